This design comes from an exercise in tuning for small area on the open sky130 flow, not from production work. RTL that was checked went through simulation tests only; none was proved equivalent to the original. The runs stand in the order in which they began. Some may have run side by side, so a run need not build on the results above it, and the first need not be the original design. The series may have gaps, and a smaller design here may also do less where the tests do not look. Function not checked in runs 5, 6, 18 and 23: the RTL went through the layout flow alone. In runs 7 to 24 the design's own scripts or RTL, not TritonCTS, make the clock network. The clock input has no modelled driver; a real chip could not lean on it and would need a root buffer or a full tree. Power and IR drop assume default switching activity.

### design/flow/config.mk
export PLATFORM = sky130hd
export DESIGN_NAME = gowin_top_entity
export DESIGN_NICKNAME = gowin_top_entity
export VERILOG_FILES = /design/flow/design.v
export SDC_FILE = /design/flow/constraint.sdc
export NUM_CORES = 4
export LEC_CHECK = 0
export CAP_MARGIN = 20
export CORE_MARGIN = 2
export CORE_UTILIZATION = 40
export SLEW_MARGIN = 20
### design/flow/constraint.sdc
create_clock -name core_clock -period 40.0 [get_ports {Sys_clk}]
set_input_delay 8.0000 -clock core_clock [delete_from_list [all_inputs] [get_ports {Sys_clk}]]
set_output_delay 8.0000 -clock core_clock [all_outputs]
set_load 0.01 [all_outputs]
### design/flow/design.v
module CW_DFF ( i_Clk , i_Rst , i_En , i_Din , o_Qout );
    parameter n = 4;
    parameter [ n -1 :0 ] RV = {n{1'b0}};
    input   i_Clk, i_Rst, i_En;
    input   [ n -1 :0 ]  i_Din;
    output  [ n -1 :0 ]  o_Qout;
    reg     [ n -1 :0 ]  o_Qout;
    always @ ( posedge i_Clk )
        if ( i_Rst )
            o_Qout <= RV;
        else if ( i_En )
            o_Qout <= i_Din;
endmodule
module CW_rDFF ( i_Clk , i_pRst, i_En, i_Din , o_Qout );
    parameter n = 4;
    input   i_Clk, i_pRst, i_En;
    input   [ n -1 :0 ]  i_Din;
    output  [ n -1 :0 ]  o_Qout;
    reg     [ n -1 :0 ]  o_Qout;
    always @ ( posedge i_Clk ) begin
        if (i_pRst)
            o_Qout <= {{n-1{1'b0}},1'b1};
        else if (i_En)
            o_Qout <= i_Din;
    end
endmodule
module CW_Div_Even (i_Clk,i_Rst,i_En,o_Clk,o_Rise,i_Div);
input i_Clk, i_Rst, i_En;
parameter WIDE = 32;
input [WIDE-1:0] i_Div;
output o_Clk, o_Rise;
reg outCLK;
reg [WIDE-1:0 ]Cnt ;
wire wrap = !(Cnt < (i_Div[WIDE-1:1]-1));
 always @ (posedge i_Clk)
 begin
 if (i_Rst) begin Cnt <= 0; outCLK <= 1'b0; end
 else if (i_En) begin
 if (!wrap) Cnt <= Cnt +32'b1;   
 else begin Cnt <= 0; outCLK <= ~outCLK; end
 end
 end
 assign o_Clk = outCLK ;
 assign o_Rise = i_En & wrap & ~outCLK ;
 endmodule
module CW_Clk_Div(i_CLK,i_Rst,i_En,o_CLK,o_Rise,i_Div);
  input i_CLK, i_Rst, i_En;
  output o_CLK, o_Rise;
  parameter WIDE = 32;
input [WIDE-1:0] i_Div ;
wire CLK_Even;
assign o_CLK = CLK_Even ;
CW_Div_Even DUT_Even (.i_Clk(i_CLK),.i_Rst(i_Rst),.i_En(i_En),.o_Clk(CLK_Even),.o_Rise(o_Rise), .i_Div(i_Div));
endmodule
module  CW_Reset_Delay ( i_Clk, i_Key, o_Reset);
parameter DELAY = 28'd16;
input       i_Clk;
input       i_Key;
output      o_Reset;
reg o_Reset;
reg [27:0]  Count;
always @ ( posedge i_Clk )
    begin
        if ( i_Key )
            begin
                Count   <=  28'h0;
                o_Reset <=  1'b0;
            end
        else
            begin
                if(Count!=DELAY)
                    begin
                        Count   <=  Count+28'h1;
                        o_Reset  <=  1'b0;
                    end
                else
                    o_Reset <=  1'b1;
            end
    end
endmodule
module CW_UDL_Count(Clk, kRst, En, pRst, Inc, Dec, Load, i_Data, o_Qout) ;
  parameter n = 8 , num = 100,initial_value = 17'd3661;
  input Clk, kRst, En, pRst, Inc, Dec, Load ;
  input  [n-1:0] i_Data ;
  output [n-1:0] o_Qout ;
  reg    [n-1:0]   next ;  
  wire carry_add,carry_sub;
  CW_DFF #(n, initial_value) Dut_UDL_Count( .i_Clk(Clk) , .i_Rst(kRst) , .i_En(En) , .i_Din(next) , .o_Qout(o_Qout) );
  assign  carry_add = pRst ? 1'b0 : ( Dec == 1'b0  &&   (o_Qout > (num - 1 ) ) ? 1'b1  :  1'b0 );
  assign  carry_sub = pRst ? 1'b0 : ( Dec == 1'b1  &&    o_Qout == {         n{1'b0}          }    ? 1'b1  :  1'b0 );
  always@(*) begin
	 casex( {pRst,carry_add, carry_sub,  Inc, Dec, Load} )
		  6'b1xxxxx: next = initial_value ;  
		  6'b0xxxx1: next = i_Data ;     
		  6'b010x0x: next = {n{1'b0}} ;  
        6'b001010: next = n - {{(n-1){1'b0}}, 1'b1} ; 
        6'b000100: next = o_Qout + {{(n-1){1'b0}}, 1'b1};  
        6'b000010: next = o_Qout - {{(n-1){1'b0}}, 1'b1};  
        default: next = o_Qout ;
    endcase
  end
endmodule
module CW_Shift_Register1(clk, rst, en, out) ;
  parameter n = 4 ;
  input clk, rst, en;
  output [n-1:0] out ;
wire [n-1:0] next =  {out[n-2:0],out[n-1]} ;
  CW_rDFF #(n) Dut_Shift_Register1(clk,rst, en, next, out) ;
endmodule
module CW_Mux21 (Data_Path_A, Data_Path_B, Sel, Data_Out);
     parameter n = 8 ;
   input[n-1:0] Data_Path_A; 
   input[n-1:0] Data_Path_B; 
   input Sel; 
   output[n-1:0] Data_Out; 
   wire  [n-1:0] Data_Out;
   assign Data_Out = (Sel == 1'b0) ? Data_Path_A : Data_Path_B ;
endmodule
module CW_Mux31 (Data_Path_A, Data_Path_B, Data_Path_C,Sel, Data_Out); 
   parameter n = 8 ;
   input[n-1:0] Data_Path_A; 
   input[n-1:0] Data_Path_B; 
   input[n-1:0] Data_Path_C; 
   input[2:0] Sel; 
   output[n-1:0] Data_Out; 
   wire  [n-1:0] Data_Out;
   assign Data_Out = (Sel ==  3'b100) ? Data_Path_A :
                     (Sel ==  3'b010) ? Data_Path_B :
                     (Sel ==  3'b001) ? Data_Path_C :  {n{1'bx}};
endmodule
module CW_Mux21_OneHot (Data_Path_A, Data_Path_B, Sel, Data_Out);
     parameter n = 8 ;
   input[n-1:0] Data_Path_A; 
   input[n-1:0] Data_Path_B; 
   input [1:0] Sel; 
   output[n-1:0] Data_Out; 
   wire  [n-1:0] Data_Out;
   assign Data_Out = (Sel == 2'b01) ? Data_Path_A : 
                     (Sel == 2'b10) ? Data_Path_B : {n{1'b0}};
endmodule
module CW_GT_Comp(a, b, eq) ;
  parameter k=8 ;
  input  [k-1:0]   a ;
  input  [k-1:0]   b ;
  output eq ;
  assign   eq = (a > b) ;
endmodule
module CW_LT_Comp(a, b, eq) ;
  parameter k=8 ;
  input  [k-1:0]   a ;
  input  [k-1:0]   b ;
  output eq ;
  assign   eq = (a < b) ;
endmodule
module CW_EqComp(a, b, eq) ;
  parameter k=8 ;
  input  [k-1:0]   a ;
  input  [k-1:0]   b ;
  output eq ;
  assign   eq = (a == b) ;
endmodule
module Dec24(a,b) ;
   parameter n=2 ;
   parameter m=4 ;
   input  [n-1:0] a ;
   output [m-1:0] b ;
   assign b = 4'b1<<a ;
endmodule
module Timer1(clk, en, krst, rst, tload, tsel, done) ;
  parameter n=3 ;
  input clk, en, krst, rst, tload, tsel ;
  output done ;
  wire [n-1:0] count ; 
  reg  [n-1:0] next_count ;
  CW_DFF  #(n) state(clk, krst, en, next_count, count) ;
  assign done = ~(|count) ; 
  always@(*) begin
    casex({rst, tload, tsel, done})
      4'b1xxx: next_count = 3'b0 ;
      4'b011x: next_count = 3'd2 ;
      4'b010x: next_count = 3'd1 ;
      4'b00x0: next_count = count - 3'b1 ;
      4'b00x1: next_count = count ;
      default: next_count = count ;
    endcase
  end
endmodule
module Flash(clk, en, krst, rst, in, out) ;
  input clk, en, krst, rst, in ;  
  output out ;	        
  reg  out ;                        
  wire [4-1:0] state, next ;  
  reg  [4-1:0] next1  ;       
  reg  tload, tsel ;                
  wire done ;                       
  CW_DFF #(4) state_reg(clk, krst, en, next, state) ;
  Timer1 timer(clk, en, krst, rst, tload, tsel, done) ;
  always @(*) begin
    case(state) 
      4'b0000: {out, tload, tsel, next1} = 
              {1'b0, 1'b1, 1'b1, in ? 4'b0001 : 4'b0000 } ;
      4'b0001:   {out, tload, tsel, next1} = 
              {1'b1, done, 1'b0, done ? 4'b0010 : 4'b0001 } ;
      4'b0010:   {out, tload, tsel, next1} = 
              {1'b0, done, 1'b1, done ? 4'b0011 : 4'b0010 } ;
      4'b0011:   {out, tload, tsel, next1} = 
              {1'b1, done, 1'b0, done ? 4'b0100 : 4'b0011 } ;
      4'b0100:   {out, tload, tsel, next1} = 
              {1'b0, done, 1'b1, done ? 4'b0101 : 4'b0100 } ;
      4'b0101:   {out, tload, tsel, next1} = 
              {1'b1, done, 1'b1, done ? 4'b1001 : 4'b0101 } ;
      4'b1001 :{out, tload, tsel, next1} = 
              {1'b0, 1'b1, 1'b1, 4'b1010 } ;
      4'b1010 :{out, tload, tsel, next1} = 
              {1'b0, 1'b1, 1'b1, 4'b1011 } ;
      4'b1011 :{out, tload, tsel, next1} = 
              {1'b0, 1'b1, 1'b1, 4'b1100 } ;
      4'b1100 :{out, tload, tsel, next1} = 
              {1'b0, 1'b1, 1'b1, 4'b1101 } ;
      4'b1101 :{out, tload, tsel, next1} = 
              {1'b0, 1'b1, 1'b1, 4'b1110 } ;
        4'b1110 :{out, tload, tsel, next1} = 
              {1'b0, 1'b1, 1'b1, 4'b1111 } ;
        4'b1111 :{out, tload, tsel, next1} = 
              {1'b0, 1'b1, 1'b1, 4'b1000 } ;
        4'b1000 :{out, tload, tsel, next1} = 
              {1'b0, 1'b1, 1'b1, 4'b0111 } ;
        4'b0111 :{out, tload, tsel, next1} = 
              {1'b0, 1'b1, 1'b1, 4'b0000 } ;
      default:{out, tload, tsel, next1} = 
              {1'b1, done, 1'b1, done ? 4'b0000 : 4'b0101 } ;
    endcase
  end
  assign next = rst ? 4'b0000 : next1 ;
endmodule 
module Timer2(clk, en, krst, rst, tload, tsel, done, codd) ;
  parameter n=4 ;
  input clk, en, krst, rst, tload, tsel, codd ;
  output done ;
  wire [n-1:0] count ; 
  reg  [n-1:0] next_count ;
  CW_DFF #(n) state(clk, krst, en, next_count, count) ;
  assign done = ~(|count) ;
  always@(*) begin
    casex({rst, tload, tsel, done})
      4'b1xxx: next_count = 4'b0 ;
      4'b011x: next_count = codd? 4'd4 :4'd4;
      4'b010x: next_count = 4'd4 ;
      4'b00x0: next_count = count - 1'b1 ;
      4'b00x1: next_count = count ;
      default: next_count = count ;
    endcase
  end
endmodule
module Counter2(clk, en, krst, rst, cload, cdec, cdone) ;
  parameter n=5 ;
  input clk, en, krst, rst, cload, cdec ;
  output cdone;
  wire [n-1:0] count ; 
  reg  [n-1:0] next_count ;
  wire cdone , codd ;
  CW_DFF #(n) state(clk, krst, en, next_count, count) ;
  assign cdone = ~(|count) ;
  always@(*) begin
    casex({rst, cload, cdec, cdone})
      4'b1xxx: next_count = 5'b0 ;
      4'b01xx: next_count = 20 - 1 ;
      4'b0010: next_count = count - 1'b1 ;
      4'b00x1: next_count = count ;
      default: next_count = count ;
    endcase
  end
endmodule
module Flash2(clk, en, krst, rst, in, out) ;
  input clk, en, krst, rst, in ;  
  output out ;	        
  reg  out ;                        
  wire [2-1:0] state, next ;  
  reg  [2-1:0] next1  ;       
  reg  tload, tsel, cload, cdec ;   
  wire tdone, cdone,codd ; 
  CW_DFF #(2) state_reg(clk, krst, en, next, state) ;
  Timer2   timer(clk, en, krst, rst, tload, tsel, tdone, 1'b1) ;
  Counter2 counter(clk, en, krst, rst, cload, cdec, cdone) ;
  always @(*) begin
    case(state) 
      2'b00:  {out, tload, tsel, cload, cdec,  next1} = 
               {1'b0, 1'b1, 1'b1, 1'b1, 1'b0, 
                in ? 2'b01 : 2'b00 } ;
      2'b01:{out, tload, tsel, cload, cdec, next1} = 
               {1'b1, tdone, 1'b0, 1'b0, 1'b0, 
                tdone ? (cdone ? 2'b00 : 2'b10) : 2'b01 } ;
      2'b10:{out, tload, tsel, cload, cdec, next1} = 
               {1'b0, tdone, 1'b1, 1'b0, tdone, 
                tdone ? 2'b01 : 2'b10 } ;
      default:{out, tload, tsel, cload, cdec, next1} = 
               {1'b0, tdone, 1'b1, 1'b0, tdone, 
                tdone ? 2'b01 : 2'b10 } ;
    endcase
  end
  assign next  = rst ?  2'b00:  next1;
endmodule  
module CW_Alarm(Clk,kRst,Clk_10hz,p_Global_Rst,Clock_Sec_Cnt,Sw,Key,BeepCtrl,Alarm_Hour_min);
input Clk,kRst,Clk_10hz,p_Global_Rst,Sw;
input [1:0] Key;
input [16:0] Clock_Sec_Cnt;
output BeepCtrl;
output [16:0]  Alarm_Hour_min;
wire [16:0] Alarm_Sec_Cnt;
wire EQ_Flag;
wire Beepctrl;
CW_EqComp #(17) Dut_Eqcomp_zero (.a(Alarm_Hour_min), .b(Clock_Sec_Cnt), .eq(EQ_Flag) );
Flash2 Dut_Flash2 (.clk(Clk), .en(Clk_10hz), .krst(kRst), .rst(p_Global_Rst), .in(EQ_Flag), .out(BeepCtrl)) ; 
CW_UDL_Count #(17,17'd86399,17'd3660) Dut_CW_UDL_Count_Alarm(
.Clk(Clk), .kRst(kRst), .En(Clk_10hz), .pRst(p_Global_Rst), .Inc(1'b0), .Dec(1'b0), .Load(Sw), 
.i_Data(Alarm_Sec_Cnt), .o_Qout(Alarm_Hour_min)) ;
 wire [3:0] Alarm_Mod_Cnt_oneHot ;
 wire [11:0] Alarm_Adjust_Increase;
 Dec24 Dut_Key2Onehot(.a(Key[1:0]),.b( Alarm_Mod_Cnt_oneHot)) ;
CW_Mux21_OneHot #(12) Dut_CW_Mux21_Alarm_Sec_Cnt(
	.Data_Path_A(12'd3600), 
	.Data_Path_B(12'd60), 
	.Sel(Alarm_Mod_Cnt_oneHot[2:1]),
	.Data_Out(Alarm_Adjust_Increase) );
wire [16:0] Alarm_Sec_Cnt_tmp;
assign Alarm_Sec_Cnt =  Alarm_Sec_Cnt_tmp > 17'd86399 ? 17'd0 : Alarm_Sec_Cnt_tmp ;	
assign Alarm_Sec_Cnt_tmp = Sw  ?   Alarm_Hour_min + Alarm_Adjust_Increase : Alarm_Hour_min ;
endmodule
module  CW_Seven_Segment_Numeric_LED_4Bit_Disp
(
	CLK, KRst, En, RSTn, idata_valid,oData_fetched,iLed_FourCode, Seven_Segment_Code_Out, Bit_Sel_Out
);
	input  CLK, KRst, En, RSTn, idata_valid;
	input  [23:0] iLed_FourCode;
	output [7:0]  Seven_Segment_Code_Out; 
	output [4:1]  Bit_Sel_Out;
	output oData_fetched;
	parameter	
	         bit_3 		= 6'b1101,
				bit_2 		= 6'b1011,
				bit_1 		= 6'b0111,
				bit_4 		= 6'b1110,
				bit_dark   	= 6'b1111,
				bit_all 	= 6'b0000;
	reg   [5:0]  Single_Seven_Segment_Code;
	wire  [23:0] Led_FourCode;
	wire  [23:0] Led_FourCode_TMP;
	wire [4:1] BIT_CS_Current;
   	wire  clk_400hz = CLK;
	CW_DFF #(24, {6'd40,6'd41,6'd63,6'd63}) Led_FourCode_DFF(.i_Clk(clk_400hz),.i_Rst(KRst),.i_En(En),.i_Din(Led_FourCode_TMP),.o_Qout(Led_FourCode));
	assign oData_fetched = idata_valid == 1'b1 &&  BIT_CS_Current == bit_2;
CW_Mux31 #(24) Dut_CW_Mux31(
	.Data_Path_A({6'd40,6'd41,6'd63,6'd63}), 
	.Data_Path_B(iLed_FourCode), 
	.Data_Path_C(Led_FourCode),
	.Sel(
	{ RSTn == 1'b0,
	~(RSTn == 1'b0) && idata_valid==1'b1 && BIT_CS_Current==4'b0111,
	~(RSTn == 1'b0|(idata_valid==1'b1 && BIT_CS_Current==4'b0111))}),
	.Data_Out(Led_FourCode_TMP) ); 
	parameter		_0    = 8'b1100_0000, 	  
					_1    = 8'b1111_1001, 	 
					_2    = 8'b10100100,	 
					_3    = 8'b10110000,	 
					_4    = 8'b10011001,	 
					_5    = 8'b10010010,	 
					_6    = 8'b10000010,	 
					_7    = 8'b11111000,	 
					_8    = 8'b10000000,	 
					_9    = 8'b10010000,	 
					_A    = 8'b11001110,	 
					_b    = 8'b11000111,	 
					_C    = 8'b11000011,	 
					_D    = 8'b11100001, 	 
					_E    = 8'b11010001,	 
					_F    = 8'b11010000,	 
					_0dot = 8'b0100_0000,
					_1dot = 8'b0111_1001, 
					_2dot = 8'b00100100,
					_3dot = 8'b00110000,
					_4dot = 8'b00011001,
					_5dot = 8'b00010010,
					_6dot = 8'b00000010,
					_7dot = 8'b01111000,
					_8dot = 8'b00000000,
					_9dot = 8'b00010000,
					_Adot = 8'b01001110,
					_bdot = 8'b01000111,
					_Cdot = 8'b01000011,
					_Ddot = 8'b01100001, 
					_Edot = 8'b01010001,
					_Fdot = 8'b01010000,
 					_neg  = 8'b10111111,            
					_h    = 8'b0000_1011,
					_i    = 8'b1101_1111, 
					_M    = 8'b0000_0000,  
					_Dark  = 8'b1111_1111;  
	always @ (*)
	 begin
		case (BIT_CS_Current)
			bit_1:     Single_Seven_Segment_Code = Led_FourCode[5:0];
			bit_2:     Single_Seven_Segment_Code = Led_FourCode[11:6];
			bit_3:     Single_Seven_Segment_Code = Led_FourCode[17:12];
			bit_4:     Single_Seven_Segment_Code = Led_FourCode[23:18];			
			default :  Single_Seven_Segment_Code = Led_FourCode[5:0];
		endcase
	end
	reg [7:0] seven_segment_code;
	always @ (*)	
	  begin
		case(Single_Seven_Segment_Code)
			6'd0:   seven_segment_code = _0;
			6'd1:   seven_segment_code = _1;
			6'd2:   seven_segment_code = _2;
			6'd3:   seven_segment_code = _3;
			6'd4:   seven_segment_code = _4;
			6'd5:   seven_segment_code = _5;
			6'd6:   seven_segment_code = _6;
			6'd7:   seven_segment_code = _7;
			6'd8:   seven_segment_code = _8;
			6'd9:   seven_segment_code = _9;
			6'd10:  seven_segment_code = _A;
			6'd11:  seven_segment_code = _b;
			6'd12:  seven_segment_code = _C;
			6'd13:  seven_segment_code = _D;
			6'd14:  seven_segment_code = _E;
			6'd15:  seven_segment_code = _F;
			6'd16:  seven_segment_code = _0dot;
			6'd17:  seven_segment_code = _1dot;
			6'd18:  seven_segment_code = _2dot;
			6'd19:  seven_segment_code = _3dot;
			6'd20:  seven_segment_code = _4dot;
			6'd21:  seven_segment_code = _5dot;
			6'd22:  seven_segment_code = _6dot;
			6'd23:  seven_segment_code = _7dot;
			6'd24:  seven_segment_code = _8dot;
			6'd25:  seven_segment_code = _9dot;
			6'd26:  seven_segment_code = _Adot;
			6'd27:  seven_segment_code = _bdot;
			6'd28:  seven_segment_code = _Cdot;
			6'd29:  seven_segment_code = _Ddot;
			6'd30:  seven_segment_code = _Edot;
			6'd31:  seven_segment_code = _Fdot;
			6'd40:  seven_segment_code = _h;
			6'd41:  seven_segment_code = _i;
			6'd62:  seven_segment_code = _M;
			6'd63:  seven_segment_code = _Dark;
		 default:  seven_segment_code = _Dark;
		endcase
	end
	assign Seven_Segment_Code_Out = ~seven_segment_code; 
	assign Bit_Sel_Out = BIT_CS_Current;
	reg [3:0] BIT_CS_next;
	CW_DFF #(4, 4'b0111) BIT_CS_DFF(.i_Clk(clk_400hz),.i_Rst(KRst),.i_En(En),.i_Din(BIT_CS_next),.o_Qout(BIT_CS_Current));
	always @ (*)
	 begin
	  case (BIT_CS_Current)
			bit_1: BIT_CS_next = bit_2;
			bit_2: BIT_CS_next = bit_3;
			bit_3: BIT_CS_next = bit_4;
			bit_4: BIT_CS_next = bit_1;
		  default:BIT_CS_next = bit_1;
	  endcase
	end
endmodule
module gowin_top_entity(
Sys_clk  ,
Beep ,
Key , 
Sw ,
Uart_rxd ,
Uart_txd ,
Blue_Led ,
Tri_color_LED_1,
Tri_color_LED_2,
Tri_color_LED_3,
Tri_color_LED_4,
Dig_Seg_Sel  ,
Seg_Blue_Led
);
    input            Sys_clk  ;        
    output       Beep ; 
    input   [8:1]  Key ;          
    input   [4:1]  Sw ;           
    input           Uart_rxd ;             
    output          Uart_txd ;            
    output  [8:1]  Blue_Led ;            
    output  [2:0] Tri_color_LED_1;         
    output  [2:0] Tri_color_LED_2;        
    output  [2:0] Tri_color_LED_3;        
    output  [2:0] Tri_color_LED_4;        
    output    [3:0]  Dig_Seg_Sel  ;        
    output    [7:0]  Seg_Blue_Led  ;        
assign Tri_color_LED_2 = 3'b000;
assign Tri_color_LED_3 = 3'b000;
assign Uart_txd = 1'b1;
wire [2:0] virtul_Tri_color_LED_1;
wire [2:0] virtul_Tri_color_LED_2;
wire [2:0] virtul_Tri_color_LED_3;
wire [2:0] virtul_Tri_color_LED_4;
wire [19:0] virtul_key;
wire  virtul_Sys_Clk_50Mhz;
wire [4:1] virtul_Sw;
wire [8:1]  virtul_Blue_Led ;  
wire    [3:0]  virtul_Dig_Seg_Sel  ;        
wire    [7:0]  virtul_Seg_Blue_Led  ;        
wire virtul_Beep ; 
wire [8:1]  Blue_Led ;  
wire [8:1]  Key;
wire [4:1]  Sw; 
wire Beep ; 
wire Sys_clk  ;        
wire    [3:0]  Dig_Seg_Sel  ;        
wire    [7:0]  Seg_Blue_Led  ;        
assign  Dig_Seg_Sel = {virtul_Dig_Seg_Sel[0],virtul_Dig_Seg_Sel[1],virtul_Dig_Seg_Sel[2],virtul_Dig_Seg_Sel[3]}  ;
assign  Seg_Blue_Led = ~virtul_Seg_Blue_Led;
assign  Beep  = virtul_Beep; 
assign  virtul_key[0] = ~Key[1] ;
assign  virtul_key[7:6] = ~Key[8:7] ;
assign virtul_Sys_Clk_50Mhz = Sys_clk;
assign virtul_Sw[1] = Sw[1];
assign virtul_Sw[2] = Sw[2];
assign virtul_Sw[3] = Sw[3];
assign virtul_Sw[4] = Sw[4];
assign Tri_color_LED_1 = virtul_Tri_color_LED_1 ;
assign Tri_color_LED_4 = virtul_Tri_color_LED_4 ;
assign virtul_Tri_color_LED_1[0] = virtul_key[0] ;
assign virtul_Tri_color_LED_1[2] = 1'b0 ;
wire Reset_Delay;
assign virtul_Tri_color_LED_1[1] = Reset_Delay;
assign Blue_Led = virtul_Blue_Led;
CW_Reset_Delay	#(28'd16)	DUT_Reset_Delay	(	
							 .i_Clk(virtul_Sys_Clk_50Mhz),   
							 .i_Key(virtul_key[0]), 
							 .o_Reset(Reset_Delay));
wire p_Global_Rst;
assign p_Global_Rst = ~ Reset_Delay ;							 
wire Clk_1khz,Clk_1hz, rst_clock;
wire [16:0] Sec_Cnt;
wire [3:0] hour_tens;
wire [3:0] hour_ones;
wire [3:0] minute_tens;
wire [3:0] minute_ones;
wire [3:0] sec_tens;
wire [3:0] sec_ones;
wire Clock_Load;
assign Clock_Load = virtul_Sw[1];
wire Adjust_Clock_Load ;
assign Adjust_Clock_Load = ~Clock_Load;
wire [16:0] Adjust_Sec_Cnt;
wire [16:0] next_Adjust_Sec_Cnt;
wire [16:0] next1_Adjust_Sec_Cnt;
wire [11:0] Adjust_Increase;
wire Tick_1khz, Tick_1hz, Tick_10hz, Tick_400hz;
wire k_Rst = virtul_key[0];
CW_Clk_Div Dut_CW_Clk_Div_1khz  (.i_CLK(virtul_Sys_Clk_50Mhz),.i_Rst(k_Rst),.i_En(1'b1),.o_CLK(Clk_1khz),.o_Rise(Tick_1khz),.i_Div(32'd4));
CW_Clk_Div  Dut_CW_Clk_Div_1hz   (.i_CLK(virtul_Sys_Clk_50Mhz),.i_Rst(k_Rst),.i_En(Tick_1khz),.o_CLK(Clk_1hz),.o_Rise(Tick_1hz),.i_Div(32'd20));
CW_UDL_Count #(17,17'd86399,17'd0) Dut_CW_UDL_Count_Run(.Clk(virtul_Sys_Clk_50Mhz), .kRst(k_Rst), .En(Tick_1hz), .pRst(p_Global_Rst), .Inc(1'b1), .Dec(1'b0), .Load(Clock_Load), .i_Data(Adjust_Sec_Cnt), .o_Qout(Sec_Cnt)) ;
 wire [1:0] Mod_Cnt_bin ;
 wire [2:0] Mod_Cnt_oneHot ;
reg previous_Sw,Sw_Pulse;
always @(posedge virtul_Sys_Clk_50Mhz)
begin
if (k_Rst) previous_Sw<=1'b0;
else if (Tick_10hz) previous_Sw<=virtul_Sw[1];
end 
always @(posedge virtul_Sys_Clk_50Mhz)
begin
if (k_Rst)
   Sw_Pulse <= 1'b0;
else if (Tick_10hz) begin
if ({previous_Sw,virtul_Sw[1]}==2'b01)
   Sw_Pulse <= 1'b1;
else if ({previous_Sw,virtul_Sw[1]}==2'b10)
   Sw_Pulse <= 1'b0;
end
end
wire Sw_Pulse_Rise = Tick_10hz & ~Sw_Pulse & ({previous_Sw,virtul_Sw[1]}==2'b01);
CW_Shift_Register1 #(3) Dut_CW_Shift_Register1(virtul_Sys_Clk_50Mhz, p_Global_Rst | k_Rst, Sw_Pulse_Rise, Mod_Cnt_oneHot) ;
assign virtul_Blue_Led [8:1] = {Mod_Cnt_oneHot,1'b0,virtul_key[7:6],1'b0,Sec_Cnt[0]};
 assign virtul_Tri_color_LED_4= Mod_Cnt_oneHot;
 CW_Mux31 #(12) Dut_CW_Mux31_Adjust_Sec_Cnt(
	.Data_Path_A(12'd3600), 
	.Data_Path_B(12'd60), 
	.Data_Path_C(12'b1),
	.Sel(Mod_Cnt_oneHot),
	.Data_Out(Adjust_Increase) );
wire [16:0] Adjust_Sec_Cnt_tmp;
assign Adjust_Sec_Cnt =  Adjust_Sec_Cnt_tmp > 17'd86399 ? 17'd0 : Adjust_Sec_Cnt_tmp ;
assign Adjust_Sec_Cnt_tmp = virtul_Sw[2]  ?   Sec_Cnt + Adjust_Increase : Sec_Cnt ;    
wire [11:0] min_sec;
assign min_sec = Sec_Cnt%12'd3600;
wire Clk_10hz;
wire GT_zero,LT_twenty;
wire Beep_ctrl;
CW_GT_Comp #(12) Dut_GTcomp_zero (.a(min_sec), .b(12'b0), .eq(GT_zero) );
CW_LT_Comp #(12) Dut_LTcomp_20seconds (.a(min_sec), .b(12'd20), .eq(LT_twenty) );
CW_Clk_Div  Dut_CW_Clk_Div_10hz   (.i_CLK(virtul_Sys_Clk_50Mhz),.i_Rst(k_Rst),.i_En(Tick_1khz),.o_CLK(Clk_10hz),.o_Rise(Tick_10hz),.i_Div(32'd2));
Flash Dut_Flash (.clk(virtul_Sys_Clk_50Mhz), .en(Tick_10hz), .krst(k_Rst), .rst(p_Global_Rst), .in(GT_zero&LT_twenty), .out(Beep_ctrl)) ; 
wire Alarm_BeepCtrl;
assign virtul_Beep = (Clk_1khz & Beep_ctrl) | (Clk_1khz & Alarm_BeepCtrl);
wire [16:0] Alarm_Sec_Cnt;
CW_Alarm Dut_alarm(
.Clk(virtul_Sys_Clk_50Mhz),
.kRst(k_Rst),
.Clk_10hz(Tick_10hz),
.p_Global_Rst(p_Global_Rst),
.Clock_Sec_Cnt(Sec_Cnt),
.Sw(virtul_Sw[3]),
.Key({~virtul_key[7],~virtul_key[6]}),
.BeepCtrl( Alarm_BeepCtrl ),
.Alarm_Hour_min(Alarm_Sec_Cnt));
wire [3:0] Alarm_hour_tens;
wire [3:0] Alarm_hour_ones;
wire [3:0] Alarm_minute_tens;
wire [3:0] Alarm_minute_ones;
wire [3:0] Alarm_sec_tens;
wire [3:0] Alarm_sec_ones;
wire [12:0] Alarm_tmp_line;
wire [11:0] Alarm_tmp_line_jia;
wire [7:0] Alarm_tmp_line_yi;
wire [5:0] Alarm_tmp_line_bing;
wire [1:0] Alarm_tmp_line_ding;
assign  { Alarm_tmp_line,Alarm_hour_tens} = Alarm_Sec_Cnt/16'd36_000;
assign  { Alarm_tmp_line_jia, Alarm_hour_ones} = (Alarm_Sec_Cnt%16'd36_000)/12'd3600 ;
assign   { Alarm_tmp_line_yi, Alarm_minute_tens} = (Alarm_Sec_Cnt%12'd3600)/10'd600;
assign   { Alarm_tmp_line_bing, Alarm_minute_ones } = (Alarm_Sec_Cnt%10'd600)/6'd60 ;
assign   { Alarm_tmp_line_ding, Alarm_sec_tens } = (Alarm_Sec_Cnt%6'd60)/4'd10 ;
assign   Alarm_sec_ones  =Alarm_Sec_Cnt%4'd10;
wire [3:0] Alarm_bit4_seg7 ;
wire [3:0] Alarm_bit3_seg7 ;
wire [3:0] Alarm_bit2_seg7 ;
wire [3:0] Alarm_bit1_seg7 ;
wire Alarm_data_fetched;
wire [23:0] Alarm_Hex_FourNum;
CW_Mux21 Alarm_Dut_mux_mod1 (.Data_Path_A({Alarm_hour_tens,Alarm_hour_ones}), .Data_Path_B({Alarm_minute_tens,Alarm_minute_ones}), .Sel(virtul_Sw[4]), .Data_Out({Alarm_bit4_seg7,Alarm_bit3_seg7}));
CW_Mux21 Alarm_Dut_mux_mod2 (.Data_Path_A({Alarm_minute_tens,Alarm_minute_ones}), .Data_Path_B({Alarm_sec_tens,Alarm_sec_ones}), .Sel(virtul_Sw[4]), .Data_Out({Alarm_bit2_seg7,Alarm_bit1_seg7}));
assign Alarm_Hex_FourNum = {{2'b01,Alarm_bit1_seg7,2'b01,Alarm_bit2_seg7,2'b01,Alarm_bit3_seg7,2'b01,Alarm_bit4_seg7}};
wire [12:0] tmp_line;
wire [11:0] tmp_line_jia;
wire [7:0] tmp_line_yi;
wire [5:0] tmp_line_bing;
wire [1:0] tmp_line_ding;
assign  { tmp_line,hour_tens} = Sec_Cnt/16'd36_000;
assign  { tmp_line_jia, hour_ones} = (Sec_Cnt%16'd36_000)/12'd3600 ;
assign   { tmp_line_yi, minute_tens} = (Sec_Cnt%12'd3600)/10'd600;
assign   { tmp_line_bing, minute_ones } = (Sec_Cnt%10'd600)/6'd60 ;
assign   { tmp_line_ding, sec_tens } = (Sec_Cnt%6'd60)/4'd10 ;
assign   sec_ones  =Sec_Cnt%4'd10;
wire [3:0] bit4_seg7 ;
wire [3:0] bit3_seg7 ;
wire [3:0] bit2_seg7 ;
wire [3:0] bit1_seg7 ;
wire data_fetched;
wire [23:0] Hex_FourNum;
CW_Mux21 Dut_mux_mod1 (.Data_Path_A({hour_tens,hour_ones}), .Data_Path_B({minute_tens,minute_ones}), .Sel(virtul_Sw[4]), .Data_Out({bit4_seg7,bit3_seg7}));
CW_Mux21 Dut_mux_mod2 (.Data_Path_A({minute_tens,minute_ones}), .Data_Path_B({sec_tens,sec_ones}), .Sel(virtul_Sw[4]), .Data_Out({bit2_seg7,bit1_seg7}));
assign Hex_FourNum = {{2'b00,bit1_seg7,2'b00,bit2_seg7,1'b0,Sec_Cnt[0],bit3_seg7,2'b00,bit4_seg7}};
wire [23:0] Hex_FourNum_path;
assign Hex_FourNum_path = virtul_Sw[3] ? Alarm_Hex_FourNum : Hex_FourNum ;
wire Clk_400hz;
CW_Clk_Div Dut_CW_Clk_400hz(.i_CLK(virtul_Sys_Clk_50Mhz),.i_Rst(k_Rst),.i_En(1'b1),.o_CLK(Clk_400hz),.o_Rise(Tick_400hz),.i_Div(32'd10) );
CW_Seven_Segment_Numeric_LED_4Bit_Disp  Dut_CW_Seven_Segment_Numeric_LED_Disp
(
	.CLK(virtul_Sys_Clk_50Mhz), .KRst(k_Rst), .En(Tick_400hz), .RSTn(~p_Global_Rst), .idata_valid(1'b1),.oData_fetched(data_fetched),
    .iLed_FourCode(Hex_FourNum_path), .Seven_Segment_Code_Out(virtul_Seg_Blue_Led), .Bit_Sel_Out(virtul_Dig_Seg_Sel) );	 
endmodule
### design/flow/run.sh
#!/bin/bash
# synth_recipe.tcl (not shown) runs the flow's synth.tcl, then flattens the netlist and writes it again
# the make line also repeats each setting of config.mk as NAME=value (left out here)
make -C /OpenROAD-flow-scripts/flow DESIGN_CONFIG=/design/flow/config.mk WORK_HOME=/design/flow/orfs CLKGATE_MAP_FILE= SYNTH_SCRIPT=/design/flow/synth_recipe.tcl finish
==> run notes, run 1 <==
- During synthesis, Yosys emitted a total of 20 warnings.
- Layout overhead on the synthesized area: 6.37%
- Hold Worst Slack: between 400 and 500 ps
- Counting flops with a built-in enable in the synthesized netlist gives 0.
- Worst path depth: 4
- Register-to-register setup slack: 26570 ps
- Int Pwr: between 0.0004 and 0.0005 W
- Average instance area after synthesis: 6.87 µm²
- The worst setup path is of the in2out kind.
- Mean number of vias per cell: approximately 6
* Post-detailed-route count of antenna-violating nets: 0
* Max transition margin: between 20% and 30%
- DPL Wire Length: between 50 and 60 mm
- From bottom edge to top edge, the die measures around 270 µm.
- The count of final hold-check violations is 0.
* Antenna diode count: 0
- Along the worst path, the maximum fanout reaches 30.
* Path type of the worst min-delay path: reg2reg
* Clock transition at the registers of the reported paths: 60 ps
* Number of buffers created by CTS: 23
- Clock tree synthesis found a total of ~210 sinks.
* Post-layout minimum cycle time: roughly 18000 ps
- The synthesized netlist contains 138 unique library cells.
- Deepest clock path buffer count: 3
- Number of post-CTS setup repair buffers: 0
- Arrival time at the worst endpoint: ~9700 ps
- The startpoint identified for the worst hold timing path is Dut_CW_Clk_400hz.DUT_Even.Cnt[0].
- Critical Path Start Type: input pin
- The worst path uses around 44% of the clock period.
- Post-synthesis cell count: roughly 4k
- In this design, the critical path's most frequently occurring cell is sky130_fd_sc_hd__clkdlybuf4s50_1.
- Max Freq: approximately 0.057 GHz
- At the end of routability-driven placement, the weighted congestion stood at 0.920.
- Grouping stages by cell kind, the critical path spends the most delay in buffers and inverters.
* Largest clock skew in the final design: ~12 ps
* Gate power share: 35.9%
* Initial core utilization: about two fifths
- Remaining Overflow, GRT: 0
* Global-route wire length before repair: about 140 mm
- Summed over all cells, the static leakage comes to around 11 nW.
- Tot Pwr: between 0.0006 and 0.0007 W
- Aggregate global-route resource usage: 22.3%
* Run status: timing/DRC/antenna clean
* First-pass detailed-route iteration total: 7
- After detailed routing, the number of remaining DRC violations is 0.
- Setup repair after global routing left no endpoint under its margin.
* Total Routed Length: 82.7 mm
* DR vias: approximately 30k
- CTS built an H-tree with a depth of 1.
- In this run switching power makes up roughly 35% of total power.
- Flop pwr share: 32.1%
- Share of the yosys chip area belonging to registers: 15.2%
- Area of the mapped netlist: 27400 µm²
* Number of cells traversed by the worst register-to-register path: 36
- Sum of buffers and inverters on the critical path: 4
- Share of total power in the clock network: ~32%
- In this run the power density over the cells is around 23 nW/µm².
- Worst hold path depth: 1
- Highest ir drop seen on vdd: around 0.04 mV
- Initial antenna violation count: 2
* IO Count: 48
- In this run the core area contains 96 standard-cell rows.
* Worst Hold Endpoint: Dut_CW_Clk_400hz.DUT_Even.Cnt[0]
* Post-cts sizing count: 0
- Synth Register Bits: between 200 and 250
- Final Max Tran Viols: 0
- The net count of the finished layout is between 3k and 4k.
- The number of hold buffers added after CTS was 0.
- Horizontal extent of the die: roughly 270 µm
- Max-Cap Viols: 0
* Worst path max stage delay: around 550 ps
- Clock latency on the worst-skew pair, taken at its later pin, is 530 ps.
- In the final routed layout, each cell accounts on average for roughly 17 µm.
- Nature of the critical path endpoint: output pin
- Setup TNS: 0 ps
- The core region is 68200 µm².
- The die covers roughly 71000 µm².
* Via count of the first global-routing pass: approximately 26k
- For this block, the initial DRC count from the detailed router was between 2k and 2.5k.
- The critical path goes through clkdlybuf4s50_1, buf_4, inv_2, clkdlybuf4s50_1.
- TritonCTS built the clock tree.
- At the pin with the least slew margin, the transition time is approximately 1100 ps.
- Finish-stage setup viols: 0
- Async SR Flop Fraction: 0%
- Largest net degree at the start of global routing: 70
* IO Port Bufs: 31
- For the worst setup path, the data required time is ~32000 ps.
* Fraction of final layout cells sized beyond drive strength 1: approximately 7%
- The slowest stage of the critical path is the sky130_fd_sc_hd__clkdlybuf4s50_1 cell.
- For this design the total switching power over the nets is between 0.0002 and 0.00025 W.
- Most frequently used flop master after synthesis: sky130_fd_sc_hd__dfxtp_1
- The tree is rooted in a sky130_fd_sc_hd__clkbuf_16.
[cells in the mapped netlist (19+ instances only)]
| cell type | instances | area [µm²] |
|---|---|---|
| sky130_fd_sc_hd__a31oi_1 | 75 | 469 |
| sky130_fd_sc_hd__nand2_1 | 374 | 1400 |
| sky130_fd_sc_hd__ha_1 | 47 | 588 |
| sky130_fd_sc_hd__and3_1 | 58 | 363 |
| sky130_fd_sc_hd__nor3_1 | 129 | 646 |
| sky130_fd_sc_hd__a21boi_0 | 19 | 143 |
| sky130_fd_sc_hd__o211ai_1 | 60 | 450 |
| sky130_fd_sc_hd__a221oi_1 | 19 | 166 |
| sky130_fd_sc_hd__inv_1 | 110 | 413 |
| sky130_fd_sc_hd__a22oi_1 | 41 | 308 |
| sky130_fd_sc_hd__buf_2 | 24 | 120 |
| sky130_fd_sc_hd__a21o_1 | 33 | 248 |
| sky130_fd_sc_hd__and2_1 | 57 | 357 |
| sky130_fd_sc_hd__a21oi_1 | 287 | 1440 |
| sky130_fd_sc_hd__o32ai_1 | 21 | 184 |
| sky130_fd_sc_hd__o21ai_0 | 299 | 1500 |
| sky130_fd_sc_hd__xor2_1 | 70 | 613 |
| sky130_fd_sc_hd__o21a_1 | 40 | 300 |
| sky130_fd_sc_hd__dfxtp_1 | 208 | 4160 |
| sky130_fd_sc_hd__o221ai_1 | 19 | 166 |
| sky130_fd_sc_hd__nor2b_1 | 50 | 313 |
| sky130_fd_sc_hd__buf_4 | 22 | 165 |
| sky130_fd_sc_hd__xnor2_1 | 164 | 1440 |
| sky130_fd_sc_hd__nand2b_1 | 37 | 231 |
| sky130_fd_sc_hd__or2_2 | 42 | 263 |
| sky130_fd_sc_hd__o21ai_1 | 20 | 100 |
| sky130_fd_sc_hd__nand3_1 | 162 | 811 |
| sky130_fd_sc_hd__nor2_1 | 411 | 1540 |
| sky130_fd_sc_hd__nor4_1 | 57 | 357 |
| sky130_fd_sc_hd__mux2i_1 | 67 | 671 |
| sky130_fd_sc_hd__a211oi_1 | 48 | 360 |
| sky130_fd_sc_hd__nand4_1 | 43 | 269 |
| sky130_fd_sc_hd__or3_1 | 48 | 300 |
| sky130_fd_sc_hd__clkbuf_1 | 193 | 724 |
| sky130_fd_sc_hd__o22ai_1 | 46 | 288 |
| sky130_fd_sc_hd__buf_1 | 29 | 109 |
| sky130_fd_sc_hd__o31ai_1 | 46 | 345 |
[layout by cell type, fill, tap and decap left out, types with 58 or more instances in the layout]
master | synthesis | layout
sky130_fd_sc_hd__xor2_1 | 70 | 70
sky130_fd_sc_hd__inv_1 | 110 | 110
sky130_fd_sc_hd__a31oi_1 | 75 | 75
sky130_fd_sc_hd__buf_4 | 22 | 60
sky130_fd_sc_hd__o211ai_1 | 60 | 60
sky130_fd_sc_hd__nand2_1 | 374 | 374
sky130_fd_sc_hd__nor2_1 | 411 | 411
sky130_fd_sc_hd__nor3_1 | 129 | 128
sky130_fd_sc_hd__nand3_1 | 162 | 162
sky130_fd_sc_hd__mux2i_1 | 67 | 67
sky130_fd_sc_hd__o21ai_0 | 299 | 298
sky130_fd_sc_hd__xnor2_1 | 164 | 164
sky130_fd_sc_hd__conb_1 | 2 | 68
sky130_fd_sc_hd__dfxtp_1 | 208 | 203
sky130_fd_sc_hd__a21oi_1 | 287 | 287
sky130_fd_sc_hd__and3_1 | 58 | 58
[layer usage]
metal	wire length (µm)	track usage, %
met1	38800	30.8
met4	2100	6.00
met2	37500	37.1
met3	4310	2.06
met5	27	0
[worst reg2reg max path, delay by kind of cell, from the launching register on]
kind	cells	cell delay, ps
mux	1	450
xor+xnor	1	230
compound gates	21	7020
flops	1	610
buf+inv	1	450
simple gates	12	4590
[final cells by class]
type | count | area, µm²
multi-input combinational | 3461 | 21900
inverter | 123 | 462
clock buffer | 32 | 639
fill | 7086 | 39000
tap | 882 | 1100
clock inverter | 6 | 123
timing repair buffer | 91 | 761
sequential | 208 | 4170
[kinds of logic (layout without fill, tap and decap cells)]
family	Yosys count	count (layout)	share of synthesized area [%]
AOI/OAI and AO/OA	1387	1387	34.7
xor gates and xnor gates	242	242	7.99
adders and majority gates	66	66	2.87
buffers and inverters	394	252	5.88
DFF	208	208	15.2
muxes	99	99	4.12
other	2	68	0.0274
and+or+nand+nor	1599	1599	29.2
[through the flow]
stage                     util, %  worst slack, ps  cell area [µm²]  cells
final                        42.8            22340            29200   4803
after global routing         42.8            22230            29200   4803
after global placement       41.7            22310            28400   4764
after CTS                    42.8            22330            29200   4802
after floorplan                 -            23200            27700   4063
after detailed placement     41.7            22330            28400   4764
[how the worst max path moves through the flow]
stage,end,start
after CTS,Tri_color_LED_1[0],Key[1]
after global placement,Tri_color_LED_1[0],Key[1]
after detailed placement,Tri_color_LED_1[0],Key[1]
final,Tri_color_LED_1[0],Key[1]
after global routing,Tri_color_LED_1[0],Key[1]
after floorplan,Tri_color_LED_1[0],Key[1]
[registers in the layout, indices dropped and copies added (netlist names), 4 cells and up, named ones only]
register                                                 flops
Dut_CW_Clk_400hz.DUT_Even.Cnt                               32
Dut_CW_Clk_Div_1hz.DUT_Even.Cnt                             32
Dut_CW_Clk_Div_1khz.DUT_Even.Cnt                            32
DUT_Reset_Delay.Count                                       28
Dut_CW_UDL_Count_Run.Dut_UDL_Count.o_Qout                   17
Dut_alarm.Dut_CW_UDL_Count_Alarm.Dut_UDL_Count.o_Qout       15
Dut_alarm.Dut_Flash2.counter.state.o_Qout                    5
Dut_CW_Seven_Segment_Numeric_LED_Disp.BIT_CS_DFF.o_Qout      4
Dut_Flash.state_reg.o_Qout                                   4
Dut_alarm.Dut_Flash2.timer.state.o_Qout                      4
[power by group through the flow]
stage               clock network [W]  registers (W)  logic [W]
finish                       0.000216       0.000217   0.000243
CTS                          0.000221       0.000217   0.000241
global placement                    0       0.000222   0.000237
detailed placement                  0       0.000222   0.000239
global route                 0.000230       0.000218   0.000269
floorplan                           0       0.000220   0.000189
==> inputs of run 2 (changes only) <==
==> design/flow/design.v (replaced) <==
module gowin_top_entity(
    Sys_clk, Beep, Key, Sw, Uart_rxd, Uart_txd, Blue_Led,
    Tri_color_LED_1, Tri_color_LED_2, Tri_color_LED_3, Tri_color_LED_4,
    Dig_Seg_Sel, Seg_Blue_Led
);
    input        Sys_clk;
    output       Beep;
    input  [8:1] Key;
    input  [4:1] Sw;
    input        Uart_rxd;
    output       Uart_txd;
    output [8:1] Blue_Led;
    output [2:0] Tri_color_LED_1;
    output [2:0] Tri_color_LED_2;
    output [2:0] Tri_color_LED_3;
    output [2:0] Tri_color_LED_4;
    output [3:0] Dig_Seg_Sel;
    output [7:0] Seg_Blue_Led;
    wire rst = ~Key[1];
    reg [3:0] u;       
    reg [2:0] q;       
    reg       rd;      
    wire u9 = (u == 4'd9);
    always @(posedge Sys_clk)
        if (rst) begin
            u  <= 4'd5;
            q  <= 3'd0;
            rd <= 1'b0;
        end else begin
            u <= u9 ? 4'd0 : u + 4'd1;
            if (u9) q <= q + 3'd1;
            if (q == 3'd2 && u == 4'd1) rd <= 1'b1;    
        end
    wire [2:0] w8      = {q[1:0], 1'b0} + u[2:0];               
    wire       tick10  = (w8 == 3'd6);                           
    wire       clk1k   = (w8[1:0] == 2'd3) | (w8[1:0] == 2'd0);  
    wire       tick1hz = (q == 3'd4) && (u == 4'd2);             
    wire       latch   = u9 && (q[1:0] == 2'd0) && rd;           
    reg       prev_sw;
    reg [2:0] md;      
    always @(posedge Sys_clk) begin
        if (rst) prev_sw <= 1'b0;
        else if (tick10) prev_sw <= Sw[1];
        if (rst) md <= 3'b001;
        else if (tick10 && rd && !prev_sw && Sw[1]) md <= {md[1:0], md[2]};
    end
    reg [4:0] hr;
    reg [5:0] mn;
    reg [5:0] sc;
    wire inc_s = ~Sw[1] | (Sw[2] & md[0]);
    wire inc_m = Sw[1] & Sw[2] & md[1];
    wire inc_h = Sw[1] & Sw[2] & md[2];
    wire hr23 = (hr == 5'd23);
    wire mn59 = (mn == 6'd59);
    wire sc59 = (sc == 6'd59);
    wire s_c  = inc_s & sc59;
    wire m_in = inc_m | s_c;
    wire m_c  = m_in & mn59;
    wire h_in = inc_h | m_c;
    always @(posedge Sys_clk)
        if (rst || (tick1hz && h_in && hr23)) begin
            hr <= 5'd0; mn <= 6'd0; sc <= 6'd0;
        end else if (tick1hz) begin
            if (inc_s) sc <= sc59 ? 6'd0 : sc + 6'd1;
            if (m_in)  mn <= mn59 ? 6'd0 : mn + 6'd1;
            if (h_in)  hr <= hr + 5'd1;
        end
    reg [4:0] ah;
    reg [5:0] am;
    wire a_en  = tick10 & rd & Sw[3];
    wire a_m   = ~Key[7] &  Key[8];    
    wire a_h   =  Key[7] & ~Key[8];    
    wire am59  = (am == 6'd59);
    wire ah23  = (ah == 5'd23);
    wire ah_in = a_h | (a_m & am59);
    always @(posedge Sys_clk)
        if (rst) begin
            ah <= 5'd1; am <= 6'd1;
        end else if (a_en && ah_in && ah23) begin
            ah <= 5'd0; am <= 6'd0;
        end else if (a_en) begin
            if (a_m)   am <= am59 ? 6'd0 : am + 6'd1;
            if (ah_in) ah <= ah + 5'd1;
        end
    reg [4:0] cp;      
    wire chime_in = (mn == 6'd0) && (sc != 6'd0) && (sc < 6'd20);
    always @(posedge Sys_clk)
        if (rst) cp <= 5'd0;
        else if (tick10) begin
            if (cp == 5'd0) cp <= chime_in ? 5'd1 : 5'd0;
            else if (cp == 5'd22) cp <= 5'd0;
            else cp <= cp + 5'd1;
        end
    wire chime_out = (cp == 5'd1) | (cp == 5'd2) | (cp == 5'd3) |
                     (cp == 5'd6) | (cp == 5'd7) | (cp == 5'd8) |
                     (cp == 5'd11) | (cp == 5'd12) | (cp == 5'd13);
    reg [5:0] fs;      
    reg [2:0] ft;      
    wire eq = (ah == hr) && (am == mn) && (sc == 6'd0);
    always @(posedge Sys_clk)
        if (rst) begin
            fs <= 6'd0; ft <= 3'd0;
        end else if (tick10) begin
            if (fs == 6'd0) begin
                if (eq) fs <= 6'd1;
                ft <= 3'd0;
            end else if (ft == 3'd4) begin
                ft <= 3'd0;
                fs <= (fs == 6'd39) ? 6'd0 : fs + 6'd1;
            end else
                ft <= ft + 3'd1;
        end
    assign Beep = clk1k & (chime_out | fs[0]);
    reg [5:0] p1, p2;    
    reg       da, dob;   
    always @(posedge Sys_clk)
        if (rst) begin
            p1 <= 6'd63; p2 <= 6'd63; da <= 1'b0; dob <= 1'b0;
        end else if (latch) begin
            p1  <= Sw[4] ? (Sw[3] ? am : mn) : (Sw[3] ? {1'b0, ah} : {1'b0, hr});
            p2  <= Sw[4] ? (Sw[3] ? 6'd0 : sc) : (Sw[3] ? am : mn);
            da  <= Sw[3] | sc[0];
            dob <= Sw[3];
        end
    wire [1:0] s = q[1:0];
    wire [5:0] pv = s[1] ? p2 : p1;
    reg  [7:0] seg;
    reg  [3:0] dg;
    always @(*) begin
        dg = s[0] ? (pv % 6'd10) : (pv / 6'd10);
        if (pv == 6'd63)
            seg = !s[1] ? 8'hFF : (s[0] ? 8'h0B : 8'hDF);
        else begin
            case (dg)
                4'd0: seg[6:0] = 7'h40;
                4'd1: seg[6:0] = 7'h79;
                4'd2: seg[6:0] = 7'h24;
                4'd3: seg[6:0] = 7'h30;
                4'd4: seg[6:0] = 7'h19;
                4'd5: seg[6:0] = 7'h12;
                4'd6: seg[6:0] = 7'h02;
                4'd7: seg[6:0] = 7'h78;
                4'd8: seg[6:0] = 7'h00;
                default: seg[6:0] = 7'h10;
            endcase
            seg[7] = ~((s == 2'd1) ? da : dob);
        end
    end
    assign Seg_Blue_Led = seg;
    assign Dig_Seg_Sel  = ~(4'b0001 << s);
    assign Blue_Led        = {md, 1'b0, ~Key[8], ~Key[7], 1'b0, sc[0]};
    assign Tri_color_LED_1 = {1'b0, rd, ~Key[1]};
    assign Tri_color_LED_2 = 3'b000;
    assign Tri_color_LED_3 = 3'b000;
    assign Tri_color_LED_4 = md;
    assign Uart_txd        = 1'b1;
endmodule
==> run notes, run 2 <==
- Largest net degree at the start of global routing: 30
* Synth Register Bits: 68
* DPL Wire Length: 7.77 mm
* Highest ir drop seen on vdd: around 0.023 mV
- Int Pwr: 0.000123 W
- Setup violations remaining at the end of the flow were counted as 0.
- Setup TNS: 0 ps
* Arrival time at the worst endpoint: between 10000 and 15000 ps
* Required time reported for the critical path endpoint: roughly 32000 ps
- After detailed routing, the met2 layer carries between 4 and 5 mm of wire.
- Pin placement for this block handled 48 I/O pins.
- Horizontal extent of the die: approximately 110 µm
- Final Max Tran Viols: 0
- The first detailed-routing pass ran for 6 iterations.
- Top area cells in the synthesized netlist: sky130_fd_sc_hd__dfxtp_1 30%, sky130_fd_sc_hd__ha_1 8.4%, sky130_fd_sc_hd__nor2_1 5.5%
- Global-route wire length before repair: about 18 mm
* Most frequently used flop master after synthesis: sky130_fd_sc_hd__dfxtp_1
- Cell-by-cell trace of the critical path: clkdlybuf4s50_1, buf_4, inv_1, clkdlybuf4s50_1
- After clock tree synthesis, the clock-pin slew on the worst setup and hold paths is 60 ps.
* Wire length on met3: 341 µm
- Dividing the detail-routed via count by the number of cells gives ~5.5.
- Share of total power in the clock network: just over 50%
- Quantity of hold-fixing buffers added after cts: 0
- Fin util: between 40% and 50%
* Worst path max stage delay: ~760 ps
- Clock tree from TritonCTS: yes
- Switching share of power: between 20% and 30%
* Post-cts sizing count: 0
- In this run the remaining antenna-violating nets after routing total 0.
- Counting flops with an async set or reset pin after synthesis yields a share of 0%.
- Synthesis produced approximately 550 cells.
- The detailed router put a total of around 5 mm of wire on met1.
- Sequential cells burn between 40% and 50% of the power.
* Clock latency on the worst-skew pair: roughly 330 ps
* Post-layout minimum cycle time: between 15000 and 20000 ps
* IO Port Bufs: 31
- Core Rows: 39
- Yosys mapped the design onto 72 distinct sky130hd cell types.
- Max-Cap Viols: 0
* Crit-path max FO: 29
- Fill count: approximately 1.1k
* Die height: between 100 and 150 µm
* Cell type with the highest aggregate area in the netlist: sky130_fd_sc_hd__dfxtp_1
- Via count of the first global-routing pass: roughly 3.8k
- Measured against its own limit, the worst slew margin works out to about 33%.
* Proportion of netlist area held by the largest area contributor: about 30%
- In this run, synthesis inferred 0 flip-flops with an integrated enable.
- The commonest cells after synthesis are 68 x sky130_fd_sc_hd__dfxtp_1, 68 x sky130_fd_sc_hd__nor2_1, 51 x sky130_fd_sc_hd__nand2_1.
* Die area: 12400 µm²
* Largest clock skew in the final design: around 7.1 ps
* Portion of the clock cycle consumed by the worst path in the final layout: between 40% and 50%
* Antenna diode count: 0
- Final-report hold violation count: 0
- Clock net sink count: 68
- Clock Tree Root: sky130_fd_sc_hd__clkbuf_16
- Fraction of final layout cells sized beyond drive strength 1: under 10%
* Number of post-CTS setup repair buffers: 0
- The run finished with no timing, DRC or antenna violations.
- Dividing the synthesized area by the synthesized cell count gives 8.34 µm².
- Setup repair after global routing missed its margin: false
- In this design, the largest share of critical-path delay is due to buffers and inverters.
- After the last flow step, the layout net total stands at 610.
- For this design the static power due to leakage is around 2 nW.
* Pwr Density: 30.3 nW/µm²
* Most frequent cells in the layout: 68 x sky130_fd_sc_hd__nor2_1, 68 x sky130_fd_sc_hd__dfxtp_1, 51 x sky130_fd_sc_hd__nand2_1
- For this run, the number of Yosys warnings is 1.
- CP max stage cell: sky130_fd_sc_hd__inv_1
* Core box area: between 10000 and 15000 µm²
- The highest metal layer carrying signal wires in the routed design is met4.
- The detailed router placed slightly below 4k vias in this run.
* Transition time of the tightest slew-check pin: between 1000 and 1500 ps
- Area of the mapped netlist: ~4600 µm²
- STA classifies the critical path endpoint as an output pin.
* Power dissipated by switching net loads: ~0.000035 W
- Global routing finished with a remaining overflow of 0.
- Initial core utilization: 40.7%
- Total Routed Length: 10.5 mm
- Most repeated library cell on the critical path: sky130_fd_sc_hd__clkdlybuf4s50_1
* Crit Path Category: in2out
- Routability-driven placement finished with a final weighted congestion of approximately 0.84.
- H-Tree Level Count: 3
- Together, buffers and inverters on the worst path number 4.
- From synthesis to final layout, the design area changed by 13.4%.
- Share of the yosys chip area belonging to registers: 29.5%
- Starting DRT DRC Count: roughly 190
- Gate power share: 5.5%
- Aggregate global-route resource usage: between 10% and 20%
- Detail-routed net length per standard cell: between 10 and 15 µm
- DR DRC count: 0
- Critical Path Start Type: input pin
- Based on the critical path, the design can be clocked at up to between 0.05 and 0.06 GHz.
* Initial antenna violation count: 0
* Number of buffers created by CTS: 9
* Deepest clock path buffer count: 2
- The tightest min-delay check is of the reg2reg type.
-- run 2: layout make-up --
cell class,instances,area [µm²],area share (%)
sequential,68,1360,26.0
clock buffer,12,256,4.91
tap,143,179,3.42
multi-input combinational,424,2950,56.5
inverter,30,113,2.15
timing repair buffer,32,318,6.08
clock inverter,4,47.5,0.910
-- run 2: kinds of logic after synthesis --
| family | share of synthesized area, % |
|---|---|
| flip-flops | 29.5 |
| other | 0.163 |
| buffers and inverters | 7.11 |
| AND/OR/NAND/NOR | 21.9 |
| multiplexers | 9.44 |
| AO/OA/AOI/OAI | 16.6 |
| XOR/XNOR | 6.84 |
| adder cells (fa/ha/maj) | 8.41 |
-- run 2: through the flow --
stage	instances	setup WS [ps]	cell area (µm²)	hold WS (ps)	total power, W
5_1_grt	713	21820	5230	483	0.000165
3_5_place_dp	697	21920	4920	449	0.0000794
4_1_cts	713	21920	5230	457	0.000161
2_1_floorplan	561	23230	4640	431	0.0000772
6_report	713	21940	5230	461	0.000158
3_3_place_gp	697	21960	4920	437	0.0000792
-- run 2: power groups by stage --
stage | clock [W] | combinational (W) | sequential (W)
2_1_floorplan | 0 | 0.00000680 | 0.0000704
3_3_place_gp | 0 | 0.00000851 | 0.0000707
3_5_place_dp | 0 | 0.00000875 | 0.0000707
4_1_cts | 0.0000826 | 0.00000877 | 0.0000692
5_1_grt | 0.0000854 | 0.00000988 | 0.0000694
6_report | 0.0000804 | 0.00000875 | 0.0000692
-- run 2: final timing paths --
check                                          end  cells past startpoint    from  slack (ps)
worst max-delay path            Tri_color_LED_1[0]                      4  Key[1]       21940
worst min-delay path                           dob                      2     dob         460
worst max register to register               am[3]                      9    q[0]       36890
worst min register to register                 dob                      2     dob         460
-- run 2: per-layer routing --
metal,up-vias,track usage [%]
li1,1953,-
met1,1844,22.8
met2,70,29.3
met3,22,4.08
met4,0,6.58
met5,-,0
-- run 2: tightest hold or removal path: stages, from the launching register on --
cell	delay (ps)
sky130_fd_sc_hd__dfxtp_1	310
sky130_fd_sc_hd__nand2_1	50
sky130_fd_sc_hd__a21oi_1	50
==> inputs of run 3 (changes only) <==
==> design/flow/flow/run.sh (new file) <==
#!/bin/bash
# Layout flow: ORFS as in standard.sh, with these changes:
#  - synthesis: the standard flow's synthesis script, but adders are left to ABC
#    (no ha/fa pre-mapping) and ABC maps for area with a deeper script
#    (flow/abc_area_deep.script); registers are inferred and named as in the
#    standard synthesis;
#  - port buffers use the smallest buffer (buf_1);
#  - CTS inserts no dummy loads.
# Each tool's output goes to a log file in this folder.
set -uo pipefail
HERE=$(pwd)
FLOWDIR=$HERE/flow
CFG=${FLOW_CONFIG:-$HERE/config.mk}
export MY_ABC_SCRIPT=$FLOWDIR/abc_area_deep.script
CTS="-sink_clustering_enable -repair_clock_nets -dont_use_dummy_load"
[ -f $FLOWDIR/cts_args.txt ] && CTS="$(cat $FLOWDIR/cts_args.txt)"
make -C $FLOW_HOME DESIGN_CONFIG=$CFG WORK_HOME=$HERE/orfs CLKGATE_MAP_FILE= \
  SYNTH_SCRIPT=$FLOWDIR/my_synth.tcl ADDER_MAP_FILE= \
  BUFFER_PORTS_ARGS="-buffer_cell sky130_fd_sc_hd__buf_1" \
  CTS_ARGS="$CTS" \
  finish > $HERE/make_finish.log 2>&1
status=$?
R=$HERE/orfs/results/${FLOW_PLATFORM:-sky130hd}/gowin_top_entity/base
if [[ -f $R/6_final.odb ]]; then
  : # left out here: write the final layout as DEF
fi
exit $status
==> design/flow/flow/abc_area_deep.script (new file) <==
strash
&get -n
&deepsyn -T 30
&put
dch
map -a
==> design/flow/flow/my_synth.tcl (new file) <==
# The standard flow's synthesis script with one change: the technology mapping ABC pass
# (the one given a -script) uses the script named in MY_ABC_SCRIPT.
proc synth {args} { yosys synth -nofsm -noshare {*}$args }
proc abc {args} {
  set i [lsearch -exact $args -script]
  if { $i >= 0 && [info exists ::env(MY_ABC_SCRIPT)] } {
    set args [lreplace $args [expr {$i + 1}] [expr {$i + 1}] $::env(MY_ABC_SCRIPT)]
  }
  yosys abc {*}$args
}
source $::env(SCRIPTS_DIR)/synth.tcl
# left out here: clear keep_hierarchy, flatten, clean up, hide names made inside functions, write 1_2_yosys.v
==> design/flow/standard.sh (new file) <==
#!/bin/bash
# synth_recipe.tcl (not shown) runs the flow's synth.tcl, then flattens the netlist and writes it again
# the make line also repeats each setting of config.mk as NAME=value (left out here)
make -C /OpenROAD-flow-scripts/flow DESIGN_CONFIG=/design/flow/config.mk WORK_HOME=/design/flow/orfs CLKGATE_MAP_FILE= SYNTH_SCRIPT=/design/flow/synth_recipe.tcl "${@:-finish}"
removed: design/flow/run.sh
==> run notes, run 3 <==
- For this run, the top clock speed supported by timing is around 0.06 GHz.
* Total Routed Length: between 8 and 9 mm
* Run status: timing/DRC/antenna clean
* Transition time of the tightest slew-check pin: 623 ps
* Clock net sink count: slightly below 70
- Fin util: approximately 44%
- Setup TNS: 0 ps
- Number of post-CTS setup repair buffers: 0
- Across the VDD grid, the largest voltage drop is about 0.018 mV.
* Post-detailed-route count of antenna-violating nets: 0
* Mean number of vias per cell: around 5.2
* DR DRC count: 0
* Critical Path Start Type: input pin
- In the post-route analysis, the smallest setup slack over all paths is between 20000 and 25000 ps.
- After clock tree synthesis, the clock-pin slew on the worst setup and hold paths is ~70 ps.
* Clock latency on the worst-skew pair: 340 ps
- The worst path uses around 43% of the clock period.
- Counting distinct cell types in the post-synthesis netlist gives 32.
- Cell area reported after detailed placement: roughly 3700 µm²
- Layout overhead on the synthesized area: 8.30%
* Crit Path Category: in2out
- The HPWL after detailed placement is roughly 6.5 mm.
* Average instance area after synthesis: 6.79 µm²
- The tightest min-delay check is of the reg2reg type.
- Finish-stage setup viols: 0
* Global-route wire length before repair: about 14 mm
- The net count of the finished layout is around 570.
- For this configuration, the core starts out at a cell density of around 41%.
- sky130_fd_sc_hd__nor2_1 is the most common cell in the netlist.
- In this run the static leakage power is 1.30 nW.
- After layout, the design draws a total of 0.000117 W.
- Top area cells in the synthesized netlist: sky130_fd_sc_hd__dfxtp_1 39%, sky130_fd_sc_hd__nor2_1 10%, sky130_fd_sc_hd__clkinv_1 9.1%
- Post-cts sizing count: 0
* Aggregate global-route resource usage: around 18%
- Via count of the first global-routing pass: between 3k and 4k
- The clock tree synthesis step divided the H-tree into 3 levels.
* Async SR Flop Fraction: 0%
- The share of the Yosys chip area taken by registers is 38.6%.
- The synthesized netlist occupies a cell area of about 3500 µm².
- Register-to-register setup slack: between 30000 and 40000 ps
* Max transition margin: 58.0%
- Along the worst path, the maximum fanout reaches 20.
* Most frequently used flop master after synthesis: sky130_fd_sc_hd__dfxtp_1
- For this run, the number of Yosys warnings is 1.
- 0 antenna diodes ended up in the layout.
* Largest clock skew in the final design: roughly 26 ps
* First-pass detailed-route iteration total: 4
* Required time reported for the critical path endpoint: 32000 ps
- The die is between 90 and 100 µm tall.
* Max-Cap Viols: 0
- The count of buffers added on input and output ports is 31.
- The top cell types in the final layout, fill and taps aside, are 94 x sky130_fd_sc_hd__nor2_1, 86 x sky130_fd_sc_hd__clkinv_1, 68 x sky130_fd_sc_hd__dfxtp_1.
- The longest clock path from root to sink contains 2 buffers.
* Final-report hold violation count: 0
- Leading cell type in the layout, fill and taps excluded: sky130_fd_sc_hd__nor2_1
- Remaining Overflow, GRT: 0
* Number of synthesized flops with an enable pin: 0
- Counting the buffers created by CTS gives 9.
* Post-synthesis cell count: between 500 and 600
- STA puts the critical path data arrival time at between 9000 and 10000 ps.
- The worst register-to-register path has a depth of 24.
* Final Max Tran Viols: 0
* Fraction of final layout cells sized beyond drive strength 1: approximately 3.1%
- Cell type with the highest aggregate area in the netlist: sky130_fd_sc_hd__dfxtp_1
* Setup repair after global routing missed its margin: false
- In this run the core area contains 34 standard-cell rows.
- After detailed routing, the average wire length per cell comes to ~13 µm.
- After clock tree synthesis, the flow added hold-fix buffers numbering 0.
- Most frequent cells after synthesis: 94 x sky130_fd_sc_hd__nor2_1, 86 x sky130_fd_sc_hd__clkinv_1, 68 x sky130_fd_sc_hd__dfxtp_1
* IO Count: 48
* Nature of the critical path endpoint: output pin
- Initial antenna violation count: 0
- For this design the ratio of total power to cell area is between 30 and 40 nW/µm².
- After routing the design area is between 3000 and 4000 µm².
- Largest net degree at the start of global routing: 21
- Clock tree from TritonCTS: yes
- Place WS: around 23000 ps
- RD Place Congestion: 0.950
- Counting flops and latches in the post-synthesis netlist gives just under 70.
- DR vias: roughly 3.4k
* Critical register-to-register path endpoint: sc[2]
* Worst Min Path Start: u[0]
- Die area: roughly 9600 µm²
- Horizontal extent of the die: approximately 100 µm
- Counting instances, the worst hold path has a depth of 1.
* Core box area: 8640 µm²
* Worst Hold Endpoint: u[0]
- Worst R2R Start: q[1]
- For the finished layout, the period the worst path requires is about 17000 ps.
- The root buffer cell chosen for the clock tree is sky130_fd_sc_hd__clkbuf_8.
- Summed over its instances, the top area cell type makes up between 30 and 40% of the synthesized netlist area.
* Starting DRT DRC Count: 189
==> run 3: cell count changes in the layout (fill, tap and decap cells not counted), moves of 10 or more <==
cell	previous run	this run
sky130_fd_sc_hd__nor3_1	8	37
sky130_fd_sc_hd__a21oi_1	24	34
sky130_fd_sc_hd__nor2_1	68	94
sky130_fd_sc_hd__clkinv_1	0	86
sky130_fd_sc_hd__ha_1	31	0
sky130_fd_sc_hd__nand3_1	26	10
sky130_fd_sc_hd__mux2i_1	15	1
sky130_fd_sc_hd__nand2_1	51	65
sky130_fd_sc_hd__o21ai_0	25	42
sky130_fd_sc_hd__xnor2_1	19	0
sky130_fd_sc_hd__inv_1	29	0
sky130_fd_sc_hd__buf_1	0	31
sky130_fd_sc_hd__clkdlybuf4s50_1	31	0
==> run 3: cell type report <==
cell class	instances	area, µm²
fill	930	4810
inverter	86	323
tap	108	135
sequential	68	1360
clock buffer	9	124
multi-input combinational	358	1760
timing repair buffer	32	124
==> run 3: cells by family after synthesis <==
group	count (synthesis)	share of synthesized area, %
other	2	0.213
AO/OA/AOI/OAI	116	19.6
XOR/XNOR	10	2.48
flip-flops	68	38.6
multiplexers	1	0.284
buffers and inverters	102	12.5
AND/OR/NAND/NOR	221	26.3
==> run 3: per-stage QoR <==
step | cells | hold WS (ps)
floorplan | 528 | 387
global placement | 652 | 409
detailed placement | 652 | 413
CTS | 661 | 429
global route | 661 | 458
finish | 661 | 433
==> run 3: how the worst max path moves through the flow <==
stage | startpoint | endpoint | slack (ps)
after detailed placement | Key[1] | Tri_color_LED_1[0] | 22920
after global routing | Key[1] | Tri_color_LED_1[0] | 22770
after global placement | Key[1] | Tri_color_LED_1[0] | 22920
after CTS | Key[1] | Tri_color_LED_1[0] | 22920
final | Key[1] | Tri_color_LED_1[0] | 22910
after floorplan | Key[1] | Tri_color_LED_1[0] | 23540
==> run 3: critical path: stages <==
cell                       delay, ps
sky130_fd_sc_hd__buf_1            60
sky130_fd_sc_hd__buf_4           230
sky130_fd_sc_hd__clkinv_1        510
sky130_fd_sc_hd__buf_1           280
==> run 3: routing by layer <==
metal	global-route usage, %	vias up	wire length [µm]
li1	-	1797	-
met1	23.7	1522	4100
met2	29.0	78	3710
met3	2.72	13	342
met4	8.44	0	199
met5	0	-	0
==> run 3: report_power, final <==
part / internal, W / switching (W)
Clock: 0.0000200 / 0.0000222
Combinational: 0.00000167 / 0.00000457
Sequential: 0.0000682 / 0.000000580
Total: 0.0000899 / 0.0000274
==> inputs of run 4 (changes only) <==
--- a/design/flow/config.mk
+++ b/design/flow/config.mk
@@ -7,5 +7,5 @@
 export LEC_CHECK = 0
 export CAP_MARGIN = 20
 export CORE_MARGIN = 2
-export CORE_UTILIZATION = 40
+export CORE_UTILIZATION = 70
 export SLEW_MARGIN = 20
==> run notes, run 4 <==
- Path type of the worst min-delay path: reg2reg
- Mean number of vias per cell: approximately 5.7
* Via count of the first global-routing pass: 2977
- Finish-stage setup viols: 0
- Wire length on met3: approximately 630 µm
- Entering global routing, the biggest net connects 21 pins.
- After synthesis, the cell types taking the most area are sky130_fd_sc_hd__dfxtp_1 39%, sky130_fd_sc_hd__nor2_1 10%, sky130_fd_sc_hd__clkinv_1 9.1%.
* Most common cell in the synthesized netlist: sky130_fd_sc_hd__nor2_1
- Deepest clock path buffer count: 2
- In the final layout, the share of cells above drive strength 1 is just over 3%.
- The H-tree was split into 3 levels.
- Clock tree synthesis selected as its root buffer the cell sky130_fd_sc_hd__clkbuf_8.
- For this block, the routed nets add up to 8.36 mm of wire.
- The count of final hold-check violations is 0.
- Async SR Flop Fraction: 0%
- In this run the worst path has a maximum fanout of 20.
* Int Pwr: 0.0000899 W
- Post-CTS timing repair inserted 0 buffers for setup.
- Power dissipated by switching net loads: ~0.000027 W
* Initial core utilization: 73.8%
- Detail-routed net length per standard cell: 13.5 µm
- Of the total power, the share spent switching nets is a little under a quarter.
- TritonCTS built the clock tree.
- Proportion of netlist area held by the largest area contributor: roughly two fifths
* Transition time of the tightest slew-check pin: between 600 and 700 ps
- Horizontal extent of the die: about 75 µm
- Core Rows: 25
- STA classifies the critical path startpoint as an input pin.
* Synth Register Bits: between 60 and 70
- Of the synthesized area, sequential elements account for between 30% and 40%.
- Relative to the synthesized area, the layout overhead comes to 6.84%.
- IO Port Bufs: 31
- Leading cell type in the layout, fill and taps excluded: sky130_fd_sc_hd__nor2_1
* Fill count: 380
- In the final timing run, aggregate negative setup slack is 0 ps.
- Hold Worst Slack: around 430 ps
- Setup repair after global routing left no endpoint under its margin.
- In this run, the combinational gates consume under 10% of the power.
* Max transition margin: ~56%
- Clock transition at the registers of the reported paths: 70 ps
- The first global-routing pass estimated 13.2 mm of wire.
- Initial antenna violation count: 0
* Post-detailed-route count of antenna-violating nets: 0
- Starting DRT DRC Count: about 260
* Most frequent cells in the layout: 94 x sky130_fd_sc_hd__nor2_1, 86 x sky130_fd_sc_hd__clkinv_1, 68 x sky130_fd_sc_hd__dfxtp_1
* Aggregate global-route resource usage: approximately 31%
- Crit Path Category: in2out
- Final Max Tran Viols: 0
- Die area: approximately 5600 µm²
- Number of synthesized flops with an enable pin: 0
* Fin nets: ~570
* Share of total power in the clock network: 35.8%
- Sorting the synthesized cells by how often they occur yields 94 x sky130_fd_sc_hd__nor2_1, 86 x sky130_fd_sc_hd__clkinv_1, 68 x sky130_fd_sc_hd__dfxtp_1.
* Max Freq: slightly below 0.06 GHz
- Average instance area after synthesis: between 6 and 7 µm²
- The number of antenna diodes in the final layout is 0.
- After floorplanning, the core was sized to cover approximately 4800 µm².
- Arrival time at the worst endpoint: 9070 ps
* Clock latency on the worst-skew pair: approximately 340 ps
- Wire segments on met2 add up to a little under 4 mm in the final route.
* Run status: timing/DRC/antenna clean
- Uppermost signal routing layer after detailed routing: met4
* Unique cell type count in the Yosys netlist: 32
- IR analysis of the VDD net gives a maximum drop of 0.0228 mV.
- The number of hold buffers added after CTS was 0.
- The cell area that synthesis handed to floorplanning was between 3000 and 4000 µm².
* DPL Wire Length: 6.33 mm
- After technology mapping, the gate count stands at 520.
- Number of buffers created by CTS: 9
- Post-cts sizing count: 0
- DR DRC count: 0
- Leakage power of the design: around 1.3 nW
- Clock net sink count: around 70
- Largest clock skew in the final design: about 14 ps
* Required time reported for the critical path endpoint: between 30000 and 40000 ps
- RD Place Congestion: 0.964
- Most frequently used flop master after synthesis: sky130_fd_sc_hd__dfxtp_1
- During I/O placement, the number of pins put on the boundary was between 40 and 50.
- sky130_fd_sc_hd__dfxtp_1 takes more of the synthesized area than any other cell.
- Nature of the critical path endpoint: output pin
- Warning count from the yosys run: 1
- Flop pwr share: 58.7%
- Across the run, the number of max-cap violations was 0.
* Pwr Density: just over 30 nW/µm²
- Subtracting the final worst setup slack from the clock period gives 17070 ps.
- Dividing the final minimum period by the clock period gives 42.7%.
* DR vias: approximately 3.6k
- The die is ~75 µm tall.
* Remaining Overflow, GRT: 0
* First-pass detailed-route iteration total: 5
- Routed metal-1 wirelength: 3.65 mm
run 4: routing by layer:
layer	up-vias	global-route usage [%]
met5	-	0
met3	17	6.02
met2	140	51.1
met4	0	12.5
met1	1611	40.6
li1	1793	-
run 4: path summary, 6_finish.rpt:
kind         startpoint                 end  slack, ps  cells after the start
max              Key[1]  Tri_color_LED_1[0]      22930                      4
min                u[0]                u[0]        430                      1
max reg2reg        q[1]               sc[3]      34970                     24
min reg2reg        u[0]                u[0]        430                      1
run 4: area by class of cell:
type                       count  area, µm²  area share, %
multi-input combinational    358       1760           46.5
clock buffer                   9        124           3.28
tap                           67       83.8           2.22
sequential                    68       1360           36.1
inverter                      86        323           8.56
timing repair buffer          32        124           3.28
run 4: power groups by stage:
stage          sequential [W]  combinational, W  clock [W]
3_5_place_dp        0.0000702        0.00000614          0
6_report            0.0000688        0.00000638  0.0000419
2_1_floorplan       0.0000701        0.00000492          0
4_1_cts             0.0000687        0.00000620  0.0000423
5_1_grt             0.0000688        0.00000712  0.0000450
3_3_place_gp        0.0000702        0.00000596          0
run 4: through the flow:
step	total power [W]	std cells	cell area [µm²]	worst slack, ps	util [%]
floorplan	0.0000750	528	3560	23540	-
global placement	0.0000762	611	3650	23000	76.2
detailed placement	0.0000764	611	3650	22960	76.2
CTS	0.000117	620	3770	22960	78.8
global route	0.000121	620	3770	22900	78.8
finish	0.000117	620	3770	22930	78.8
run 4: worst max-delay path, stage by stage:
cell                       delay [ps]
sky130_fd_sc_hd__buf_1             70
sky130_fd_sc_hd__buf_4            220
sky130_fd_sc_hd__clkinv_1         500
sky130_fd_sc_hd__buf_1            270
run 4: cells by family (layout without fill, tap and decap cells):
logic type	count (synthesis)	count (layout)	share of synthesized area, %
AOI/OAI and AO/OA	116	116	19.6
xor gates and xnor gates	10	10	2.48
buffers and inverters	102	127	12.5
DFF	68	68	38.6
muxes	1	1	0.284
other	2	10	0.213
and+or+nand+nor	221	221	26.3
==> inputs of run 5 (changes only) <==
--- a/design/flow/design.v
+++ b/design/flow/design.v
@@ -19,18 +19,20 @@
     wire rst = ~Key[1];
     reg [3:0] u;       
     reg [2:0] q;       
-    reg       rd;      
+    reg       fl;      
     wire u9 = (u == 4'd9);
     always @(posedge Sys_clk)
         if (rst) begin
             u  <= 4'd5;
             q  <= 3'd0;
-            rd <= 1'b0;
+            fl <= 1'b1;
         end else begin
             u <= u9 ? 4'd0 : u + 4'd1;
             if (u9) q <= q + 3'd1;
-            if (q == 3'd2 && u == 4'd1) rd <= 1'b1;    
+            if (u9 && q == 3'd7) fl <= 1'b0;
         end
+    wire rd = ~fl | (q > 3'd2) | ((q == 3'd2) & (u > 4'd1));
+    wire hi = fl & ((q < 3'd4) | (q == 3'd4));
     wire [2:0] w8      = {q[1:0], 1'b0} + u[2:0];               
     wire       tick10  = (w8 == 3'd6);                           
     wire       clk1k   = (w8[1:0] == 2'd3) | (w8[1:0] == 2'd0);  
@@ -39,8 +41,7 @@
     reg       prev_sw;
     reg [2:0] md;      
     always @(posedge Sys_clk) begin
-        if (rst) prev_sw <= 1'b0;
-        else if (tick10) prev_sw <= Sw[1];
+        if (tick10) prev_sw <= Sw[1];    
         if (rst) md <= 3'b001;
         else if (tick10 && rd && !prev_sw && Sw[1]) md <= {md[1:0], md[2]};
     end
@@ -97,26 +98,21 @@
     reg [5:0] fs;      
     reg [2:0] ft;      
     wire eq = (ah == hr) && (am == mn) && (sc == 6'd0);
-    always @(posedge Sys_clk)
-        if (rst) begin
-            fs <= 6'd0; ft <= 3'd0;
-        end else if (tick10) begin
+    always @(posedge Sys_clk) begin
+        if (rst) fs <= 6'd0;
+        else if (tick10) begin
             if (fs == 6'd0) begin
                 if (eq) fs <= 6'd1;
-                ft <= 3'd0;
-            end else if (ft == 3'd4) begin
-                ft <= 3'd0;
+            end else if (ft == 3'd4)
                 fs <= (fs == 6'd39) ? 6'd0 : fs + 6'd1;
-            end else
-                ft <= ft + 3'd1;
         end
+        if (tick10) ft <= (fs == 6'd0 || ft == 3'd4) ? 3'd0 : ft + 3'd1;
+    end
     assign Beep = clk1k & (chime_out | fs[0]);
     reg [5:0] p1, p2;    
     reg       da, dob;   
     always @(posedge Sys_clk)
-        if (rst) begin
-            p1 <= 6'd63; p2 <= 6'd63; da <= 1'b0; dob <= 1'b0;
-        end else if (latch) begin
+        if (latch) begin
             p1  <= Sw[4] ? (Sw[3] ? am : mn) : (Sw[3] ? {1'b0, ah} : {1'b0, hr});
             p2  <= Sw[4] ? (Sw[3] ? 6'd0 : sc) : (Sw[3] ? am : mn);
             da  <= Sw[3] | sc[0];
@@ -128,7 +124,7 @@
     reg  [3:0] dg;
     always @(*) begin
         dg = s[0] ? (pv % 6'd10) : (pv / 6'd10);
-        if (pv == 6'd63)
+        if (hi)
             seg = !s[1] ? 8'hFF : (s[0] ? 8'h0B : 8'hDF);
         else begin
             case (dg)
==> design/flow/flow/cts_args.txt (new file) <==
-sink_clustering_enable -sink_clustering_size 100 -sink_clustering_max_diameter 500 -buf_list sky130_fd_sc_hd__clkbuf_16 -root_buf sky130_fd_sc_hd__clkbuf_16 -dont_use_dummy_load -repair_clock_nets
--- a/design/flow/config.mk
+++ b/design/flow/config.mk
@@ -7,5 +7,5 @@
 export LEC_CHECK = 0
 export CAP_MARGIN = 20
 export CORE_MARGIN = 2
-export CORE_UTILIZATION = 70
+export CORE_UTILIZATION = 60
 export SLEW_MARGIN = 20
==> run notes, run 5 <==
- After synthesis, the cell types taking the most area are sky130_fd_sc_hd__dfxtp_1 28%, sky130_fd_sc_hd__edfxtp_1 15%, sky130_fd_sc_hd__nor2_1 10%.
- Starting DRT DRC Count: around 190
* Clock transition at the registers of the reported paths: about 50 ps
- Across the VDD grid, the largest voltage drop is approximately 0.027 mV.
- The die is 81.1 µm tall.
* Most frequently used flop master after synthesis: sky130_fd_sc_hd__dfxtp_1
- DPL Wire Length: 6.14 mm
- Area of the mapped netlist: roughly 3600 µm²
* Fraction of final layout cells sized beyond drive strength 1: 2.41%
- Summing all multi-input logic gate instances after layout gives ~1600 µm².
* Global-route wire length before repair: around 13 mm
* Unique cell type count in the Yosys netlist: 27
- For the worst setup path, the data arrival time is ~8900 ps.
- Share of the yosys chip area belonging to registers: 43.2%
- Counting the fill cells in the layout gives between 500 and 600.
- Quantity of hold-fixing buffers added after cts: 0
- Core Rows: 28
- The number of setup buffers added after CTS is 0.
- Final-report hold violation count: 0
- Initial antenna violation count: 0
- Cell type with the highest aggregate area in the netlist: sky130_fd_sc_hd__dfxtp_1
- TritonCTS built the clock tree.
- The synthesized design devotes to its leading area cell type between 20% and 30% of total area.
* DR DRC count: 0
- In this run the static leakage power is roughly 1.3 nW.
- Counting flops with a built-in enable in the synthesized netlist gives 18.
* Hold Worst Slack: between 400 and 500 ps
* Warning count from the yosys run: 1
* Post-route standard cell area excluding fillers: just under 4000 µm²
- Horizontal extent of the die: 81.1 µm
- RD Place Congestion: between 0.8 and 0.9
- Prior to clock tree synthesis, the placed netlist has a worst setup slack of 23130 ps.
- Across the run, the number of max-cap violations was 0.
* Number of cells traversed by the worst register-to-register path: 34
- Detailed routing placed a total of 3.60 mm of wire on met2.
- Async SR Flop Fraction: 0%
- TritonCTS created 9 clock buffers.
- First-pass detailed-route iteration total: 5
- Path type of the worst min-delay path: reg2reg
- Routed metal-1 wirelength: 3.71 mm
- Counting every sink on the clock net gives 68.
* H-Tree Level Count: 3
- Max transition margin: ~33%
- The clock arrives with 17.6 ps of skew.
- Nature of the critical path endpoint: output pin
- Global routing used a little over a quarter of the available tracks.
* Mean number of vias per cell: roughly 5.5
- Most frequent cells in the layout: 98 x sky130_fd_sc_hd__nor2_1, 96 x sky130_fd_sc_hd__clkinv_1, 67 x sky130_fd_sc_hd__nand2_1
* Uppermost signal routing layer after detailed routing: met4
- Deepest clock path buffer count: 2
- The max-slew violation count is 0.
* Post-synthesis cell count: between 500 and 600
- The via count of the first global-routing pass came to between 2k and 3k.
- Pwr Density: 36.0 nW/µm²
* DR vias: 3373
* Fin nets: roughly 560
- In the final layout, flip-flops and latches occupy approximately 1500 µm².
- Counting I/O delays and the setup requirement, the final critical path takes approximately 17000 ps.
* Remaining Overflow, GRT: 0
- For this configuration, the core starts out at a cell density of between 60% and 70%.
- In this run the remaining antenna-violating nets after routing total 0.
* IO Count: 48
- Buffers placed on the I/O ports in this run total 31.
- Transition time of the tightest slew-check pin: ~1000 ps
- Portion of the clock cycle consumed by the worst path in the final layout: roughly 42%
- In this run the worst setup path begins at Key[1].
- Most common cell in the synthesized netlist: sky130_fd_sc_hd__nor2_1
- Largest net degree at the start of global routing: 21
- STA classifies the critical path startpoint as an input pin.
* Average instance area after synthesis: a little over 7 µm²
* Clock latency on the worst-skew pair: about 330 ps
- Setup violations remaining at the end of the flow were counted as 0.
- Core box area: ~5800 µm²
* Detail-routed net length per standard cell: 13.0 µm
- Leaving out fill and tap cells, the most frequent cell in the layout is sky130_fd_sc_hd__nor2_1.
- The critical path in this run is classified as in2out.
- Worst R2R Start: u[0]
- Crit path capture: Tri_color_LED_1[0]
* Final setup margin: roughly 23000 ps
* Max Freq: about 0.059 GHz
- Setup repair after global routing left no endpoint under its margin.
- In this run the cell area measured after placement is between 3000 and 4000 µm².
- Run status: timing/DRC/antenna clean
- Required time reported for the critical path endpoint: ~32000 ps
- Crit-path max FO: 20
- Counting instances in the post-synthesis netlist gives the leading cell types as 98 x sky130_fd_sc_hd__nor2_1, 96 x sky130_fd_sc_hd__clkinv_1, 67 x sky130_fd_sc_hd__nand2_1.
* Wire length on met3: 490 µm
* Register-to-register setup slack: between 30000 and 40000 ps
* Total Routed Length: 8.02 mm
- The cell sitting at the root of the clock tree is a sky130_fd_sc_hd__clkbuf_16.
- Adding up every negative setup slack in the final design gives 0 ps.
- In this run the critical register-to-register path is captured at am[4].
- Die area: about 6600 µm²
- The number of gates resized after CTS was 0.
* Layout overhead on the synthesized area: 10.2%
* Synth Register Bits: 68
- Antenna diode count: 0
run 5: worst min path at each step:
stage | from | end | slack (ps) | cells past startpoint
2_1_floorplan | u[0] | u[0] | 390 | 1
3_3_place_gp | u[0] | u[0] | 410 | 1
3_5_place_dp | u[0] | u[0] | 410 | 1
4_1_cts | u[0] | u[0] | 420 | 1
5_1_grt | u[0] | u[0] | 460 | 1
6_report | u[0] | u[0] | 420 | 1
run 5: layout make-up:
| class | instances | area share, % |
|---|---|---|
| multi-input cells | 334 | 40.2 |
| clock buffers | 9 | 5.73 |
| inverters | 96 | 9.17 |
| flip-flops and latches | 68 | 39.2 |
| repair buffers | 33 | 3.34 |
| well taps | 75 | 2.39 |
run 5: report_power, final:
group          leakage [nW]  internal, W  switching, W
logic                 0.648   0.00000161    0.00000462
clock network         0.111    0.0000392     0.0000244
registers             0.569    0.0000712   0.000000568
run 5: through the flow:
step                      instances  total power, W  utilization [%]
after global routing            615        0.000146             67.6
after floorplan                 514       0.0000779                -
final                           615        0.000142             67.6
after CTS                       615        0.000142             67.6
after detailed placement        606       0.0000792             63.7
after global placement          606       0.0000791             63.7
run 5: kinds of logic (layout without fill, tap and decap cells):
| family | count (synthesis) | in the layout | synth area share (%) |
|---|---|---|---|
| mux | 1 | 1 | 0.281 |
| flops | 68 | 68 | 43.2 |
| xor+xnor | 5 | 5 | 1.23 |
| buf+inv | 112 | 138 | 13.5 |
| other cells | 2 | 10 | 0.211 |
| simple gates | 217 | 217 | 25.1 |
| compound gates | 101 | 101 | 16.5 |
run 5: layer usage:
| metal | track usage, % | up-vias |
|---|---|---|
| li1 | - | 1734 |
| met1 | 34.5 | 1508 |
| met2 | 42.1 | 111 |
| met3 | 4.33 | 20 |
| met4 | 13.7 | 0 |
| met5 | 0 | - |
run 5: worst max-delay path, stage by stage:
cell and delay, ps:
sky130_fd_sc_hd__buf_1 70, sky130_fd_sc_hd__buf_4 230, sky130_fd_sc_hd__clkinv_1 360, sky130_fd_sc_hd__buf_1 230
==> inputs of run 6 (changes only) <==
==> design/flow/flow/cts_args.txt (replaced) <==
-sink_clustering_enable -sink_clustering_size 100 -sink_clustering_max_diameter 500 -dont_use_dummy_load -repair_clock_nets
==> run notes, run 6 <==
- The number of gates resized after CTS was 0.
- The count of final hold-check violations was 0.
- DR vias: between 3k and 4k
* Nature of the critical path endpoint: output pin
* Max transition margin: 32.8%
- Clock transition at the registers of the reported paths: roughly 70 ps
- Largest clock skew in the final design: roughly 26 ps
* Pwr Density: ~31 nW/µm²
* Post-detailed-route count of antenna-violating nets: 0
- Remaining Overflow, GRT: 0
- IO Count: 48
* Proportion of netlist area held by the largest area contributor: roughly 28%
- The startpoint identified for the worst hold timing path is u[0].
- Clock latency on the worst-skew pair: around 340 ps
- Number of cells traversed by the worst register-to-register path: 34
* Share of the yosys chip area belonging to registers: approximately 43%
* Unique cell type count in the Yosys netlist: 27
- Quantity of hold-fixing buffers added after cts: 0
- IO Port Bufs: 31
- Worst Hold Endpoint: u[0]
- Setup repair after global routing missed its margin: false
* Die area: about 6600 µm²
- Clock net sink count: between 60 and 70
- Across all register-to-register paths, the minimum setup slack is 34920 ps.
* Transition time of the tightest slew-check pin: 1000 ps
* Final Max Tran Viols: 0
- Leaving out fill and tap cells, the most frequent cell in the layout is sky130_fd_sc_hd__nor2_1.
- Initial antenna violation count: 0
- Layout overhead on the synthesized area: 7.40%
- For the worst setup path, the data required time is ~32000 ps.
- The via count of the first global-routing pass is roughly 3k.
- In this run, the number of DRC markers left after iteration 0 of detailed routing was around 140.
- Detail-routed net length per standard cell: about 13 µm
* Async SR Flop Fraction: 0%
- TritonCTS built the clock tree.
* Portion of the clock cycle consumed by the worst path in the final layout: 42.2%
- Mean number of vias per cell: 5.42
- The first global-routing pass estimated about 13 mm of wire.
- Clock Tree Root: sky130_fd_sc_hd__clkbuf_8
- In this run the critical register-to-register path is launched from u[0].
- Across the VDD grid, the largest voltage drop is roughly 0.024 mV.
- The routed design could run at a clock period as short as 16900 ps.
- At the end of the flow, the number of nets in the layout was 556.
- The worst register-to-register path ends at am[2].
* Number of post-CTS setup repair buffers: 0
- Leakage power of the design: 1.28 nW
* First-pass detailed-route iteration total: 5
- In this run the worst path has a maximum fanout of 20.
- Setup violations remaining at the end of the flow were counted as 0.
* Die height: 81.1 µm
* Most frequently used flop master after synthesis: sky130_fd_sc_hd__dfxtp_1
* Path type of the worst min-delay path: reg2reg
- Of all cell types, the one taking the most synthesized area is sky130_fd_sc_hd__dfxtp_1.
- Crit Path Category: in2out
- In the routed design, unresolved DRC markers number 0.
- Antenna diode count: 0
- For this run, the top clock speed supported by timing is approximately 0.059 GHz.
- Counting the fill cells in the layout gives about 550.
- Total Routed Length: 7.90 mm
* Number of buffers created by CTS: 9
* H-Tree Level Count: 3
- Most repeated library cell on the critical path: sky130_fd_sc_hd__buf_1
* Deepest clock path buffer count: 2
- The sequential cells in the finished layout cover a total of between 1500 and 2000 µm².
- Global routing used a little over a quarter of the available tracks.
- For the final routed database, the setup TNS stands at 0 ps.
- Summing all multi-input logic gate instances after layout gives 1580 µm².
- Cell area reported after detailed placement: roughly 3700 µm²
* Most common cell in the synthesized netlist: sky130_fd_sc_hd__nor2_1
- Largest net degree at the start of global routing: 21
- Routability-driven placement finished with a final weighted congestion of between 0.8 and 0.9.
- A synthesized cell averages roughly 7.0 µm².
* Fraction of final layout cells sized beyond drive strength 1: ~2.4%
- Yosys attributes the largest share of cell area to sky130_fd_sc_hd__dfxtp_1 28%, sky130_fd_sc_hd__edfxtp_1 15%, sky130_fd_sc_hd__nor2_1 10%.
* Run status: timing/DRC/antenna clean
- CP max stage cell: sky130_fd_sc_hd__clkinv_1
- DPL Wire Length: 6.14 mm
* Area of the mapped netlist: about 3600 µm²
* Core Rows: 28
- Counting instances in the post-synthesis netlist gives the leading cell types as 98 x sky130_fd_sc_hd__nor2_1, 96 x sky130_fd_sc_hd__clkinv_1, 67 x sky130_fd_sc_hd__nand2_1.
* Critical Path Start Type: input pin
* Worst hold path depth: 1
- For this run, the number of Yosys warnings is 1.
* Arrival time at the worst endpoint: approximately 9000 ps
- Most frequent cells in the layout: 98 x sky130_fd_sc_hd__nor2_1, 96 x sky130_fd_sc_hd__clkinv_1, 67 x sky130_fd_sc_hd__nand2_1
- For this run, the share of the core covered by cells in the final layout is 65.9%.
* Core box area: approximately 5800 µm²
* Cell-by-cell trace of the critical path: buf_1, buf_4, clkinv_1, buf_1
- Initial core utilization: 61.3%
- In this design, the stage delay of the slowest critical-path cell is approximately 360 ps.
* Post-route standard cell area excluding fillers: roughly 3800 µm²
- Synthesis handed over a netlist of around 500 instances.
* Horizontal extent of the die: a little over 80 µm
- Number of synthesized flops with an enable pin: 18
- Synth Register Bits: 68
* Max-Cap Viols: 0
run 6: routing by layer:
| metal | GRT usage, % | up-vias | wire length, µm |
|---|---|---|---|
| met2 | 40.9 | 110 | 3510 |
| met5 | 0 | - | 0 |
| li1 | - | 1733 | - |
| met1 | 34.6 | 1470 | 3670 |
| met3 | 4.33 | 23 | 461 |
| met4 | 13.7 | 0 | 258 |
run 6: kinds of logic (layout without fill, tap and decap cells):
family                 Yosys count  count (layout)  share of synthesized area, %
XOR/XNOR                         5               5                          1.23
buffers and inverters          112             138                          13.5
flip-flops                      68              68                          43.2
other                            2              10                         0.211
AO/OA/AOI/OAI                  101             101                          16.5
AND/OR/NAND/NOR                217             217                          25.1
multiplexers                     1               1                         0.281
run 6: area by class of cell:
type | count | share of cell area, %
inverter | 96 | 9.41
tap | 75 | 2.45
clock buffer | 9 | 3.23
timing repair buffer | 33 | 3.43
sequential | 68 | 40.2
multi-input combinational | 334 | 41.2
run 6: worst max-delay path by stage:
stage,startpoint,end,slack [ps]
after floorplan,Key[1],Tri_color_LED_1[0],23660
after global placement,Key[1],Tri_color_LED_1[0],23160
after detailed placement,Key[1],Tri_color_LED_1[0],23130
after CTS,Key[1],Tri_color_LED_1[0],23130
after global routing,Key[1],Tri_color_LED_1[0],23010
final,Key[1],Tri_color_LED_1[0],23100
run 6: where the power goes:
part / internal (W) / total (W) / switching, W / leakage (nW)
registers: 0.0000711 / 0.0000716 / 0.000000567 / 0.569
logic: 0.00000161 / 0.00000620 / 0.00000459 / 0.648
clock network: 0.0000200 / 0.0000419 / 0.0000219 / 0.0647
total: 0.0000927 / 0.000120 / 0.0000270 / 1.28
run 6: per-stage QoR:
| step | power (W) | hold slack (ps) | worst slack, ps | cells |
|---|---|---|---|---|
| 2_1_floorplan | 0.0000779 | 388 | 23660 | 514 |
| 3_3_place_gp | 0.0000791 | 410 | 23160 | 606 |
| 3_5_place_dp | 0.0000792 | 410 | 23130 | 606 |
| 4_1_cts | 0.000120 | 428 | 23130 | 615 |
| 5_1_grt | 0.000124 | 461 | 23010 | 615 |
| 6_report | 0.000120 | 424 | 23100 | 615 |
run 6: critical path, delay by kind of cell:
family,cells,cell delay [ps]
buffers and inverters,4,900
==> inputs of run 7 (changes only) <==
--- a/design/flow/design.v
+++ b/design/flow/design.v
@@ -86,10 +86,9 @@
     reg [4:0] cp;      
     wire chime_in = (mn == 6'd0) && (sc != 6'd0) && (sc < 6'd20);
     always @(posedge Sys_clk)
-        if (rst) cp <= 5'd0;
+        if (rst) cp <= 5'd23;
         else if (tick10) begin
-            if (cp == 5'd0) cp <= chime_in ? 5'd1 : 5'd0;
-            else if (cp == 5'd22) cp <= 5'd0;
+            if (cp == 5'd23) cp <= chime_in ? 5'd1 : 5'd23;
             else cp <= cp + 5'd1;
         end
     wire chime_out = (cp == 5'd1) | (cp == 5'd2) | (cp == 5'd3) |
@@ -98,24 +97,24 @@
     reg [5:0] fs;      
     reg [2:0] ft;      
     wire eq = (ah == hr) && (am == mn) && (sc == 6'd0);
+    wire f_idle = (fs == 6'd0);
     always @(posedge Sys_clk) begin
         if (rst) fs <= 6'd0;
         else if (tick10) begin
-            if (fs == 6'd0) begin
-                if (eq) fs <= 6'd1;
-            end else if (ft == 3'd4)
-                fs <= (fs == 6'd39) ? 6'd0 : fs + 6'd1;
+            if (f_idle) begin
+                if (eq) fs <= 6'd39;
+            end else if (ft == 3'b100)
+                fs <= fs - 6'd1;
         end
-        if (tick10) ft <= (fs == 6'd0 || ft == 3'd4) ? 3'd0 : ft + 3'd1;
+        if (tick10) ft <= f_idle ? 3'b000 : {ft[1:0], ~ft[1] & ~ft[2]};
     end
     assign Beep = clk1k & (chime_out | fs[0]);
     reg [5:0] p1, p2;    
-    reg       da, dob;   
+    reg       dob;       
     always @(posedge Sys_clk)
         if (latch) begin
             p1  <= Sw[4] ? (Sw[3] ? am : mn) : (Sw[3] ? {1'b0, ah} : {1'b0, hr});
             p2  <= Sw[4] ? (Sw[3] ? 6'd0 : sc) : (Sw[3] ? am : mn);
-            da  <= Sw[3] | sc[0];
             dob <= Sw[3];
         end
     wire [1:0] s = q[1:0];
@@ -139,7 +138,7 @@
                 4'd8: seg[6:0] = 7'h00;
                 default: seg[6:0] = 7'h10;
             endcase
-            seg[7] = ~((s == 2'd1) ? da : dob);
+            seg[7] = ~(dob | ((s == 2'd1) & sc[0]));
         end
     end
     assign Seg_Blue_Led = seg;
==> design/flow/flow/run.sh (replaced) <==
#!/bin/bash
# Layout flow: ORFS as in standard.sh, with these changes:
#  - synthesis: the standard flow's synthesis script, but adders are left to ABC
#    (no ha/fa pre-mapping) and ABC maps for area with a deeper script
#    (flow/abc_area_deep.script); registers are inferred and named as in the
#    standard synthesis;
#  - port buffers use the smallest buffer (buf_1);
#  - one tie cell per constant value, without splitting its fanout;
set -uo pipefail
HERE=$(pwd)
FLOWDIR=$HERE/flow
CFG=${FLOW_CONFIG:-$HERE/config.mk}
export MY_ABC_SCRIPT=$FLOWDIR/abc_area_deep.script
[ -f $FLOWDIR/clk_buf.txt ] && export MY_CLK_BUF="$(cat $FLOWDIR/clk_buf.txt)"
[ -f $FLOWDIR/clk_n.txt ] && export MY_CLK_N="$(cat $FLOWDIR/clk_n.txt)"
make -C $FLOW_HOME DESIGN_CONFIG=$CFG WORK_HOME=$HERE/orfs CLKGATE_MAP_FILE= \
  SYNTH_SCRIPT=$FLOWDIR/my_synth.tcl ADDER_MAP_FILE= \
  BUFFER_PORTS_ARGS="-buffer_cell sky130_fd_sc_hd__buf_1" \
  PRE_CTS_TCL=$FLOWDIR/pre_cts.tcl SKIP_REPAIR_TIE_FANOUT=1 \
  finish > $HERE/make_finish.log 2>&1
status=$?
R=$HERE/orfs/results/${FLOW_PLATFORM:-sky130hd}/gowin_top_entity/base
if [[ -f $R/6_final.odb ]]; then
  : # left out here: write the final layout as DEF
fi
exit $status
==> design/flow/flow/clk_buf.txt (new file) <==
sky130_fd_sc_hd__clkbuf_8
==> design/flow/flow/clk_n.txt (new file) <==
4
==> design/flow/flow/pre_cts.tcl (new file) <==
set cts_buf_cell sky130_fd_sc_hd__clkbuf_8
if { [info exists ::env(MY_CLK_BUF)] } { set cts_buf_cell $::env(MY_CLK_BUF) }
set k 4
if { [info exists ::env(MY_CLK_N)] } { set k $::env(MY_CLK_N) }
set block [ord::get_db_block]
set clknet [$block findNet Sys_clk]
set master [[ord::get_db] findMaster $cts_buf_cell]

set sinks {}
foreach it [$clknet getITerms] {
  set bb [[$it getInst] getBBox]
  lappend sinks [list $it [expr {([$bb xMin] + [$bb xMax]) / 2.0}] [expr {([$bb yMin] + [$bb yMax]) / 2.0}]]
}
# initial centres: spread along the diagonal of the sinks' bounding box
set xs [lsort -real [lmap s $sinks {lindex $s 1}]]
set ys [lsort -real [lmap s $sinks {lindex $s 2}]]
set n [llength $sinks]
set centres {}
for {set c 0} {$c < $k} {incr c} {
  set i [expr {int(($c + 0.5) * $n / $k)}]
  lappend centres [list [lindex $xs $i] [lindex $ys [expr {($c % 2) ? $n - 1 - $i : $i}]]]
}
for {set iter 0} {$iter < 20} {incr iter} {
  set assign {}
  foreach s $sinks {
    set best 0; set bd 1e30
    for {set c 0} {$c < $k} {incr c} {
      lassign [lindex $centres $c] cx cy
      set d [expr {abs([lindex $s 1] - $cx) + abs([lindex $s 2] - $cy)}]
      if { $d < $bd } { set bd $d; set best $c }
    }
    lappend assign $best
  }
  set newc {}
  for {set c 0} {$c < $k} {incr c} {
    set sx 0.0; set sy 0.0; set m 0
    foreach s $sinks a $assign {
      if { $a == $c } { set sx [expr {$sx + [lindex $s 1]}]; set sy [expr {$sy + [lindex $s 2]}]; incr m }
    }
    if { $m > 0 } { lappend newc [list [expr {$sx / $m}] [expr {$sy / $m}]] } else { lappend newc [lindex $centres $c] }
  }
  set centres $newc
}
for {set c 0} {$c < $k} {incr c} {
  set members {}
  foreach s $sinks a $assign { if { $a == $c } { lappend members [lindex $s 0] } }
  if { [llength $members] == 0 } { continue }
  set inst [odb::dbInst_create $block $master clkbuf_leaf_$c]
  set net [odb::dbNet_create $block clknet_leaf_$c]
  $net setSigType CLOCK
  foreach it $members { $it disconnect; $it connect $net }
  [$inst findITerm A] connect $clknet
  [$inst findITerm X] connect $net
  lassign [lindex $centres $c] cx cy
  $inst setLocation [expr {int($cx)}] [expr {int($cy)}]
  $inst setPlacementStatus PLACED
  puts "pre_cts: $cts_buf_cell clkbuf_leaf_$c drives [llength $members] registers"
}
proc clock_tree_synthesis {args} { puts "pre_cts: clock_tree_synthesis skipped" }
removed: design/flow/flow/cts_args.txt
==> run notes, run 7 <==
- In this run the static leakage power is approximately 1.2 nW.
- Hold Worst Slack: around 460 ps
- sky130_fd_sc_hd__clkinv_1 is the most common cell in the netlist.
- Final Max Tran Viols: 0
* Area of the mapped netlist: 3470 µm²
- Power dissipated by switching net loads: between 0.00002 and 0.000025 W
* Core box area: ~5500 µm²
- Share of the yosys chip area belonging to registers: approximately 44%
- Worst hold path depth: 1
- Global routing used 25.6% of the available tracks.
* Setup TNS: 0 ps
- Largest clock skew in the final design: 40.2 ps
- Number of post-CTS setup repair buffers: 0
* Initial core utilization: approximately 63%
- Of the total power, the clock network draws between 20 and 25%.
* Worst path depth: 4
- The critical path contains buffers and inverters numbering 4 combined.
* Average instance area after synthesis: about 7.2 µm²
- Along the worst path, the maximum fanout reaches 18.
* Int Pwr: between 0.00008 and 0.00009 W
- Mean number of vias per cell: around 5.5
* Most frequently used flop master after synthesis: sky130_fd_sc_hd__dfxtp_1
- Gate power share: between 6 and 7%
* Leading cell type in the layout, fill and taps excluded: sky130_fd_sc_hd__clkinv_1
- After technology mapping, the gate count stands at 482.
* Cell-by-cell trace of the critical path: buf_1, buf_4, clkinv_1, buf_1
- IO Port Bufs: 31
- Post-cts sizing count: 0
- The detail route stage leaves a number of antenna-violating nets equal to 0.
- Post-layout minimum cycle time: 17110 ps
* Detail-routed net length per standard cell: 13.8 µm
- The worst setup path is launched from an input pin.
* Number of cells traversed by the worst register-to-register path: 23
* IO Count: 48
- For this design, the slowest cell found on the critical path is sky130_fd_sc_hd__clkinv_1.
* Final-report hold violation count: 0
* Antenna diode count: 0
* Number of synthesized flops with an enable pin: 17
- In this run the power density over the cells is about 28 nW/µm².
- At the worst endpoint, the arrival time is between 9000 and 10000 ps.
- Measured against its own limit, the worst slew margin works out to 42.7%.
- Met2 global-route usage: between 40% and 50%
- The worst hold path begins at u[0].
* Most used routing layer: met2
- The layout has ~540 filler cells.
- In the global route stage, met3 resource usage came out at 2.04%.
- IR analysis of the VDD net gives a maximum drop of 0.0250 mV.
- The via count of the first global-routing pass is ~2.9k.
* Layout overhead on the synthesized area: 4.51%
- In the finished design, the share of the clock period the worst path needs comes to 42.8%.
- Most repeated library cell on the critical path: sky130_fd_sc_hd__buf_1
- Fin nets: ~520
* Flop pwr share: 68.8%
- The number of antenna violations at the first check in global routing is 0.
- Quantity of hold-fixing buffers added after cts: 0
- In the routed design, unresolved DRC markers number 0.
- DR vias: about 3.2k
- The tool flagged a number of max-cap violations equal to 0.
* First-pass detailed-route iteration total: 4
- The die is approximately 80 µm wide.
* RD Place Congestion: 0.896
- Clock latency on the worst-skew pair, taken at its later pin, is 180 ps.
- Die area: around 6400 µm²
- Die height: roughly 80 µm
- Most frequent cells in the layout: 91 x sky130_fd_sc_hd__clkinv_1, 82 x sky130_fd_sc_hd__nor2_1, 76 x sky130_fd_sc_hd__nand2_1
* Fraction of met1 tracks used by global routing: 36.1%
* Switching share of power: about a fifth
- Global-route wire length before repair: around 13 mm
- Crit Path Category: in2out
- The worst hold path terminates at u[0].
- For the pin with the worst max-slew slack, the measured transition is about 850 ps.
- Total Routed Length: 7.96 mm
- In this run, synthesis produced a sequential element count of 67.
- Warning count from the yosys run: 1
* Remaining Overflow, GRT: 0
* Top area cells in the synthesized netlist: sky130_fd_sc_hd__dfxtp_1 29%, sky130_fd_sc_hd__edfxtp_1 15%, sky130_fd_sc_hd__clkinv_1 9.9%
- Finish-stage setup viols: 0
- The detailed router finished its first iteration with ~120 violations.
- Path type of the worst min-delay path: reg2reg
* Unique cell type count in the Yosys netlist: 26
* Register-to-register setup slack: 35020 ps
- In the synthesized netlist, the cells that appear most often are 91 x sky130_fd_sc_hd__clkinv_1, 82 x sky130_fd_sc_hd__nor2_1, 76 x sky130_fd_sc_hd__nand2_1.
- The initialized floorplan defines 27 standard-cell rows.
* Nature of the critical path endpoint: output pin
* Async SR Flop Fraction: 0%
* Clock transition at the registers of the reported paths: between 100 and 150 ps
* Critical register-to-register path endpoint: mn[4]
- Top delay family on crit path: buffers and inverters
- Proportion of netlist area held by the largest area contributor: 28.9%
- Run status: timing/DRC/antenna clean
- Cell type with the highest aggregate area in the netlist: sky130_fd_sc_hd__dfxtp_1
- Summed over all nets, the half-perimeter wirelength after detailed placement is between 6 and 7 mm.
* Largest net degree at the start of global routing: 22
* Worst R2R Start: q[0]
* Max Freq: a little under 0.06 GHz
* Worst path max stage delay: between 500 and 600 ps
- Setup repair after global routing left no endpoint under its margin.
- Of the cells placed in the final design, the portion with a size suffix greater than 1 is 1.59%.
- At the worst endpoint, the required time is roughly 32000 ps.
-- run 7: cell types whose count changed after synthesis, sizes merged, moves of 4 or more --
cell / before / now
a221oi: 1 / 6
nand2: 67 / 76
o221ai: 2 / 10
nor2: 98 / 82
nand3: 11 / 6
o21ai: 35 / 22
a22oi: 10 / 4
o211ai: 0 / 4
a21oi: 28 / 24
clkinv: 96 / 91
-- run 7: cell families (layout without fill, tap and decap cells) --
kind of cell,Yosys count,count (layout),share of synthesized area [%]
buffers and inverters,107,128,13.3
other,2,2,0.217
xor gates and xnor gates,3,3,0.758
AOI/OAI and AO/OA,94,94,17.1
DFF,67,67,43.6
and+or+nand+nor,209,209,24.9
-- run 7: worst max path at each step --
stage | from | endpoint | slack, ps
after floorplan | Key[1] | Tri_color_LED_1[0] | 23490
after global placement | Key[1] | Tri_color_LED_1[0] | 22920
after detailed placement | Key[1] | Tri_color_LED_1[0] | 22910
after CTS | Key[1] | Tri_color_LED_1[0] | 22900
after global routing | Key[1] | Tri_color_LED_1[0] | 22800
final | Key[1] | Tri_color_LED_1[0] | 22890
-- run 7: area by class of cell --
cell class	count	area [µm²]	area share, %
Sequential cell	67	1510	41.7
Multi-Input combinational cell	308	1490	41.2
Inverter	91	342	9.43
Timing Repair Buffer	33	131	3.63
Tap cell	72	90.1	2.49
Buffer	4	55.1	1.52
-- run 7: metrics by stage --
| step | cell area [µm²] | instances | power (W) | utilization [%] | worst slack, ps |
|---|---|---|---|---|---|
| after detailed placement | 3570 | 571 | 0.0000786 | 64.4 | 22910 |
| final | 3620 | 575 | 0.000102 | 65.4 | 22890 |
| after floorplan | 3470 | 482 | 0.0000773 | - | 23490 |
| after global routing | 3620 | 575 | 0.000106 | 65.4 | 22800 |
| after global placement | 3570 | 571 | 0.0000783 | 64.4 | 22920 |
| after CTS | 3620 | 575 | 0.0000979 | 65.4 | 22900 |
-- run 7: power groups by stage --
stage	clock network, W	registers [W]	logic (W)
floorplan	0	0.0000719	0.00000540
global placement	0	0.0000720	0.00000636
detailed placement	0	0.0000720	0.00000654
CTS	0.0000192	0.0000720	0.00000660
global route	0.0000278	0.0000706	0.00000779
finish	0.0000252	0.0000705	0.00000670
-- run 7: routing by layer --
| metal | part of all wire, % | vias up |
|---|---|---|
| met5 | 0 | - |
| met1 | 46 | 1437 |
| met3 | 5.7 | 6 |
| met4 | 0.78 | 0 |
| met2 | 47 | 83 |
| li1 | - | 1651 |
==> inputs of run 8 (changes only) <==
==> design/flow/flow/pre_cts.tcl (replaced) <==
# Clock distribution for this small design: instead of a clock tree, the
# registers are split by location into MY_CLK_N groups (1, 2 or 4) of equal
# size, and one clock buffer at the centre of each group drives it. The clock port
# then feeds those buffers only. clock_tree_synthesis is made a no-op for the
# rest of this step.
set cts_buf_cell sky130_fd_sc_hd__clkbuf_8
if { [info exists ::env(MY_CLK_BUF)] } { set cts_buf_cell $::env(MY_CLK_BUF) }
set k 4
if { [info exists ::env(MY_CLK_N)] } { set k $::env(MY_CLK_N) }
set block [ord::get_db_block]
set clknet [$block findNet Sys_clk]
set master [[ord::get_db] findMaster $cts_buf_cell]

set sinks {}
foreach it [$clknet getITerms] {
  set bb [[$it getInst] getBBox]
  lappend sinks [list $it [expr {([$bb xMin] + [$bb xMax]) / 2.0}] [expr {([$bb yMin] + [$bb yMax]) / 2.0}]]
}
# groups of equal size: split at the median x, then each half at its
# median y (k = 4), or at the median x only (k = 2)
proc bisect { pts axis } {
  set srt [lsort -real -index $axis $pts]
  set h [expr {[llength $srt] / 2}]
  return [list [lrange $srt 0 [expr {$h - 1}]] [lrange $srt $h end]]
}
if { $k == 1 } {
  set groups [list $sinks]
} elseif { $k == 2 } {
  set groups [bisect $sinks 1]
} else {
  set k 4
  set groups {}
  foreach half [bisect $sinks 1] { lappend groups {*}[bisect $half 2] }
}
set centres {}
foreach g $groups {
  set sx 0.0; set sy 0.0
  foreach s $g { set sx [expr {$sx + [lindex $s 1]}]; set sy [expr {$sy + [lindex $s 2]}] }
  lappend centres [list [expr {$sx / [llength $g]}] [expr {$sy / [llength $g]}]]
}
for {set c 0} {$c < $k} {incr c} {
  set members [lmap s [lindex $groups $c] {lindex $s 0}]
  if { [llength $members] == 0 } { continue }
  set inst [odb::dbInst_create $block $master clkbuf_leaf_$c]
  set net [odb::dbNet_create $block clknet_leaf_$c]
  $net setSigType CLOCK
  foreach it $members { $it disconnect; $it connect $net }
  [$inst findITerm A] connect $clknet
  [$inst findITerm X] connect $net
  lassign [lindex $centres $c] cx cy
  $inst setLocation [expr {int($cx)}] [expr {int($cy)}]
  $inst setPlacementStatus PLACED
  puts "pre_cts: $cts_buf_cell clkbuf_leaf_$c drives [llength $members] registers"
}
proc clock_tree_synthesis {args} { puts "pre_cts: clock_tree_synthesis skipped" }
==> run notes, run 8 <==
- Fraction of final layout cells sized beyond drive strength 1: ~1.6%
* Total Routed Length: approximately 8.0 mm
* Setup repair after global routing missed its margin: false
* Transition time of the tightest slew-check pin: 840 ps
* Run status: timing/DRC/antenna clean
- Portion of netlist area occupied by mux cells: 0%
- Required time reported for the critical path endpoint: approximately 32000 ps
- Clock latency on the worst-skew pair, taken at its later pin, is between 150 and 200 ps.
- Derived from the worst setup path, the maximum achievable clock frequency is between 0.05 and 0.06 GHz.
- The via count of the first global-routing pass was approximately 2.9k.
* Complex-gate fraction of the synthesized area: between 10% and 20%
- Cell type with the highest aggregate area in the netlist: sky130_fd_sc_hd__dfxtp_1
- Clock transition at the registers of the reported paths: ~110 ps
* Worst R2R Start: q[0]
- Top area cells in the synthesized netlist: sky130_fd_sc_hd__dfxtp_1 29%, sky130_fd_sc_hd__edfxtp_1 15%, sky130_fd_sc_hd__clkinv_1 9.9%
- Crit path capture: Tri_color_LED_1[0]
* Arrival time at the worst endpoint: roughly 9100 ps
* Die area: 6400 µm²
- Remaining Overflow, GRT: 0
- Die height: 80 µm
* Worst Min Path Start: u[0]
- Most frequent cells in the layout: 91 x sky130_fd_sc_hd__clkinv_1, 82 x sky130_fd_sc_hd__nor2_1, 76 x sky130_fd_sc_hd__nand2_1
* Share of the synthesized netlist area taken by xor and xnor gates: less than 1%
- Tot Pwr: 0.000102 W
* Register-to-register setup slack: ~35000 ps
- RD Place Congestion: around 0.90
* Number of cells traversed by the worst register-to-register path: 23
* First-pass detailed-route iteration total: 4
- Post-Synth Adder-Cell Area: 0%
- Max-Cap Viols: 0
- Setup TNS: 0 ps
- Leading cell type in the layout, fill and taps excluded: sky130_fd_sc_hd__clkinv_1
- Antenna diode count: 0
- Synth Register Bits: 67
- Initial core utilization: 62.6%
- Of the available clock period, the critical path in the final layout requires 42.8%.
- Detailed placement ended at an HPWL of 6.28 mm.
* Most frequently used flop master after synthesis: sky130_fd_sc_hd__dfxtp_1
* Async SR Flop Fraction: 0%
* Crit Path Category: in2out
- Quantity of hold-fixing buffers added after cts: 0
- After synthesis, flip-flops and latches occupy between 40% and 50% of the total area.
* Largest clock skew in the final design: roughly 17 ps
- The mapped netlist covers 3470 µm².
* Highest ir drop seen on vdd: about 0.025 mV
- Initial antenna violation count: 0
* IO Port Bufs: 31
- The most critical setup path has its startpoint at Key[1].
- Warning count from the yosys run: 1
- Core Rows: 27
- In the post-synthesis netlist, the cell with the most instances is sky130_fd_sc_hd__clkinv_1.
* Proportion of netlist area held by the largest area contributor: roughly 29%
- Critical register-to-register path endpoint: mn[4]
* Fill count: around 530
- After synthesis, the mean cell area works out to between 7 and 8 µm².
* DR vias: roughly 3.2k
* Largest net degree at the start of global routing: 19
- Fraction of the mapped netlist area in simple logic gates: about a quarter
- Post-detailed-route count of antenna-violating nets: 0
- Core box area: between 5000 and 6000 µm²
* Largest family of logic cells by synthesized area: simple AND/OR/NAND/NOR gates
- Post-synthesis cell count: 482
- In this run the tightest slew margin relative to its limit is between 40 and 50%.
- Setup violations remaining at the end of the flow were counted as 0.
- Layout overhead on the synthesized area: 4.51%
- Path type of the worst min-delay path: reg2reg
* Final Max Tran Viols: 0
- Post-layout minimum cycle time: about 17000 ps
* Nature of the critical path endpoint: output pin
- Dividing total power by cell area gives a power density of roughly 28 nW/µm².
- In the final design database the tool counted ~520 nets.
- Pin placement for this block handled 48 I/O pins.
- Yosys mapped a number of flops with a built-in enable equal to 17.
- In this run, the number of DRC markers left after iteration 0 of detailed routing was around 110.
- Detail-routed net length per standard cell: roughly 14 µm
- The count of final hold-check violations came to 0.
* Horizontal extent of the die: ~80 µm
- Crit-path max FO: 18
- Counting instances, the worst hold path has a depth of 1.
* Critical Path Start Type: input pin
* Number of post-CTS setup repair buffers: 0
- Mean number of vias per cell: 5.53
- The commonest cells after synthesis are 91 x sky130_fd_sc_hd__clkinv_1, 82 x sky130_fd_sc_hd__nor2_1, 76 x sky130_fd_sc_hd__nand2_1.
- DR DRC count: 0
* Aggregate global-route resource usage: 25.6%
* Leakage power of the design: ~1.2 nW
- The first global-routing pass estimated 13.3 mm of wire.
* Unique cell type count in the Yosys netlist: 26
* Post-cts sizing count: 0
## run 8: cell counts after synthesis
Identical to the previous run, type by type.
## run 8: cell type report
cell class,count,area [µm²],share of cell area (%)
plain buffers,4,55.1,1.52
well taps,72,90.1,2.49
multi-input cells,308,1490,41.2
repair buffers,33,131,3.63
flip-flops and latches,67,1510,41.7
inverters,91,342,9.43
## run 8: logic make-up after synthesis
| logic type | Yosys count |
|---|---|
| buf+inv | 107 |
| simple gates | 209 |
| other cells | 2 |
| xor+xnor | 3 |
| flops | 67 |
| compound gates | 94 |
## run 8: how the worst min path moves through the flow
stage | to | slack (ps)
after floorplan | u[0] | 390
after global placement | u[0] | 400
after detailed placement | u[0] | 420
after CTS | u[0] | 420
after global routing | u[0] | 470
final | u[0] | 460
## run 8: layer usage
| metal | up-vias | wire length (µm) | part of all wire [%] | track usage [%] |
|---|---|---|---|---|
| li1 | 1645 | - | - | - |
| met1 | 1438 | 3640 | 46 | 36.0 |
| met2 | 82 | 3710 | 47 | 43.9 |
| met3 | 14 | 509 | 6.4 | 2.60 |
| met4 | 0 | 110 | 1.4 | 3.05 |
| met5 | - | 0 | 0 | 0 |
## run 8: per-stage QoR
step	worst slack, ps	cell area, µm²	cells	utilization (%)	hold WS, ps
2_1_floorplan	23490	3470	482	-	388
3_3_place_gp	22920	3570	571	64.4	404
3_5_place_dp	22910	3570	571	64.4	419
4_1_cts	22900	3620	575	65.4	419
5_1_grt	22800	3620	575	65.4	467
6_report	22890	3620	575	65.4	459
## run 8: where the power goes
part / total (W) / switching, W / leakage (nW) / internal (W)
Clock: 0.0000252 / 0.0000159 / 0.0288 / 0.00000928
Sequential: 0.0000705 / 0.000000534 / 0.560 / 0.0000699
Combinational: 0.00000671 / 0.00000500 / 0.605 / 0.00000171
Total: 0.000102 / 0.0000215 / 1.19 / 0.0000809
## run 8: critical path, stage by stage
cell and delay (ps):
sky130_fd_sc_hd__buf_1 70, sky130_fd_sc_hd__buf_4 220, sky130_fd_sc_hd__clkinv_1 530, sky130_fd_sc_hd__buf_1 280
==> inputs of run 9 (changes only) <==
==> design/flow/flow/abc_area_deep.script (replaced) <==
strash
&get -n
&deepsyn -T 30
&put
dch
amap -m
==> run notes, run 9 <==
* Initial antenna violation count: 0
- DR DRC count: 0
* Fraction of final layout cells sized beyond drive strength 1: between 1 and 1.5%
* Most frequent cells after synthesis: 85 x sky130_fd_sc_hd__nor2_1, 69 x sky130_fd_sc_hd__clkinv_1, 50 x sky130_fd_sc_hd__dfxtp_1
* Top area cells in the synthesized netlist: sky130_fd_sc_hd__dfxtp_1 29%, sky130_fd_sc_hd__edfxtp_1 15%, sky130_fd_sc_hd__nor2_1 9.4%
- The number of hold buffers added after CTS was 0.
- Critical Path Start Type: input pin
* Most frequent cells in the layout: 85 x sky130_fd_sc_hd__nor2_1, 69 x sky130_fd_sc_hd__clkinv_1, 50 x sky130_fd_sc_hd__dfxtp_1
- Leakage power of the design: between 1 and 1.5 nW
- For the worst setup path, the data arrival time is ~9200 ps.
- Area of the mapped netlist: between 3000 and 4000 µm²
* Setup TNS: 0 ps
- Clock transition at the registers of the reported paths: 100 ps
* Leading cell type in the layout, fill and taps excluded: sky130_fd_sc_hd__nor2_1
- Switching share of power: 21.0%
- Share of total power in the clock network: roughly 25%
- After synthesis the netlist holds a flip-flop and latch count of 67.
- The clock reaches the later pin of the worst-skew pair after ~160 ps.
* Int Pwr: about 0.000081 W
* Core Rows: 27
- IO Port Bufs: 31
* Fill count: just over 500
- After routing the design area is approximately 3500 µm².
* Proportion of netlist area held by the largest area contributor: 29.5%
- Required time reported for the critical path endpoint: 32000 ps
- Fin nets: 470
- The first global-routing pass estimated 12.8 mm of wire.
- The tool flagged a number of max-cap violations equal to 0.
* Worst R2R Start: q[1]
- Post-cts sizing count: 0
- Pwr Density: about 29 nW/µm²
- Register-to-register setup slack: roughly 35000 ps
* Detail-routed net length per standard cell: ~15 µm
- Max Freq: just under 0.06 GHz
- Most common cell in the synthesized netlist: sky130_fd_sc_hd__nor2_1
- Counting flops with a built-in enable in the synthesized netlist gives 17.
* Highest ir drop seen on vdd: 0.0219 mV
- Share of the yosys chip area belonging to registers: approximately 45%
* Number of post-CTS setup repair buffers: 0
- Most frequently used flop master after synthesis: sky130_fd_sc_hd__dfxtp_1
- Die area: 6270 µm²
* Crit Path Category: in2out
- Remaining Overflow, GRT: 0
* Transition time of the tightest slew-check pin: roughly 900 ps
- Layout overhead on the synthesized area: 4.61%
- Antenna diode count: 0
* Cell type with the highest aggregate area in the netlist: sky130_fd_sc_hd__dfxtp_1
- Once the floorplan was initialized, standard cells occupied 62.0% of the core.
- Horizontal extent of the die: 79.2 µm
* Power dissipated by switching net loads: about 0.000022 W
- Post-detailed-route count of antenna-violating nets: 0
- After the first detailed-routing iteration, the DRC count stood at 226.
- Max transition margin: approximately 40%
- After detailed routing, the number of vias per cell comes to a little under 6.
* Via count of the first global-routing pass: 2745
* First-pass detailed-route iteration total: 7
- Aggregate global-route resource usage: 24.9%
- Total Routed Length: roughly 7.7 mm
* IO Count: 48
* Warning count from the yosys run: 1
* Core box area: 5470 µm²
- In this run the most critical hold path is launched from u[0].
- The HPWL after detailed placement is between 6 and 7 mm.
- Flop pwr share: ~69%
* Final Max Tran Viols: 0
- Once placement finished, the instance area stood at ~3500 µm².
* Post-layout minimum cycle time: between 15000 and 20000 ps
- The run finished with no timing, DRC or antenna violations.
- Largest net degree at the start of global routing: 20
- Finish-stage setup viols: 0
- Synthesis handed over a netlist of about 430 instances.
- The multi-input combinational cells in the finished layout cover a total of 1500 µm².
* Portion of the clock cycle consumed by the worst path in the final layout: 42.9%
* Setup repair after global routing missed its margin: false
* Footprint of the flip-flops and latches: approximately 1500 µm²
* RD Place Congestion: about 0.94
* Final-report hold violation count: 0
* Start point of the critical path: Key[1]
- The die is approximately 79 µm tall.
- A synthesized cell averages between 7 and 8 µm².
- For the final database, setup skew stands at 5.04 ps.
- Nature of the critical path endpoint: output pin
* Async SR Flop Fraction: 0%
- Of all nets on the critical path, the largest fanout is 19.
* DR vias: 3051
* Hold Worst Slack: roughly 460 ps
- Path type of the worst min-delay path: reg2reg
- Gate power share: 6.1%
* Unique cell type count in the Yosys netlist: 43
## run 9: cell types whose count changed after synthesis, sizes merged, moves of 4 or more
cell / change
a211oi: +14
nor3: -19
or2: +4
o21ai: -4
nand4: -4
a21oi: -6
o21a: +5
nand2: -38
clkinv: -22
## run 9: cells by family after synthesis
family	synth area share, %
buf+inv	11.2
simple gates	20.7
flops	44.5
compound gates	23.3
other cells	0.221
## run 9: worst max-delay path, stage by stage
cell and delay (ps):
sky130_fd_sc_hd__buf_1 70, sky130_fd_sc_hd__buf_4 210, sky130_fd_sc_hd__clkinv_1 560, sky130_fd_sc_hd__buf_1 300
## run 9: layer usage
layer / routed length [µm] / GRT usage, % / vias up
li1: - / - / 1563
met1: 3550 / 35.7 / 1391
met2: 3590 / 43.1 / 87
met3: 429 / 1.59 / 10
met4: 104 / 2.41 / 0
met5: 0 / 0 / -
## run 9: final timing paths
kind	endpoint	depth (start not counted)
worst max-delay path	Tri_color_LED_1[0]	4
worst min-delay path	u[0]	1
worst min register to register	u[0]	1
worst max register to register	mn[5]	22
## run 9: through the flow
step | util [%] | cells | setup WS [ps] | power [W]
global placement | 63.9 | 522 | 22880 | 0.0000781
global route | 64.9 | 526 | 22770 | 0.000106
floorplan | - | 433 | 23490 | 0.0000770
finish | 64.9 | 526 | 22840 | 0.000102
detailed placement | 63.9 | 522 | 22870 | 0.0000782
CTS | 64.9 | 526 | 22860 | 0.0000975
## run 9: cell type report
| type | instances | share of cell area [%] |
|---|---|---|
| Buffer | 4 | 1.55 |
| Inverter | 69 | 7.30 |
| Multi-Input combinational cell | 281 | 42.3 |
| Sequential cell | 67 | 42.6 |
| Tap cell | 72 | 2.54 |
| Timing Repair Buffer | 33 | 3.70 |
## run 9: power groups by stage
stage / clock [W] / sequential, W / combinational, W
final: 0.0000257 / 0.0000705 / 0.00000625
after global routing: 0.0000284 / 0.0000706 / 0.00000702
after CTS: 0.0000192 / 0.0000721 / 0.00000620
after detailed placement: 0 / 0.0000721 / 0.00000619
after global placement: 0 / 0.0000720 / 0.00000606
after floorplan: 0 / 0.0000719 / 0.00000508
==> inputs of run 10 (changes only) <==
--- a/design/flow/config.mk
+++ b/design/flow/config.mk
@@ -5,7 +5,7 @@
 export SDC_FILE = /design/flow/constraint.sdc
 export NUM_CORES = 4
 export LEC_CHECK = 0
-export CAP_MARGIN = 20
+export CAP_MARGIN = 0
 export CORE_MARGIN = 2
 export CORE_UTILIZATION = 60
-export SLEW_MARGIN = 20
+export SLEW_MARGIN = 0
==> run notes, run 10 <==
- Run status: timing/DRC/antenna clean
- Portion of netlist area occupied by mux cells: 0%
* Async SR Flop Fraction: 0%
* Required time reported for the critical path endpoint: 32000 ps
- Setup repair after global routing left no endpoint under its margin.
- Nature of the critical path endpoint: output pin
- Post-layout minimum cycle time: 17160 ps
* Number of synthesized flops with an enable pin: 17
* Fraction of the mapped netlist area in simple logic gates: between 20% and 30%
- Using the TritonRoute via totals, the vias-per-cell ratio works out to a little under 6.
- Die height: roughly 80 µm
* Clock latency on the worst-skew pair: approximately 160 ps
- The average instance in the mapped netlist occupies around 7.8 µm².
- The largest total area in the synthesized netlist belongs to sky130_fd_sc_hd__dfxtp_1.
- Gate power share: a little over 6%
- For this run, design rule violations remaining after detail routing come to 0.
- Via count of the first global-routing pass: approximately 2.7k
- Internal power comes to between 0.00008 and 0.00009 W.
- Initial antenna violation count: 0
- Gates resized during post-CTS repair numbered 0.
- Largest net degree at the start of global routing: 20
- After clock tree synthesis, the flow added hold-fix buffers numbering 0.
* Detail-routed net length per standard cell: roughly 15 µm
* Post-Place Cells: 522
- The initialized floorplan defines 27 standard-cell rows.
- Share of the synthesized netlist area taken by xor and xnor gates: 0%
- Counting distinct cell types in the post-synthesis netlist gives 43.
* Final-report hold violation count: 0
- Finish-stage setup viols: 0
- Final setup margin: 22840 ps
* Footprint of the multi-input gates: between 1500 and 2000 µm²
- Share of total power in the clock network: between 20% and 30%
* Non-filler instance count after layout: 526
- STA puts the critical path data arrival time at between 9000 and 10000 ps.
* Initial core utilization: about 62%
* Total Routed Length: roughly 7.7 mm
* Pwr Density: 28.9 nW/µm²
- Most frequently used flop master after synthesis: sky130_fd_sc_hd__dfxtp_1
* DPL Wire Length: approximately 6.0 mm
- In the synthesized netlist, the number of instances is about 430.
* Post-detailed-route count of antenna-violating nets: 0
* Complex-gate fraction of the synthesized area: between 20% and 30%
* Layout overhead on the synthesized area: 4.61%
- Fraction of final layout cells sized beyond drive strength 1: around 1.3%
- Largest clock skew in the final design: 5.04 ps
- The core region is roughly 5500 µm².
* Footprint of the flip-flops and latches: ~1500 µm²
- Horizontal extent of the die: 79.2 µm
* Highest ir drop seen on vdd: ~0.022 mV
- Leaving out fill and tap cells, the most frequent cell in the layout is sky130_fd_sc_hd__nor2_1.
- At the end of the flow, the number of nets in the layout was between 400 and 500.
* Place WS: roughly 23000 ps
- Fill count: just over 500
* Post-Synth Adder-Cell Area: 0%
- Synth Register Bits: 67
- Power dissipated by switching net loads: approximately 0.000022 W
- DR vias: between 3k and 4k
- Path type of the worst min-delay path: reg2reg
- The congestion estimate from routability-driven global placement came to 0.936.
- Remaining Overflow, GRT: 0
- Warning count from the yosys run: 1
* Share of the yosys chip area belonging to registers: approximately 45%
- By area, the combinational part of the netlist is dominated by compound AO/OA/AOI/OAI gates.
* Crit Path Category: in2out
- The die covers between 6000 and 7000 µm².
- Crit-path max FO: 19
- Net switching is between 20% and 30% of the power.
* Antenna diode count: 0
* Transition time of the tightest slew-check pin: approximately 900 ps
- First-pass detailed-route iteration total: 7
* Proportion of netlist area held by the largest area contributor: between 20% and 30%
- Max-Cap Viols: 0
* Starting DRT DRC Count: about 230
- 48 I/O pins were placed.
- The worst path uses 42.9% of the clock period.
- Based on the critical path, the design can be clocked at up to slightly below 0.06 GHz.
- Flop pwr share: between 60% and 70%
- Global-route wire length before repair: between 10 and 15 mm
- Input and output buffers added on the ports amount to 31.
- Counting instances in the post-synthesis netlist gives the leading cell types as 85 x sky130_fd_sc_hd__nor2_1, 69 x sky130_fd_sc_hd__clkinv_1, 50 x sky130_fd_sc_hd__dfxtp_1.
- Leakage power of the design: 1.17 nW
* Max transition margin: about two fifths
- Final Max Tran Viols: 0
* Area of the mapped netlist: about 3400 µm²
* Top area cells in the synthesized netlist: sky130_fd_sc_hd__dfxtp_1 29%, sky130_fd_sc_hd__edfxtp_1 15%, sky130_fd_sc_hd__nor2_1 9.4%
* Most common cell in the synthesized netlist: sky130_fd_sc_hd__nor2_1
- Number of post-CTS setup repair buffers: 0
* Clock transition at the registers of the reported paths: about 100 ps
- Aggregate global-route resource usage: about a quarter
* Critical Path Start Type: input pin
* Setup TNS: 0 ps
- In the layout the commonest cells are 85 x sky130_fd_sc_hd__nor2_1, 69 x sky130_fd_sc_hd__clkinv_1, 50 x sky130_fd_sc_hd__dfxtp_1.
## run 10: final cells by class
| cell class | instances | share of cell area, % |
|---|---|---|
| inverter | 69 | 7.30 |
| tap | 72 | 2.54 |
| sequential | 67 | 42.6 |
| buffer | 4 | 1.55 |
| multi-input combinational | 281 | 42.3 |
| timing repair buffer | 33 | 3.70 |
## run 10: worst paths after layout
check | slack [ps] | endpoint | startpoint | depth (start not counted)
worst max-delay path | 22840 | Tri_color_LED_1[0] | Key[1] | 4
worst max register to register | 35190 | mn[5] | q[1] | 22
worst min-delay path | 460 | u[0] | u[0] | 1
worst min register to register | 460 | u[0] | u[0] | 1
## run 10: metrics by stage
stage	power, W	hold WS (ps)	utilization (%)	instance area [µm²]
after detailed placement	0.0000782	441	63.9	3490
after global placement	0.0000781	435	63.9	3490
after global routing	0.000106	501	64.9	3550
after CTS	0.0000975	442	64.9	3550
after floorplan	0.0000770	405	-	3390
final	0.000102	461	64.9	3550
## run 10: worst max-delay path, stage by stage
cell                       delay, ps
sky130_fd_sc_hd__buf_1            70
sky130_fd_sc_hd__buf_4           210
sky130_fd_sc_hd__clkinv_1        560
sky130_fd_sc_hd__buf_1           300
## run 10: power by group through the flow
stage	combinational [W]	sequential, W	clock [W]
2_1_floorplan	0.00000508	0.0000719	0
3_3_place_gp	0.00000606	0.0000720	0
3_5_place_dp	0.00000619	0.0000721	0
4_1_cts	0.00000620	0.0000721	0.0000192
5_1_grt	0.00000702	0.0000706	0.0000284
6_report	0.00000625	0.0000705	0.0000257
## run 10: cell families (layout without fill, tap and decap cells)
logic type | after synthesis | in the layout
flops | 67 | 67
other cells | 2 | 2
simple gates | 165 | 165
buf+inv | 85 | 106
compound gates | 114 | 114
## run 10: per-layer routing
layer	global-route usage (%)	wire length [µm]	share of wire, %	vias to the layer above
met1	35.7	3550	46	1391
li1	-	-	-	1563
met2	43.1	3590	47	87
met5	0	0	0	-
met3	1.59	429	5.6	10
met4	2.41	104	1.4	0
==> inputs of run 11 (changes only) <==
--- a/design/flow/flow/run.sh
+++ b/design/flow/flow/run.sh
@@ -1,16 +1,16 @@
 #!/bin/bash
 # Layout flow: ORFS as in standard.sh, with these changes:
 #  - synthesis: the standard flow's synthesis script, but adders are left to ABC
-#    (no ha/fa pre-mapping) and ABC maps for area with a deeper script
-#    (flow/abc_area_deep.script); registers are inferred and named as in the
-#    standard synthesis;
+#    (no ha/fa pre-mapping), and ABC maps for area with deeper scripts
+#    (flow/abc*.script; the smallest result is kept, see flow/my_synth.tcl);
+#    registers are inferred and named as in the standard synthesis;
 #  - port buffers use the smallest buffer (buf_1);
 #  - one tie cell per constant value, without splitting its fanout;
 set -uo pipefail
 HERE=$(pwd)
 FLOWDIR=$HERE/flow
 CFG=${FLOW_CONFIG:-$HERE/config.mk}
-export MY_ABC_SCRIPT=$FLOWDIR/abc_area_deep.script
+export MY_ABC_SCRIPTS="$FLOWDIR/abc1.script $FLOWDIR/abc2.script $FLOWDIR/abc3.script $FLOWDIR/abc4.script"
 [ -f $FLOWDIR/clk_buf.txt ] && export MY_CLK_BUF="$(cat $FLOWDIR/clk_buf.txt)"
 [ -f $FLOWDIR/clk_n.txt ] && export MY_CLK_N="$(cat $FLOWDIR/clk_n.txt)"
 make -C $FLOW_HOME DESIGN_CONFIG=$CFG WORK_HOME=$HERE/orfs CLKGATE_MAP_FILE= \
==> design/flow/flow/abc1.script (new file) <==
strash
&get -n
&deepsyn -T 30
&put
dch
amap -m
==> design/flow/flow/abc2.script (new file) <==
strash
&get -n
&deepsyn -T 30
&put
dch -f
amap -m
==> design/flow/flow/abc3.script (new file) <==
strash
&get -n
&deepsyn -T 30
&put
dch
amap -F 3 -A 10
==> design/flow/flow/abc4.script (new file) <==
strash
&get -n
&deepsyn -T 30
&put
dch
map -a
==> design/flow/flow/my_synth.tcl (replaced) <==
# The standard flow's synthesis script with one change: the technology mapping ABC pass
# (the one given a -script) is run once with each script in MY_ABC_SCRIPTS,
# and the result with the least cell area is kept. Registers are not touched
# by ABC, so they stay as the standard synthesis makes them.
proc synth {args} { yosys synth -nofsm -noshare {*}$args }
proc abc_area_of_design {} {
  set lib_args {}
  foreach lib $::env(LIB_FILES) { lappend lib_args -liberty $lib }
  set s [tee -q -s result.string stat {*}$lib_args]
  if { [regexp {Chip area for (?:top )?module[^:]*:\s*([0-9.eE+-]+)} $s -> a] } { return $a }
  return 1e30
}
proc abc {args} {
  set i [lsearch -exact $args -script]
  if { $i < 0 || ![info exists ::env(MY_ABC_SCRIPTS)] } {
    yosys abc {*}$args
    return
  }
  yosys design -save pre_abc
  set best ""
  set best_area 1e30
  foreach s $::env(MY_ABC_SCRIPTS) {
    yosys design -load pre_abc
    yosys abc {*}[lreplace $args [expr {$i + 1}] [expr {$i + 1}] $s]
    set a [abc_area_of_design]
    puts "my_synth: ABC script $s gives area $a"
    if { $a < $best_area } {
      set best_area $a
      set best $s
      yosys design -save best_abc
    }
  }
  puts "my_synth: keeping the result of $best ($best_area)"
  yosys design -load best_abc
}
source $::env(SCRIPTS_DIR)/synth.tcl
# left out here: clear keep_hierarchy, flatten, clean up, hide names made inside functions, write 1_2_yosys.v
--- a/design/flow/config.mk
+++ b/design/flow/config.mk
@@ -5,7 +5,7 @@
 export SDC_FILE = /design/flow/constraint.sdc
 export NUM_CORES = 4
 export LEC_CHECK = 0
-export CAP_MARGIN = 0
+export CAP_MARGIN = 20
 export CORE_MARGIN = 2
 export CORE_UTILIZATION = 60
-export SLEW_MARGIN = 0
+export SLEW_MARGIN = 20
removed: design/flow/flow/abc_area_deep.script
==> run notes, run 11 <==
- For the final database, setup skew stands at 10.7 ps.
- Pwr Density: between 20 and 30 nW/µm²
- Warning count from the yosys run: 1
* Transition time of the tightest slew-check pin: roughly 700 ps
- Post-detailed-route count of antenna-violating nets: 0
- Once the clock tree was built, the setup fixing pass inserted 0 buffers.
- Portion of the clock cycle consumed by the worst path in the final layout: 42.6%
- Setup repair after global routing missed its margin: false
* Unique cell type count in the Yosys netlist: 44
- Setup TNS: 0 ps
- Most common cell in the synthesized netlist: sky130_fd_sc_hd__nor2_1
- Fraction of final layout cells sized beyond drive strength 1: under 10%
- Setup violations remaining at the end of the flow were counted as 0.
- Final Max Tran Viols: 0
* DR vias: around 3k
- Final-report hold violation count: 0
- For this block, the initial DRC count from the detailed router was approximately 130.
* Max Freq: 0.0587 GHz
- Most frequent cells in the layout: 77 x sky130_fd_sc_hd__nor2_1, 65 x sky130_fd_sc_hd__clkinv_1, 50 x sky130_fd_sc_hd__dfxtp_1
* Die area: 6270 µm²
* Mean number of vias per cell: approximately 5.7
* Initial core utilization: 62.0%
* Critical Path Start Type: input pin
- Footprint of the multi-input gates: 1520 µm²
* Register-to-register setup slack: 35650 ps
- sky130_fd_sc_hd__dfxtp_1 takes more of the synthesized area than any other cell.
- Share of the yosys chip area belonging to registers: approximately 45%
- Walking the worst path, the cells encountered are buf_1, buf_4, clkinv_1, buf_1.
* Post-route standard cell area excluding fillers: between 3000 and 4000 µm²
- The synthesized design devotes to its leading area cell type 29.5% of total area.
- In this run the horizontal extent of the chip is 79.2 µm.
- For this run, the slowest stage of the critical path takes slightly below 500 ps.
- Core box area: around 5500 µm²
- Max-Cap Viols: 0
* Cell area reported after detailed placement: between 3000 and 4000 µm²
- Number of synthesized flops with an enable pin: 17
* Arrival time at the worst endpoint: just over 9000 ps
- The number of antenna violations at the first check in global routing was 0.
- In this run, synthesis produced a sequential element count of 67.
* Die height: slightly below 80 µm
* RD Place Congestion: 0.868
- Post-synthesis cell count: 428
- Post-Place Cells: slightly above 500
- Remaining Overflow, GRT: 0
- The net count of the finished layout is 466.
- Non-filler instance count after layout: approximately 520
- In this run the static leakage power is 1.18 nW.
- Final setup margin: 22950 ps
- At the worst endpoint, the required time is between 30000 and 40000 ps.
- Total Routed Length: around 7.6 mm
- In this run, post-CTS repair resized a total of 0 instances.
- Quantity of hold-fixing buffers added after cts: 0
- Most frequent cells after synthesis: 77 x sky130_fd_sc_hd__nor2_1, 65 x sky130_fd_sc_hd__clkinv_1, 50 x sky130_fd_sc_hd__dfxtp_1
- Among all stages on the critical path, the largest delay is contributed by sky130_fd_sc_hd__clkinv_1.
* Top area cells in the synthesized netlist: sky130_fd_sc_hd__dfxtp_1 30%, sky130_fd_sc_hd__edfxtp_1 15%, sky130_fd_sc_hd__nor2_1 8.5%
* Average instance area after synthesis: around 8 µm²
- The worst hold path belongs to the class reg2reg.
* Antenna diode count: 0
- Sum of buffers and inverters on the critical path: 4
* Largest net degree at the start of global routing: 19
- In the final routed layout, each cell accounts on average for roughly 15 µm.
- Clock latency on the worst-skew pair: around 160 ps
- Run status: timing/DRC/antenna clean
- IO Port Bufs: 31
- The pre-antenna-repair detailed-routing pass consisted of 5 iterations.
- Crit-path max FO: 18
* Highest ir drop seen on vdd: just under 0.03 mV
* Area of the mapped netlist: between 3000 and 4000 µm²
- The layout has 500 filler cells.
- The kind of cell with the highest combined delay along the critical path is buffers and inverters.
- Global-route wire length before repair: approximately 13 mm
- Most repeated library cell on the critical path: sky130_fd_sc_hd__buf_1
* Layout overhead on the synthesized area: 4.83%
* Max transition margin: a little over half
- Most frequently used flop master after synthesis: sky130_fd_sc_hd__dfxtp_1
* Post-layout minimum cycle time: approximately 17000 ps
- Via count of the first global-routing pass: ~2.7k
* Leading cell type in the layout, fill and taps excluded: sky130_fd_sc_hd__nor2_1
- Counting flops with an async set or reset pin after synthesis yields a share of 0%.
- Place WS: around 23000 ps
* Clock transition at the registers of the reported paths: between 100 and 150 ps
- IO Count: 48
* DR DRC count: 0
- Core Rows: 27
- Aggregate global-route resource usage: between 20% and 30%
- The worst setup path is captured at an output pin.
* Footprint of the flip-flops and latches: between 1500 and 2000 µm²
* Crit Path Category: in2out
- Summed over all nets, the half-perimeter wirelength after detailed placement is 5.96 mm.
-- run 11: cell count changes after synthesis, sizes merged, moves of 3 or more --
cell     before  now
nor2         85   77
nand3         6    9
clkinv       69   65
nand2        38   41
a2111oi       1    6
o22ai        13   17
-- run 11: worst paths after layout --
path | depth (start not counted) | to | start
max | 4 | Tri_color_LED_1[0] | Key[1]
min | 1 | u[0] | u[0]
max reg2reg | 16 | am[4] | q[1]
min reg2reg | 1 | u[0] | u[0]
-- run 11: cell type report --
| class | count | area share, % |
|---|---|---|
| buffer | 4 | 1.55 |
| inverter | 65 | 6.86 |
| multi-input combinational | 280 | 42.6 |
| sequential | 67 | 42.5 |
| tap | 72 | 2.53 |
| timing repair buffer | 34 | 3.91 |
-- run 11: logic make-up after synthesis --
logic type | synth area share (%)
flops | 44.6
simple gates | 20.5
compound gates | 23.9
buf+inv | 10.7
other cells | 0.221
-- run 11: metrics by stage --
stage,util [%],power [W],hold WS [ps]
finish,65.0,0.000103,467
global route,65.0,0.000106,505
CTS,65.0,0.0000977,435
detailed placement,64.0,0.0000784,437
global placement,64.0,0.0000782,434
floorplan,-,0.0000770,405
-- run 11: power breakdown --
part           internal [W]  switching [W]
Clock            0.00000930      0.0000166
Combinational    0.00000188     0.00000447
Sequential        0.0000699    0.000000555
-- run 11: per-layer routing --
| layer | global-route usage [%] | share of wire [%] |
|---|---|---|
| met1 | 34.1 | 46 |
| met3 | 1.82 | 5.3 |
| met4 | 3.79 | 2.0 |
| met5 | 0 | 0 |
| met2 | 43.4 | 47 |
-- run 11: worst register-to-register path: cells and delay by family (launching register included) --
family	cells	cell delay (ps)
AND/OR/NAND/NOR	11	2280
buffers and inverters	2	510
flip-flops	1	640
AO/OA/AOI/OAI	3	830
==> inputs of run 12 (changes only) <==
==> design/flow/flow/run.sh (replaced) <==
#!/bin/bash
# Layout flow: ORFS as in standard.sh, with these changes:
#  - synthesis: the standard flow's synthesis script, but adders are left to ABC
#    (no ha/fa pre-mapping) and ABC maps for area with a deeper script
#    (flow/abc_area_deep.script); registers are inferred and named as in the
#    standard synthesis;
#  - port buffers use the smallest buffer (buf_1);
#  - one tie cell per constant value, without splitting its fanout;
set -uo pipefail
HERE=$(pwd)
FLOWDIR=$HERE/flow
CFG=${FLOW_CONFIG:-$HERE/config.mk}
export MY_ABC_SCRIPT=$FLOWDIR/abc_area_deep.script
[ -f $FLOWDIR/clk_buf.txt ] && export MY_CLK_BUF="$(cat $FLOWDIR/clk_buf.txt)"
[ -f $FLOWDIR/clk_n.txt ] && export MY_CLK_N="$(cat $FLOWDIR/clk_n.txt)"
make -C $FLOW_HOME DESIGN_CONFIG=$CFG WORK_HOME=$HERE/orfs CLKGATE_MAP_FILE= \
  SYNTH_SCRIPT=$FLOWDIR/my_synth.tcl ADDER_MAP_FILE= \
  BUFFER_PORTS_ARGS="-buffer_cell sky130_fd_sc_hd__buf_1" \
  PRE_CTS_TCL=$FLOWDIR/pre_cts.tcl SKIP_REPAIR_TIE_FANOUT=1 \
  finish > $HERE/make_finish.log 2>&1
status=$?
R=$HERE/orfs/results/${FLOW_PLATFORM:-sky130hd}/gowin_top_entity/base
if [[ -f $R/6_final.odb ]]; then
  : # left out here: write the final layout as DEF
fi
exit $status
==> design/flow/flow/abc_area_deep.script (new file) <==
strash
&get -n
&deepsyn -T 30
&put
dch
amap -m
==> design/flow/flow/clk_buf.txt (replaced) <==
sky130_fd_sc_hd__buf_6
==> design/flow/flow/my_synth.tcl (replaced) <==
# The standard flow's synthesis script with one change: the technology mapping ABC pass
# (the one given a -script) uses the script named in MY_ABC_SCRIPT.
proc synth {args} { yosys synth -nofsm -noshare {*}$args }
proc abc {args} {
  set i [lsearch -exact $args -script]
  if { $i >= 0 && [info exists ::env(MY_ABC_SCRIPT)] } {
    set args [lreplace $args [expr {$i + 1}] [expr {$i + 1}] $::env(MY_ABC_SCRIPT)]
  }
  yosys abc {*}$args
}
source $::env(SCRIPTS_DIR)/synth.tcl
# left out here: clear keep_hierarchy, flatten, clean up, hide names made inside functions, write 1_2_yosys.v
removed: design/flow/flow/abc1.script
removed: design/flow/flow/abc2.script
removed: design/flow/flow/abc3.script
removed: design/flow/flow/abc4.script
==> run notes, run 12 <==
- Critical Path Start Type: input pin
- In the post-route analysis, the smallest setup slack over all paths is around 23000 ps.
- Setup repair after global routing missed its margin: false
* Most frequent cells in the layout: 85 x sky130_fd_sc_hd__nor2_1, 69 x sky130_fd_sc_hd__clkinv_1, 50 x sky130_fd_sc_hd__dfxtp_1
- Leading cell type in the layout, fill and taps excluded: sky130_fd_sc_hd__nor2_1
- Once placement completed, the tool counted placed cells totaling around 520.
- For this run, the number of Yosys warnings is 1.
- At the end of the flow, the number of nets in the layout was between 400 and 500.
- Die area: roughly 6300 µm²
* IO Count: 48
* Remaining Overflow, GRT: 0
- Synth Register Bits: 67
- Path type of the worst min-delay path: reg2reg
- After detailed routing, the number of vias per cell comes to 5.82.
- CP max stage cell: sky130_fd_sc_hd__clkinv_1
- Detail-routed net length per standard cell: roughly 15 µm
- Highest ir drop seen on vdd: around 0.036 mV
- In this run the critical register-to-register path is captured at mn[5].
* Total Routed Length: 7.67 mm
- Setup slack on the worst reg-to-reg path comes out at between 30000 and 40000 ps.
- Post-cts sizing count: 0
* Worst path depth: 4
- Global-route wire length before repair: between 10 and 15 mm
- The netlist uses 43 different library cells.
- Fin util: 64.7%
* Final-report hold violation count: 0
- Buffers inserted to repair hold after CTS numbered 0.
* Most frequently used flop master after synthesis: sky130_fd_sc_hd__dfxtp_1
* Proportion of netlist area held by the largest area contributor: 29.5%
* Share of total power in the clock network: between 20% and 30%
* Most frequent cells after synthesis: 85 x sky130_fd_sc_hd__nor2_1, 69 x sky130_fd_sc_hd__clkinv_1, 50 x sky130_fd_sc_hd__dfxtp_1
* Antenna diode count: 0
- In this design, the stage delay of the slowest critical-path cell is about 560 ps.
- Int Pwr: approximately 0.000080 W
- Pwr Density: about 29 nW/µm²
- Adding up every negative setup slack in the final design gives 0 ps.
- Via count of the first global-routing pass: about 2.8k
* Cell type with the highest aggregate area in the netlist: sky130_fd_sc_hd__dfxtp_1
- Summing the sequential cell areas from Yosys gives ~45% of the chip area.
- Max transition margin: approximately two fifths
* Die height: roughly 79 µm
- Timing would allow up to 0.0583 GHz.
- DPL Wire Length: 6.02 mm
* Post-detailed-route count of antenna-violating nets: 0
- Number of cells traversed by the worst register-to-register path: 22
* Switching share of power: between 20% and 30%
- Post-layout minimum cycle time: between 15000 and 20000 ps
* First-pass detailed-route iteration total: 5
* Run status: timing/DRC/antenna clean
* Clock transition at the registers of the reported paths: about 110 ps
- Portion of the clock cycle consumed by the worst path in the final layout: between 40% and 50%
* Top area cells in the synthesized netlist: sky130_fd_sc_hd__dfxtp_1 29%, sky130_fd_sc_hd__edfxtp_1 15%, sky130_fd_sc_hd__nor2_1 9.4%
- Initial core utilization: roughly 62%
- Clock latency on the worst-skew pair: ~140 ps
* Max-Cap Viols: 0
- Among the stages of the critical path, the cell type that occurs most often is sky130_fd_sc_hd__buf_1.
- Counting flops with an async set or reset pin after synthesis yields a share of 0%.
- Gate power share: 6.2%
- The analysis attributes to net switching a power of ~0.000021 W.
- Nature of the critical path endpoint: output pin
- Flop pwr share: 69.7%
- STA puts the critical path data required time at roughly 32000 ps.
- The cell area that synthesis handed to floorplanning was 3390 µm².
- Post-synthesis cell count: roughly 430
* DR vias: between 3k and 4k
- Starting DRT DRC Count: 218
- Number of synthesized flops with an enable pin: 17
* Largest net degree at the start of global routing: 20
- Horizontal extent of the die: about 79 µm
* IO Port Bufs: 31
* Largest clock skew in the final design: around 6.3 ps
- Arrival time at the worst endpoint: about 9000 ps
* Most common cell in the synthesized netlist: sky130_fd_sc_hd__nor2_1
- After the flow finishes, the layout carries non-filler instances totaling 526.
- In the final layout, the share of cells above drive strength 1 is between 1 and 1.5%.
* Number of post-CTS setup repair buffers: 0
- The initialized floorplan defines 27 standard-cell rows.
- Walking the worst path, the cells encountered are buf_1, buf_4, clkinv_1, buf_1.
- In the routed design, unresolved DRC markers number 0.
* Core box area: approximately 5500 µm²
* Initial antenna violation count: 0
- RD Place Congestion: just over 0.9
- Along the worst path, the maximum fanout reaches 19.
* Worst R2R Start: q[1]
- The critical path in this run is classified as in2out.
* Average instance area after synthesis: around 7.8 µm²
- The area growth from synthesis to layout is 4.31%.
- Top delay family on crit path: buffers and inverters
- Following the worst setup path forward leads to its endpoint at Tri_color_LED_1[0].
* Transition time of the tightest slew-check pin: between 800 and 900 ps
* Aggregate global-route resource usage: between 20% and 30%
* Place WS: between 20000 and 25000 ps
* Finish-stage setup viols: 0
* Sum of buffers and inverters on the critical path: 4
* Leakage power of the design: about 1.2 nW
- Final Max Tran Viols: 0
* Start point of the critical path: Key[1]
[run 12: area by class of cell]
type	count	area, µm²
Fill cell	508	1930
Sequential cell	67	1510
Multi-Input combinational cell	281	1500
Inverter	69	259
Timing Repair Buffer	33	131
Tap cell	72	90.1
Buffer	4	45.0
[run 12: cells by family (layout without fill, tap and decap cells)]
kind of cell | count (synthesis) | after routing | synth area share [%]
AO/OA/AOI/OAI | 114 | 114 | 23.3
AND/OR/NAND/NOR | 165 | 165 | 20.7
flip-flops | 67 | 67 | 44.5
other | 2 | 2 | 0.221
buffers and inverters | 85 | 106 | 11.2
[run 12: worst min-delay path by stage]
stage / start / cells past startpoint / slack, ps / to
6_report: u[0] / 1 / 460 / u[0]
5_1_grt: u[0] / 1 / 500 / u[0]
4_1_cts: u[0] / 1 / 440 / u[0]
3_5_place_dp: u[0] / 1 / 440 / u[0]
3_3_place_gp: u[0] / 1 / 430 / u[0]
2_1_floorplan: u[0] / 1 / 400 / u[0]
[run 12: metal layers]
metal | track usage (%) | part of all wire [%] | vias to the layer above
met1 | 35.4 | 47 | 1405
li1 | - | - | 1566
met4 | 2.41 | 1.1 | 0
met3 | 1.59 | 5.2 | 7
met2 | 43.3 | 47 | 81
met5 | 0 | 0 | -
[run 12: stage by stage]
stage	power [W]	hold WS (ps)	instance area, µm²
2_1_floorplan	0.0000770	405	3390
3_3_place_gp	0.0000781	435	3490
3_5_place_dp	0.0000782	441	3490
4_1_cts	0.0000963	442	3540
5_1_grt	0.000105	503	3540
6_report	0.000101	463	3540
[run 12: power by group through the flow]
stage                     Clock [W]  Sequential, W  Combinational, W
final                     0.0000244      0.0000705        0.00000625
after global routing      0.0000269      0.0000706        0.00000702
after CTS                 0.0000181      0.0000721        0.00000620
after detailed placement          0      0.0000721        0.00000619
after global placement            0      0.0000720        0.00000606
after floorplan                   0      0.0000719        0.00000508
==> inputs of run 13 (changes only) <==
--- a/design/flow/config.mk
+++ b/design/flow/config.mk
@@ -8,4 +8,5 @@
 export CAP_MARGIN = 20
 export CORE_MARGIN = 2
 export CORE_UTILIZATION = 60
+export GPL_TIMING_DRIVEN = 0
 export SLEW_MARGIN = 20
==> run notes, run 13 <==
* Most frequent cells after synthesis: 85 x sky130_fd_sc_hd__nor2_1, 69 x sky130_fd_sc_hd__clkinv_1, 50 x sky130_fd_sc_hd__dfxtp_1
* Required time reported for the critical path endpoint: 32000 ps
* Proportion of netlist area held by the largest area contributor: a little under 30%
- Crit-path max FO: 19
* Initial antenna violation count: 0
- Clock latency on the worst-skew pair: 140 ps
- Initial core utilization: slightly above 60%
- Place WS: around 22000 ps
- Unique cell type count in the Yosys netlist: 43
* Max transition margin: roughly 40%
- Number of synthesized flops with an enable pin: 17
- Core box area: about 5500 µm²
- For the worst setup path, the data arrival time is a little under 10000 ps.
- DR DRC count: 0
* Aggregate global-route resource usage: roughly 25%
* Warning count from the yosys run: 1
- Nature of the critical path endpoint: output pin
* Die area: 6270 µm²
* Global-route wire length before repair: roughly 13 mm
- Most frequently used flop master after synthesis: sky130_fd_sc_hd__dfxtp_1
- In this run the post-CTS setup repair buffer count came out at 0.
- Post-synthesis cell count: ~430
* Leading cell type in the layout, fill and taps excluded: sky130_fd_sc_hd__nor2_1
- Worst R2R Start: q[1]
- The die is 79.2 µm wide.
- Final-report hold violation count: 0
- For this run, the detailed router's first-pass iteration total came to 4.
- Critical Path Start Type: input pin
- Across the run, the number of max-cap violations was 0.
- For this run the aggregate overflow at the end of global routing stands at 0.
* Path type of the worst min-delay path: reg2reg
* Quantity of hold-fixing buffers added after cts: 0
- Starting DRT DRC Count: ~220
- Top area cells in the synthesized netlist: sky130_fd_sc_hd__dfxtp_1 29%, sky130_fd_sc_hd__edfxtp_1 15%, sky130_fd_sc_hd__nor2_1 9.4%
* Transition time of the tightest slew-check pin: around 900 ps
- Antenna diode count: 0
- The worst path in the final design needs a cycle of around 18000 ps, including I/O delays and setup.
- Post-detailed-route count of antenna-violating nets: 0
- Via count of the first global-routing pass: between 2k and 3k
* Number of cells traversed by the worst register-to-register path: 22
- Area of the mapped netlist: 3390 µm²
- In this run the core area contains 27 standard-cell rows.
- Counting instances, the worst hold path has a depth of 1.
- Average instance area after synthesis: approximately 7.8 µm²
- Setup repair after global routing left no endpoint under its margin.
* Die height: a little under 80 µm
- Final Max Tran Viols: 0
- Pwr Density: about 28 nW/µm²
* Final setup margin: 22240 ps
* IO Port Bufs: 31
- Synth Register Bits: 67
* Most frequent cells in the layout: 85 x sky130_fd_sc_hd__nor2_1, 69 x sky130_fd_sc_hd__clkinv_1, 50 x sky130_fd_sc_hd__dfxtp_1
- Most common cell in the synthesized netlist: sky130_fd_sc_hd__nor2_1
- Total Routed Length: 7.79 mm
- Dividing the detail-routed via count by the number of cells gives 5.77.
- Share of the yosys chip area belonging to registers: around 45%
- Setup TNS: 0 ps
* RD Place Congestion: around 0.98
- IO Count: 48
- Detail-routed net length per standard cell: roughly 14 µm
- Post-cts sizing count: 0
- In the final layout, the share of cells above drive strength 1 is around 4.7%.
- Portion of the clock cycle consumed by the worst path in the final layout: approximately 44%
* Highest ir drop seen on vdd: ~0.023 mV
* Largest net degree at the start of global routing: 20
- Largest clock skew in the final design: ~9.8 ps
- Fin util: between 60% and 70%
- The routed layout has ~3.1k vias.
- Worst Min Path Start: u[0]
- Async SR Flop Fraction: 0%
* Max Freq: between 0.05 and 0.06 GHz
- Finish-stage setup viols: 0
- For this design the static power due to leakage is between 1 and 1.5 nW.
- Crit Path Category: in2out
- Start point of the critical path: Key[1]
- Cell type with the highest aggregate area in the netlist: sky130_fd_sc_hd__dfxtp_1
- DPL Wire Length: 6.00 mm
- Layout overhead on the synthesized area: 7.78%
- After clock tree synthesis, the clock-pin slew on the worst setup and hold paths is around 110 ps.
- The run finished with no timing, DRC or antenna violations.
* Fin nets: a little under 500
-- run 13: cell count changes in the layout (fill, tap and decap cells not counted) --
| cell | before | now |
|---|---|---|
| sky130_fd_sc_hd__buf_4 | 2 | 17 |
| sky130_fd_sc_hd__nor3_1 | 13 | 12 |
| sky130_fd_sc_hd__nor3_2 | 0 | 1 |
-- run 13: cell families after synthesis --
logic type,after synthesis,share of synthesized area [%]
buffers and inverters,85,11.2
other,2,0.221
and+or+nand+nor,165,20.7
AOI/OAI and AO/OA,114,23.3
DFF,67,44.5
-- run 13: final cells by class --
| cell class | instances | area [µm²] |
|---|---|---|
| inverter | 69 | 259 |
| fill | 480 | 1820 |
| multi-input combinational | 281 | 1510 |
| tap | 72 | 90.1 |
| buffer | 20 | 165 |
| sequential | 67 | 1510 |
| timing repair buffer | 32 | 124 |
-- run 13: worst max-delay path, stage by stage --
cell and delay [ps]:
sky130_fd_sc_hd__buf_1 520, sky130_fd_sc_hd__clkinv_1 760, sky130_fd_sc_hd__buf_4 360, sky130_fd_sc_hd__buf_1 120
-- run 13: worst paths after layout --
path / to / slack (ps)
setup / recovery: Tri_color_LED_1[0] / 22240
hold / removal: u[0] / 460
setup reg to reg: mn[5] / 35070
hold reg to reg: u[0] / 460
-- run 13: stage by stage --
stage / cell area, µm² / std cells / power [W] / hold slack [ps]
5_1_grt: 3660 / 541 / 0.000106 / 489
2_1_floorplan: 3390 / 433 / 0.0000770 / 405
3_3_place_gp: 3600 / 536 / 0.0000788 / 430
3_5_place_dp: 3610 / 537 / 0.0000790 / 441
4_1_cts: 3660 / 541 / 0.0000971 / 440
6_report: 3660 / 541 / 0.000102 / 464
-- run 13: power breakdown --
part            total [W]  switching (W)  internal (W)
combinational  0.00000703     0.00000468    0.00000235
sequential      0.0000705    0.000000600     0.0000699
clock           0.0000247      0.0000166    0.00000810
-- run 13: metal layers --
layer / vias up / wire length, µm / track usage, %
met2: 104 / 3460 / 41.2
li1: 1598 / - / -
met3: 17 / 371 / 2.27
met5: - / 0 / 0
met1: 1402 / 3730 / 35.1
met4: 0 / 221 / 7.07
==> inputs of run 14 (changes only) <==
--- a/design/flow/flow/run.sh
+++ b/design/flow/flow/run.sh
@@ -13,10 +13,12 @@
 export MY_ABC_SCRIPT=$FLOWDIR/abc_area_deep.script
 [ -f $FLOWDIR/clk_buf.txt ] && export MY_CLK_BUF="$(cat $FLOWDIR/clk_buf.txt)"
 [ -f $FLOWDIR/clk_n.txt ] && export MY_CLK_N="$(cat $FLOWDIR/clk_n.txt)"
+EXTRA_MAKE=""
+[ -f $FLOWDIR/extra_make.txt ] && EXTRA_MAKE="$(cat $FLOWDIR/extra_make.txt)"
 make -C $FLOW_HOME DESIGN_CONFIG=$CFG WORK_HOME=$HERE/orfs CLKGATE_MAP_FILE= \
   SYNTH_SCRIPT=$FLOWDIR/my_synth.tcl ADDER_MAP_FILE= \
   BUFFER_PORTS_ARGS="-buffer_cell sky130_fd_sc_hd__buf_1" \
-  PRE_CTS_TCL=$FLOWDIR/pre_cts.tcl SKIP_REPAIR_TIE_FANOUT=1 \
+  PRE_CTS_TCL=$FLOWDIR/pre_cts.tcl SKIP_REPAIR_TIE_FANOUT=1 $EXTRA_MAKE \
   finish > $HERE/make_finish.log 2>&1
 status=$?
 R=$HERE/orfs/results/${FLOW_PLATFORM:-sky130hd}/gowin_top_entity/base
==> design/flow/flow/extra_make.txt (new file) <==
SYNTH_INSBUF=0
==> run notes, run 14 <==
* Leading cell type in the layout, fill and taps excluded: sky130_fd_sc_hd__nor2_1
- Number of post-CTS setup repair buffers: 0
- Pwr Density: roughly 29 nW/µm²
- Fin nets: approximately 470
- After detailed routing, the average wire length per cell comes to approximately 15 µm.
- Hold Worst Slack: approximately 470 ps
- Max Freq: 0.0568 GHz
* Arrival time at the worst endpoint: 9610 ps
- Portion of the clock cycle consumed by the worst path in the final layout: around 44%
- Of all nets on the critical path, the largest fanout is 19.
- Horizontal extent of the die: ~80 µm
- 0 antenna diodes ended up in the layout.
* Post-detailed-route count of antenna-violating nets: 0
- For this run, the number of Yosys warnings is 1.
- After synthesis, the share of flip-flops with an asynchronous set or reset is 0%.
- Layout overhead on the synthesized area: 7.99%
* Share of the yosys chip area belonging to registers: between 40% and 50%
* Worst Min Path Start: u[0]
* Most repeated library cell on the critical path: sky130_fd_sc_hd__buf_1
- The analysis attributes to cell leakage a power of between 1 and 1.5 nW.
- DR vias: 3105
- The floorplan step defined a die boundary enclosing roughly 6100 µm².
- Proportion of netlist area held by the largest area contributor: between 30% and 40%
* Top area cells in the synthesized netlist: sky130_fd_sc_hd__dfxtp_1 31%, sky130_fd_sc_hd__edfxtp_1 16%, sky130_fd_sc_hd__nor2_1 9.7%
- Most used routing layer: met2
- Global routing consumed, over all layers together, about a quarter of the routing resources.
- Fraction of final layout cells sized beyond drive strength 1: under 10%
* Final Max Tran Viols: 0
- Core box area: between 5000 and 6000 µm²
* Worst path max stage delay: roughly 760 ps
- Between clock sinks in the finished design, the worst skew comes to between 15 and 20 ps.
- Initial antenna violation count: 0
* Crit Path Category: in2out
* Nature of the critical path endpoint: output pin
- For this run, the leading register cell type out of synthesis is sky130_fd_sc_hd__dfxtp_1.
- Tracing the worst setup path back leads to its startpoint at Key[1].
- The synthesized design contains 17 enable-type register cells.
- The synthesized design contains 67 register bits.
- DR DRC count: 0
* Fin util: between 60% and 70%
- The first detailed-routing pass ran for 5 iterations.
* Clock transition at the registers of the reported paths: approximately 120 ps
* Setup repair after global routing missed its margin: false
- Post-cts sizing count: 0
- Most frequent cells after synthesis: 85 x sky130_fd_sc_hd__nor2_1, 69 x sky130_fd_sc_hd__clkinv_1, 50 x sky130_fd_sc_hd__dfxtp_1
- Most common cell in the synthesized netlist: sky130_fd_sc_hd__nor2_1
* Cell type with the highest aggregate area in the netlist: sky130_fd_sc_hd__dfxtp_1
- Max transition margin: a little over a third
- In this design, the largest share of critical-path delay is due to buffers and inverters.
* Finish-stage setup viols: 0
- During I/O placement, the number of pins put on the boundary was between 40 and 50.
- The floorplan has 26 rows.
- Cell-by-cell trace of the critical path: buf_1, clkinv_1, buf_1
- Via count of the first global-routing pass: 2771
- Post-Place Cells: just over 500
* Non-filler instance count after layout: 523
* Max-Cap Viols: 0
- CP max stage cell: sky130_fd_sc_hd__clkinv_1
- After clock tree synthesis, the flow added hold-fix buffers numbering 0.
- Global routing consumed, on the met2 layer, between 40% and 50% of the routing resources.
- Using the TritonRoute via totals, the vias-per-cell ratio works out to 5.94.
* Sum of buffers and inverters on the critical path: 3
- The top cell types in the final layout, fill and taps aside, are 85 x sky130_fd_sc_hd__nor2_1, 69 x sky130_fd_sc_hd__clkinv_1, 50 x sky130_fd_sc_hd__dfxtp_1.
* Unique cell type count in the Yosys netlist: 42
- DPL Wire Length: around 6 mm
* Post-synthesis cell count: around 420
- Run status: timing/DRC/antenna clean
- Path type of the worst min-delay path: reg2reg
* Initial core utilization: 63.3%
- For this run, global-route usage on met3 was measured as 0.930%.
- Total Routed Length: 7.72 mm
* Starting DRT DRC Count: 287
- Power comes to ~0.0001 W.
- Worst R2R Start: q[1]
* Fraction of met1 tracks used by global routing: a little over a third
- Largest net degree at the start of global routing: 20
* Final-report hold violation count: 0
- For the pin with the worst max-slew slack, the measured transition is 942 ps.
- Die height: around 80 µm
- The clock period could shrink to roughly 18000 ps.
- In the final timing run, aggregate negative setup slack is 0 ps.
- IO Port Bufs: 31
* RD Place Congestion: between 0.9 and 1
* Highest ir drop seen on vdd: approximately 0.030 mV
- Area of the mapped netlist: ~3300 µm²
- Average instance area after synthesis: 7.85 µm²
* Register-to-register setup slack: approximately 35000 ps
- At the worst endpoint, the required time is around 32000 ps.
- Global-route wire length before repair: approximately 13 mm
- Remaining Overflow, GRT: 0
- Critical Path Start Type: input pin
* Clock latency on the worst-skew pair: 140 ps
[run 14: cell types whose count changed in the layout (fill, tap and decap cells not counted), sizes merged]
cell / before / now
buf: 52 / 36
[run 14: area by class of cell]
type / instances / area, µm²
fillers: 422 / 1640
flip-flops and latches: 67 / 1510
inverters: 69 / 259
multi-input cells: 281 / 1510
repair buffers: 32 / 124
plain buffers: 4 / 45.0
well taps: 70 / 87.6
[run 14: final timing paths]
path                   endpoint  depth (start not counted)
max          Tri_color_LED_1[0]                          3
min                        u[0]                          1
max reg2reg               mn[2]                         22
min reg2reg                u[0]                          1
[run 14: cells by family (layout without fill, tap and decap cells)]
logic type             after synthesis  count (layout)  synth area share, %
and+or+nand+nor                    165             165                 21.5
AOI/OAI and AO/OA                  114             114                 24.2
DFF                                 67              67                 46.2
buffers and inverters               69             105                 7.91
other                                2               2                0.229
[run 14: metrics by stage]
stage,area [µm²],setup slack [ps]
after CTS,3530,22410
after floorplan,3270,23700
final,3530,22390
after global routing,3530,22290
after detailed placement,3490,22400
after global placement,3480,22410
[run 14: per-layer routing]
| layer | part of all wire (%) | up-vias |
|---|---|---|
| met2 | 47 | 104 |
| met3 | 5.9 | 18 |
| met5 | 0 | - |
| met4 | 2.1 | 0 |
| li1 | - | 1558 |
| met1 | 45 | 1425 |
[run 14: worst register-to-register path, delay by kind of cell, from the launching register on]
| kind | cells | cell delay (ps) |
|---|---|---|
| AO/OA/AOI/OAI | 6 | 1460 |
| flip-flops | 1 | 490 |
| buffers and inverters | 3 | 500 |
| AND/OR/NAND/NOR | 13 | 2410 |
[run 14: report_power, final]
group	switching, W	total [W]	internal [W]
combinational	0.00000457	0.00000623	0.00000166
clock	0.0000167	0.0000248	0.00000811
sequential	0.000000574	0.0000705	0.0000699
total	0.0000219	0.000102	0.0000797
==> inputs of run 15 (changes only) <==
--- a/design/flow/flow/run.sh
+++ b/design/flow/flow/run.sh
@@ -1,16 +1,16 @@
 #!/bin/bash
 # Layout flow: ORFS as in standard.sh, with these changes:
 #  - synthesis: the standard flow's synthesis script, but adders are left to ABC
-#    (no ha/fa pre-mapping) and ABC maps for area with a deeper script
-#    (flow/abc_area_deep.script); registers are inferred and named as in the
-#    standard synthesis;
+#    (no ha/fa pre-mapping), and ABC maps for area with deeper scripts
+#    (flow/abc*.script; the smallest result is kept, see flow/my_synth.tcl);
+#    registers are inferred and named as in the standard synthesis;
 #  - port buffers use the smallest buffer (buf_1);
 #  - one tie cell per constant value, without splitting its fanout;
 set -uo pipefail
 HERE=$(pwd)
 FLOWDIR=$HERE/flow
 CFG=${FLOW_CONFIG:-$HERE/config.mk}
-export MY_ABC_SCRIPT=$FLOWDIR/abc_area_deep.script
+export MY_ABC_SCRIPTS="$(ls $FLOWDIR/abc*.script | tr "\n" " ")"
 [ -f $FLOWDIR/clk_buf.txt ] && export MY_CLK_BUF="$(cat $FLOWDIR/clk_buf.txt)"
 [ -f $FLOWDIR/clk_n.txt ] && export MY_CLK_N="$(cat $FLOWDIR/clk_n.txt)"
 EXTRA_MAKE=""
==> design/flow/flow/abc1.script (new file) <==
strash
&get -n
&deepsyn -J 150 -T 120 -S 0
&put
dch
amap -m
==> design/flow/flow/abc2.script (new file) <==
strash
&get -n
&deepsyn -J 150 -T 120 -S 0
&put
dch -f
amap -m
==> design/flow/flow/abc3.script (new file) <==
strash
&get -n
&deepsyn -J 150 -T 120 -S 0
&put
dch
amap -F 3 -A 10
==> design/flow/flow/abc4.script (new file) <==
strash
&get -n
&deepsyn -J 150 -T 120 -S 1
&put
dch
amap -m
==> design/flow/flow/abc5.script (new file) <==
strash
&get -n
&deepsyn -J 150 -T 120 -S 2
&put
dch
amap -m
==> design/flow/flow/abc6.script (new file) <==
strash
&get -n
&deepsyn -J 150 -T 120 -S 3
&put
dch
amap -m
==> design/flow/flow/my_synth.tcl (replaced) <==
# The standard flow's synthesis script with one change: the technology mapping ABC pass
# (the one given a -script) is run once with each script in MY_ABC_SCRIPTS,
# and the result with the least cell area is kept. Registers are not touched
# by ABC, so they stay as the standard synthesis makes them.
proc synth {args} { yosys synth -nofsm -noshare {*}$args }
proc abc_area_of_design {} {
  set lib_args {}
  foreach lib $::env(LIB_FILES) { lappend lib_args -liberty $lib }
  set s [tee -q -s result.string stat {*}$lib_args]
  if { [regexp {Chip area for (?:top )?module[^:]*:\s*([0-9.eE+-]+)} $s -> a] } { return $a }
  return 1e30
}
proc abc {args} {
  set i [lsearch -exact $args -script]
  if { $i < 0 || ![info exists ::env(MY_ABC_SCRIPTS)] } {
    yosys abc {*}$args
    return
  }
  yosys design -save pre_abc
  set best ""
  set best_area 1e30
  foreach s $::env(MY_ABC_SCRIPTS) {
    yosys design -load pre_abc
    yosys abc {*}[lreplace $args [expr {$i + 1}] [expr {$i + 1}] $s]
    set a [abc_area_of_design]
    puts "my_synth: ABC script $s gives area $a"
    if { $a < $best_area } {
      set best_area $a
      set best $s
      yosys design -save best_abc
    }
  }
  puts "my_synth: keeping the result of $best ($best_area)"
  yosys design -load best_abc
}
source $::env(SCRIPTS_DIR)/synth.tcl
# left out here: clear keep_hierarchy, flatten, clean up, hide names made inside functions, write 1_2_yosys.v
--- a/design/flow/config.mk
+++ b/design/flow/config.mk
@@ -8,5 +8,5 @@
 export CAP_MARGIN = 20
 export CORE_MARGIN = 2
 export CORE_UTILIZATION = 60
-export GPL_TIMING_DRIVEN = 0
+export PLACE_DENSITY = 0.8
 export SLEW_MARGIN = 20
removed: design/flow/flow/abc_area_deep.script
removed: design/flow/flow/extra_make.txt
==> run notes, run 15 <==
* Proportion of netlist area held by the largest area contributor: a little under a third
- Most common cell in the synthesized netlist: sky130_fd_sc_hd__nor2_1
- Run status: timing/DRC/antenna clean
* Start point of the critical path: Key[1]
- After layout, the worst path uses a little over two fifths of the clock period.
* RD Place Congestion: around 0.94
- The tightest hold path in the finished design has a slack of between 400 and 500 ps.
- Leaving out fill and tap cells, the most frequent cell in the layout is sky130_fd_sc_hd__nor2_1.
* Die area: 6100 µm²
- Pwr Density: between 20 and 30 nW/µm²
- Setup repair after global routing missed its margin: false
- The worst setup path is launched from an input pin.
- By area the synthesized netlist is led by sky130_fd_sc_hd__dfxtp_1 30%, sky130_fd_sc_hd__edfxtp_1 15%, sky130_fd_sc_hd__nor2_1 8.5%.
* Share of the yosys chip area belonging to registers: about 46%
* Total Routed Length: 6.92 mm
* Post-detailed-route count of antenna-violating nets: 0
- Largest clock skew in the final design: between 9 and 10 ps
* Via count of the first global-routing pass: between 2k and 3k
- Area of the mapped netlist: approximately 3300 µm²
* Path type of the worst min-delay path: reg2reg
- Number of post-CTS setup repair buffers: 0
- Once the floorplan was initialized, standard cells occupied between 60% and 70% of the core.
- DPL Wire Length: ~5.3 mm
* Quantity of hold-fixing buffers added after cts: 0
- The first TritonRoute pass finished after 4 iterations.
- Antenna diode count: 0
* Worst path max stage delay: 620 ps
- Synth Register Bits: 67
- In this run the worst path has a maximum fanout of 15.
* Unique cell type count in the Yosys netlist: 36
- Arrival time at the worst endpoint: roughly 9400 ps
- For this block, the initial DRC count from the detailed router was about 180.
- The first global-routing pass estimated 11.7 mm of wire.
* Worst R2R Start: u[0]
* Fill count: 470
- Most repeated library cell on the critical path: sky130_fd_sc_hd__buf_1
- The number of antenna violations at the first check in global routing came to 0.
- The top cell types in the final layout, fill and taps aside, are 75 x sky130_fd_sc_hd__nor2_1, 54 x sky130_fd_sc_hd__clkinv_1, 50 x sky130_fd_sc_hd__dfxtp_1.
* Core box area: between 5000 and 6000 µm²
* Detail-routed net length per standard cell: approximately 14 µm
* Transition time of the tightest slew-check pin: 710 ps
* Horizontal extent of the die: between 70 and 80 µm
* Fin nets: about 450
- Most frequently used flop master after synthesis: sky130_fd_sc_hd__dfxtp_1
- The count of buffers added on input and output ports is 31.
- Crit Path Category: in2out
- Clock transition at the registers of the reported paths: between 100 and 150 ps
- Nature of the critical path endpoint: output pin
* Max Freq: roughly 0.057 GHz
- Aggregate global-route resource usage: between 20% and 30%
- The number of buffers and inverters on the critical path is 3.
* Post-synthesis cell count: 415
- The tool flagged a number of max-cap violations equal to 0.
- Post-layout minimum cycle time: about 17000 ps
- Die height: between 70 and 80 µm
- Clock latency on the worst-skew pair, taken at its later pin, is 140 ps.
* Max transition margin: between 50 and 60%
* Highest ir drop seen on vdd: approximately 0.023 mV
- DR DRC count: 0
* Number of synthesized flops with an enable pin: 17
* Core Rows: 26
- The max-slew violation count was 0.
- Entering global routing, the biggest net connects 18 pins.
- Fraction of final layout cells sized beyond drive strength 1: between 1 and 1.5%
* Async SR Flop Fraction: 0%
* Remaining Overflow, GRT: 0
* Finish-stage setup viols: 0
- Final-report hold violation count: 0
- Across all layers, the routed design uses 2895 vias.
- Worst Min Path Start: u[0]
* Setup TNS: 0 ps
- Warning count from the yosys run: 1
- Mean number of vias per cell: about 5.7
- Leakage power of the design: ~1.1 nW
- Average instance area after synthesis: between 7 and 8 µm²
* Post-cts sizing count: 0
- From synthesis to final layout, the design area changed by 4.14%.
* Most frequent cells after synthesis: 75 x sky130_fd_sc_hd__nor2_1, 54 x sky130_fd_sc_hd__clkinv_1, 50 x sky130_fd_sc_hd__dfxtp_1
- Cell type with the highest aggregate area in the netlist: sky130_fd_sc_hd__dfxtp_1
- Required time reported for the critical path endpoint: about 32000 ps
- Top delay family on crit path: buffers and inverters
- CP max stage cell: sky130_fd_sc_hd__clkinv_1
- IO Count: 48
- Traced cell by cell, the critical path runs through buf_1, clkinv_1, buf_1.
-- run 15: cell types whose count changed after synthesis, moves of 3 or more --
cell,delta
sky130_fd_sc_hd__o221ai_1,-7
sky130_fd_sc_hd__a221oi_1,-4
sky130_fd_sc_hd__a21oi_1,-3
sky130_fd_sc_hd__a222oi_1,-3
sky130_fd_sc_hd__nor4_1,-4
sky130_fd_sc_hd__o21ai_0,+6
sky130_fd_sc_hd__nor2_1,-10
sky130_fd_sc_hd__nand4_1,+3
sky130_fd_sc_hd__o22ai_1,+24
sky130_fd_sc_hd__buf_4,+16
sky130_fd_sc_hd__clkinv_1,-15
-- run 15: through the flow --
step	worst slack, ps	instance area (µm²)	util (%)	power, W	cells
global placement	22630	3390	65.1	0.0000779	501
global route	22490	3430	65.9	0.000105	505
finish	22590	3430	65.9	0.000101	505
CTS	22640	3430	65.9	0.0000962	505
floorplan	23590	3300	-	0.0000768	415
detailed placement	22630	3390	65.1	0.0000781	501
-- run 15: final timing paths --
path                                            to  slack, ps  cells past startpoint
worst max register to register               sc[3]      35490                     21
worst max-delay path            Tri_color_LED_1[0]      22590                      3
worst min-delay path                          u[0]        460                      1
worst min register to register                u[0]        460                      1
-- run 15: per-layer routing --
layer | track usage (%) | wire (µm) | up-vias
met4 | 5.79 | 130 | 0
met1 | 30.9 | 3310 | 1297
met3 | 1.61 | 341 | 11
met5 | 0 | 0 | -
met2 | 39.3 | 3140 | 75
li1 | - | - | 1512
-- run 15: area by class of cell --
| class | count | area, µm² | share of cell area (%) |
|---|---|---|---|
| flip-flops and latches | 67 | 1510 | 44.0 |
| multi-input cells | 278 | 1460 | 42.6 |
| inverters | 54 | 203 | 5.91 |
| repair buffers | 32 | 124 | 3.61 |
| well taps | 70 | 87.6 | 2.55 |
| plain buffers | 4 | 45.0 | 1.31 |
-- run 15: logic make-up (layout without fill, tap and decap cells) --
logic type	count (synthesis)	after routing	synth area share, %
compound gates	125	125	24.5
flops	67	67	45.9
buf+inv	70	90	9.80
simple gates	151	151	19.6
other cells	2	2	0.228
-- run 15: where the power goes --
part	switching [W]	total, W	leakage [nW]	internal, W
registers	0.000000618	0.0000706	0.561	0.0000700
clock network	0.0000165	0.0000246	0.0242	0.00000810
logic	0.00000446	0.00000611	0.544	0.00000165
==> inputs of run 16 (changes only) <==
--- a/design/flow/config.mk
+++ b/design/flow/config.mk
@@ -8,5 +8,4 @@
 export CAP_MARGIN = 20
 export CORE_MARGIN = 2
 export CORE_UTILIZATION = 60
-export PLACE_DENSITY = 0.8
 export SLEW_MARGIN = 20
==> run notes, run 16 <==
- Cell-by-cell trace of the critical path: buf_1, clkinv_1, buf_1
- Most frequent cells after synthesis: 75 x sky130_fd_sc_hd__nor2_1, 54 x sky130_fd_sc_hd__clkinv_1, 50 x sky130_fd_sc_hd__dfxtp_1
- The max-slew violation count was 0.
* Unique cell type count in the Yosys netlist: 36
- For this run, the leading register cell type out of synthesis is sky130_fd_sc_hd__dfxtp_1.
- From synthesis to final layout, the design area changed by 4.14%.
- Required time reported for the critical path endpoint: between 30000 and 40000 ps
- Horizontal extent of the die: roughly 78 µm
* IO Count: 48
* Routed metal-1 wirelength: about 3.4 mm
- Mean number of vias per cell: 5.77
- Of the cells placed in the final design, the portion with a size suffix greater than 1 is 1.15%.
- Fin nets: roughly 450
- Of all flip-flops after synthesis, the portion carrying an async set or reset was 0%.
- Worst Min Path Start: u[0]
- IO Port Bufs: 31
* Highest ir drop seen on vdd: between 0.02 and 0.025 mV
- The die is slightly below 80 µm tall.
- Global-route wire length before repair: between 10 and 15 mm
* Number of post-CTS setup repair buffers: 0
- After global routing the overflow that remains totals 0.
- Before CTS, the worst setup slack after placement is between 20000 and 25000 ps.
* Antenna diode count: 0
- Cell type with the highest aggregate area in the netlist: sky130_fd_sc_hd__dfxtp_1
- Across the run, the number of max-cap violations was 0.
- Max Freq: 0.0572 GHz
- After detailed routing, no signal wire sits above met4.
* RD Place Congestion: roughly 0.85
* DPL Wire Length: between 5 and 6 mm
- First-pass detailed-route iteration total: 4
* Met2 Wirelength: 3.17 mm
* Leading cell type in the layout, fill and taps excluded: sky130_fd_sc_hd__nor2_1
- Largest clock skew in the final design: 9.85 ps
- Most common cell in the synthesized netlist: sky130_fd_sc_hd__nor2_1
- Setup TNS: 0 ps
- Total Routed Length: ~7 mm
* Path type of the worst min-delay path: reg2reg
- Post-layout minimum cycle time: approximately 17000 ps
* Aggregate global-route resource usage: between 20% and 30%
- Post-cts sizing count: 0
- Measured against its own limit, the worst slew margin works out to between 50% and 60%.
- DR DRC count: 0
- Clock latency on the worst-skew pair: 140 ps
* Largest net degree at the start of global routing: 18
- In the layout the commonest cells are 75 x sky130_fd_sc_hd__nor2_1, 54 x sky130_fd_sc_hd__clkinv_1, 50 x sky130_fd_sc_hd__dfxtp_1.
- Along the worst path, the maximum fanout reaches 15.
- Top area cells in the synthesized netlist: sky130_fd_sc_hd__dfxtp_1 30%, sky130_fd_sc_hd__edfxtp_1 15%, sky130_fd_sc_hd__nor2_1 8.5%
* Final setup margin: 22530 ps
- The worst register-to-register path has a depth of 20.
- Synth Register Bits: 67
- Via count of the first global-routing pass: approximately 2.6k
- Arrival time at the worst endpoint: 9470 ps
- Clock transition at the registers of the reported paths: roughly 110 ps
* Detail-routed net length per standard cell: around 14 µm
- At the pin with the least slew margin, the transition time is 740 ps.
- After synthesis, flip-flops and latches occupy 45.9% of the total area.
- The setup path with the least slack is of type in2out.
- Setup violations remaining at the end of the flow were counted as 0.
- Hold repair after CTS inserted 0 buffers.
- Along the worst hold path, the cell count comes to 1.
- Warning count from the yosys run: 1
- The floorplan has 26 rows.
* Proportion of netlist area held by the largest area contributor: a little under a third
* Worst path max stage delay: approximately 660 ps
- In the finished design, the share of the clock period the worst path needs comes to a little over two fifths.
- Wire segments on met3 add up to ~320 µm in the final route.
* Post-synthesis cell count: ~420
- Critical Path Start Type: input pin
- The worst setup path is captured at an output pin.
* Worst R2R Start: q[1]
- In this run, the number of DRC markers left after iteration 0 of detailed routing was between 200 and 300.
* Leakage power of the design: roughly 1.1 nW
- Average instance area after synthesis: 7.94 µm²
* DR vias: approximately 3k
* Pwr Density: 29.5 nW/µm²
* CP max stage cell: sky130_fd_sc_hd__clkinv_1
* Run status: timing/DRC/antenna clean
* Final-report hold violation count: 0
- Post-detailed-route count of antenna-violating nets: 0
- Setup repair after global routing missed its margin: false
* Start point of the critical path: Key[1]
* Area of the mapped netlist: around 3300 µm²
- Initial antenna violation count: 0
- Once the floorplan was initialized, standard cells occupied between 60% and 70% of the core.
* Die area: a little over 6000 µm²
- Yosys mapped a number of flops with a built-in enable equal to 17.
- Most repeated library cell on the critical path: sky130_fd_sc_hd__buf_1
- Core box area: approximately 5200 µm²
==> run 16: worst max-delay path, delay by kind of cell <==
family                 cells  cell delay (ps)
buffers and inverters      3             1460
==> run 16: power by group <==
group | switching, W | internal (W) | total [W]
logic | 0.00000443 | 0.00000165 | 0.00000608
registers | 0.000000610 | 0.0000700 | 0.0000706
clock network | 0.0000164 | 0.00000810 | 0.0000245
==> run 16: path summary, 6_finish.rpt <==
kind,endpoint,slack [ps]
worst max-delay path,Tri_color_LED_1[0],22530
worst min-delay path,u[0],460
worst max register to register,sc[5],35360
worst min register to register,u[0],460
==> run 16: cells by family (layout without fill, tap and decap cells) <==
family,Yosys count,after routing,share of synthesized area (%)
compound gates,125,125,24.5
simple gates,151,151,19.6
buf+inv,70,90,9.80
other cells,2,2,0.228
flops,67,67,45.9
==> run 16: final cells by class <==
cell class	instances	area, µm²
fill	468	1770
sequential	67	1510
multi-input combinational	278	1460
inverter	54	203
timing repair buffer	32	124
tap	70	87.6
buffer	4	45.0
==> run 16: stage by stage <==
step | utilization (%) | cell area (µm²) | total power [W] | std cells | hold slack, ps
2_1_floorplan | - | 3300 | 0.0000768 | 415 | 405
3_3_place_gp | 65.1 | 3390 | 0.0000780 | 501 | 426
3_5_place_dp | 65.1 | 3390 | 0.0000781 | 501 | 435
4_1_cts | 65.9 | 3430 | 0.0000962 | 505 | 437
5_1_grt | 65.9 | 3430 | 0.000105 | 505 | 499
6_report | 65.9 | 3430 | 0.000101 | 505 | 460
==> run 16: routing by layer <==
| layer | up-vias | track usage [%] |
|---|---|---|
| met5 | - | 0 |
| met4 | 0 | 2.46 |
| met3 | 7 | 1.03 |
| met2 | 74 | 39.1 |
| met1 | 1311 | 34.1 |
| li1 | 1524 | - |
==> inputs of run 17 (changes only) <==
--- a/design/flow/design.v
+++ b/design/flow/design.v
@@ -39,11 +39,12 @@
     wire       tick1hz = (q == 3'd4) && (u == 4'd2);             
     wire       latch   = u9 && (q[1:0] == 2'd0) && rd;           
     reg       prev_sw;
-    reg [2:0] md;      
+    reg [1:0] mb;      
+    wire [2:0] md = {mb[1], mb[0], ~mb[1] & ~mb[0]};    
     always @(posedge Sys_clk) begin
         if (tick10) prev_sw <= Sw[1];    
-        if (rst) md <= 3'b001;
-        else if (tick10 && rd && !prev_sw && Sw[1]) md <= {md[1:0], md[2]};
+        if (rst) mb <= 2'd0;
+        else if (tick10 && rd && !prev_sw && Sw[1]) mb <= {mb[0], ~mb[1] & ~mb[0]};
     end
     reg [4:0] hr;
     reg [5:0] mn;
@@ -86,14 +87,14 @@
     reg [4:0] cp;      
     wire chime_in = (mn == 6'd0) && (sc != 6'd0) && (sc < 6'd20);
     always @(posedge Sys_clk)
-        if (rst) cp <= 5'd23;
+        if (rst) cp <= 5'd31;
         else if (tick10) begin
-            if (cp == 5'd23) cp <= chime_in ? 5'd1 : 5'd23;
+            if (cp == 5'd31) cp <= chime_in ? 5'd9 : 5'd31;
             else cp <= cp + 5'd1;
         end
-    wire chime_out = (cp == 5'd1) | (cp == 5'd2) | (cp == 5'd3) |
-                     (cp == 5'd6) | (cp == 5'd7) | (cp == 5'd8) |
-                     (cp == 5'd11) | (cp == 5'd12) | (cp == 5'd13);
+    wire chime_out = (cp == 5'd9) | (cp == 5'd10) | (cp == 5'd11) |
+                     (cp == 5'd14) | (cp == 5'd15) | (cp == 5'd16) |
+                     (cp == 5'd19) | (cp == 5'd20) | (cp == 5'd21);
     reg [5:0] fs;      
     reg [2:0] ft;      
     wire eq = (ah == hr) && (am == mn) && (sc == 6'd0);
==> run notes, run 17 <==
* Total Routed Length: approximately 7.4 mm
* Setup repair after global routing missed its margin: false
- The worst-case IR drop observed on VDD is 0.0287 mV.
- Worst path max stage delay: just under 700 ps
- Horizontal extent of the die: about 78 µm
* Pwr Density: slightly below 30 nW/µm²
- For this run, global-route usage on met3 was measured as approximately 2.6%.
- Compared with the post-synthesis result, the final layout area differs by 4.36%.
- The run finished with no timing, DRC or antenna violations.
* RD Place Congestion: around 0.9
- After detailed placement, the total cell area comes to approximately 3400 µm².
- Starting DRT DRC Count: roughly 200
- In the layout the commonest cells are 71 x sky130_fd_sc_hd__clkinv_1, 64 x sky130_fd_sc_hd__nor2_1, 49 x sky130_fd_sc_hd__dfxtp_1.
- Hold Worst Slack: approximately 430 ps
- Static timing analysis puts the maximum clock frequency at 0.0572 GHz.
- Before CTS, the worst setup slack after placement is approximately 23000 ps.
- The analysis attributes to cell leakage a power of approximately 1.1 nW.
- In the final routed layout, each cell accounts on average for about 15 µm.
* Clock transition at the registers of the reported paths: 110 ps
- Adding up every negative setup slack in the final design gives 0 ps.
* Portion of the clock cycle consumed by the worst path in the final layout: roughly 44%
- Summing all multi-input logic gate instances after layout gives between 1000 and 1500 µm².
- Required time reported for the critical path endpoint: between 30000 and 40000 ps
- Warning count from the yosys run: 1
- In this run, synthesis inferred 17 flip-flops with an integrated enable.
- Post-cts sizing count: 0
* DR DRC count: 0
- Core box area: ~5200 µm²
- Global-route wire length before repair: around 13 mm
* Final-report hold violation count: 0
* Top area cells in the synthesized netlist: sky130_fd_sc_hd__dfxtp_1 30%, sky130_fd_sc_hd__edfxtp_1 15%, sky130_fd_sc_hd__clkinv_1 8.1%
- Arrival time at the worst endpoint: approximately 9500 ps
- In this run the biggest area consumer among cell types represents between 20% and 30% of the synthesized area.
- In this run the cell area of the synthesized design comes to roughly 3300 µm².
- Most used routing layer: met2
- Unique cell type count in the Yosys netlist: 33
- Counting flops and latches in the post-synthesis netlist gives 66.
- The die is 78.2 µm tall.
- In the final design database the tool counted 452 nets.
- IO Port Bufs: 31
- Remaining Overflow, GRT: 0
- Footprint of the flip-flops and latches: 1490 µm²
- The floorplan has 26 rows.
- Among the stages of the critical path, the cell type that occurs most often is sky130_fd_sc_hd__buf_1.
- Most common cell in the synthesized netlist: sky130_fd_sc_hd__clkinv_1
* Met2 global-route usage: around 43%
* DR vias: approximately 3.0k
* Post-detailed-route count of antenna-violating nets: 0
- Transition time of the tightest slew-check pin: between 700 and 800 ps
- Crit Path Category: in2out
- Cell type with the highest aggregate area in the netlist: sky130_fd_sc_hd__dfxtp_1
- Buffers added to address setup during post-CTS repair amount to 0.
- Between clock sinks in the finished design, the worst skew comes to slightly below 9 ps.
- Synthesis produced 415 cells.
- Largest net degree at the start of global routing: 18
* Max-Cap Viols: 0
- Via count of the first global-routing pass: approximately 2.7k
- DPL Wire Length: 5.74 mm
- Final setup margin: roughly 23000 ps
- Async SR Flop Fraction: 0%
- Quantity of hold-fixing buffers added after cts: 0
- The initial utilization of the core area, before any placement, comes to between 60 and 70%.
* Initial antenna violation count: 0
* Mean number of vias per cell: slightly below 6
* Antenna diode count: 0
- Aggregate global-route resource usage: around a quarter
- For this run, global-route usage on met1 was measured as roughly 38%.
- Final Max Tran Viols: 0
- Leading cell type in the layout, fill and taps excluded: sky130_fd_sc_hd__clkinv_1
- With fillers left out, the area of the finished cells amounts to approximately 3400 µm².
- The commonest cells after synthesis are 71 x sky130_fd_sc_hd__clkinv_1, 64 x sky130_fd_sc_hd__nor2_1, 49 x sky130_fd_sc_hd__dfxtp_1.
- Average instance area after synthesis: 7.95 µm²
* Max transition margin: a little under half
* Fraction of final layout cells sized beyond drive strength 1: 1.38%
- First-pass detailed-route iteration total: 5
- Fill count: 470
- In the synthesized netlist the dominant register cell turns out to be sky130_fd_sc_hd__dfxtp_1.
- STA classifies the critical path endpoint as an output pin.
* Critical Path Start Type: input pin
* Cell-by-cell trace of the critical path: buf_1, clkinv_1, buf_1
- IO Count: 48
* Post-layout minimum cycle time: approximately 17000 ps
- The worst hold path belongs to the class reg2reg.
- At the end of the flow the core is filled with cells to approximately two thirds.
* Share of the yosys chip area belonging to registers: a little under half
* Crit-path max FO: 17
- Setup violations remaining at the end of the flow were counted as 0.
- On the critical path, the stage with the largest delay is an instance of sky130_fd_sc_hd__clkinv_1.
* Die area: between 6000 and 7000 µm²
- The clock reaches the later pin of the worst-skew pair after approximately 140 ps.
-- run 17: cell types whose count changed in the layout (fill, tap and decap cells not counted), moves of 5 or more --
cell / change
sky130_fd_sc_hd__o22ai_1: -18
sky130_fd_sc_hd__clkinv_1: +17
sky130_fd_sc_hd__nor2_1: -11
sky130_fd_sc_hd__o221ai_1: +9
sky130_fd_sc_hd__o21ai_0: +8
sky130_fd_sc_hd__nand2_1: -6
sky130_fd_sc_hd__a2111oi_0: +5
-- run 17: through the flow --
stage | power, W | instances
finish | 0.000102 | 506
global route | 0.000106 | 506
CTS | 0.0000972 | 506
detailed placement | 0.0000793 | 502
global placement | 0.0000790 | 502
floorplan | 0.0000776 | 415
-- run 17: per-layer routing --
metal | part of all wire [%] | routed length (µm)
met3 | 7.2 | 532
met2 | 46 | 3390
met1 | 46 | 3410
met4 | 1.4 | 105
met5 | 0 | 0
-- run 17: final timing paths --
check | depth (start not counted) | startpoint | end | slack (ps)
worst min register to register | 1 | u[0] | u[0] | 430
worst min-delay path | 1 | u[0] | u[0] | 430
worst max-delay path | 3 | Key[1] | Tri_color_LED_1[0] | 22510
worst max register to register | 26 | u[0] | mn[3] | 34180
-- run 17: where the power goes --
group           total (W)  internal [W]  switching [W]  leakage [nW]
registers       0.0000704     0.0000694     0.00000109         0.554
logic          0.00000743    0.00000224     0.00000519         0.507
clock network   0.0000245    0.00000810      0.0000164        0.0242
-- run 17: worst max-delay path: cells and delay by family --
family | cells | cell delay [ps]
buf+inv | 3 | 1490
-- run 17: final cells by class --
cell class / count / area share, %
buffer: 4 / 1.31
inverter: 71 / 7.74
multi-input combinational: 262 / 41.3
sequential: 66 / 43.3
tap: 70 / 2.54
timing repair buffer: 33 / 3.82
-- run 17: logic make-up (layout without fill, tap and decap cells) --
kind of cell    Yosys count  count (layout)  synth area share (%)
simple gates            138             138                  18.2
flops                    66              66                  45.2
compound gates          122             122                  24.6
other cells               2               2                 0.228
buf+inv                  87             108                  11.7
==> inputs of run 18 (changes only) <==
--- a/design/flow/design.v
+++ b/design/flow/design.v
@@ -87,14 +87,14 @@
     reg [4:0] cp;      
     wire chime_in = (mn == 6'd0) && (sc != 6'd0) && (sc < 6'd20);
     always @(posedge Sys_clk)
-        if (rst) cp <= 5'd31;
+        if (rst) cp <= 5'd23;
         else if (tick10) begin
-            if (cp == 5'd31) cp <= chime_in ? 5'd9 : 5'd31;
+            if (cp == 5'd23) cp <= chime_in ? 5'd1 : 5'd23;
             else cp <= cp + 5'd1;
         end
-    wire chime_out = (cp == 5'd9) | (cp == 5'd10) | (cp == 5'd11) |
-                     (cp == 5'd14) | (cp == 5'd15) | (cp == 5'd16) |
-                     (cp == 5'd19) | (cp == 5'd20) | (cp == 5'd21);
+    wire chime_out = (cp == 5'd1) | (cp == 5'd2) | (cp == 5'd3) |
+                     (cp == 5'd6) | (cp == 5'd7) | (cp == 5'd8) |
+                     (cp == 5'd11) | (cp == 5'd12) | (cp == 5'd13);
     reg [5:0] fs;      
     reg [2:0] ft;      
     wire eq = (ah == hr) && (am == mn) && (sc == 6'd0);
==> design/flow/flow/abc01.script (new file) <==
strash
&get -n
&deepsyn -J 150 -T 120 -S 0
&put
dch
amap -m
==> design/flow/flow/abc02.script (new file) <==
strash
&get -n
&deepsyn -J 150 -T 120 -S 0
&put
dch -f
amap -m
==> design/flow/flow/abc03.script (new file) <==
strash
&get -n
&deepsyn -J 150 -T 120 -S 0
&put
dch
amap -F 3 -A 10
==> design/flow/flow/abc04.script (new file) <==
strash
&get -n
&deepsyn -J 150 -T 120 -S 1
&put
dch
amap -m
==> design/flow/flow/abc05.script (new file) <==
strash
&get -n
&deepsyn -J 150 -T 120 -S 2
&put
dch
amap -m
==> design/flow/flow/abc06.script (new file) <==
strash
&get -n
&deepsyn -J 150 -T 120 -S 3
&put
dch
amap -m
==> design/flow/flow/abc07.script (new file) <==
strash
&get -n
&deepsyn -J 150 -T 120 -S 4
&put
dch
amap -m
==> design/flow/flow/abc08.script (new file) <==
strash
&get -n
&deepsyn -J 150 -T 120 -S 5
&put
dch
amap -m
==> design/flow/flow/abc09.script (new file) <==
strash
&get -n
&deepsyn -J 150 -T 120 -S 6
&put
dch
amap -m
==> design/flow/flow/abc10.script (new file) <==
strash
&get -n
&deepsyn -J 150 -T 120 -S 7
&put
dch
amap -m
removed: design/flow/flow/abc1.script
removed: design/flow/flow/abc2.script
removed: design/flow/flow/abc3.script
removed: design/flow/flow/abc4.script
removed: design/flow/flow/abc5.script
removed: design/flow/flow/abc6.script
==> run notes, run 18 <==
- Post-synthesis cell count: about 410
* Initial core utilization: a little over three fifths
* Transition time of the tightest slew-check pin: 702 ps
- Die area: ~6000 µm²
- Mean number of vias per cell: 5.74
- Antenna diode count: 0
* Detail-routed net length per standard cell: approximately 14 µm
- Global routing used between 20% and 30% of the available tracks.
- Adding up every negative setup slack in the final design gives 0 ps.
* Arrival time at the worst endpoint: about 9000 ps
- Top area cells in the synthesized netlist: sky130_fd_sc_hd__dfxtp_1 30%, sky130_fd_sc_hd__edfxtp_1 16%, sky130_fd_sc_hd__nor2_1 8.8%
* Crit Path Category: in2out
* IO Count: 48
- Post-cts sizing count: 0
- Each instance of the synthesized netlist takes up on average about 7.9 µm².
- Global-route wire length before repair: approximately 12 mm
- Derived from the worst setup path, the maximum achievable clock frequency is ~0.059 GHz.
- The number of antenna violations at the first check in global routing is 0.
- Headroom to the max-slew limit came out at a little over half.
- Clock-pin slew was measured on the worst setup and hold paths at ~110 ps.
- The area growth from synthesis to layout is 4.97%.
- The flow ran to the end and the layout has no timing, DRC or antenna violations.
- Fin nets: ~450
- After layout, the worst path uses 42.6% of the clock period.
- DPL Wire Length: between 5 and 6 mm
- Setup repair after global routing left no endpoint under its margin.
- Core Rows: 26
* Clock latency on the worst-skew pair: approximately 140 ps
- Warning count from the yosys run: 1
- Post-detailed-route count of antenna-violating nets: 0
* Final Max Tran Viols: 0
* Most frequent cells in the layout: 77 x sky130_fd_sc_hd__nor2_1, 63 x sky130_fd_sc_hd__clkinv_1, 49 x sky130_fd_sc_hd__dfxtp_1
* Final-report hold violation count: 0
- The core region is slightly above 5000 µm².
- Starting DRT DRC Count: approximately 200
- Final setup margin: roughly 23000 ps
- In this run the worst hold path is classified as reg2reg.
* Most common cell in the synthesized netlist: sky130_fd_sc_hd__nor2_1
- Fraction of final layout cells sized beyond drive strength 1: 2.06%
* Hold Worst Slack: 479 ps
* Critical Path Start Type: input pin
- Area of the mapped netlist: 3270 µm²
- Start point of the critical path: Key[1]
- From bottom edge to top edge, the die measures 77.9 µm.
- Pwr Density: between 30 and 40 nW/µm²
- Finish-stage setup viols: 0
- Buffers inserted to repair hold after CTS numbered 0.
- For this block, the via count after detailed routing is 2911.
- IR analysis of the VDD net gives a maximum drop of ~0.027 mV.
- The final layout contains routed wiring with a total length of just over 7 mm.
- Crit-path max FO: 18
- Largest net degree at the start of global routing: 19
- Place WS: 22980 ps
* Synth Register Bits: 66
* Leakage power of the design: approximately 1.1 nW
- Data on the critical path is required at its endpoint by around 32000 ps.
- After clock tree synthesis, the setup repair step added 0 buffers.
- Most frequently used flop master after synthesis: sky130_fd_sc_hd__dfxtp_1
- Global routing finished with a remaining overflow of 0.
- Of all flip-flops after synthesis, the portion carrying an async set or reset was 0%.
- The largest total area in the synthesized netlist belongs to sky130_fd_sc_hd__dfxtp_1.
- The startpoint identified for the worst hold timing path is u[0].
* DR DRC count: 0
* Nature of the critical path endpoint: output pin
* Unique cell type count in the Yosys netlist: 35
- Post-layout minimum cycle time: 17020 ps
* Worst R2R Start: u[0]
* Tot Pwr: 0.000106 W
- Share of the yosys chip area belonging to registers: 45.5%
- Max-cap violations in this run came to 0.
* RD Place Congestion: about 0.89
- The top cell type by area accounts for 30.0% of the synthesized area.
- Most frequent cells after synthesis: 77 x sky130_fd_sc_hd__nor2_1, 63 x sky130_fd_sc_hd__clkinv_1, 49 x sky130_fd_sc_hd__dfxtp_1
* Number of synthesized flops with an enable pin: 17
- Setup slack on the worst reg-to-reg path comes out at approximately 35000 ps.
- Via count of the first global-routing pass: 2804
- Leading cell type in the layout, fill and taps excluded: sky130_fd_sc_hd__nor2_1
- Largest clock skew in the final design: roughly 11 ps
- First-pass detailed-route iteration total: 4
- Horizontal extent of the die: 77.9 µm
- IO Port Bufs: 31
==> run 18: changes by cell type after synthesis, moves of 4 or more <==
| cell | before | now |
|---|---|---|
| sky130_fd_sc_hd__a21oi_1 | 18 | 13 |
| sky130_fd_sc_hd__a222oi_1 | 4 | 0 |
| sky130_fd_sc_hd__clkinv_1 | 71 | 63 |
| sky130_fd_sc_hd__nand2_1 | 30 | 41 |
| sky130_fd_sc_hd__nor2_1 | 64 | 77 |
| sky130_fd_sc_hd__o21ai_0 | 32 | 15 |
| sky130_fd_sc_hd__o221ai_1 | 10 | 4 |
| sky130_fd_sc_hd__o22ai_1 | 19 | 25 |
| sky130_fd_sc_hd__o32ai_1 | 0 | 6 |
==> run 18: report_power, final <==
part | internal [W] | switching [W] | total, W
sequential | 0.0000697 | 0.00000155 | 0.0000712
clock | 0.00000810 | 0.0000165 | 0.0000246
combinational | 0.00000304 | 0.00000669 | 0.00000973
==> run 18: worst max-delay path: stages <==
cell,delay (ps)
sky130_fd_sc_hd__buf_1,70
sky130_fd_sc_hd__buf_4,230
sky130_fd_sc_hd__clkinv_1,460
sky130_fd_sc_hd__buf_1,260
==> run 18: metal layers <==
layer	GRT usage (%)	wire length, µm	vias up
li1	-	-	1512
met1	31.8	3370	1320
met2	44.5	3330	71
met3	2.09	375	8
met4	3.75	90	0
met5	0	0	-
==> run 18: path summary, 6_finish.rpt <==
check | depth (start not counted) | to
worst max-delay path | 4 | Tri_color_LED_1[0]
worst min-delay path | 1 | u[0]
worst max register to register | 21 | sc[3]
worst min register to register | 1 | u[0]
==> run 18: layout make-up <==
class | instances | area [µm²]
Buffer | 4 | 45.0
Fill cell | 463 | 1740
Inverter | 63 | 236
Multi-Input combinational cell | 269 | 1430
Sequential cell | 66 | 1490
Tap cell | 70 | 87.6
Timing Repair Buffer | 35 | 144
==> run 18: cells by family (layout without fill, tap and decap cells) <==
family / Yosys count / in the layout / share of synthesized area (%)
compound gates: 110 / 110 / 23.2
flops: 66 / 66 / 45.5
simple gates: 157 / 157 / 20.1
buf+inv: 79 / 102 / 10.9
other cells: 2 / 2 / 0.229
==> run 18: through the flow <==
step	cell area, µm²	util [%]	std cells
2_1_floorplan	3270	-	414
3_3_place_gp	3390	65.5	502
3_5_place_dp	3390	65.6	503
4_1_cts	3440	66.4	507
5_1_grt	3440	66.4	507
6_report	3440	66.4	507
==> inputs of run 19 (changes only) <==
--- a/design/flow/design.v
+++ b/design/flow/design.v
@@ -87,14 +87,14 @@
     reg [4:0] cp;      
     wire chime_in = (mn == 6'd0) && (sc != 6'd0) && (sc < 6'd20);
     always @(posedge Sys_clk)
-        if (rst) cp <= 5'd23;
+        if (rst) cp <= 5'd31;
         else if (tick10) begin
-            if (cp == 5'd23) cp <= chime_in ? 5'd1 : 5'd23;
+            if (cp == 5'd31) cp <= chime_in ? 5'd9 : 5'd31;
             else cp <= cp + 5'd1;
         end
-    wire chime_out = (cp == 5'd1) | (cp == 5'd2) | (cp == 5'd3) |
-                     (cp == 5'd6) | (cp == 5'd7) | (cp == 5'd8) |
-                     (cp == 5'd11) | (cp == 5'd12) | (cp == 5'd13);
+    wire chime_out = (cp == 5'd9) | (cp == 5'd10) | (cp == 5'd11) |
+                     (cp == 5'd14) | (cp == 5'd15) | (cp == 5'd16) |
+                     (cp == 5'd19) | (cp == 5'd20) | (cp == 5'd21);
     reg [5:0] fs;      
     reg [2:0] ft;      
     wire eq = (ah == hr) && (am == mn) && (sc == 6'd0);
==> run notes, run 19 <==
* Run status: timing/DRC/antenna clean
- For the final database, setup skew stands at ~8.9 ps.
- Antenna diode count: 0
- Total Routed Length: around 7.4 mm
* Aggregate global-route resource usage: between 20% and 30%
- After layout, the worst path uses between 40% and 50% of the clock period.
- The post-route netlist has ~1.4% of its cells at a drive strength greater than 1.
- Critical register-to-register path endpoint: mn[3]
- In this run the count of I/O pins placed on the die edge is 48.
- Most common cell in the synthesized netlist: sky130_fd_sc_hd__clkinv_1
* Via count of the first global-routing pass: around 2.7k
- Synthesis handed over a netlist of 415 instances.
- The routed layout has about 3.0k vias.
* Worst hold path depth: 1
- The worst-case IR drop observed on VDD is 0.0287 mV.
- By count the netlist is led by 71 x sky130_fd_sc_hd__clkinv_1, 64 x sky130_fd_sc_hd__nor2_1, 49 x sky130_fd_sc_hd__dfxtp_1.
* Fin util: between 60 and 70%
- Across the run, the number of max-cap violations was 0.
* Most frequent cells in the layout: 71 x sky130_fd_sc_hd__clkinv_1, 64 x sky130_fd_sc_hd__nor2_1, 49 x sky130_fd_sc_hd__dfxtp_1
* Finish-stage setup viols: 0
- A synthesized cell averages about 8 µm².
- After clock tree synthesis, the repair step resized 0 gates.
- Most frequently used flop master after synthesis: sky130_fd_sc_hd__dfxtp_1
- Final-report hold violation count: 0
- The number of antenna violations at the first check in global routing is 0.
- The die covers roughly 6100 µm².
* Pwr Density: 29.7 nW/µm²
- The die is around 78 µm wide.
- Unique cell type count in the Yosys netlist: 33
- Static timing analysis puts the maximum clock frequency at 0.0572 GHz.
- Register-to-register setup slack: between 30000 and 40000 ps
- For this design the static power due to leakage is 1.09 nW.
- The startpoint identified for the worst hold timing path is u[0].
- Die height: 78.2 µm
- Once detail routing completed, the nets flagged for antenna violations numbered 0.
- Warning count from the yosys run: 1
- Worst R2R Start: u[0]
* Async SR Flop Fraction: 0%
- DR DRC count: 0
- The library cell used most frequently in the layout, excluding fill and tap cells, is sky130_fd_sc_hd__clkinv_1.
* Clock transition at the registers of the reported paths: about 110 ps
- After routing, the total negative slack on setup checks comes to 0 ps.
- After synthesis the netlist holds a flip-flop and latch count of 66.
- Setup repair after global routing left no endpoint under its margin.
* Core box area: ~5200 µm²
* Area of the mapped netlist: around 3300 µm²
- Counting flops with a built-in enable in the synthesized netlist gives 17.
- Mean number of vias per cell: 5.95
- Crit Path Category: in2out
* Post-layout minimum cycle time: roughly 17000 ps
* Core Rows: 26
- Top area cells in the synthesized netlist: sky130_fd_sc_hd__dfxtp_1 30%, sky130_fd_sc_hd__edfxtp_1 15%, sky130_fd_sc_hd__clkinv_1 8.1%
- Remaining Overflow, GRT: 0
* Worst Hold Endpoint: u[0]
- The max-slew violation count is 0.
- The first global-routing pass estimated about 13 mm of wire.
- Initial core utilization: 63.4%
* Arrival time at the worst endpoint: 9490 ps
* Starting DRT DRC Count: about 200
- The number of hold buffers added after CTS was 0.
- The synthesized design spends more area on one cell type than any other, namely sky130_fd_sc_hd__dfxtp_1.
* Critical Path Start Type: input pin
- The path class of the tightest hold or removal check is reg2reg.
- Entering global routing, the biggest net connects 18 pins.
* Detail-routed net length per standard cell: 14.7 µm
* Number of post-CTS setup repair buffers: 0
- In the final design database the tool counted about 450 nets.
- DPL Wire Length: 5.74 mm
* Max transition margin: between 40 and 50%
- The share of synthesized area in the top cell type comes to between 20 and 30%.
- STA classifies the critical path endpoint as an output pin.
- Start point of the critical path: Key[1]
- Summing the sequential cell areas from Yosys gives a little under half of the chip area.
- Required time reported for the critical path endpoint: approximately 32000 ps
* Number of cells traversed by the worst register-to-register path: 26
- Clock latency on the worst-skew pair, taken at its later pin, is 140 ps.
* RD Place Congestion: about 0.89
* IO Port Bufs: 31
- Compared with the post-synthesis result, the final layout area differs by 4.36%.
- Transition time of the tightest slew-check pin: between 700 and 800 ps
- Crit-path max FO: 17
- First-pass detailed-route iteration total: 5
[run 19: changes by cell type after synthesis, moves of 8 or more]
| cell | change |
|---|---|
| sky130_fd_sc_hd__o21ai_0 | +17 |
| sky130_fd_sc_hd__nor2_1 | -13 |
| sky130_fd_sc_hd__nand2_1 | -11 |
| sky130_fd_sc_hd__clkinv_1 | +8 |
[run 19: critical path, stage by stage]
cell	delay (ps)
sky130_fd_sc_hd__buf_1	530
sky130_fd_sc_hd__clkinv_1	680
sky130_fd_sc_hd__buf_1	280
[run 19: worst max path at each step]
stage	to	slack [ps]	depth (start not counted)
2_1_floorplan	Tri_color_LED_1[0]	23520	2
4_1_cts	Tri_color_LED_1[0]	22530	3
5_1_grt	Tri_color_LED_1[0]	22340	3
6_report	Tri_color_LED_1[0]	22510	3
3_5_place_dp	Tri_color_LED_1[0]	22520	3
3_3_place_gp	Tri_color_LED_1[0]	22550	3
[run 19: final cells by class]
cell class	count	area, µm²
plain buffers	4	45.0
flip-flops and latches	66	1490
fillers	470	1760
repair buffers	33	131
inverters	71	267
multi-input cells	262	1420
well taps	70	87.6
[run 19: cells by family after synthesis]
logic type	synth area share (%)
other	0.228
buffers and inverters	11.7
AND/OR/NAND/NOR	18.2
AO/OA/AOI/OAI	24.6
flip-flops	45.2
[run 19: per-layer routing]
metal  track usage, %  up-vias  part of all wire [%]
li1                 -     1516                     -
met1             37.7     1373                    46
met2             42.8      116                    46
met3             2.64        6                   7.2
met4             2.81        0                   1.4
met5                0        -                     0
[run 19: through the flow]
step | setup WS [ps] | cells | total power, W | hold slack (ps) | cell area (µm²)
CTS | 22530 | 506 | 0.0000972 | 407 | 3440
detailed placement | 22520 | 502 | 0.0000793 | 406 | 3400
global route | 22340 | 506 | 0.000106 | 471 | 3440
floorplan | 23520 | 415 | 0.0000776 | 385 | 3300
global placement | 22550 | 502 | 0.0000790 | 397 | 3400
finish | 22510 | 506 | 0.000102 | 432 | 3440
[run 19: power breakdown]
part	switching, W	internal, W	total, W
combinational	0.00000519	0.00000224	0.00000743
clock	0.0000164	0.00000810	0.0000245
sequential	0.00000109	0.0000694	0.0000704
==> inputs of run 20 (changes only) <==
--- a/design/flow/design.v
+++ b/design/flow/design.v
@@ -39,12 +39,11 @@
     wire       tick1hz = (q == 3'd4) && (u == 4'd2);             
     wire       latch   = u9 && (q[1:0] == 2'd0) && rd;           
     reg       prev_sw;
-    reg [1:0] mb;      
-    wire [2:0] md = {mb[1], mb[0], ~mb[1] & ~mb[0]};    
+    reg [2:0] md;      
     always @(posedge Sys_clk) begin
         if (tick10) prev_sw <= Sw[1];    
-        if (rst) mb <= 2'd0;
-        else if (tick10 && rd && !prev_sw && Sw[1]) mb <= {mb[0], ~mb[1] & ~mb[0]};
+        if (rst) md <= 3'b001;
+        else if (tick10 && rd && !prev_sw && Sw[1]) md <= {md[1:0], md[2]};
     end
     reg [4:0] hr;
     reg [5:0] mn;
@@ -87,14 +86,14 @@
     reg [4:0] cp;      
     wire chime_in = (mn == 6'd0) && (sc != 6'd0) && (sc < 6'd20);
     always @(posedge Sys_clk)
-        if (rst) cp <= 5'd31;
+        if (rst) cp <= 5'd23;
         else if (tick10) begin
-            if (cp == 5'd31) cp <= chime_in ? 5'd9 : 5'd31;
+            if (cp == 5'd23) cp <= chime_in ? 5'd1 : 5'd23;
             else cp <= cp + 5'd1;
         end
-    wire chime_out = (cp == 5'd9) | (cp == 5'd10) | (cp == 5'd11) |
-                     (cp == 5'd14) | (cp == 5'd15) | (cp == 5'd16) |
-                     (cp == 5'd19) | (cp == 5'd20) | (cp == 5'd21);
+    wire chime_out = (cp == 5'd1) | (cp == 5'd2) | (cp == 5'd3) |
+                     (cp == 5'd6) | (cp == 5'd7) | (cp == 5'd8) |
+                     (cp == 5'd11) | (cp == 5'd12) | (cp == 5'd13);
     reg [5:0] fs;      
     reg [2:0] ft;      
     wire eq = (ah == hr) && (am == mn) && (sc == 6'd0);
==> run notes, run 20 <==
- The flow ran to the end and the layout has no timing, DRC or antenna violations.
* Leakage power of the design: 1.13 nW
* Largest net degree at the start of global routing: 18
- In this design, the critical path's most frequently occurring cell is sky130_fd_sc_hd__buf_1.
* Post-synthesis cell count: between 400 and 500
- Quantity of hold-fixing buffers added after cts: 0
- Summed over all failing endpoints, the final setup total negative slack is 0 ps.
* First-pass detailed-route iteration total: 4
* Total Routed Length: roughly 6.9 mm
* Portion of the clock cycle consumed by the worst path in the final layout: 43.7%
- The clock reaches the later pin of the worst-skew pair after between 100 and 150 ps.
- Switching share of power: between 20% and 30%
* Max transition margin: 50.7%
- Global-route wire length before repair: around 12 mm
* Share of the yosys chip area belonging to registers: a little under half
- Start point of the critical path: Key[1]
- For the worst flop-to-flop path, the logic depth is 20.
- For met3 alone, demand over resource in global routing was 1.03%.
- Initial core utilization: ~63%
- Worst path max stage delay: roughly 660 ps
- At the pin with the least slew margin, the transition time is 740 ps.
* Top delay family on crit path: buffers and inverters
* Aggregate global-route resource usage: ~23%
* Setup repair after global routing missed its margin: false
- Critical Path Start Type: input pin
* Core Rows: 26
* Register-to-register setup slack: 35360 ps
* Required time reported for the critical path endpoint: roughly 32000 ps
- The detail route stage leaves a number of antenna-violating nets equal to 0.
- Global routing consumed, on the met2 layer, approximately 39% of the routing resources.
- The worst register-to-register path begins at q[1].
* Path type of the worst min-delay path: reg2reg
- CP max stage cell: sky130_fd_sc_hd__clkinv_1
* Most frequent cells in the layout: 75 x sky130_fd_sc_hd__nor2_1, 54 x sky130_fd_sc_hd__clkinv_1, 50 x sky130_fd_sc_hd__dfxtp_1
- Initial antenna violation count: 0
- Pwr Density: ~29 nW/µm²
- The critical path runs through a total of 3 cells.
- Power dissipated by switching net loads: ~0.000021 W
- The netlist uses 36 different library cells.
- The floorplan step defined a die boundary enclosing approximately 6000 µm².
- The mapped netlist covers approximately 3300 µm².
- Sorting the synthesized cells by how often they occur yields 75 x sky130_fd_sc_hd__nor2_1, 54 x sky130_fd_sc_hd__clkinv_1, 50 x sky130_fd_sc_hd__dfxtp_1.
- Max Freq: 0.0572 GHz
- Finish-stage setup viols: 0
- Fill cells in the final layout number roughly 470.
* Sum of buffers and inverters on the critical path: 3
* Die height: between 70 and 80 µm
- Gate power share: 6.0%
* Most used routing layer: met2
- For this run, the number of Yosys warnings is 1.
- Port buffering added 31 buffers.
* IO Count: 48
- For this run, design rule violations remaining after detail routing come to 0.
- Number of post-CTS setup repair buffers: 0
- The largest total area in the synthesized netlist belongs to sky130_fd_sc_hd__dfxtp_1.
* Largest clock skew in the final design: approximately 9.8 ps
- Of the post-synthesis cell area, the dominant cell type holds a little under a third.
* Number of synthesized flops with an enable pin: 17
* Post-cts sizing count: 0
* Nature of the critical path endpoint: output pin
- Clock transition at the registers of the reported paths: around 110 ps
- The HPWL after detailed placement is ~5.4 mm.
- Arrival time at the worst endpoint: approximately 9500 ps
* Most common cell in the synthesized netlist: sky130_fd_sc_hd__nor2_1
* Layout overhead on the synthesized area: 4.14%
- Dividing the detail-routed wire length by the instance count gives approximately 14 µm.
- Share of total power in the clock network: 24.2%
* Via count of the first global-routing pass: 2587
* Fraction of final layout cells sized beyond drive strength 1: between 1 and 1.5%
- The congestion estimate from routability-driven global placement came to roughly 0.85.
* Flop pwr share: about 70%
- Int Pwr: about 0.000080 W
* Mean number of vias per cell: 5.77
* Final Max Tran Viols: 0
* Tot Pwr: 0.000101 W
- Top area cells in the synthesized netlist: sky130_fd_sc_hd__dfxtp_1 30%, sky130_fd_sc_hd__edfxtp_1 15%, sky130_fd_sc_hd__nor2_1 8.5%
* Final-report hold violation count: 0
- Async SR Flop Fraction: 0%
- Post-layout minimum cycle time: between 15000 and 20000 ps
- Fraction of met1 tracks used by global routing: 34.1%
- Walking the worst path, the cells encountered are buf_1, clkinv_1, buf_1.
- 0 antenna diodes ended up in the layout.
- Among all flip-flop cells after synthesis, the most frequent one is sky130_fd_sc_hd__dfxtp_1.
- Average instance area after synthesis: about 8 µm²
- For this block, the initial DRC count from the detailed router was 251.
- Detailed routing inserted a total of 2916 vias.
- The critical path is of the in2out type.
- Critical register-to-register path endpoint: sc[5]
- Fin nets: about 450
- In the final layout, flip-flops and latches occupy between 1500 and 2000 µm².
- Highest ir drop seen on vdd: about 0.021 mV
* Core box area: ~5200 µm²
- After global routing the overflow that remains totals 0.
- Footprint of the multi-input gates: about 1500 µm²
- Max-Cap Viols: 0
- From left edge to right edge, the die measures 78.1 µm.
- In this run the worst setup path terminates at Tri_color_LED_1[0].
* Synth Register Bits: 67
- Of all nets on the critical path, the largest fanout is 15.
* Leading cell type in the layout, fill and taps excluded: sky130_fd_sc_hd__nor2_1
==> run 20: cell types whose count changed after synthesis, moves of 6 or more <==
cell	previous run	this run
sky130_fd_sc_hd__clkinv_1	71	54
sky130_fd_sc_hd__nand2_1	30	36
sky130_fd_sc_hd__nor2_1	64	75
sky130_fd_sc_hd__o21ai_0	32	24
sky130_fd_sc_hd__o221ai_1	10	1
sky130_fd_sc_hd__o22ai_1	19	37
==> run 20: worst min path at each step <==
| stage | depth (start not counted) | startpoint | end |
|---|---|---|---|
| floorplan | 1 | u[0] | u[0] |
| global placement | 1 | u[0] | u[0] |
| detailed placement | 1 | u[0] | u[0] |
| CTS | 1 | u[0] | u[0] |
| global route | 1 | u[0] | u[0] |
| finish | 1 | u[0] | u[0] |
==> run 20: cells by family (layout without fill, tap and decap cells) <==
logic type,after synthesis,count (layout),share of synthesized area (%)
AND/OR/NAND/NOR,151,151,19.6
AO/OA/AOI/OAI,125,125,24.5
buffers and inverters,70,90,9.80
flip-flops,67,67,45.9
other,2,2,0.228
==> run 20: per-layer routing <==
layer  vias to the layer above  wire length (µm)
li1                       1524                 -
met5                         -                 0
met2                        74              3170
met4                         0                93
met3                         7               323
met1                      1311              3360
==> run 20: per-stage QoR <==
stage | worst slack, ps | cells | util, % | area [µm²] | hold WS (ps)
after CTS | 22600 | 505 | 65.9 | 3430 | 437
after global placement | 22580 | 501 | 65.1 | 3390 | 426
final | 22530 | 505 | 65.9 | 3430 | 460
after floorplan | 23590 | 415 | - | 3300 | 405
after detailed placement | 22600 | 501 | 65.1 | 3390 | 435
after global routing | 22400 | 505 | 65.9 | 3430 | 499
==> run 20: area by class of cell <==
class	instances	area share, %
well taps	70	2.55
multi-input cells	278	42.6
flip-flops and latches	67	44.0
plain buffers	4	1.31
inverters	54	5.91
repair buffers	32	3.61
==> run 20: worst register-to-register path, cell delays in order (launching register included) <==
cell and delay (ps):
sky130_fd_sc_hd__dfxtp_1 480, sky130_fd_sc_hd__nor2_1 190, sky130_fd_sc_hd__clkinv_1 130, sky130_fd_sc_hd__nor3_1 170, sky130_fd_sc_hd__nand3_1 120, sky130_fd_sc_hd__a21oi_1 210
sky130_fd_sc_hd__nand2_1 140, sky130_fd_sc_hd__nor2_1 240, sky130_fd_sc_hd__nand4_1 180, sky130_fd_sc_hd__o21ai_0 150, sky130_fd_sc_hd__nand2_1 120, sky130_fd_sc_hd__nor2_1 220
sky130_fd_sc_hd__clkinv_1 160, sky130_fd_sc_hd__nor4_1 390, sky130_fd_sc_hd__o21bai_1 190, sky130_fd_sc_hd__nand2_1 110, sky130_fd_sc_hd__nor2_1 240, sky130_fd_sc_hd__a31oi_1 150
sky130_fd_sc_hd__a21oi_1 600, sky130_fd_sc_hd__nand2b_1 270, sky130_fd_sc_hd__a221oi_1 70
==> run 20: power groups by stage <==
| stage | logic [W] | registers, W | clock network (W) |
|---|---|---|---|
| 2_1_floorplan | 0.00000482 | 0.0000720 | 0 |
| 5_1_grt | 0.00000687 | 0.0000707 | 0.0000279 |
| 6_report | 0.00000608 | 0.0000706 | 0.0000245 |
| 4_1_cts | 0.00000598 | 0.0000721 | 0.0000181 |
| 3_5_place_dp | 0.00000596 | 0.0000721 | 0 |
| 3_3_place_gp | 0.00000589 | 0.0000721 | 0 |
==> inputs of run 21 (changes only) <==
--- a/design/flow/design.v
+++ b/design/flow/design.v
@@ -39,11 +39,12 @@
     wire       tick1hz = (q == 3'd4) && (u == 4'd2);             
     wire       latch   = u9 && (q[1:0] == 2'd0) && rd;           
     reg       prev_sw;
-    reg [2:0] md;      
+    reg [1:0] mb;      
+    wire [2:0] md = {mb[1], mb[0], ~mb[1] & ~mb[0]};    
     always @(posedge Sys_clk) begin
         if (tick10) prev_sw <= Sw[1];    
-        if (rst) md <= 3'b001;
-        else if (tick10 && rd && !prev_sw && Sw[1]) md <= {md[1:0], md[2]};
+        if (rst) mb <= 2'd0;
+        else if (tick10 && rd && !prev_sw && Sw[1]) mb <= {mb[0], ~mb[1] & ~mb[0]};
     end
     reg [4:0] hr;
     reg [5:0] mn;
@@ -86,14 +87,14 @@
     reg [4:0] cp;      
     wire chime_in = (mn == 6'd0) && (sc != 6'd0) && (sc < 6'd20);
     always @(posedge Sys_clk)
-        if (rst) cp <= 5'd23;
+        if (rst) cp <= 5'd31;
         else if (tick10) begin
-            if (cp == 5'd23) cp <= chime_in ? 5'd1 : 5'd23;
+            if (cp == 5'd31) cp <= chime_in ? 5'd9 : 5'd31;
             else cp <= cp + 5'd1;
         end
-    wire chime_out = (cp == 5'd1) | (cp == 5'd2) | (cp == 5'd3) |
-                     (cp == 5'd6) | (cp == 5'd7) | (cp == 5'd8) |
-                     (cp == 5'd11) | (cp == 5'd12) | (cp == 5'd13);
+    wire chime_out = (cp == 5'd9) | (cp == 5'd10) | (cp == 5'd11) |
+                     (cp == 5'd14) | (cp == 5'd15) | (cp == 5'd16) |
+                     (cp == 5'd19) | (cp == 5'd20) | (cp == 5'd21);
     reg [5:0] fs;      
     reg [2:0] ft;      
     wire eq = (ah == hr) && (am == mn) && (sc == 6'd0);
--- a/design/flow/config.mk
+++ b/design/flow/config.mk
@@ -7,5 +7,5 @@
 export LEC_CHECK = 0
 export CAP_MARGIN = 20
 export CORE_MARGIN = 2
-export CORE_UTILIZATION = 60
+export CORE_UTILIZATION = 80
 export SLEW_MARGIN = 20
==> run notes, run 21 <==
- Most common cell in the synthesized netlist: sky130_fd_sc_hd__clkinv_1
* CP max stage cell: sky130_fd_sc_hd__clkinv_1
- In this run, the clock network consumes about a quarter of the power.
- The congestion estimate from routability-driven global placement came to about 1.1.
- The via count of the first global-routing pass was approximately 2.7k.
- Yosys attributes the largest share of cell area to sky130_fd_sc_hd__dfxtp_1 30%, sky130_fd_sc_hd__edfxtp_1 15%, sky130_fd_sc_hd__clkinv_1 8.1%.
- A synthesized cell averages 7.95 µm².
- The cell count after synthesis came out at between 400 and 500.
- The worst hold path belongs to the class reg2reg.
- Leaving out fill and tap cells, the most frequent cell in the layout is sky130_fd_sc_hd__clkinv_1.
- Area of the mapped netlist: about 3300 µm²
* Die area: 4650 µm²
- The worst-case IR drop observed on VDD is 0.0303 mV.
* Setup TNS: 0 ps
- Crit-path max FO: 17
- The first TritonRoute pass finished after 5 iterations.
* Max Freq: around 0.057 GHz
* Quantity of hold-fixing buffers added after cts: 0
- Among all flip-flop cells after synthesis, the most frequent one is sky130_fd_sc_hd__dfxtp_1.
- The number of setup buffers added after CTS is 0.
* Final-report hold violation count: 0
- Final Max Tran Viols: 0
* Mean number of vias per cell: between 6 and 7
* Initial antenna violation count: 0
* GR met3 Demand/Resource: about 3.8%
- In this design, the stage delay of the slowest critical-path cell is roughly 650 ps.
- Summed over all nets, the switching power comes to approximately 0.000022 W.
- Global-route wire length before repair: 12.6 mm
- Unique cell type count in the Yosys netlist: 33
- The final layout contains 452 nets.
- At the later pin of the worst-skew pair, clock insertion delay measures between 100 and 150 ps.
- IO Count: 48
- Flop pwr share: 69.1%
- Detail-routed net length per standard cell: roughly 16 µm
- Detailed placement finished with a half-perimeter wire length of between 5 and 6 mm.
- From synthesis to final layout, the design area changed by 3.60%.
- STA puts the critical path data required time at between 30000 and 40000 ps.
* Async SR Flop Fraction: 0%
- The detailed router finished its first iteration with around 230 violations.
* Most repeated library cell on the critical path: sky130_fd_sc_hd__buf_1
- Net switching is between 20% and 30% of the power.
* Setup repair after global routing missed its margin: false
- Across every metal layer, demand over resource in global routing totals 35.1%.
- For this design the static power due to leakage is about 1.1 nW.
* Post-route standard cell area excluding fillers: between 3000 and 4000 µm²
- STA classifies the critical path startpoint as an input pin.
- Run status: timing/DRC/antenna clean
- Int Pwr: approximately 0.000080 W
- The critical path goes through buf_1, clkinv_1, buf_1.
- The worst setup path is of the in2out kind.
- Die height: 68.2 µm
- Nature of the critical path endpoint: output pin
- After synthesis, flip-flops and latches occupy 45.2% of the total area.
- For this run, global-route usage on met1 was measured as 46.7%.
* Transition time of the tightest slew-check pin: roughly 860 ps
- Entering global routing, the biggest net connects 18 pins.
- Gate power share: roughly 7.3%
- DR vias: between 3k and 4k
- Fill count: about 250
- In this run the biggest area consumer among cell types represents 29.7% of the synthesized area.
* DR DRC count: 0
- Most frequent cells in the layout: 71 x sky130_fd_sc_hd__clkinv_1, 64 x sky130_fd_sc_hd__nor2_1, 49 x sky130_fd_sc_hd__dfxtp_1
* Antenna diode count: 0
- Largest clock skew in the final design: ~9 ps
- Warning count from the yosys run: 1
* Initial core utilization: a little over 80%
- After synthesis the netlist holds a flip-flop and latch count of 66.
* Number of synthesized flops with an enable pin: 17
- Max transition margin: 42.0%
- Share of the synthesized netlist area taken by xor and xnor gates: 0%
* Cell area reported after detailed placement: 3370 µm²
- Fin util: a little under nine tenths
- Portion of the clock cycle consumed by the worst path in the final layout: roughly 44%
* Post-detailed-route count of antenna-violating nets: 0
- The number of buffers and inverters on the critical path is 3.
- Remaining Overflow, GRT: 0
- Post-Synth Adder-Cell Area: 0%
- Core box area: 3970 µm²
- Largest family of logic cells by synthesized area: compound AO/OA/AOI/OAI gates
- Pwr Density: 29.8 nW/µm²
* Post-layout minimum cycle time: approximately 17000 ps
- Core Rows: 23
- Summing the areas of all compound-gate instances in the mapped netlist gives about 25% of the synthesized area.
* Finish-stage setup viols: 0
* Horizontal extent of the die: roughly 68 µm
- The post-route netlist has 1.38% of its cells at a drive strength greater than 1.
- Max-Cap Viols: 0
* Portion of netlist area occupied by mux cells: 0%
- For this block, the routed nets add up to around 8 mm of wire.
- Clock transition at the registers of the reported paths: ~110 ps
* Met2 global-route usage: roughly three fifths
- In this design, the largest share of critical-path delay is due to buffers and inverters.
* Arrival time at the worst endpoint: 9450 ps
- Of all cell types, the one taking the most synthesized area is sky130_fd_sc_hd__dfxtp_1.
- The synthesized netlist devotes about 18% of its cell area to simple gates.
- IO Port Bufs: 31
* Most frequent cells after synthesis: 71 x sky130_fd_sc_hd__clkinv_1, 64 x sky130_fd_sc_hd__nor2_1, 49 x sky130_fd_sc_hd__dfxtp_1
* Most used routing layer: met2
- Post-cts sizing count: 0
[run 21: kinds of logic (layout without fill, tap and decap cells)]
family                 count (synthesis)  count (layout)
buffers and inverters                 87             108
AO/OA/AOI/OAI                        122             122
other                                  2               2
AND/OR/NAND/NOR                      138             138
flip-flops                            66              66
[run 21: cell type report]
type / instances / area, µm² / area share [%]
well taps: 50 / 62.6 / 1.83
plain buffers: 4 / 45.0 / 1.32
inverters: 71 / 267 / 7.80
repair buffers: 33 / 131 / 3.84
flip-flops and latches: 66 / 1490 / 43.6
multi-input cells: 262 / 1420 / 41.6
[run 21: metal layers]
layer / wire length (µm) / share of wire (%) / vias up
met1: 3210 / 41 / 1423
li1: - / - / 1522
met3: 646 / 8.2 / 33
met5: 0 / 0 / -
met2: 3720 / 47 / 161
met4: 293 / 3.7 / 0
[run 21: path summary, 6_finish.rpt]
path          start                 end  slack, ps  cells after the start
max          Key[1]  Tri_color_LED_1[0]      22550                      3
min            u[0]                u[0]        420                      1
max reg2reg    u[0]               sc[3]      34090                     26
min reg2reg    u[0]                u[0]        420                      1
[run 21: power by group through the flow]
stage / clock network, W / logic, W / registers, W
floorplan: 0 / 0.00000598 / 0.0000716
global placement: 0 / 0.00000696 / 0.0000719
detailed placement: 0 / 0.00000719 / 0.0000719
CTS: 0.0000179 / 0.00000724 / 0.0000719
global route: 0.0000261 / 0.00000834 / 0.0000706
finish: 0.0000241 / 0.00000741 / 0.0000704
[run 21: stage by stage]
step / hold WS, ps / power [W] / std cells / setup slack (ps)
2_1_floorplan: 385 / 0.0000776 / 415 / 23520
3_3_place_gp: 395 / 0.0000788 / 482 / 22620
3_5_place_dp: 399 / 0.0000791 / 482 / 22590
4_1_cts: 399 / 0.0000971 / 486 / 22590
5_1_grt: 449 / 0.000105 / 486 / 22460
6_report: 424 / 0.000102 / 486 / 22550
==> inputs of run 22 (changes only) <==
--- a/design/flow/design.v
+++ b/design/flow/design.v
@@ -110,16 +110,18 @@
         if (tick10) ft <= f_idle ? 3'b000 : {ft[1:0], ~ft[1] & ~ft[2]};
     end
     assign Beep = clk1k & (chime_out | fs[0]);
-    reg [5:0] p1, p2;    
+    reg [5:0] px, py;
     reg       dob;       
+    reg       m4;
     always @(posedge Sys_clk)
         if (latch) begin
-            p1  <= Sw[4] ? (Sw[3] ? am : mn) : (Sw[3] ? {1'b0, ah} : {1'b0, hr});
-            p2  <= Sw[4] ? (Sw[3] ? 6'd0 : sc) : (Sw[3] ? am : mn);
+            px  <= Sw[3] ? am : mn;
+            py  <= Sw[4] ? (Sw[3] ? 6'd0 : sc) : (Sw[3] ? {1'b0, ah} : {1'b0, hr});
             dob <= Sw[3];
+            m4  <= Sw[4];
         end
     wire [1:0] s = q[1:0];
-    wire [5:0] pv = s[1] ? p2 : p1;
+    wire [5:0] pv = (s[1] ^ m4) ? px : py;
     reg  [7:0] seg;
     reg  [3:0] dg;
     always @(*) begin
--- a/design/flow/flow/my_synth.tcl
+++ b/design/flow/flow/my_synth.tcl
@@ -21,7 +21,10 @@
   set best_area 1e30
   foreach s $::env(MY_ABC_SCRIPTS) {
     yosys design -load pre_abc
-    yosys abc {*}[lreplace $args [expr {$i + 1}] [expr {$i + 1}] $s]
+    if { [catch { yosys abc {*}[lreplace $args [expr {$i + 1}] [expr {$i + 1}] $s] } err] } {
+      puts "my_synth: ABC script $s failed: $err"
+      continue
+    }
     set a [abc_area_of_design]
     puts "my_synth: ABC script $s gives area $a"
     if { $a < $best_area } {
@@ -30,6 +33,12 @@
       yosys design -save best_abc
     }
   }
+  if { $best eq "" } {
+    puts "my_synth: every ABC script failed; using the given script"
+    yosys design -load pre_abc
+    yosys abc {*}$args
+    return
+  }
   puts "my_synth: keeping the result of $best ($best_area)"
   yosys design -load best_abc
 }
--- a/design/flow/config.mk
+++ b/design/flow/config.mk
@@ -7,5 +7,5 @@
 export LEC_CHECK = 0
 export CAP_MARGIN = 20
 export CORE_MARGIN = 2
-export CORE_UTILIZATION = 80
+export CORE_UTILIZATION = 60
 export SLEW_MARGIN = 20
==> run notes, run 22 <==
* Int Pwr: 0.0000806 W
- For this run, the number of Yosys warnings is 1.
- Input and output buffers added on the ports amount to 31.
* Switching share of power: between 20% and 30%
* Gate power share: 6.8%
- STA classifies the critical path endpoint as an output pin.
- Flop pwr share: between 60% and 70%
- Fraction of final layout cells sized beyond drive strength 1: between 1.5 and 2%
- In the synthesized netlist, the cells that appear most often are 78 x sky130_fd_sc_hd__nor2_1, 69 x sky130_fd_sc_hd__clkinv_1, 49 x sky130_fd_sc_hd__dfxtp_1.
- Place WS: 22970 ps
- After synthesis, the largest family of logic cells by area is simple AND/OR/NAND/NOR gates.
- Using the TritonRoute via totals, the vias-per-cell ratio works out to ~5.8.
* Area of the mapped netlist: 3300 µm²
* Post-synthesis cell count: ~420
* Most frequently used flop master after synthesis: sky130_fd_sc_hd__dfxtp_1
- Post-Synth Adder-Cell Area: 0%
* Quantity of hold-fixing buffers added after cts: 0
- Final-report hold violation count: 0
- Final setup margin: 22970 ps
- Based on the critical path, the design can be clocked at up to 0.0587 GHz.
- Required time reported for the critical path endpoint: around 32000 ps
- DR vias: slightly below 3k
- In this run, the clock network consumes 23.8% of the power.
- Die area: between 6000 and 7000 µm²
- Post-detailed-route count of antenna-violating nets: 0
- Detail-routed net length per standard cell: 13.6 µm
- Initial core utilization: between 60 and 70%
- In this run the critical register-to-register path is launched from u[0].
- Of all nets on the critical path, the largest fanout is 17.
* Path type of the worst min-delay path: reg2reg
- Non-filler instance count after layout: between 500 and 600
- The clock reaches the later pin of the worst-skew pair after 140 ps.
* Number of synthesized flops with an enable pin: 18
- The total area inside the core boundary comes to between 5000 and 6000 µm².
* Cell area reported after detailed placement: about 3400 µm²
- The first global-routing pass estimated approximately 12 mm of wire.
* Top area cells in the synthesized netlist: sky130_fd_sc_hd__dfxtp_1 30%, sky130_fd_sc_hd__edfxtp_1 16%, sky130_fd_sc_hd__nor2_1 8.9%
- The synthesized design contains 67 register bits.
* Average instance area after synthesis: 7.89 µm²
- Fin nets: between 400 and 500
- Setup repair after global routing missed its margin: false
- DPL Wire Length: between 5 and 6 mm
- Summed over all instances, the cell type with the most area after synthesis is sky130_fd_sc_hd__dfxtp_1.
- Post-Place Cells: 505
- Power dissipated by switching net loads: approximately 0.000022 W
- Antenna diode count: 0
* Proportion of netlist area held by the largest area contributor: between 20 and 30%
* Horizontal extent of the die: roughly 78 µm
- Number of post-CTS setup repair buffers: 0
- 48 I/O pins were placed.
- Max transition margin: between 20 and 30%
* Finish-stage setup viols: 0
* First-pass detailed-route iteration total: 4
* Clock transition at the registers of the reported paths: between 100 and 150 ps
- Aggregate global-route resource usage: a little under a quarter
- Max-Cap Viols: 0
- Pwr Density: between 20 and 30 nW/µm²
* Largest net degree at the start of global routing: 18
- Summing the areas of all and, or, nand and nor instances in the mapped netlist gives between 20% and 30% of the synthesized area.
* Share of the yosys chip area belonging to registers: a little under half
- Crit Path Category: in2out
- Core Rows: 26
* Async SR Flop Fraction: 0%
* Leading cell type in the layout, fill and taps excluded: sky130_fd_sc_hd__nor2_1
* Most common cell in the synthesized netlist: sky130_fd_sc_hd__nor2_1
- Largest clock skew in the final design: roughly 11 ps
- The worst setup path is launched from an input pin.
- Summing the areas of all compound-gate instances in the mapped netlist gives 20.6% of the synthesized area.
* Highest ir drop seen on vdd: around 0.031 mV
* Fill count: 480
- The routed design has between 6 and 7 mm of wire.
- The worst path in the final design needs a cycle of between 15000 and 20000 ps, including I/O delays and setup.
* Die height: 78.1 µm
- For the pin with the worst max-slew slack, the measured transition is about 1100 ps.
- Critical register-to-register path endpoint: mn[2]
* Leakage power of the design: 1.08 nW
* Portion of the clock cycle consumed by the worst path in the final layout: between 40% and 50%
- Final Max Tran Viols: 0
- The library cells used most frequently in the layout, excluding fill and tap cells, are 78 x sky130_fd_sc_hd__nor2_1, 69 x sky130_fd_sc_hd__clkinv_1, 49 x sky130_fd_sc_hd__dfxtp_1.
- The via count of the first global-routing pass was around 2.6k.
- The path with the worst hold slack has its endpoint at u[0].
* DR DRC count: 0
* Number of cells traversed by the worst register-to-register path: 22
- Portion of netlist area occupied by mux cells: 0%
- The total overflow left after global routing is 0.
- Worst Min Path Start: u[0]
- Arrival time at the worst endpoint: approximately 9000 ps
- The area growth from synthesis to layout is 4.52%.
- Register-to-register setup slack: roughly 34000 ps
- For the final routed database, the setup TNS stands at 0 ps.
- Run status: timing/DRC/antenna clean
- Post-route standard cell area excluding fillers: around 3400 µm²
- Worst hold path depth: 1
* Tot Pwr: a little over 0.0001 W
- RD Place Congestion: 0.867
* Unique cell type count in the Yosys netlist: 34
- Initial antenna violation count: 0
* Post-cts sizing count: 0
- After Yosys synthesis, XOR and XNOR cells account for 0% of the synthesized area.
- Starting DRT DRC Count: approximately 200
==> run 22: cell type report <==
cell class / instances / area, µm² / area share [%]
multi-input combinational: 266 / 1400 / 40.7
tap: 70 / 87.6 / 2.54
buffer: 4 / 45.0 / 1.31
timing repair buffer: 33 / 131 / 3.81
inverter: 69 / 259 / 7.52
sequential: 67 / 1520 / 44.2
==> run 22: cells by family after synthesis <==
family / Yosys count
AND/OR/NAND/NOR: 161
AO/OA/AOI/OAI: 103
buffers and inverters: 85
flip-flops: 67
other: 2
==> run 22: worst max-delay path, stage by stage <==
cell                       delay, ps
sky130_fd_sc_hd__buf_1            70
sky130_fd_sc_hd__buf_4           210
sky130_fd_sc_hd__clkinv_1        470
sky130_fd_sc_hd__buf_1           270
==> run 22: worst max-delay path by stage <==
stage / from / endpoint / slack (ps)
final: Key[1] / Tri_color_LED_1[0] / 22970
after global routing: Key[1] / Tri_color_LED_1[0] / 22880
after CTS: Key[1] / Tri_color_LED_1[0] / 22970
after detailed placement: Key[1] / Tri_color_LED_1[0] / 22970
after global placement: Key[1] / Tri_color_LED_1[0] / 22970
after floorplan: Key[1] / Tri_color_LED_1[0] / 23530
==> run 22: per-stage QoR <==
| step | util [%] | hold slack, ps |
|---|---|---|
| floorplan | - | 408 |
| global placement | 65.3 | 432 |
| detailed placement | 65.3 | 441 |
| CTS | 66.2 | 441 |
| global route | 66.2 | 515 |
| finish | 66.2 | 472 |
==> run 22: power by group through the flow <==
stage	sequential [W]	combinational, W	clock [W]
floorplan	0.0000726	0.00000564	0
global placement	0.0000729	0.00000684	0
detailed placement	0.0000729	0.00000694	0
CTS	0.0000729	0.00000697	0.0000181
global route	0.0000715	0.00000812	0.0000274
finish	0.0000713	0.00000702	0.0000244
==> run 22: layer usage <==
metal	track usage [%]	routed length [µm]	share of wire, %
met5	0	0	0
met3	1.72	288	4.2
met1	32.2	3330	48
met4	3.68	76	1.1
met2	38.9	3210	46
==> inputs of run 23 (changes only) <==
--- a/design/flow/design.v
+++ b/design/flow/design.v
@@ -39,12 +39,11 @@
     wire       tick1hz = (q == 3'd4) && (u == 4'd2);             
     wire       latch   = u9 && (q[1:0] == 2'd0) && rd;           
     reg       prev_sw;
-    reg [1:0] mb;      
-    wire [2:0] md = {mb[1], mb[0], ~mb[1] & ~mb[0]};    
+    reg [2:0] md;      
     always @(posedge Sys_clk) begin
         if (tick10) prev_sw <= Sw[1];    
-        if (rst) mb <= 2'd0;
-        else if (tick10 && rd && !prev_sw && Sw[1]) mb <= {mb[0], ~mb[1] & ~mb[0]};
+        if (rst) md <= 3'b001;
+        else if (tick10 && rd && !prev_sw && Sw[1]) md <= {md[1:0], md[2]};
     end
     reg [4:0] hr;
     reg [5:0] mn;
@@ -87,14 +86,14 @@
     reg [4:0] cp;      
     wire chime_in = (mn == 6'd0) && (sc != 6'd0) && (sc < 6'd20);
     always @(posedge Sys_clk)
-        if (rst) cp <= 5'd31;
+        if (rst) cp <= 5'd23;
         else if (tick10) begin
-            if (cp == 5'd31) cp <= chime_in ? 5'd9 : 5'd31;
+            if (cp == 5'd23) cp <= chime_in ? 5'd1 : 5'd23;
             else cp <= cp + 5'd1;
         end
-    wire chime_out = (cp == 5'd9) | (cp == 5'd10) | (cp == 5'd11) |
-                     (cp == 5'd14) | (cp == 5'd15) | (cp == 5'd16) |
-                     (cp == 5'd19) | (cp == 5'd20) | (cp == 5'd21);
+    wire chime_out = (cp == 5'd1) | (cp == 5'd2) | (cp == 5'd3) |
+                     (cp == 5'd6) | (cp == 5'd7) | (cp == 5'd8) |
+                     (cp == 5'd11) | (cp == 5'd12) | (cp == 5'd13);
     reg [5:0] fs;      
     reg [2:0] ft;      
     wire eq = (ah == hr) && (am == mn) && (sc == 6'd0);
==> run notes, run 23 <==
* Number of post-CTS setup repair buffers: 0
- The number of antenna violations at the first check in global routing is 0.
- Counting I/O delays and the setup requirement, the final critical path takes between 15000 and 20000 ps.
- The path class of the tightest hold or removal check is reg2reg.
- DR DRC count: 0
- Cell type with the highest aggregate area in the netlist: sky130_fd_sc_hd__dfxtp_1
- The pre-antenna-repair detailed-routing pass consisted of 4 iterations.
- Setup repair after global routing missed its margin: false
- Most frequent cells in the layout: 83 x sky130_fd_sc_hd__nor2_1, 64 x sky130_fd_sc_hd__clkinv_1, 50 x sky130_fd_sc_hd__dfxtp_1
- Leaving out fill and tap cells, the most frequent cell in the layout is sky130_fd_sc_hd__nor2_1.
- Fin nets: roughly 450
* Crit Path Category: in2out
* Top area cells in the synthesized netlist: sky130_fd_sc_hd__dfxtp_1 30%, sky130_fd_sc_hd__edfxtp_1 16%, sky130_fd_sc_hd__nor2_1 9.4%
- Async SR Flop Fraction: 0%
* Initial core utilization: about 60%
- Portion of the clock cycle consumed by the worst path in the final layout: a little over two fifths
- Max Freq: 0.0589 GHz
- By instance count, the leading cell after synthesis is sky130_fd_sc_hd__nor2_1.
- Entering global routing, the biggest net connects 18 pins.
* DR vias: between 2k and 3k
- Area of the mapped netlist: 3310 µm²
- Nature of the critical path endpoint: output pin
* DPL Wire Length: 5.44 mm
* Hold Worst Slack: between 400 and 500 ps
- Horizontal extent of the die: 78.3 µm
- For this design the top-level I/O count stands at 48.
- Via count of the first global-routing pass: between 2k and 3k
- Data on the critical path is required at its endpoint by between 30000 and 40000 ps.
* Max-Cap Viols: 0
- Core box area: approximately 5400 µm²
- In the global route stage, overall resource usage came out at a little under a quarter.
- Dividing the detail-routed wire length by the instance count gives around 14 µm.
- Die area: 6130 µm²
* Post-cts sizing count: 0
- Most frequently used flop master after synthesis: sky130_fd_sc_hd__dfxtp_1
- Most frequent cells after synthesis: 83 x sky130_fd_sc_hd__nor2_1, 64 x sky130_fd_sc_hd__clkinv_1, 50 x sky130_fd_sc_hd__dfxtp_1
- Setup violations remaining at the end of the flow were counted as 0.
- The first global-routing pass estimated ~12 mm of wire.
- Post-synthesis cell count: 416
- Largest clock skew in the final design: roughly 9.9 ps
* Proportion of netlist area held by the largest area contributor: 30.2%
- The area growth from synthesis to layout is 4.80%.
* Pwr Density: 29.5 nW/µm²
* Core Rows: 27
- Arrival time at the worst endpoint: 8990 ps
- RD Place Congestion: 0.885
* Fraction of final layout cells sized beyond drive strength 1: about 1.8%
- 0 antenna diodes ended up in the layout.
- Summing all placed instances gives a cell area of 3420 µm².
- For this design the static power due to leakage is 1.10 nW.
* Highest ir drop seen on vdd: approximately 0.025 mV
* Setup TNS: 0 ps
- Synth Register Bits: between 60 and 70
* Transition time of the tightest slew-check pin: around 990 ps
- Starting DRT DRC Count: about 180
- The clock reaches the later pin of the worst-skew pair after ~140 ps.
- Max transition margin: 33.9%
- Unique cell type count in the Yosys netlist: 39
* Share of the yosys chip area belonging to registers: between 40% and 50%
* IO Port Bufs: 31
- Routed metal-1 wirelength: approximately 3.3 mm
- Crit-path max FO: 16
- A synthesized cell averages 7.96 µm².
* Mean number of vias per cell: around 5.8
* Warning count from the yosys run: 1
- Post-detailed-route count of antenna-violating nets: 0
* Uppermost signal routing layer after detailed routing: met4
- Run status: timing/DRC/antenna clean
* Number of synthesized flops with an enable pin: 18
* Quantity of hold-fixing buffers added after cts: 0
- The max-slew violation count was 0.
- The worst setup path is launched from an input pin.
* Tot Pwr: between 0.0001 and 0.00015 W
- Global routing finished with a remaining overflow of 0.
- Die height: 78.3 µm
- Met2 Wirelength: ~3.3 mm
- After routing the design area is about 3500 µm².
- For this block, the routed nets add up to 7.07 mm of wire.
- Clock-pin slew was measured on the worst setup and hold paths at ~120 ps.
- The count of final hold-check violations came to 0.
- Summed over all nets, wire length on met3 after detailed routing comes to approximately 320 µm.
## run 23: cell count changes after synthesis, moves of 3 or more
cell	change
sky130_fd_sc_hd__nor3_1	-7
sky130_fd_sc_hd__a211oi_1	+5
sky130_fd_sc_hd__clkinv_1	-5
sky130_fd_sc_hd__nor2_1	+5
sky130_fd_sc_hd__o221ai_1	-3
sky130_fd_sc_hd__o22a_1	+3
sky130_fd_sc_hd__o22ai_1	+3
## run 23: per-stage QoR
stage	std cells	utilization [%]	worst slack (ps)
3_5_place_dp	506	63.3	23010
4_1_cts	510	64.2	23010
5_1_grt	510	64.2	22920
6_report	510	64.2	23010
3_3_place_gp	506	63.3	23010
2_1_floorplan	416	-	23580
## run 23: per-layer routing
metal  track usage, %  vias to the layer above
li1                 -                     1503
met1             32.0                     1348
met2             41.6                       73
met3             1.15                       11
met4             4.21                        0
met5                0                        -
## run 23: cell families (layout without fill, tap and decap cells)
logic type      count (synthesis)  count (layout)  synth area share, %
compound gates                110             110                 22.0
buf+inv                        80             102                 10.9
flops                          68              68                 46.6
other cells                     2               2                0.227
simple gates                  156             156                 20.3
## run 23: worst paths after layout
kind	startpoint	endpoint	slack [ps]	cells past startpoint
max	Key[1]	Tri_color_LED_1[0]	23010	4
min	u[0]	u[0]	470	1
max reg2reg	u[0]	mn[2]	35600	23
min reg2reg	u[0]	u[0]	470	1
## run 23: area by class of cell
cell class,count,area [µm²]
tap,72,90.1
timing repair buffer,34,139
sequential,68,1540
multi-input combinational,268,1410
buffer,4,45.0
inverter,64,240
fill,479,1940
## run 23: worst max-delay path, stage by stage
cell and delay, ps:
sky130_fd_sc_hd__buf_1 60, sky130_fd_sc_hd__buf_4 220, sky130_fd_sc_hd__clkinv_1 450, sky130_fd_sc_hd__buf_1 260
## run 23: report_power, final
part | total [W] | switching (W) | internal (W) | leakage (nW)
sequential | 0.0000716 | 0.000000634 | 0.0000710 | 0.570
combinational | 0.00000556 | 0.00000396 | 0.00000160 | 0.504
clock | 0.0000250 | 0.0000169 | 0.00000811 | 0.0242
==> inputs of run 24 (changes only) <==
--- a/design/flow/design.v
+++ b/design/flow/design.v
@@ -39,11 +39,12 @@
     wire       tick1hz = (q == 3'd4) && (u == 4'd2);             
     wire       latch   = u9 && (q[1:0] == 2'd0) && rd;           
     reg       prev_sw;
-    reg [2:0] md;      
+    reg [1:0] mb;      
+    wire [2:0] md = {mb[1], mb[0], ~mb[1] & ~mb[0]};    
     always @(posedge Sys_clk) begin
         if (tick10) prev_sw <= Sw[1];    
-        if (rst) md <= 3'b001;
-        else if (tick10 && rd && !prev_sw && Sw[1]) md <= {md[1:0], md[2]};
+        if (rst) mb <= 2'd0;
+        else if (tick10 && rd && !prev_sw && Sw[1]) mb <= {mb[0], ~mb[1] & ~mb[0]};
     end
     reg [4:0] hr;
     reg [5:0] mn;
@@ -103,24 +104,22 @@
         else if (tick10) begin
             if (f_idle) begin
                 if (eq) fs <= 6'd39;
-            end else if (ft == 3'b100)
+            end else if (ft == 3'd0)
                 fs <= fs - 6'd1;
         end
-        if (tick10) ft <= f_idle ? 3'b000 : {ft[1:0], ~ft[1] & ~ft[2]};
+        if (tick10) ft <= (f_idle || ft == 3'd0) ? 3'd4 : ft - 3'd1;
     end
     assign Beep = clk1k & (chime_out | fs[0]);
-    reg [5:0] px, py;
+    reg [5:0] p1, p2;    
     reg       dob;       
-    reg       m4;
     always @(posedge Sys_clk)
         if (latch) begin
-            px  <= Sw[3] ? am : mn;
-            py  <= Sw[4] ? (Sw[3] ? 6'd0 : sc) : (Sw[3] ? {1'b0, ah} : {1'b0, hr});
+            p1  <= Sw[4] ? (Sw[3] ? am : mn) : (Sw[3] ? {1'b0, ah} : {1'b0, hr});
+            p2  <= Sw[4] ? (Sw[3] ? 6'd0 : sc) : (Sw[3] ? am : mn);
             dob <= Sw[3];
-            m4  <= Sw[4];
         end
     wire [1:0] s = q[1:0];
-    wire [5:0] pv = (s[1] ^ m4) ? px : py;
+    wire [5:0] pv = s[1] ? p2 : p1;
     reg  [7:0] seg;
     reg  [3:0] dg;
     always @(*) begin
==> run notes, run 24 <==
- The top cell type by area accounts for 29.9% of the synthesized area.
- Start point of the critical path: Key[1]
- Global-route wire length before repair: between 10 and 15 mm
- Arrival time at the worst endpoint: approximately 9500 ps
* Gate power share: under 10%
* Run status: timing/DRC/antenna clean
- In the finished design, the share of the clock period the worst path needs comes to ~44%.
- Sequential cells account for 69.9% of the total power.
- In this run the register-to-register setup slack is between 30000 and 40000 ps.
* Worst R2R Start: q[0]
* Average instance area after synthesis: 7.90 µm²
* Post-cts sizing count: 0
- Required time reported for the critical path endpoint: between 30000 and 40000 ps
- During placement, the flow inserted port buffers numbering 31.
* Most common cell in the synthesized netlist: sky130_fd_sc_hd__nor2_1
* Post-layout minimum cycle time: 17510 ps
- Fill cells in the final layout number roughly 490.
- The first detailed-routing pass took 5 iterations.
* Pwr Density: 28.9 nW/µm²
- The cell area that synthesis handed to floorplanning was between 3000 and 4000 µm².
* Clock latency on the worst-skew pair: roughly 140 ps
- The count of final hold-check violations came to 0.
- Tot Pwr: 0.0000992 W
* Int Pwr: 0.0000785 W
- The number of setup buffers added after CTS is 0.
- Counting instances, the worst hold path has a depth of 1.
- The worst pin sits at a relative slew slack of 50.8%.
- Dividing the detail-routed via count by the number of cells gives ~6.
- Largest net degree at the start of global routing: 18
* Fin util: between 60% and 70%
- Crit Path Category: in2out
- In the final timing run, aggregate negative setup slack is 0 ps.
- Pin placement for this block handled 48 I/O pins.
* Share of total power in the clock network: 24.2%
- Transition time of the tightest slew-check pin: around 730 ps
* Die area: approximately 6100 µm²
- Share of the yosys chip area belonging to registers: a little under half
* DPL Wire Length: between 5 and 6 mm
- The final layout contains around 450 nets.
- Detail-routed net length per standard cell: 14.2 µm
- Critical Path Start Type: input pin
- Setup repair after global routing left no endpoint under its margin.
* DR DRC count: 0
- Switching share of power: a little over a fifth
* Final Max Tran Viols: 0
- Initial antenna violation count: 0
* Via count of the first global-routing pass: 2684
- Core Rows: 26
- Across the VDD grid, the largest voltage drop is approximately 0.022 mV.
- Compared with the post-synthesis result, the final layout area differs by 4.38%.
- For this run the aggregate overflow at the end of global routing stands at 0.
- The die is roughly 78 µm wide.
* Max Freq: 0.0571 GHz
- Most frequent cells after synthesis: 73 x sky130_fd_sc_hd__nor2_1, 59 x sky130_fd_sc_hd__clkinv_1, 49 x sky130_fd_sc_hd__dfxtp_1
* Leading cell type in the layout, fill and taps excluded: sky130_fd_sc_hd__nor2_1
- Yosys mapped a number of flops with a built-in enable equal to 17.
- DR vias: roughly 3.0k
- The total area inside the core boundary comes to 5200 µm².
- Starting DRT DRC Count: around 260
* Top area cells in the synthesized netlist: sky130_fd_sc_hd__dfxtp_1 30%, sky130_fd_sc_hd__edfxtp_1 16%, sky130_fd_sc_hd__nor2_1 8.3%
* Max-Cap Viols: 0
- sky130_fd_sc_hd__dfxtp_1 takes more of the synthesized area than any other cell.
- Setup violations remaining at the end of the flow were counted as 0.
- Unique cell type count in the Yosys netlist: 38
- The worst setup path is captured at an output pin.
* RD Place Congestion: 0.899
- Of all nets on the critical path, the largest fanout is 16.
- Die height: 78.0 µm
- 0 antenna diodes ended up in the layout.
* Synth Register Bits: 66
- Leakage power of the design: roughly 1.1 nW
- Most frequent cells in the layout: 73 x sky130_fd_sc_hd__nor2_1, 59 x sky130_fd_sc_hd__clkinv_1, 49 x sky130_fd_sc_hd__dfxtp_1
- In this run the worst hold path is classified as reg2reg.
- Clock transition at the registers of the reported paths: ~110 ps
* Post-synthesis cell count: 416
- The routed design has 7.21 mm of wire.
- After synthesis, the share of flip-flops with an asynchronous set or reset is 0%.
* Quantity of hold-fixing buffers added after cts: 0
- Warning count from the yosys run: 1
* Crit path capture: Tri_color_LED_1[0]
* Critical register-to-register path endpoint: mn[2]
- Post-detailed-route count of antenna-violating nets: 0
* Most frequently used flop master after synthesis: sky130_fd_sc_hd__dfxtp_1
- The analysis attributes to net switching a power of 0.0000207 W.
- Number of cells traversed by the worst register-to-register path: 20
- Largest clock skew in the final design: between 8 and 9 ps
- Fraction of final layout cells sized beyond drive strength 1: 1.37%
- Initial core utilization: between 60 and 70%
* Aggregate global-route resource usage: around 24%
-- run 24: cell count changes in the layout (fill, tap and decap cells not counted), moves of 2 or more --
cell	delta
sky130_fd_sc_hd__a21oi_1	+2
sky130_fd_sc_hd__a31oi_1	+2
sky130_fd_sc_hd__clkinv_1	-5
sky130_fd_sc_hd__nand2_1	+6
sky130_fd_sc_hd__nor2_1	-10
sky130_fd_sc_hd__nor3_1	+3
sky130_fd_sc_hd__o21ai_0	+7
sky130_fd_sc_hd__o221ai_1	+3
sky130_fd_sc_hd__o22a_1	-4
-- run 24: cells by family (layout without fill, tap and decap cells) --
kind of cell | after synthesis | in the layout | synth area share, %
other | 2 | 2 | 0.229
AO/OA/AOI/OAI | 122 | 122 | 24.2
AND/OR/NAND/NOR | 151 | 151 | 19.7
flip-flops | 66 | 66 | 45.4
buffers and inverters | 75 | 96 | 10.4
-- run 24: area by class of cell --
cell class	instances	area (µm²)	area share, %
multi-input cells	275	1450	42.3
flip-flops and latches	66	1490	43.5
repair buffers	33	131	3.83
well taps	70	87.6	2.55
plain buffers	4	45.0	1.31
inverters	59	221	6.46
-- run 24: power by group through the flow --
stage	sequential, W	combinational (W)	clock [W]
2_1_floorplan	0.0000708	0.00000454	0
3_3_place_gp	0.0000709	0.00000565	0
3_5_place_dp	0.0000709	0.00000571	0
4_1_cts	0.0000709	0.00000573	0.0000179
5_1_grt	0.0000695	0.00000655	0.0000269
6_report	0.0000694	0.00000581	0.0000240
-- run 24: worst max-delay path, cell delays in order --
cell	delay, ps
sky130_fd_sc_hd__buf_1	550
sky130_fd_sc_hd__clkinv_1	680
sky130_fd_sc_hd__buf_1	280
-- run 24: how the worst min path moves through the flow --
stage / startpoint / end
global placement: u[0] / u[0]
finish: u[0] / u[0]
CTS: u[0] / u[0]
detailed placement: u[0] / u[0]
global route: u[0] / u[0]
floorplan: u[0] / u[0]
-- run 24: layer usage --
metal  global-route usage, %  vias to the layer above  routed length, µm
met5                       0                        -                  0
met4                    3.33                        0                104
met3                    2.56                       10                462
met2                    41.8                       99               3350
met1                    34.2                     1348               3300
li1                        -                     1522                  -
-- run 24: stage by stage --
| step | instances | cell area [µm²] | hold WS, ps | worst slack (ps) |
|---|---|---|---|---|
| finish | 507 | 3430 | 464 | 22490 |
| global placement | 503 | 3380 | 430 | 22460 |
| floorplan | 416 | 3280 | 408 | 23550 |
| CTS | 507 | 3430 | 433 | 22460 |
| global route | 507 | 3430 | 488 | 22290 |
| detailed placement | 503 | 3380 | 432 | 22460 |

[afterwards: timing with drivers on the ports]
The flow's constraints put no driver on any port. The routed layouts listed below were extracted and timed again, unchanged, in two steps. Step 1: set_driving_cell puts a clkbuf_16 on Sys_clk and a buf_2 on each other input, an assumption about the parent block. Step 2 moves the port delays by t, midway between the first and last clock arrival at a register: inputs arrive t later, outputs are due t later. That takes back most of the time a late clock gives input paths. Three values: ideal ports, drivers, drivers and shift; two values: the first two.
run | t, ns | setup WS [ns] | hold WS [ns] | worst setup path after step 2 | worst register clock-pin slew, ns
run 1 | 0.566 | 22.335 / 22.314 / 22.314 | 0.434 / 0.434 / 0.434 | input to output | 0.07 / 0.07
run 2 | 0.366 | 21.936 / 21.915 / 21.915 | 0.461 / 0.461 / 0.461 | input to output | 0.06 / 0.06
run 3 | 0.359 | 22.910 / 22.888 / 22.888 | 0.433 / 0.433 / 0.433 | input to output | 0.08 / 0.08
run 4 | 0.364 | 22.934 / 22.912 / 22.912 | 0.430 / 0.430 / 0.430 | input to output | 0.07 / 0.07
run 5 | 0.353 | 23.113 / 23.092 / 23.092 | 0.421 / 0.421 / 0.421 | input to output | 0.06 / 0.06
run 6 | 0.360 | 23.101 / 23.080 / 23.080 | 0.424 / 0.424 / 0.424 | input to output | 0.08 / 0.08
run 7 | 0.217 | 22.889 / 22.868 / 22.868 | 0.457 / 0.457 / 0.457 | input to output | 0.12 / 0.12
run 8 | 0.219 | 22.887 / 22.865 / 22.865 | 0.459 / 0.459 / 0.459 | input to output | 0.11 / 0.11
run 9 | 0.217 | 22.845 / 22.822 / 22.822 | 0.461 / 0.461 / 0.461 | input to output | 0.10 / 0.10
run 10 | 0.217 | 22.845 / 22.822 / 22.822 | 0.461 / 0.461 / 0.461 | input to output | 0.10 / 0.10
run 11 | 0.216 | 22.954 / 22.929 / 22.929 | 0.467 / 0.467 / 0.467 | input to output | 0.11 / 0.11
run 12 | 0.196 | 22.850 / 22.827 / 22.827 | 0.463 / 0.463 / 0.463 | input to output | 0.11 / 0.11
run 13 | 0.196 | 22.238 / 22.212 / 22.212 | 0.464 / 0.464 / 0.464 | input to output | 0.11 / 0.11
run 14 | 0.195 | 22.394 / 22.370 / 22.370 | 0.473 / 0.473 / 0.473 | input to output | 0.12 / 0.12
run 15 | 0.197 | 22.595 / 22.572 / 22.572 | 0.462 / 0.462 / 0.462 | input to output | 0.12 / 0.12
run 16 | 0.193 | 22.529 / 22.505 / 22.505 | 0.460 / 0.460 / 0.460 | input to output | 0.11 / 0.11
run 17 | 0.198 | 22.506 / 22.482 / 22.482 | 0.432 / 0.432 / 0.432 | input to output | 0.11 / 0.11
run 18 | 0.194 | 22.975 / 22.953 / 22.953 | 0.479 / 0.479 / 0.479 | input to output | 0.11 / 0.11
run 19 | 0.198 | 22.506 / 22.482 / 22.482 | 0.432 / 0.432 / 0.432 | input to output | 0.11 / 0.11
run 20 | 0.193 | 22.529 / 22.505 / 22.505 | 0.460 / 0.460 / 0.460 | input to output | 0.11 / 0.11
run 21 | 0.191 | 22.549 / 22.523 / 22.523 | 0.424 / 0.424 / 0.424 | input to output | 0.11 / 0.11
run 22 | 0.194 | 22.973 / 22.952 / 22.952 | 0.472 / 0.472 / 0.472 | input to output | 0.12 / 0.12
run 23 | 0.199 | 23.013 / 22.992 / 22.992 | 0.467 / 0.467 / 0.467 | input to output | 0.12 / 0.12
run 24 | 0.195 | 22.486 / 22.460 / 22.460 | 0.464 / 0.464 / 0.464 | input to output | 0.11 / 0.11
After both steps setup and hold are still met in every run listed.
